From an optimization exercise on the open Yosys and OpenROAD flow, aimed at a short achievable clock period and few clock cycles; shortcuts taken in it are not production practice.
RTL that was checked went through simulation tests only; none was proved equivalent to the original.
Order is by start time. A run may have started before the one above it ended, and the first run may already hold edits.
Not every run is shown, and edits may drop behaviour that the tests do not exercise.
For runs 2, 3, 5, 12 and 13, only the layout was checked, not whether the RTL still works.
No activity file was given, so power comes from the tool's default toggle rates.

[run.sh]
#!/bin/bash
# synth_recipe.tcl (not shown) runs the flow's synth.tcl, then flattens the netlist and writes it again
# the make line also repeats each setting of config.mk as NAME=value (left out here)
make -C /OpenROAD-flow-scripts/flow DESIGN_CONFIG=/design/flow/config.mk WORK_HOME=/design/flow/orfs CLKGATE_MAP_FILE= SYNTH_SCRIPT=/design/flow/synth_recipe.tcl finish
[config.mk]
export PLATFORM = sky130hd
export DESIGN_NAME = riscv_forwarding_pipeline
export DESIGN_NICKNAME = riscv_forwarding_pipeline
export VERILOG_FILES = /design/flow/design.v
export SDC_FILE = /design/flow/constraint.sdc
export NUM_CORES = 4
export LEC_CHECK = 0
export CAP_MARGIN = 20
export CORE_MARGIN = 2
export CORE_UTILIZATION = 40
export SLEW_MARGIN = 20
[constraint.sdc]
create_clock -name core_clock -period 7.0 [get_ports {clk}]
set_input_delay 1.4000 -clock core_clock [delete_from_list [all_inputs] [get_ports {clk}]]
set_output_delay 1.4000 -clock core_clock [all_outputs]
set_load 0.01 [all_outputs]
[design.v]
localparam[3:0] ALUOP_AND = 4'b0000;
localparam[3:0] ALUOP_OR = 4'b0001;
localparam[3:0] ALUOP_ADD = 4'b0010;
localparam[3:0] ALUOP_SUB = 4'b0011;
localparam[3:0] ALUOP_LT = 4'b0111;
localparam[3:0] ALUOP_XOR = 4'b1101;
`timescale 1 ns / 1 ps 
module alu(op1, op2, alu_op, result);
    input [31:0] op1, op2;
    input [3:0] alu_op;
    output [31:0] result;
localparam[3:0] ALUOP_AND = 4'b0000;
localparam[3:0] ALUOP_OR = 4'b0001;
localparam[3:0] ALUOP_ADD = 4'b0010;
localparam[3:0] ALUOP_SUB = 4'b0011;
localparam[3:0] ALUOP_LT = 4'b0111;
localparam[3:0] ALUOP_XOR = 4'b1101;
    logic [31:0] math;
    always_comb begin
        math = op1 + op2;
        case (alu_op)
            ALUOP_AND: 
                math = op1 & op2;
            ALUOP_OR: 
                math = op1 | op2;
            ALUOP_SUB: 
                math = op1 - op2;
            ALUOP_LT: 
                math = $signed(op1) < $signed(op2);
            ALUOP_XOR: 
                math = op1 ^ op2;
            default: 
                math = op1 + op2;
        endcase
    end
    assign result = math;
endmodule
`timescale 1 ns / 1 ps 
module regfile(clk, regAddrA, regAddrB, regAddrWrite, regWriteData, regWrite, regReadDataA, regReadDataB);
    input clk, regWrite;
    input [4:0] regAddrA, regAddrB, regAddrWrite;
    input [31:0] regWriteData;
    output logic [31:0] regReadDataA, regReadDataB;
    localparam regZero = 5'b00000;
    logic [31:0] register[31:0];
    always_ff@(posedge clk) begin
        regReadDataA <= (regAddrA == regZero) ? 32'h0 : register[regAddrA];
        regReadDataB <= (regAddrB == regZero) ? 32'h0 : register[regAddrB];
        if(regWrite && !(regAddrWrite == regZero)) begin
            register[regAddrWrite] <= regWriteData;
            if (regAddrA == regAddrWrite)
                regReadDataA <= regWriteData;
            if (regAddrB == regAddrWrite)
                regReadDataB <= regWriteData;
        end
    end
endmodule
`timescale 1 ns / 1 ps 
module riscv_forwarding_pipeline #(parameter INITIAL_PC = 32'h00400000)
(clk, rst, instruction, dReadData, PC, iMemRead, dAddress, dWriteData, MemRead, MemWrite);
    input wire logic clk, rst;
    input wire logic [31:0] instruction, dReadData;
    output logic iMemRead, MemRead, MemWrite;
    output logic [31:0] PC, dAddress, dWriteData;
localparam[3:0] ALUOP_AND = 4'b0000;
localparam[3:0] ALUOP_OR = 4'b0001;
localparam[3:0] ALUOP_ADD = 4'b0010;
localparam[3:0] ALUOP_SUB = 4'b0011;
localparam[3:0] ALUOP_LT = 4'b0111;
localparam[3:0] ALUOP_XOR = 4'b1101;
    localparam [31:0] PC_INIT = 32'h00400000;
    localparam [19:0] IMM_ONES = 20'hfffff;
    localparam [19:0] IMM_ZEROS = 20'h00000;
    localparam ZERO_HI = 1'b1;
    localparam ZERO_LOW = 1'b0;
    localparam LOAD_PC_HIGH = 1'b1;
    localparam [6:0] BRANCH_OPCODE = 7'b1100011;
    localparam [6:0] R_TYPE_OPCODE = 7'b0110011;
    localparam [6:0] LOAD_OPCODE = 7'b0000011;
    localparam [6:0] IMM_OPCODE = 7'b0010011;
    localparam [6:0] STORE_OPCODE = 7'b0100011;
    localparam[3:0] FUNC3_AND = 3'b111;
    localparam[3:0] FUNC3_OR = 3'b110;
    localparam[3:0] FUNC3_ADD = 3'b000;
    localparam[3:0] FUNC3_LT = 3'b010;
    localparam[3:0] FUNC3_XOR = 3'b100;
    localparam[6:0] FUNC7_SUB = 7'b0100000;
    localparam[6:0] FUNC7_ADD = 7'b0000000;
    localparam[31:0] NOP_INSTRUCTION = 32'h00000013;
    localparam [4:0] REG_ZERO = 5'b00000;
    logic [31:0] if_PC;
    logic [31:0] id_PC;
    logic [6:0] id_opCode, id_func7;
    logic [2:0] id_func3;
    logic [31:0] id_s_imm_data, id_i_imm_data, id_imm_data, id_branch_offset;
    logic [3:0] id_ALUCtrl;
    logic id_s_type, id_branch, id_ALUSrc, id_MemWrite, id_MemRead, id_RegWrite, id_MemtoReg;
    logic [4:0] id_regWriteAddr, id_rs1, id_rs2;
    logic [31:0] ex_PC, ex_imm_data, ex_op2, ex_op1, ex_op2_forwarding, ex_result;
    logic [3:0] ex_ALUCtrl;
    logic [31:0] ex_regReadDataA, ex_regReadDataB, ex_branch_target, ex_branch_offset;
    logic ex_Zero, ex_branch, ex_ALUSrc, ex_MemWrite, ex_MemRead, ex_RegWrite, ex_MemtoReg;
    logic [4:0] ex_regWriteAddr, ex_rs1, ex_rs2;
    logic [31:0] mem_PC, mem_result;
    logic mem_PCSrc, mem_MemWrite, mem_MemRead;
    logic [31:0] mem_branch_target, mem_regReadDataB, mem_dWriteData, mem_dAddress, mem_op2_forwarding;
    logic mem_Zero, mem_branch, mem_RegWrite, mem_MemtoReg;    
    logic [4:0] mem_regWriteAddr;
    logic [31:0] wb_PC;
    logic wb_MemtoReg, wb_RegWrite, wb_Zero, wb_branch;
    logic [31:0] wb_regWriteData, wb_result;
    logic [4:0] wb_regWriteAddr;
    logic load_use_hazard, branch_mem_taken, branch_wb_taken;
    always_ff@(posedge clk) begin
        if (rst)
            if_PC <= INITIAL_PC;
        else if (load_use_hazard)
            if_PC <= if_PC;
        else if (mem_PCSrc)
            if_PC <= mem_branch_target; 
        else
            if_PC <= if_PC + 4;  
    end
    always_ff@(posedge clk) begin
        if(rst)
            id_PC <= PC_INIT;
        else if (load_use_hazard)
            id_PC <= id_PC;
        else
            id_PC <= if_PC;
    end 
    assign iMemRead = !load_use_hazard;
    assign id_opCode = instruction[6:0];
    assign id_func3 = instruction[14:12];
    assign id_func7 = instruction[31:25];    
    assign id_rs1 = instruction[19:15];
    assign id_rs2 = instruction[24:20];
    assign id_MemRead = (id_opCode == LOAD_OPCODE);
    assign id_MemWrite = (id_opCode == STORE_OPCODE);
    assign id_branch = (id_opCode == BRANCH_OPCODE);
    assign id_MemtoReg = (id_opCode == LOAD_OPCODE);
    assign id_RegWrite = ((id_opCode == R_TYPE_OPCODE) || (id_opCode == LOAD_OPCODE) || (id_opCode == IMM_OPCODE));
    assign id_ALUSrc = ((id_opCode == R_TYPE_OPCODE) || (id_opCode == BRANCH_OPCODE))?1'b0:1'b1;
    always_comb begin
        case (id_func3)
                FUNC3_AND: begin
                    id_ALUCtrl = ALUOP_AND;
            end FUNC3_OR: begin
                    id_ALUCtrl = ALUOP_OR;
            end FUNC3_ADD: begin 
                    if ((id_func7 == FUNC7_SUB) && (id_opCode == R_TYPE_OPCODE))
                        id_ALUCtrl = ALUOP_SUB;
                    else 
                        id_ALUCtrl = ALUOP_ADD;
            end FUNC3_LT: begin
                    id_ALUCtrl = ALUOP_LT;
            end FUNC3_XOR: begin
                    id_ALUCtrl = ALUOP_XOR;
            end default: begin
                    id_ALUCtrl = ALUOP_ADD;
            end
        endcase
        if (id_opCode == BRANCH_OPCODE)
          id_ALUCtrl = ALUOP_SUB;
        if ((id_opCode == LOAD_OPCODE) || (id_opCode == STORE_OPCODE))
          id_ALUCtrl = ALUOP_ADD;    
        id_regWriteAddr = instruction[11:7];   
    end
    assign id_i_imm_data[11:0] = instruction[31:20];
    assign id_i_imm_data[31:12] = id_i_imm_data[11]?IMM_ONES:IMM_ZEROS;
    assign id_s_imm_data[4:0] = instruction[11:7];
    assign id_s_imm_data[11:5] = instruction[31:25];
    assign id_s_imm_data[31:12] = id_s_imm_data[11]?IMM_ONES:IMM_ZEROS;
    assign id_s_type = (instruction[7:0] == STORE_OPCODE)?1'b1:1'b0;
    assign id_imm_data = id_s_type?id_s_imm_data:id_i_imm_data;
    assign id_branch_offset[0] = ZERO_LOW;
    assign id_branch_offset[4:1] = instruction[11:8];
    assign id_branch_offset[10:5] = instruction[30:25];
    assign id_branch_offset[11] = instruction[7]; 
    assign id_branch_offset[12] = instruction[31];
    assign id_branch_offset[31:13] = id_branch_offset[12]?19'b1111111111111111111:19'b0000000000000000000;
    regfile my_regfile(.clk(clk), .regAddrA(instruction[19:15]), .regAddrB(instruction[24:20]), .regAddrWrite(wb_regWriteAddr),
                        .regWriteData(wb_regWriteData), .regWrite(wb_RegWrite), .regReadDataA(ex_regReadDataA), .regReadDataB(ex_regReadDataB));
    always_ff@(posedge clk) begin
        if (rst || load_use_hazard || branch_mem_taken || branch_wb_taken) begin 
            ex_PC <= PC_INIT; 
            ex_ALUSrc <= 1'b0;
            ex_RegWrite <= 0;
            ex_MemtoReg <= 0;
            ex_ALUCtrl <= ALUOP_ADD;
            ex_MemRead <= 0;
            ex_MemWrite <= 0;
            ex_branch <= 0;
            ex_branch_offset <= 0;
            ex_regWriteAddr <= 0;
            ex_imm_data <= 0;
            ex_rs1 <= 0;
            ex_rs2 <= 0;
        end
        else begin
            ex_PC <= id_PC;
            ex_ALUCtrl <= id_ALUCtrl;
            ex_imm_data <= id_imm_data;
            ex_ALUSrc <= id_ALUSrc;
            ex_MemWrite <= id_MemWrite;
            ex_MemRead <= id_MemRead;
            ex_RegWrite <= id_RegWrite;
            ex_MemtoReg <= id_MemtoReg;
            ex_regWriteAddr <= id_regWriteAddr;
            ex_branch_offset <= id_branch_offset;
            ex_branch <= id_branch;
            ex_rs1 <= id_rs1;
            ex_rs2 <= id_rs2;
        end
    end
    always_comb begin
        ex_op1 = ex_regReadDataA;
        ex_op2_forwarding = ex_regReadDataB;
        ex_op2 = ex_op2_forwarding;
        if(!(ex_rs1 == REG_ZERO)) begin
            if ((mem_regWriteAddr == ex_rs1) && mem_RegWrite)
                ex_op1 = mem_result;
            else if ((wb_regWriteAddr == ex_rs1) && wb_RegWrite)
                ex_op1 = wb_regWriteData;   
        end
        if(!(ex_rs2 == REG_ZERO)) begin
            if ((mem_regWriteAddr == ex_rs2) && mem_RegWrite)
                ex_op2_forwarding = mem_result;
            else if ((wb_regWriteAddr == ex_rs2) && wb_RegWrite)
                ex_op2_forwarding = wb_regWriteData;  
        end
        if(ex_ALUSrc)
            ex_op2 = ex_imm_data;
        else 
            ex_op2 = ex_op2_forwarding;
    end
    alu my_alu(.op1(ex_op1), .op2(ex_op2), .alu_op(ex_ALUCtrl), .result(ex_result));
    assign ex_Zero = ex_result?1'b0:1'b1;
    assign ex_branch_target = ex_PC + $signed(ex_branch_offset);
    always_ff@(posedge clk) begin
        if (rst || branch_mem_taken || branch_wb_taken) begin
            mem_PC <= PC_INIT;
            mem_result <= 0;
            mem_Zero <= 0;
            mem_branch <= 0;
            mem_branch_target <= 0;
            mem_MemWrite <= 0;
            mem_MemRead <= 0;
            mem_MemtoReg <= 0;
            mem_RegWrite <= 0;
            mem_regWriteAddr <= 0;
            mem_regReadDataB <= 0;
        end
        else begin 
            mem_PC <= ex_PC;
            mem_result <= ex_result;
            mem_Zero <= ex_Zero;
            mem_branch <= ex_branch;
            mem_branch_target <= ex_branch_target;
            mem_MemWrite <= ex_MemWrite;
            mem_MemRead <= ex_MemRead;
            mem_MemtoReg <= ex_MemtoReg;
            mem_RegWrite <= ex_RegWrite;
            mem_regWriteAddr <= ex_regWriteAddr;
            mem_regReadDataB <= ex_regReadDataB;
            mem_op2_forwarding <= ex_op2_forwarding;
        end
    end
    assign mem_PCSrc = (mem_Zero && mem_branch);
    assign branch_mem_taken = (mem_Zero && mem_branch);
    assign mem_dWriteData = mem_op2_forwarding;
    assign mem_dAddress = mem_result;
    assign MemRead = mem_MemRead;
    assign MemWrite = mem_MemWrite;
    always_ff@(posedge clk) begin
        if(rst || branch_wb_taken) begin
            wb_PC <= PC_INIT;
            wb_result <= 0;
            wb_MemtoReg <= 0;
            wb_RegWrite <= 0;
            wb_regWriteAddr <= 0;
            wb_Zero <= 0;
            wb_branch <= 0;
        end
        else begin
            wb_PC <= mem_PC;
            wb_result <= mem_result;
            wb_MemtoReg <= mem_MemtoReg;
            wb_RegWrite <= mem_RegWrite;
            wb_regWriteAddr <= mem_regWriteAddr;
            wb_Zero <= mem_Zero;
            wb_branch <= mem_branch;
        end
    end
    assign wb_regWriteData = wb_MemtoReg?dReadData:wb_result;
    assign branch_wb_taken = (wb_Zero && wb_branch);
    assign PC = if_PC;  
    assign dWriteData = mem_dWriteData;  
    assign dAddress = mem_dAddress;
    assign load_use_hazard = (ex_MemRead && ((ex_regWriteAddr == id_rs1) || (ex_regWriteAddr == id_rs2)) && !(mem_Zero && mem_branch));
endmodule
==> results.py, run 1 <==
metrics = {
    "run_status": {
        "outcome": "timing/DRC/antenna clean",
    },
    "yosys": {
        "yosysWarnings": 3,
        "synth.top_cell.area_share_pct": 46.6,
        "syn_avg_cell_area_um2": 12.7,
        "synth-async-reset-ratio_pct": 0,
        "synth_ff_type": "edfxtp_1",
        "synth-edff-count": 1056,
        "yosysUniqueCellTypes": 100,
        "synthTopCellsByArea": "edfxtp_1 47%, dfxtp_1 9.1%, mux4_2 8.7%",
        "synth_top_area_cell": "edfxtp_1",
        "ys_ff_latch": 1367,
        "yosysSeqAreaShare_pct": 55.7,
        "netlist_instances": 5354,
        "synthesis.area_um2": 68100,
    },
    "global_routing": {
        "antenna_found_initial": 3,
        "track_usage_pct": 26.7,
        "overflow": 0,
        "grt_pass1_wl_um": 338000,
        "grt_pass1_vias": 48100,
        "grt_max_degree": 93,
    },
    "route": {
        "dr.max_layer_used": "met4",
        "wl_per_cell_um": 30.2,
        "wl_met3_um": 20600,
        "wl_um": 236000,
        "drcViolationCount": 0,
        "wl_met1_um": 94200,
        "vias": 49100,
        "via_per_inst": 6.27,
        "met2WireLength_um": 112000,
        "dr.pass1.iters": 8,
        "drtIter0Drc": 4996,
        "ant_nets": 0,
    },
    "cts": {
        "cts_max_path_buffers": 3,
        "cts_tree": "yes",
        "cts_resized": 0,
        "clkTransAtPathRegs_ps": 60,
        "cts.htree.levels": 4,
        "cts_sinks": 1367,
        "cts-root-buf": "clkbuf_16",
        "cts_buffers": 142,
        "clock_latency_ps": 800,
        "ctsHoldBuffers": 0,
        "post_cts_buffers": 0,
    },
    "placed_design": {
        "hpwl_um": 144000,
        "portBuffers": 164,
        "dp_cells": 7556,
        "place_congestion": 0.946,
    },
    "timing": {
        "finalCritPeriodShare_pct": 90.0,
        "finalSetupTns_ps": 0,
        "relSlewSlack_pct": 23.7,
        "finalClockSkew_ps": 33.8,
        "grt_setup_unrepaired": "no",
        "clock.fmax_ghz": 0.159,
        "setup_viol": 0,
        "hold_violations": 0,
        "tightest_slew_ps": 1130,
        "report.final.slew_viol_count": 0,
        "min_period_ps": 6300,
    },
    "job": {
        "maxCapViolations": 0,
    },
    "finish": {
        "nets": 5679,
        "final-seq-area_um2": 37900,
        "area_growth_syn_to_layout_pct": 14.1,
        "multi_input_area_um2": 28500,
        "fin_cells": 7819,
        "drive_gt1_share_pct": 15.9,
        "nFillCells": 15000,
    },
    "die": {
        "core_area_um2": 169000,
        "core.rowCount": 151,
        "die-area_um2": 173000,
        "io_pins": 165,
        "die_h_um": 416,
        "start_util_pct": 40.2,
        "dieWidth_um": 416,
    },
    "setup_path": {
        "cp_max_fo": 19,
        "crit_path_start_kind": "flop",
        "critical_path_class": "flop to flop",
        "arrival_ps": 7050,
        "critical_path_required_ps": 7750,
        "end_kind": "flop",
    },
    "pwr": {
        "vdd_drop_max_uv": 211,
        "p_per_area_nw_per_um2": 258,
        "p_leak_nw": 27.4,
    },
    "worst_hold_path": {
        "hp-class": "flop to flop",
    },
}
[kinds of logic after synthesis]
kind of cell | after synthesis | synth area share [%]
buffers and inverters | 532 | 3.04
other | 1 | 0.00551
DFF | 1367 | 55.7
adders and majority gates | 130 | 2.42
and+or+nand+nor | 1000 | 7.03
muxes | 819 | 17.1
xor gates and xnor gates | 93 | 1.20
AOI/OAI and AO/OA | 1412 | 13.5
[sequential cells by signal, summed over array words and instances (netlist names), 4 cells and up]
signal	count
my_regfile.register	1024
ex_PC	32
id_PC	32
if_PC	32
mem_branch_target	32
mem_op2_forwarding	32
mem_result	32
my_regfile.regReadDataA	32
my_regfile.regReadDataB	32
wb_result	32
ex_imm_data	12
ex_branch_offset	5
ex_rs1	5
ex_rs2	5
mem_regWriteAddr	5
wb_regWriteAddr	5
ex_ALUCtrl	4
[cell type report]
| class | instances | share of cell area, % |
|---|---|---|
| flip-flops and latches | 1367 | 48.9 |
| multi-input cells | 3486 | 36.8 |
| diodes | 2 | 0.00645 |
| inverters | 152 | 0.735 |
| well taps | 2218 | 3.57 |
| repair buffers | 334 | 4.08 |
| clock inverters | 72 | 0.957 |
| clock buffers | 188 | 5.02 |
[through the flow]
stage / total power, mW / worst slack (ps) / util, % / cell area (um2) / hold WS, ps
finish: 20.0 / 698 / 45.9 / 77600 / 436
global route: 20.7 / 328 / 45.9 / 77600 / 461
CTS: 20.1 / 814 / 45.8 / 77600 / 444
detailed placement: 12.5 / 420 / 43.1 / 73000 / 430
global placement: 12.4 / 488 / 43.1 / 73000 / 421
floorplan: 11.2 / 1790 / - / 68200 / 415
[power breakdown]
| group | internal (mW) | switching [mW] |
|---|---|---|
| Sequential | 9.08 | 0.185 |
| Clock | 4.36 | 3.30 |
| Combinational | 1.10 | 1.99 |
[synthesized netlist by cell type (31+ instances only)]
master,number
buf_1,75
nand2_1,187
o21ai_0,361
ha_1,127
a21oi_1,333
nand3_1,51
mux2_2,127
clkbuf_1,283
dfxtp_1,311
xnor2_1,39
nor2_1,407
inv_1,150
and2_1,117
nor3_1,43
a21o_1,31
a22oi_1,126
xor2_1,54
mux2i_1,430
o22ai_1,71
mux4_2,262
a221oi_1,127
edfxtp_1,1056
o211ai_1,85
a211oi_1,56
o22a_1,35
[cell usage in the layout, fill, tap and decap left out, types with 145 or more instances in the layout]
master and count:
mux4_2 262, clkdlybuf4s50_1 153, a21oi_1 331, nor2_1 370, inv_1 145, nand2_1 185, clkbuf_16 145, o21ai_0 360
dfxtp_1 309, buf_4 154, edfxtp_1 1056, mux2i_1 430
[critical path, cell delays in order (launching register included)]
cell and delay (ps):
dfxtp_1 650, xor2_1 140, nor4_1 330, nand3_1 190, or2_2 390, buf_4 260
nor2_1 130, a21oi_1 50, o21ai_0 250, o21ai_0 220, ha_1 690, inv_1 210
nand2b_1 190, a211oi_1 80, a211oi_1 500, o211ai_2 210, and2_4 220, a2111o_1 400
a22o_1 250, nor4_1 390, and4_1 290, and4_1 190
[path summary, 6_finish.rpt]
path / startpoint / to / slack, ps / depth (start not counted)
setup / recovery: wb_regWriteAddr[3] / mem_Zero / 700 / 21
hold reg to reg: mem_branch_target[0] / if_PC[0] / 440 / 2
hold / removal: mem_branch_target[0] / if_PC[0] / 440 / 2
setup reg to reg: wb_regWriteAddr[3] / mem_Zero / 700 / 21
[routing by layer]
metal / vias to the layer above / track usage, %
li1: 21000 / -
met1: 25100 / 34.9
met2: 2394 / 43.8
met3: 493 / 5.08
met4: 0 / 10.4
met5: - / 0
Testbench counts, summed over its fixed seeds: cycles 287,081.
==> inputs of run 2 (changes only) <==
==> design.v (replaced) <==
localparam[3:0] ALUOP_AND = 4'b0000;
localparam[3:0] ALUOP_OR = 4'b0001;
localparam[3:0] ALUOP_ADD = 4'b0010;
localparam[3:0] ALUOP_SUB = 4'b0011;
localparam[3:0] ALUOP_LT = 4'b0111;
localparam[3:0] ALUOP_XOR = 4'b1101;
`timescale 1 ns / 1 ps
module alu(op1, op2, op_add, op_sub, op_and, op_or, op_xor, op_slt, result);
    input  [31:0] op1, op2;
    input         op_add, op_sub, op_and, op_or, op_xor, op_slt;
    output [31:0] result;
    logic [31:0] sum, diff;
    logic        lt;
    assign sum  = op1 + op2;
    assign diff = op1 - op2;
    assign lt   = (op1[31] ^ op2[31]) ? op1[31] : diff[31];
    assign result = ({32{op_add}} & sum)
                  | ({32{op_sub}} & diff)
                  | ({32{op_and}} & (op1 & op2))
                  | ({32{op_or}}  & (op1 | op2))
                  | ({32{op_xor}} & (op1 ^ op2))
                  | ({31'b0, op_slt & lt});
endmodule
`timescale 1 ns / 1 ps
module regfile(clk, regAddrA, regAddrB, regAddrWrite, regWriteData, regWrite, regReadDataA, regReadDataB);
    input clk, regWrite;
    input [4:0] regAddrA, regAddrB, regAddrWrite;
    input [31:0] regWriteData;
    output logic [31:0] regReadDataA, regReadDataB;
    logic [31:0] register[31:1];
    always_ff@(posedge clk) begin
        if (regWrite && regAddrWrite != 5'd0)
            register[regAddrWrite] <= regWriteData;
    end
    always_comb begin
        if (regAddrA == 5'd0)
            regReadDataA = 32'h0;
        else if (regWrite && regAddrWrite == regAddrA)
            regReadDataA = regWriteData;
        else
            regReadDataA = register[regAddrA];
        if (regAddrB == 5'd0)
            regReadDataB = 32'h0;
        else if (regWrite && regAddrWrite == regAddrB)
            regReadDataB = regWriteData;
        else
            regReadDataB = register[regAddrB];
    end
endmodule
`timescale 1 ns / 1 ps
module riscv_forwarding_pipeline #(parameter INITIAL_PC = 32'h00400000)
(clk, rst, instruction, dReadData, PC, iMemRead, dAddress, dWriteData, MemRead, MemWrite);
    input wire logic clk, rst;
    input wire logic [31:0] instruction, dReadData;
    output logic iMemRead, MemRead, MemWrite;
    output logic [31:0] PC, dAddress, dWriteData;
    localparam [6:0] BRANCH_OPCODE = 7'b1100011;
    localparam [6:0] R_TYPE_OPCODE = 7'b0110011;
    localparam [6:0] LOAD_OPCODE   = 7'b0000011;
    localparam [6:0] IMM_OPCODE    = 7'b0010011;
    localparam [6:0] STORE_OPCODE  = 7'b0100011;
    localparam BTB_BITS = 3;
    localparam BTB_N    = 1 << BTB_BITS;
    logic [31:0] pc_f;
    logic        stall;                  
    logic        btb_v    [BTB_N];
    logic [31:BTB_BITS+2] btb_tag [BTB_N];
    logic [31:0] btb_tgt  [BTB_N];
    logic [31:0] btb_word [BTB_N];
    logic [31:0] pc_d;
    logic        d_valid;
    logic        d_pred;                 
    logic [31:0] d_pred_word;            
    logic [31:0] ex_a, ex_b, ex_sd;      
    logic [31:0] ex_tgt;                 
    logic        ex_add, ex_sub, ex_and, ex_or, ex_xor, ex_slt;
    logic        ex_cbr, ex_ld, ex_st, ex_wr;
    logic [4:0]  ex_rd;
    logic        fa_m, fa_w, fa_wl;      
    logic        fb_m, fb_w, fb_wl;      
    logic        fs_m, fs_w, fs_wl;      
    logic [31:0] mem_res, mem_sd;
    logic        mem_ld, mem_st, mem_wr;
    logic [4:0]  mem_rd;
    logic [31:0] wb_res;
    logic        wb_ld, wb_wr;
    logic [4:0]  wb_rd;
    logic [31:0] wb_data;
    assign wb_data = wb_ld ? dReadData : wb_res;
    logic [31:0] op_a, op_b, op_sd, ex_result;
    logic        ex_redirect;
    assign op_a  = fa_wl ? dReadData : fa_m ? mem_res : fa_w ? wb_res : ex_a;
    assign op_b  = fb_wl ? dReadData : fb_m ? mem_res : fb_w ? wb_res : ex_b;
    assign op_sd = fs_wl ? dReadData : fs_m ? mem_res : fs_w ? wb_res : ex_sd;
    alu my_alu(.op1(op_a), .op2(op_b), .op_add(ex_add), .op_sub(ex_sub), .op_and(ex_and),
               .op_or(ex_or), .op_xor(ex_xor), .op_slt(ex_slt), .result(ex_result));
    assign ex_redirect = ex_cbr && !stall && (op_a == op_b);
    logic [6:0]  d_op;
    logic [2:0]  d_f3;
    logic [4:0]  d_rs1, d_rs2, d_rd;
    logic        d_is_r, d_is_i, d_is_ld, d_is_st, d_is_br, d_dk;
    logic        d_use1, d_use2, d_wr, d_alusrc;
    logic [31:0] d_iimm, d_simm, d_boff, d_imm, d_tgt, d_pc4;
    logic [31:0] rf_a, rf_b;
    logic        d_add, d_sub, d_and, d_or, d_xor, d_slt;
    assign d_op  = instruction[6:0];
    assign d_f3  = instruction[14:12];
    assign d_rd  = instruction[11:7];
    assign d_rs1 = instruction[19:15];
    assign d_rs2 = instruction[24:20];
    assign d_is_r  = (d_op == R_TYPE_OPCODE);
    assign d_is_i  = (d_op == IMM_OPCODE);
    assign d_is_ld = (d_op == LOAD_OPCODE);
    assign d_is_st = (d_op == STORE_OPCODE);
    assign d_is_br = (d_op == BRANCH_OPCODE);
    assign d_dk    = d_is_br && (d_rs1 == d_rs2);        
    assign d_use1   = d_is_r || d_is_i || d_is_ld || d_is_st || (d_is_br && !d_dk);
    assign d_use2   = d_is_r || d_is_st || (d_is_br && !d_dk);
    assign d_wr     = (d_is_r || d_is_i || d_is_ld) && (d_rd != 5'd0);
    assign d_alusrc = d_is_i || d_is_ld || d_is_st;
    assign d_iimm = {{20{instruction[31]}}, instruction[31:20]};
    assign d_simm = {{20{instruction[31]}}, instruction[31:25], instruction[11:7]};
    assign d_boff = {{19{instruction[31]}}, instruction[31], instruction[7], instruction[30:25], instruction[11:8], 1'b0};
    assign d_imm  = d_is_st ? d_simm : d_iimm;
    assign d_tgt  = pc_d + d_boff;
    assign d_pc4  = pc_d + 32'd4;
    always_comb begin
        d_add = 1'b0; d_sub = 1'b0; d_and = 1'b0; d_or = 1'b0; d_xor = 1'b0; d_slt = 1'b0;
        if (d_is_r || d_is_i) begin
            case (d_f3)
                3'b111: d_and = 1'b1;
                3'b110: d_or  = 1'b1;
                3'b100: d_xor = 1'b1;
                3'b010: d_slt = 1'b1;
                3'b000: if (d_is_r && instruction[31:25] == 7'b0100000) d_sub = 1'b1; else d_add = 1'b1;
                default: d_add = 1'b1;
            endcase
        end else
            d_add = 1'b1;
    end
    regfile my_regfile(.clk(clk), .regAddrA(d_rs1), .regAddrB(d_rs2), .regAddrWrite(wb_rd),
                       .regWriteData(wb_data), .regWrite(wb_wr), .regReadDataA(rf_a), .regReadDataB(rf_b));
    logic d_mismatch, d_redirect, d_adv, load_use;
    assign d_mismatch = d_pred && (instruction != d_pred_word);
    assign d_redirect = d_valid && !stall && !ex_redirect && (d_pred ? d_mismatch : d_dk);
    assign d_adv      = d_valid && !stall && !ex_redirect;    
    assign load_use = ex_ld && ((d_use1 && d_rs1 == ex_rd) || (d_use2 && d_rs2 == ex_rd));
    logic [BTB_BITS-1:0] f_idx, d_idx;
    logic                btb_hit;
    assign f_idx   = pc_f[BTB_BITS+1:2];
    assign d_idx   = pc_d[BTB_BITS+1:2];
    assign btb_hit = btb_v[f_idx] && (btb_tag[f_idx] == pc_f[31:BTB_BITS+2]);
    always_ff @(posedge clk) begin
        if (rst)
            pc_f <= INITIAL_PC;
        else if (stall)
            pc_f <= pc_f;
        else if (ex_redirect)
            pc_f <= ex_tgt;
        else if (d_redirect)
            pc_f <= d_dk ? d_tgt : d_pc4;
        else if (btb_hit)
            pc_f <= btb_tgt[f_idx];
        else
            pc_f <= pc_f + 32'd4;
    end
    always_ff @(posedge clk) begin
        if (rst) begin
            for (int i = 0; i < BTB_N; i++) btb_v[i] <= 1'b0;
        end else if (d_redirect) begin
            btb_v[d_idx]    <= d_dk;
            btb_tag[d_idx]  <= pc_d[31:BTB_BITS+2];
            btb_tgt[d_idx]  <= d_tgt;
            btb_word[d_idx] <= instruction;
        end
    end
    always_ff @(posedge clk) begin
        if (rst) begin
            d_valid <= 1'b0;
            d_pred  <= 1'b0;
        end else if (!stall) begin
            d_valid <= !(ex_redirect || d_redirect);
            d_pred  <= btb_hit && !(ex_redirect || d_redirect);
        end
        if (!stall) begin
            pc_d        <= pc_f;
            d_pred_word <= btb_word[f_idx];
        end
    end
    always_ff @(posedge clk) begin
        if (rst)
            stall <= 1'b0;
        else
            stall <= d_adv && load_use;
    end
    assign iMemRead = !stall;
    always_ff @(posedge clk) begin
        if (rst) begin
            ex_cbr <= 1'b0; ex_ld <= 1'b0; ex_st <= 1'b0; ex_wr <= 1'b0;
            fa_m <= 1'b0; fa_w <= 1'b0; fa_wl <= 1'b0;
            fb_m <= 1'b0; fb_w <= 1'b0; fb_wl <= 1'b0;
            fs_m <= 1'b0; fs_w <= 1'b0; fs_wl <= 1'b0;
        end else if (stall) begin
            ex_a  <= op_a;
            ex_b  <= op_b;
            ex_sd <= op_sd;
            fa_wl <= fa_m && mem_ld; fa_m <= 1'b0; fa_w <= 1'b0;
            fb_wl <= fb_m && mem_ld; fb_m <= 1'b0; fb_w <= 1'b0;
            fs_wl <= fs_m && mem_ld; fs_m <= 1'b0; fs_w <= 1'b0;
        end else begin
            ex_a   <= rf_a;
            ex_b   <= d_alusrc ? d_imm : rf_b;
            ex_sd  <= rf_b;
            ex_tgt <= d_tgt;
            ex_rd  <= d_rd;
            ex_add <= d_add; ex_sub <= d_sub; ex_and <= d_and;
            ex_or  <= d_or;  ex_xor <= d_xor; ex_slt <= d_slt;
            ex_cbr <= d_adv && d_is_br && !d_dk;
            ex_ld  <= d_adv && d_is_ld;
            ex_st  <= d_adv && d_is_st;
            ex_wr  <= d_adv && d_wr;
            fa_m  <= d_rs1 != 5'd0 && ex_wr && ex_rd == d_rs1;
            fa_w  <= d_rs1 != 5'd0 && !(ex_wr && ex_rd == d_rs1) && mem_wr && !mem_ld && mem_rd == d_rs1;
            fa_wl <= d_rs1 != 5'd0 && !(ex_wr && ex_rd == d_rs1) && mem_wr &&  mem_ld && mem_rd == d_rs1;
            fb_m  <= !d_alusrc && d_rs2 != 5'd0 && ex_wr && ex_rd == d_rs2;
            fb_w  <= !d_alusrc && d_rs2 != 5'd0 && !(ex_wr && ex_rd == d_rs2) && mem_wr && !mem_ld && mem_rd == d_rs2;
            fb_wl <= !d_alusrc && d_rs2 != 5'd0 && !(ex_wr && ex_rd == d_rs2) && mem_wr &&  mem_ld && mem_rd == d_rs2;
            fs_m  <= d_rs2 != 5'd0 && ex_wr && ex_rd == d_rs2;
            fs_w  <= d_rs2 != 5'd0 && !(ex_wr && ex_rd == d_rs2) && mem_wr && !mem_ld && mem_rd == d_rs2;
            fs_wl <= d_rs2 != 5'd0 && !(ex_wr && ex_rd == d_rs2) && mem_wr &&  mem_ld && mem_rd == d_rs2;
        end
    end
    always_ff @(posedge clk) begin
        if (rst || stall) begin
            mem_ld <= 1'b0; mem_st <= 1'b0; mem_wr <= 1'b0;
        end else begin
            mem_ld <= ex_ld;
            mem_st <= ex_st;
            mem_wr <= ex_wr;
        end
        mem_res <= ex_result;
        mem_sd  <= op_sd;
        mem_rd  <= ex_rd;
    end
    assign MemRead    = mem_ld;
    assign MemWrite   = mem_st;
    assign dAddress   = mem_res;
    assign dWriteData = mem_sd;
    assign PC         = pc_f;
    always_ff @(posedge clk) begin
        if (rst) begin
            wb_ld <= 1'b0; wb_wr <= 1'b0;
        end else begin
            wb_ld <= mem_ld;
            wb_wr <= mem_wr;
        end
        wb_res <= mem_res;
        wb_rd  <= mem_rd;
    end
endmodule
--- a/config.mk
+++ b/config.mk
@@ -8,4 +8,5 @@
 export CAP_MARGIN = 20
 export CORE_MARGIN = 2
 export CORE_UTILIZATION = 40
+export SETUP_SLACK_MARGIN = 4.0
 export SLEW_MARGIN = 20
==> run 2 against run 1 <==
Against the previous run: critical path depth is 3 lower; flip-flop and latch count is 726 higher; die area is 43% higher; core utilization is 6.0 points higher; critical endpoint is now pc_f[1]; largest cell class unchanged.
==> results.py, run 2 <==
metrics = {
    "run_status": {
        "outcome": "timing/DRC/antenna clean",
    },
    "pwr": {
        "p_leak_nw": 42.8,
        "vdd_drop_max_uv": 212,
        "p_per_area_nw_per_um2": 241,
    },
    "timing": {
        "finalClockSkew_ps": 48.3,
        "hold_slack_ps": 394,
        "relSlewSlack_pct": 29.6,
        "min_period_ps": 4380,
        "tightest_slew_ps": 1060,
        "finalSetupTns_ps": 0,
        "report.final.slew_viol_count": 0,
        "hold_violations": 0,
        "grt_setup_unrepaired": "yes",
        "finalCritPeriodShare_pct": 62.6,
        "clock.fmax_ghz": 0.228,
        "worst_slack_ps": 2620,
        "setup_viol": 0,
    },
    "die": {
        "start_util_pct": 40.2,
        "die_h_um": 498,
        "core_area_um2": 243000,
        "dieWidth_um": 498,
        "io_pins": 165,
        "die-area_um2": 248000,
        "core.rowCount": 181,
    },
    "yosys": {
        "yosysWarnings": 2,
        "synth-async-reset-ratio_pct": 0,
        "synthSimpleGateAreaFrac_pct": 4.87,
        "synthTopCellsByArea": "edfxtp_1 59%, mux4_2 14%, mux2i_1 3.7%",
        "synth_xor_area_share_pct": 1.76,
        "yosysSeqAreaShare_pct": 62.6,
        "synthesis.area_um2": 97800,
        "synth_compound_area_share_pct": 7.65,
        "yosysUniqueCellTypes": 77,
        "synth_mux_area_share_pct": 19.1,
        "synth_most_common_cell": "edfxtp_1",
        "synth_top_area_cell": "edfxtp_1",
        "synth_ff_type": "edfxtp_1",
        "synth.top_cell.area_share_pct": 59.3,
        "synthTopCellsByCount": "1931 x edfxtp_1, 600 x mux4_2, 464 x a21oi_1",
        "ys_ff_latch": 2093,
        "synth_adder_area_share_pct": 1.71,
        "synth-edff-count": 1931,
        "netlist_instances": 6339,
        "synth_top_family_by_area": "multiplexers",
        "syn_avg_cell_area_um2": 15.4,
    },
    "finish": {
        "largest-register": "my_regfile.register",
        "post-route-util_pct": 51.9,
        "area_growth_syn_to_layout_pct": 29.0,
        "drive_gt1_share_pct": 37.7,
        "nFillCells": 19500,
        "layout_commonest_cell": "edfxtp_1",
        "top_regs": "my_regfile.register: 992 flops, btb_tgt: 256 flops, btb_word: 256 flops",
        "fin_cells": 10600,
        "nets": 7382,
        "largest_reg_flops": 992,
        "most-common-layout-cells": "1931 x edfxtp_1, 600 x mux4_2, 426 x buf_4, 370 x a21oi_1, 350 x mux2i_1",
    },
    "route": {
        "wl_um": 368000,
        "vias": 67600,
        "wl_per_cell_um": 34.8,
        "via_per_inst": 6.40,
        "drcViolationCount": 0,
        "drtIter0Drc": 9295,
        "ant_nets": 0,
        "dr.pass1.iters": 9,
    },
    "global_routing": {
        "overflow": 0,
        "use_met2_pct": 44.5,
        "antenna_found_initial": 35,
        "track_usage_pct": 28.7,
        "met1_usage_pct": 37.8,
        "grt_max_degree": 68,
        "grt_pass1_vias": 65600,
        "grt_pass1_wl_um": 508000,
        "top_usage_layer": "met2",
        "use_met3_pct": 6.48,
    },
    "cts": {
        "cts_max_path_buffers": 3,
        "cts.htree.levels": 4,
        "cts_buffers": 211,
        "ctsHoldBuffers": 0,
        "clock_latency_ps": 900,
        "cts_sinks": 2093,
        "cts_tree": "yes",
        "cts-root-buf": "clkbuf_16",
        "clkTransAtPathRegs_ps": 70,
    },
    "setup_path": {
        "crit_chain": "clkdlybuf4s50_1 -> nand2_1 -> o21ai_2 -> inv_1 -> ha_4 -> nor3_4 -> nand2_2 -> nand4b_1 -> or4_4 -> o2111ai_4 -> buf_12 -> buf_12 -> nor2_4 -> buf_4 -> or3_1 -> a21oi_2 -> mux2i_1 -> nor2_1",
        "max_stage_delay_ps": 660,
        "r2r-start": "fb_w",
        "r2r-end": "pc_f[1]",
        "critical_path_required_ps": 7800,
        "arrival_ps": 5180,
        "cp_slowest_cell": "or4_4",
        "end_kind": "flop",
        "crit_top_cell": "buf_12",
        "ff2ff_path_depth": 21,
        "regToRegSetupSlack_ps": 2650,
        "critical_path_class": "input pin to flop",
        "crit_path_start_kind": "input pin",
        "cp_max_fo": 6,
    },
    "placed_design": {
        "dp_slack_ps": 546,
        "portBuffers": 164,
        "place_congestion": 0.909,
        "dp_cells": 9457,
        "hpwl_um": 190000,
    },
    "worst_hold_path": {
        "hold_path_end": "wb_res[15]",
        "hold_path_depth": 0,
        "min_from": "mem_res[15]",
        "hp-class": "flop to flop",
    },
    "job": {
        "maxCapViolations": 0,
    },
}
run 2: kinds of logic after synthesis:
family	Yosys count
buffers and inverters	569
AO/OA/AOI/OAI	1214
AND/OR/NAND/NOR	1035
flip-flops	2093
adder cells (fa/ha/maj)	131
multiplexers	1100
XOR/XNOR	197
run 2: per-stage QoR:
stage	area, um2	total power, mW
after global routing	126000	31.2
after CTS	123000	30.1
final	126000	30.4
after detailed placement	104000	17.9
after global placement	104000	17.8
after floorplan	98300	16.6
run 2: cell type report:
cell class	count	area [um2]	area share [%]
inverter	130	552	0.437
timing repair buffer	1054	14100	11.2
timing repair inverter	1	8.76	0.00694
antenna	8	20.0	0.0159
clock buffer	253	5560	4.41
clock inverter	138	1600	1.27
multi-input combinational	3694	38800	30.8
sequential	2093	61500	48.7
tap	3202	4010	3.18
run 2: metal layers:
| metal | up-vias | part of all wire, % | wire length (um) |
|---|---|---|---|
| met2 | 4427 | 45 | 167000 |
| met4 | 24 | 6.4 | 23800 |
| met3 | 1107 | 11 | 41000 |
| met5 | - | 0.049 | 179 |
| met1 | 34900 | 37 | 136000 |
| li1 | 27200 | - | - |
run 2: report_power, final:
part | leakage [nW] | switching, mW | internal (mW) | total (mW)
registers | 18.9 | 0.218 | 14.2 | 14.4
clock network | 3.47 | 5.10 | 6.76 | 11.9
logic | 20.3 | 2.46 | 1.63 | 4.09
run 2: what timing repair did:
action                                   CTS  global route
pin swaps                                169           168
endpoints found under the setup margin  1292          1393
cloned                                   145             9
resized for setup                       1340           362
endpoints found under the hold margin      0             0
setup buffers                            380           183
run 2: how the worst max path moves through the flow:
stage	from	to	slack [ps]	depth (start not counted)
2_1_floorplan	dReadData[12]	btb_v[1]	1260	14
3_3_place_gp	dReadData[7]	mem_res[31]	580	18
3_5_place_dp	dReadData[7]	mem_res[31]	550	18
4_1_cts	fb_w	mem_res[31]	2790	21
5_1_grt	fa_w	mem_res[31]	2520	21
6_report	dReadData[27]	pc_f[1]	2620	18
run 2: worst max-delay path, delay by kind of cell:
kind	cells	cell delay, ps
AND/OR/NAND/NOR	8	1850
multiplexers	1	100
adder cells (fa/ha/maj)	1	260
buffers and inverters	5	1140
AO/OA/AOI/OAI	3	420
==> inputs of run 3 (changes only) <==
==> design.v (replaced) <==
localparam[3:0] ALUOP_AND = 4'b0000;
localparam[3:0] ALUOP_OR = 4'b0001;
localparam[3:0] ALUOP_ADD = 4'b0010;
localparam[3:0] ALUOP_SUB = 4'b0011;
localparam[3:0] ALUOP_LT = 4'b0111;
localparam[3:0] ALUOP_XOR = 4'b1101;
`timescale 1 ns / 1 ps
module ks_add #(parameter W = 32) (a, b, cin, s);
    input  [W-1:0] a, b;
    input          cin;
    output [W-1:0] s;
    localparam L = $clog2(W);
    logic [W-1:0] g [0:L];
    logic [W-1:0] p [0:L];
    logic [W-1:0] x, c;
    always_comb begin
        g[0] = a & b;
        p[0] = a | b;
        g[0][0] = (a[0] & b[0]) | ((a[0] | b[0]) & cin);
        for (int l = 0; l < L; l++) begin
            for (int i = 0; i < W; i++) begin
                if (i >= (1 << l)) begin
                    g[l+1][i] = g[l][i] | (p[l][i] & g[l][i - (1 << l)]);
                    p[l+1][i] = p[l][i] & p[l][i - (1 << l)];
                end else begin
                    g[l+1][i] = g[l][i];
                    p[l+1][i] = p[l][i];
                end
            end
        end
    end
    assign x = a ^ b;
    assign c = {g[L][W-2:0], cin};
    assign s = x ^ c;
endmodule
module alu(op1, op2, lop1, lop2, op_add, op_sub, op_and, op_or, op_xor, op_slt, sum, result);
    input  [31:0] op1, op2;          
    input  [31:0] lop1, lop2;        
    input         op_add, op_sub, op_and, op_or, op_xor, op_slt;
    output [31:0] sum;
    output [31:0] result;
    logic [31:0] diff;
    logic        lt;
    ks_add #(32) add_u(.a(op1), .b(op2),  .cin(1'b0), .s(sum));
    ks_add #(32) sub_u(.a(op1), .b(~op2), .cin(1'b1), .s(diff));
    assign lt = (op1[31] ^ op2[31]) ? op1[31] : diff[31];
    assign result = ({32{op_add}} & sum)
                  | ({32{op_sub}} & diff)
                  | ({32{op_and}} & (lop1 & lop2))
                  | ({32{op_or}}  & (lop1 | lop2))
                  | ({32{op_xor}} & (lop1 ^ lop2))
                  | ({31'b0, op_slt & lt});
endmodule
`timescale 1 ns / 1 ps
module regfile(clk, regAddrA, regAddrB, regAddrWrite, regWriteData, regWrite, regReadDataA, regReadDataB);
    input clk, regWrite;
    input [4:0] regAddrA, regAddrB, regAddrWrite;
    input [31:0] regWriteData;
    output logic [31:0] regReadDataA, regReadDataB;
    logic [31:0] register[31:1];
    always_ff@(posedge clk) begin
        if (regWrite && regAddrWrite != 5'd0)
            register[regAddrWrite] <= regWriteData;
    end
    assign regReadDataA = (regAddrA == 5'd0) ? 32'h0 : register[regAddrA];
    assign regReadDataB = (regAddrB == 5'd0) ? 32'h0 : register[regAddrB];
endmodule
`timescale 1 ns / 1 ps
module riscv_forwarding_pipeline #(parameter INITIAL_PC = 32'h00400000)
(clk, rst, instruction, dReadData, PC, iMemRead, dAddress, dWriteData, MemRead, MemWrite);
    input wire logic clk, rst;
    input wire logic [31:0] instruction, dReadData;
    output logic iMemRead, MemRead, MemWrite;
    output logic [31:0] PC, dAddress, dWriteData;
    localparam [6:0] BRANCH_OPCODE = 7'b1100011;
    localparam [6:0] R_TYPE_OPCODE = 7'b0110011;
    localparam [6:0] LOAD_OPCODE   = 7'b0000011;
    localparam [6:0] IMM_OPCODE    = 7'b0010011;
    localparam [6:0] STORE_OPCODE  = 7'b0100011;
    localparam BTB_N    = 4;                  
    localparam TAG_HI   = 11;                 
    localparam TAG_LO   = 2;
    logic [31:0] pc_f;
    logic        stall, stall2;               
    logic [BTB_N-1:0] btb_v;
    logic [TAG_HI:TAG_LO] btb_tag [BTB_N];
    logic [31:0] btb_tgt  [BTB_N];
    logic [31:0] btb_word [BTB_N];
    logic [31:TAG_HI+1] btb_hi [BTB_N];      
    logic [1:0]  btb_ptr;                     
    logic        bw_en;
    logic [TAG_HI:TAG_LO] bw_tag;
    logic [31:0] bw_tgt, bw_word;
    logic [31:TAG_HI+1] bw_hi;
    logic [31:0] pc_d;
    logic [31:13] pc_d_hi_p1, pc_d_hi_m1;     
    logic        d_valid;
    logic        d_pred;                      
    logic [BTB_N-1:0] d_hitv;                 
    logic [31:0] d_pred_word;                 
    logic [31:TAG_HI+1] d_pred_hi;            
    logic [31:0] ex_a, ex_b, ex_sd;           
    logic [31:0] ex_tgt;                      
    logic [31:0] ex_pc;                       
    logic [BTB_N-1:0] ex_hitv;
    logic        ex_add, ex_sub, ex_and, ex_or, ex_xor, ex_slt;
    logic        ex_cbr, ex_fix, ex_ld, ex_st, ex_wr, ex_go;
    logic [4:0]  ex_rd;
    logic        la0, la1, lb0, lb1, ls0, ls1;
    logic [31:0] mem_res, dq_addr, dq_wdata;
    logic        mem_ld, mem_st, mem_wr;
    logic [4:0]  mem_rd;
    logic [31:0] wb_res;
    logic        wb_ld, wb_wr;
    logic [4:0]  wb_rd;
    logic [31:0] wb_data;
    assign wb_data = wb_ld ? dReadData : wb_res;
    logic [31:0] opf_a, opf_b, opf_sd, ex_sum, ex_result;
    logic        ex_taken, ex_redirect;
    assign opf_a  = la0 ? dReadData : ex_a;
    assign opf_b  = lb0 ? dReadData : ex_b;
    assign opf_sd = ls0 ? dReadData : ex_sd;
    alu my_alu(.op1(ex_a), .op2(ex_b), .lop1(opf_a), .lop2(opf_b),
               .op_add(ex_add), .op_sub(ex_sub), .op_and(ex_and),
               .op_or(ex_or), .op_xor(ex_xor), .op_slt(ex_slt),
               .sum(ex_sum), .result(ex_result));
    assign ex_taken    = ex_cbr && (ex_a == ex_b);
    assign ex_redirect = ex_go && (ex_taken || ex_fix);
    logic [6:0]  d_op;
    logic [2:0]  d_f3;
    logic [4:0]  d_rs1, d_rs2, d_rd;
    logic        d_is_r, d_is_i, d_is_ld, d_is_st, d_is_br, d_dk, d_logic;
    logic        d_use1, d_use2, d_wr, d_alusrc, d_slow1, d_slow2;
    logic [31:0] d_iimm, d_simm, d_imm, d_tgt;
    logic [12:0] d_boff;
    logic [13:0] d_tgt_lo;
    logic [31:0] rf_a, rf_b;
    logic        d_add, d_sub, d_and, d_or, d_xor, d_slt;
    assign d_op  = instruction[6:0];
    assign d_f3  = instruction[14:12];
    assign d_rd  = instruction[11:7];
    assign d_rs1 = instruction[19:15];
    assign d_rs2 = instruction[24:20];
    assign d_is_r  = (d_op == R_TYPE_OPCODE);
    assign d_is_i  = (d_op == IMM_OPCODE);
    assign d_is_ld = (d_op == LOAD_OPCODE);
    assign d_is_st = (d_op == STORE_OPCODE);
    assign d_is_br = (d_op == BRANCH_OPCODE);
    assign d_dk    = d_is_br && (d_rs1 == d_rs2);        
    assign d_logic = (d_is_r || d_is_i) && (d_f3 == 3'b100 || d_f3 == 3'b110 || d_f3 == 3'b111);
    assign d_use1   = d_is_r || d_is_i || d_is_ld || d_is_st || (d_is_br && !d_dk);
    assign d_use2   = d_is_r || d_is_st || (d_is_br && !d_dk);
    assign d_wr     = (d_is_r || d_is_i || d_is_ld) && (d_rd != 5'd0);
    assign d_alusrc = d_is_i || d_is_ld || d_is_st;
    assign d_slow1  = d_use1 && !d_logic;
    assign d_slow2  = (d_is_r && !d_logic) || (d_is_br && !d_dk);
    assign d_iimm = {{20{instruction[31]}}, instruction[31:20]};
    assign d_simm = {{20{instruction[31]}}, instruction[31:25], instruction[11:7]};
    assign d_imm  = d_is_st ? d_simm : d_iimm;
    assign d_boff = {instruction[31], instruction[7], instruction[30:25], instruction[11:8], 1'b0};
    ks_add #(14) tgt_add(.a({1'b0, pc_d[12:0]}), .b({1'b0, d_boff}), .cin(1'b0), .s(d_tgt_lo));
    always_comb begin
        d_tgt[12:0] = d_tgt_lo[12:0];
        case ({instruction[31], d_tgt_lo[13]})
            2'b01:   d_tgt[31:13] = pc_d_hi_p1;
            2'b10:   d_tgt[31:13] = pc_d_hi_m1;
            default: d_tgt[31:13] = pc_d[31:13];
        endcase
    end
    always_comb begin
        d_add = 1'b0; d_sub = 1'b0; d_and = 1'b0; d_or = 1'b0; d_xor = 1'b0; d_slt = 1'b0;
        if (d_is_r || d_is_i) begin
            case (d_f3)
                3'b111: d_and = 1'b1;
                3'b110: d_or  = 1'b1;
                3'b100: d_xor = 1'b1;
                3'b010: d_slt = 1'b1;
                3'b000: if (d_is_r && instruction[31:25] == 7'b0100000) d_sub = 1'b1; else d_add = 1'b1;
                default: d_add = 1'b1;
            endcase
        end else
            d_add = 1'b1;
    end
    regfile my_regfile(.clk(clk), .regAddrA(d_rs1), .regAddrB(d_rs2), .regAddrWrite(wb_rd),
                       .regWriteData(wb_data), .regWrite(wb_wr), .regReadDataA(rf_a), .regReadDataB(rf_b));
    logic d_adv, d_redirect, d_mismatch;
    assign d_adv      = d_valid && !stall && !ex_redirect;    
    assign d_redirect = d_adv && !d_pred && d_dk;
    assign d_mismatch = d_pred && (instruction != d_pred_word || pc_d[31:TAG_HI+1] != d_pred_hi);
    logic e1a, e1b, m2a, m2b;
    assign e1a = ex_wr && (ex_rd == d_rs1);
    assign e1b = ex_wr && (ex_rd == d_rs2);
    assign m2a = !e1a && mem_wr && (mem_rd == d_rs1);
    assign m2b = !e1b && mem_wr && (mem_rd == d_rs2);
    logic haz_one, haz_two;
    assign haz_two = ex_ld && ((e1a && d_slow1) || (e1b && d_slow2));
    assign haz_one = ex_ld && ((e1a && d_use1) || (e1b && d_use2)) ||
                     mem_ld && ((m2a && d_slow1) || (m2b && d_slow2));
    logic [BTB_N-1:0] f_hitv;
    logic             btb_hit, d_redir_raw;
    logic [31:0]      btb_t, btb_w, pc_seq, pc_next;
    logic [31:TAG_HI+1] btb_h;
    always_comb begin
        btb_t = 32'h0;
        btb_w = 32'h0;
        btb_h = '0;
        for (int i = 0; i < BTB_N; i++) begin
            f_hitv[i] = btb_v[i] && (btb_tag[i] == pc_f[TAG_HI:TAG_LO]);
            btb_t = btb_t | ({32{f_hitv[i]}} & btb_tgt[i]);
            btb_w = btb_w | ({32{f_hitv[i]}} & btb_word[i]);
            btb_h = btb_h | ({(31-TAG_HI){f_hitv[i]}} & btb_hi[i]);
        end
    end
    assign btb_hit = |f_hitv;
    assign d_redir_raw = d_valid && !d_pred && d_dk;
    always_comb begin
        pc_seq = btb_hit ? btb_t : pc_f + 32'd4;
        if (ex_redirect)
            pc_next = ex_fix ? ex_pc : ex_tgt;
        else if (d_redir_raw)
            pc_next = d_tgt;
        else
            pc_next = pc_seq;
    end
    always_ff @(posedge clk) begin
        if (rst)
            pc_f <= INITIAL_PC;
        else if (!stall)
            pc_f <= pc_next;
    end
    always_ff @(posedge clk) begin
        if (rst)
            bw_en <= 1'b0;
        else
            bw_en <= d_redirect;
        bw_tag  <= pc_d[TAG_HI:TAG_LO];
        bw_tgt  <= d_tgt;
        bw_word <= instruction;
        bw_hi   <= pc_d[31:TAG_HI+1];
    end
    always_ff @(posedge clk) begin
        if (rst) begin
            btb_v   <= '0;
            btb_ptr <= 2'd0;
        end else if (ex_redirect && ex_fix) begin
            btb_v   <= btb_v & ~ex_hitv;
        end else if (bw_en) begin
            btb_v[btb_ptr]    <= 1'b1;
            btb_tag[btb_ptr]  <= bw_tag;
            btb_tgt[btb_ptr]  <= bw_tgt;
            btb_word[btb_ptr] <= bw_word;
            btb_hi[btb_ptr]   <= bw_hi;
            btb_ptr           <= btb_ptr + 2'd1;
        end
    end
    always_ff @(posedge clk) begin
        if (rst) begin
            d_valid <= 1'b0;
            d_pred  <= 1'b0;
        end else if (!stall) begin
            d_valid <= !(ex_redirect || d_redirect);
            d_pred  <= btb_hit && !(ex_redirect || d_redirect);
            d_hitv  <= f_hitv;
        end
        if (!stall) begin
            pc_d        <= pc_f;
            pc_d_hi_p1  <= pc_f[31:13] + 19'd1;
            pc_d_hi_m1  <= pc_f[31:13] - 19'd1;
            d_pred_word <= btb_w;
            d_pred_hi   <= btb_h;
        end
    end
    always_ff @(posedge clk) begin
        if (rst) begin
            stall  <= 1'b0;
            stall2 <= 1'b0;
        end else begin
            stall  <= stall2 || (d_adv && (haz_one || haz_two));
            stall2 <= d_adv && haz_two;
        end
    end
    assign iMemRead = !stall;
    logic [31:0] hold_a, hold_b, hold_sd;         
    logic [31:0] nx_a, nx_b, nx_sd;
    logic        w3a, w3b, rfa, rfb;
    assign w3a = !e1a && !m2a && wb_wr && (wb_rd == d_rs1);
    assign w3b = !e1b && !m2b && wb_wr && (wb_rd == d_rs2);
    assign rfa = !e1a && !m2a && !w3a && (d_rs1 != 5'd0);
    assign rfb = !e1b && !m2b && !w3b && (d_rs2 != 5'd0);
    assign nx_a  = ({32{e1a}} & ex_result) | ({32{m2a}} & mem_res) |
                   ({32{w3a}} & wb_data)   | ({32{rfa}} & rf_a);
    assign nx_sd = ({32{e1b}} & ex_result) | ({32{m2b}} & mem_res) |
                   ({32{w3b}} & wb_data)   | ({32{rfb}} & rf_b);
    assign nx_b  = d_alusrc ? d_imm : nx_sd;
    always_ff @(posedge clk) begin
        ex_a    <= !stall ? nx_a  : la0 ? dReadData : hold_a;
        ex_b    <= !stall ? nx_b  : lb0 ? dReadData : hold_b;
        ex_sd   <= !stall ? nx_sd : ls0 ? dReadData : hold_sd;
        hold_a  <= !stall ? nx_a  : la0 ? dReadData : ex_a;
        hold_b  <= !stall ? nx_b  : lb0 ? dReadData : ex_b;
        hold_sd <= !stall ? nx_sd : ls0 ? dReadData : ex_sd;
    end
    always_ff @(posedge clk) begin
        if (rst) begin
            ex_cbr <= 1'b0; ex_fix <= 1'b0; ex_ld <= 1'b0; ex_st <= 1'b0; ex_wr <= 1'b0;
            ex_go <= 1'b1;
            la0 <= 1'b0; la1 <= 1'b0; lb0 <= 1'b0; lb1 <= 1'b0; ls0 <= 1'b0; ls1 <= 1'b0;
        end else if (stall) begin
            la0 <= la1; la1 <= 1'b0;
            lb0 <= lb1; lb1 <= 1'b0;
            ls0 <= ls1; ls1 <= 1'b0;
            ex_go <= !stall2;
        end else begin
            la1 <= e1a && ex_ld;
            la0 <= m2a && mem_ld;
            lb1 <= !d_alusrc && e1b && ex_ld;
            lb0 <= !d_alusrc && m2b && mem_ld;
            ls1 <= e1b && ex_ld;
            ls0 <= m2b && mem_ld;
            ex_tgt     <= d_tgt;
            ex_pc      <= pc_d;
            ex_hitv    <= d_hitv;
            ex_rd      <= d_rd;
            ex_add <= d_add; ex_sub <= d_sub; ex_and <= d_and;
            ex_or  <= d_or;  ex_xor <= d_xor; ex_slt <= d_slt;
            ex_cbr <= d_adv && d_is_br && !d_dk;
            ex_fix <= d_adv && d_mismatch;
            ex_ld  <= d_adv && d_is_ld;
            ex_st  <= d_adv && d_is_st;
            ex_wr  <= d_adv && d_wr;
            ex_go  <= !(d_adv && (haz_one || haz_two));
        end
    end
    always_ff @(posedge clk) begin
        if (rst || stall || ex_fix) begin
            mem_ld <= 1'b0; mem_st <= 1'b0; mem_wr <= 1'b0;
        end else begin
            mem_ld <= ex_ld;
            mem_st <= ex_st;
            mem_wr <= ex_wr;
        end
        mem_res <= ex_result;
        mem_rd  <= ex_rd;
        if ((ex_ld || ex_st) && !stall)
            dq_addr <= ex_sum;
        if (ex_st && !stall)
            dq_wdata <= opf_sd;
    end
    assign MemRead    = mem_ld;
    assign MemWrite   = mem_st;
    assign dAddress   = dq_addr;
    assign dWriteData = dq_wdata;
    assign PC         = pc_f;
    always_ff @(posedge clk) begin
        if (rst) begin
            wb_ld <= 1'b0; wb_wr <= 1'b0;
        end else begin
            wb_ld <= mem_ld;
            wb_wr <= mem_wr;
        end
        wb_res <= mem_res;
        wb_rd  <= mem_rd;
    end
endmodule
==> flow/run.sh (new file) <==
#!/bin/bash
# Layout flow: the standard ORFS flow, with one change to synthesis:
# no ADDER_MAP_FILE, so Yosys does not extract full/half adder cells and
# ABC maps the adders (and everything else) as plain logic. Registers,
# their names and cell types are the same as in the standard synthesis.
set -euo pipefail
bash standard.sh ADDER_MAP_FILE= finish > flow_make.log 2>&1
==> standard.sh (new file) <==
#!/bin/bash
# synth_recipe.tcl (not shown) runs the flow's synth.tcl, then flattens the netlist and writes it again
# the make line also repeats each setting of config.mk as NAME=value (left out here)
make -C /OpenROAD-flow-scripts/flow DESIGN_CONFIG=/design/flow/config.mk WORK_HOME=/design/flow/orfs CLKGATE_MAP_FILE= SYNTH_SCRIPT=/design/flow/synth_recipe.tcl "${@:-finish}"
removed: run.sh
==> run 3 against run 2 <==
Against the previous run: fmax grew 33%; cell area shrank 11%; synthesized area shrank 6.1%; worst setup slack gained 1100 ps.
==> results.py, run 3 <==
metrics = {
    "run_status": {
        "outcome": "timing/DRC/antenna clean",
    },
    "yosys": {
        "synth_ff_type": "edfxtp_1",
        "synth_most_common_cell": "edfxtp_1",
        "synth.top_cell.area_share_pct": 53.5,
        "synth-async-reset-ratio_pct": 0,
        "synth-edff-count": 1635,
        "yosysSeqAreaShare_pct": 62.6,
        "netlist_instances": 6036,
        "synth_top_area_cell": "edfxtp_1",
        "synth_mux_area_share_pct": 18.0,
        "syn_avg_cell_area_um2": 15.2,
        "yosysWarnings": 8,
        "synth_xor_area_share_pct": 2.56,
        "synth_compound_area_share_pct": 8.63,
        "synthTopCellsByCount": "1635 x edfxtp_1, 576 x mux4_2, 420 x dfxtp_1",
        "yosysUniqueCellTypes": 104,
        "ys_ff_latch": 2055,
        "synth_top_family_by_area": "multiplexers",
        "synth_adder_area_share_pct": 0.535,
        "synthTopCellsByArea": "edfxtp_1 53%, mux4_2 14%, dfxtp_1 9.2%",
        "synthSimpleGateAreaFrac_pct": 5.31,
        "synthesis.area_um2": 91900,
    },
    "route": {
        "wl_um": 304000,
        "ant_nets": 0,
        "vias": 60000,
        "drtIter0Drc": 7339,
        "wl_per_cell_um": 31.5,
        "dr.pass1.iters": 6,
        "via_per_inst": 6.21,
        "drcViolationCount": 0,
    },
    "die": {
        "io_pins": 165,
        "dieWidth_um": 483,
        "start_util_pct": 40.3,
        "die-area_um2": 233000,
        "die_h_um": 483,
        "core.rowCount": 175,
        "core_area_um2": 228000,
    },
    "finish": {
        "drive_gt1_share_pct": 31.5,
        "multi_input_area_um2": 35500,
        "layout_commonest_cell": "edfxtp_1",
        "most-common-layout-cells": "1635 x edfxtp_1, 576 x mux4_2, 329 x dfxtp_1, 281 x buf_4, 276 x nand2_1",
        "largest-register": "my_regfile.register",
        "top_regs": "my_regfile.register: 992 flops, btb_tgt: 128 flops, btb_word: 128 flops",
        "final-seq-area_um2": 57700,
        "nets": 6520,
        "area_growth_syn_to_layout_pct": 22.2,
        "nFillCells": 18700,
        "largest_reg_flops": 992,
    },
    "setup_path": {
        "crit_chain": "buf_16 -> buf_16 -> buf_12 -> buf_16 -> mux4_2 -> mux4_2 -> mux2i_4 -> o21ai_2 -> a41oi_2 -> o211ai_1 -> nor2_1 -> o21ba_2",
        "critical_path_required_ps": 7760,
        "max_stage_delay_ps": 520,
        "cp_max_fo": 7,
        "crit_path_start_kind": "input pin",
        "critical_path_class": "input pin to flop",
        "arrival_ps": 4060,
        "crit_top_cell": "buf_16",
        "cp_slowest_cell": "mux4_2",
        "end_kind": "flop",
    },
    "pwr": {
        "p_leak_nw": 37.3,
        "internal-power_mw": 22.3,
        "p_comb_share_pct": 15.0,
        "seqPwrFrac_pct": 47.6,
        "power.share.clock_pct": 37.5,
        "vdd_drop_max_uv": 241,
        "power_mw": 30.2,
        "p_per_area_nw_per_um2": 269,
        "switching_share_pct": 26.3,
        "switchingPower_mw": 7.94,
    },
    "cts": {
        "cts_tree": "yes",
        "cts-root-buf": "clkbuf_16",
        "cts_max_path_buffers": 3,
        "clock_latency_ps": 870,
        "cts.htree.levels": 4,
        "clkTransAtPathRegs_ps": 60,
        "cts_sinks": 2055,
        "cts_buffers": 204,
    },
    "global_routing": {
        "track_usage_pct": 25.0,
        "grt_max_degree": 149,
        "grt_pass1_vias": 57100,
        "overflow": 0,
        "antenna_found_initial": 20,
        "grt_pass1_wl_um": 422000,
    },
    "timing": {
        "setup_viol": 0,
        "relSlewSlack_pct": 29.8,
        "finalClockSkew_ps": 41.7,
        "finalSetupTns_ps": 0,
        "hold_violations": 0,
        "grt_setup_unrepaired": "yes",
        "min_period_ps": 3300,
        "clock.fmax_ghz": 0.303,
        "finalCritPeriodShare_pct": 47.1,
        "tightest_slew_ps": 1050,
        "report.final.slew_viol_count": 0,
        "worst_slack_ps": 3700,
        "hold_slack_ps": 369,
    },
    "placed_design": {
        "portBuffers": 164,
        "place_congestion": 0.934,
        "hpwl_um": 172000,
        "dp_slack_ps": 1830,
    },
    "job": {
        "maxCapViolations": 0,
    },
    "worst_hold_path": {
        "hp-class": "flop to flop",
    },
}
[run 3: power groups by stage]
stage | sequential, mW | clock (mW) | combinational, mW
2_1_floorplan | 14.4 | 0 | 2.43
3_3_place_gp | 14.6 | 0 | 3.48
3_5_place_dp | 14.6 | 0 | 3.53
4_1_cts | 14.3 | 11.4 | 4.12
5_1_grt | 14.4 | 11.9 | 4.74
6_report | 14.4 | 11.3 | 4.52
[run 3: routing by layer]
| metal | global-route usage (%) | routed length [um] |
|---|---|---|
| met1 | 34.1 | 120000 |
| met4 | 9.27 | 12200 |
| met3 | 4.65 | 27500 |
| met5 | 0 | 39 |
| met2 | 40.0 | 144000 |
[run 3: layout make-up]
| class | count | area share (%) |
|---|---|---|
| diodes | 9 | 0.0201 |
| clock buffers | 270 | 5.03 |
| clock inverters | 116 | 1.11 |
| inverters | 104 | 0.369 |
| multi-input cells | 3436 | 31.6 |
| flip-flops and latches | 2055 | 51.5 |
| well taps | 3009 | 3.35 |
| repair buffers | 650 | 6.99 |
| repair inverters | 3 | 0.0234 |
[run 3: final timing paths]
kind | slack (ps) | start | end | depth (start not counted)
max | 3700 | instruction[20] | hold_sd[15] | 12
min | 370 | mem_res[4] | wb_res[4] | 0
max reg2reg | 3810 | ex_b[3] | hold_sd[14] | 11
min reg2reg | 370 | mem_res[4] | wb_res[4] | 0
[run 3: repair_timing]
action,in CTS,in global routing
setup endpoints to repair,548,325
resized for setup,852,308
endpoints found under the hold margin,0,0
hold buffers,0,0
setup buffers,194,100
gates cloned,46,14
pin swaps,97,112
[run 3: through the flow]
step           util, %  area (um2)  instances
5_1_grt           49.2      112000       9650
4_1_cts           48.2      110000       9529
3_5_place_dp      42.7       97400       8903
6_report          49.2      112000       9652
2_1_floorplan        -       93200       6036
3_3_place_gp      42.7       97400       8902
[run 3: kinds of logic (layout without fill, tap and decap cells)]
family | Yosys count | in the layout
flops | 2055 | 2055
compound gates | 1171 | 1171
simple gates | 1021 | 1024
mux | 924 | 924
buf+inv | 548 | 1143
xor+xnor | 268 | 268
fa+ha+maj | 49 | 49
other cells | 0 | 9
[run 3: worst max-delay path: cells and delay by family]
family | cells | cell delay (ps)
multiplexers | 3 | 1240
AND/OR/NAND/NOR | 1 | 190
AO/OA/AOI/OAI | 4 | 650
buffers and inverters | 4 | 530
==> inputs of run 4 (changes only) <==
--- a/design.v
+++ b/design.v
@@ -5,11 +5,10 @@
 localparam[3:0] ALUOP_LT = 4'b0111;
 localparam[3:0] ALUOP_XOR = 4'b1101;
 `timescale 1 ns / 1 ps
-module ks_add #(parameter W = 32) (a, b, cin, s);
+module ks_add #(parameter W = 32, parameter L = 5) (a, b, cin, s);   
     input  [W-1:0] a, b;
     input          cin;
     output [W-1:0] s;
-    localparam L = $clog2(W);
     logic [W-1:0] g [0:L];
     logic [W-1:0] p [0:L];
     logic [W-1:0] x, c;
@@ -158,7 +157,7 @@
     assign d_simm = {{20{instruction[31]}}, instruction[31:25], instruction[11:7]};
     assign d_imm  = d_is_st ? d_simm : d_iimm;
     assign d_boff = {instruction[31], instruction[7], instruction[30:25], instruction[11:8], 1'b0};
-    ks_add #(14) tgt_add(.a({1'b0, pc_d[12:0]}), .b({1'b0, d_boff}), .cin(1'b0), .s(d_tgt_lo));
+    ks_add #(14, 4) tgt_add(.a({1'b0, pc_d[12:0]}), .b({1'b0, d_boff}), .cin(1'b0), .s(d_tgt_lo));
     always_comb begin
         d_tgt[12:0] = d_tgt_lo[12:0];
         case ({instruction[31], d_tgt_lo[13]})
==> run 4 against run 3 <==
Against the previous run: non-clock buffer count stayed put; wire length is the same; synthesized area unchanged; critical endpoint unchanged; largest power group unchanged; highest routed layer unchanged.
==> results.py, run 4 <==
metrics = {
    "run_status": {
        "outcome": "timing/DRC/antenna clean",
    },
    "yosys": {
        "netlist_instances": 6036,
        "synthTopCellsByArea": "edfxtp_1 53%, mux4_2 14%, dfxtp_1 9.2%",
        "syn_avg_cell_area_um2": 15.2,
        "synthTopCellsByCount": "1635 x edfxtp_1, 576 x mux4_2, 420 x dfxtp_1",
        "synthesis.area_um2": 91900,
        "synth_most_common_cell": "edfxtp_1",
        "synth_top_area_cell": "edfxtp_1",
        "synth_ff_type": "edfxtp_1",
        "synth-async-reset-ratio_pct": 0,
        "ys_ff_latch": 2055,
        "synth-edff-count": 1635,
        "synth.top_cell.area_share_pct": 53.5,
        "yosysWarnings": 8,
        "yosysUniqueCellTypes": 104,
        "yosysSeqAreaShare_pct": 62.6,
    },
    "cts": {
        "cts_buffers": 204,
        "cts_max_path_buffers": 3,
        "clock_latency_ps": 870,
        "cts_tree": "yes",
        "cts_sinks": 2055,
        "clkTransAtPathRegs_ps": 60,
        "cts-root-buf": "clkbuf_16",
        "cts.htree.levels": 4,
    },
    "global_routing": {
        "grt_pass1_wl_um": 422000,
        "grt_pass1_vias": 57100,
        "grt_max_degree": 149,
        "antenna_found_initial": 20,
        "overflow": 0,
        "track_usage_pct": 25.0,
    },
    "route": {
        "wl_per_cell_um": 31.5,
        "ant_nets": 0,
        "via_per_inst": 6.21,
        "vias": 60000,
        "drcViolationCount": 0,
        "wl_um": 304000,
        "dr.pass1.iters": 6,
        "drtIter0Drc": 7339,
    },
    "timing": {
        "relSlewSlack_pct": 29.8,
        "min_period_ps": 3300,
        "tightest_slew_ps": 1050,
        "finalCritPeriodShare_pct": 47.1,
        "hold_violations": 0,
        "finalSetupTns_ps": 0,
        "grt_setup_unrepaired": "yes",
        "clock.fmax_ghz": 0.303,
        "finalClockSkew_ps": 41.7,
        "setup_viol": 0,
        "report.final.slew_viol_count": 0,
    },
    "finish": {
        "drive_gt1_share_pct": 31.5,
        "most-common-layout-cells": "1635 x edfxtp_1, 576 x mux4_2, 329 x dfxtp_1, 281 x buf_4, 276 x nand2_1",
        "area_growth_syn_to_layout_pct": 22.2,
        "nFillCells": 18700,
        "nets": 6520,
        "layout_commonest_cell": "edfxtp_1",
        "top_regs": "my_regfile.register: 992 flops, btb_tgt: 128 flops, btb_word: 128 flops",
        "largest-register": "my_regfile.register",
        "largest_reg_flops": 992,
        "fin_cells": 9652,
    },
    "pwr": {
        "power.share.clock_pct": 37.5,
        "p_leak_nw": 37.3,
        "switchingPower_mw": 7.94,
        "internal-power_mw": 22.3,
        "seqPwrFrac_pct": 47.6,
        "switching_share_pct": 26.3,
        "p_per_area_nw_per_um2": 269,
        "p_comb_share_pct": 15.0,
        "vdd_drop_max_uv": 241,
    },
    "placed_design": {
        "dp_cells": 8903,
        "hpwl_um": 172000,
        "place_congestion": 0.934,
        "portBuffers": 164,
    },
    "die": {
        "io_pins": 165,
        "start_util_pct": 40.3,
        "die-area_um2": 233000,
        "dieWidth_um": 483,
        "core.rowCount": 175,
        "die_h_um": 483,
        "core_area_um2": 228000,
    },
    "worst_hold_path": {
        "hp-class": "flop to flop",
    },
    "setup_path": {
        "cp_max_fo": 7,
        "critical_path_class": "input pin to flop",
        "crit_path_start_kind": "input pin",
        "critical_path_required_ps": 7760,
        "end_kind": "flop",
        "arrival_ps": 4060,
    },
    "job": {
        "maxCapViolations": 0,
    },
}
run 4: cell counts after synthesis:
No cell type changed its count.
run 4: path summary, 6_finish.rpt:
check | startpoint | endpoint | slack [ps] | cells after the start
max | instruction[20] | hold_sd[15] | 3700 | 12
min reg2reg | mem_res[4] | wb_res[4] | 370 | 0
max reg2reg | ex_b[3] | hold_sd[14] | 3810 | 11
min | mem_res[4] | wb_res[4] | 370 | 0
run 4: kinds of logic after synthesis:
group                    after synthesis  share of synthesized area [%]
flip-flops                          2055                           62.6
AO/OA/AOI/OAI                       1171                           8.63
AND/OR/NAND/NOR                     1021                           5.31
multiplexers                         924                           18.0
buffers and inverters                548                           2.37
XOR/XNOR                             268                           2.56
adder cells (fa/ha/maj)               49                          0.535
run 4: area by class of cell:
class / count / area, um2 / area share, %
Multi-Input combinational cell: 3436 / 35500 / 31.6
Clock buffer: 270 / 5640 / 5.03
Tap cell: 3009 / 3760 / 3.35
Timing Repair Buffer: 650 / 7850 / 6.99
Antenna cell: 9 / 22.5 / 0.0201
Clock inverter: 116 / 1240 / 1.11
Timing Repair inverter: 3 / 26.3 / 0.0234
Sequential cell: 2055 / 57700 / 51.5
Inverter: 104 / 414 / 0.369
run 4: power by group through the flow:
stage	clock (mW)	sequential, mW	combinational, mW
finish	11.3	14.4	4.52
global route	11.9	14.4	4.74
CTS	11.4	14.3	4.12
detailed placement	0	14.6	3.53
global placement	0	14.6	3.48
floorplan	0	14.4	2.43
run 4: critical path: stages:
cell	delay [ps]
buf_16	140
buf_16	160
buf_12	110
buf_16	120
mux4_2	500
mux4_2	520
mux2i_4	220
o21ai_2	90
a41oi_2	160
o211ai_1	230
nor2_1	190
o21ba_2	170
run 4: stage by stage:
step,util [%],power (mW),instance area (um2),hold WS (ps),setup slack (ps)
floorplan,-,16.8,93200,351,2380
global placement,42.7,18.1,97400,357,1830
detailed placement,42.7,18.1,97400,359,1830
CTS,48.2,29.9,110000,363,3750
global route,49.2,31.1,112000,377,3670
finish,49.2,30.2,112000,369,3700
run 4: repair_timing:
action | CTS | global route
endpoints found under the setup margin | 548 | 325
resized for setup | 852 | 308
endpoints found under the hold margin | 0 | 0
pin swaps | 97 | 112
cloned | 46 | 14
buffers inserted | 194 | 100
hold buffers | 0 | 0
run 4: routing by layer:
| metal | vias to the layer above | global-route usage (%) | share of wire (%) |
|---|---|---|---|
| met3 | 620 | 4.65 | 9.1 |
| met5 | - | 0 | 0.013 |
| met2 | 3065 | 40.0 | 47 |
| met4 | 6 | 9.27 | 4.0 |
| met1 | 31300 | 34.1 | 40 |
| li1 | 25000 | - | - |
Testbench counts for the RTL of run 4, summed over its fixed seeds: cycles 223,586.
==> inputs of run 5 (changes only) <==
--- a/design.v
+++ b/design.v
@@ -186,11 +186,13 @@
     assign d_adv      = d_valid && !stall && !ex_redirect;    
     assign d_redirect = d_adv && !d_pred && d_dk;
     assign d_mismatch = d_pred && (instruction != d_pred_word || pc_d[31:TAG_HI+1] != d_pred_hi);
-    logic e1a, e1b, m2a, m2b;
+    logic e1a, e1b, m2a, m2b, sh_m, sh_w;
+    assign sh_m = ex_wr && (ex_rd == mem_rd);
+    assign sh_w = (ex_wr && (ex_rd == wb_rd)) || (mem_wr && (mem_rd == wb_rd));
     assign e1a = ex_wr && (ex_rd == d_rs1);
     assign e1b = ex_wr && (ex_rd == d_rs2);
-    assign m2a = !e1a && mem_wr && (mem_rd == d_rs1);
-    assign m2b = !e1b && mem_wr && (mem_rd == d_rs2);
+    assign m2a = mem_wr && !sh_m && (mem_rd == d_rs1);
+    assign m2b = mem_wr && !sh_m && (mem_rd == d_rs2);
     logic haz_one, haz_two;
     assign haz_two = ex_ld && ((e1a && d_slow1) || (e1b && d_slow2));
     assign haz_one = ex_ld && ((e1a && d_use1) || (e1b && d_use2)) ||
@@ -227,6 +229,13 @@
         else if (!stall)
             pc_f <= pc_next;
     end
+    logic [31:0] pc_out;
+    always_ff @(posedge clk) begin
+        if (rst)
+            pc_out <= INITIAL_PC;
+        else
+            pc_out <= (stall && !stall2) ? pc_f : pc_next;
+    end
     always_ff @(posedge clk) begin
         if (rst)
             bw_en <= 1'b0;
@@ -269,23 +278,26 @@
             d_pred_hi   <= btb_h;
         end
     end
+    logic fetch_en;                           
     always_ff @(posedge clk) begin
         if (rst) begin
-            stall  <= 1'b0;
-            stall2 <= 1'b0;
+            stall    <= 1'b0;
+            stall2   <= 1'b0;
+            fetch_en <= 1'b1;
         end else begin
-            stall  <= stall2 || (d_adv && (haz_one || haz_two));
-            stall2 <= d_adv && haz_two;
+            stall    <= stall2 || (d_adv && (haz_one || haz_two));
+            stall2   <= d_adv && haz_two;
+            fetch_en <= !(stall2 || (d_adv && (haz_one || haz_two)));
         end
     end
-    assign iMemRead = !stall;
+    assign iMemRead = fetch_en;
     logic [31:0] hold_a, hold_b, hold_sd;         
     logic [31:0] nx_a, nx_b, nx_sd;
     logic        w3a, w3b, rfa, rfb;
-    assign w3a = !e1a && !m2a && wb_wr && (wb_rd == d_rs1);
-    assign w3b = !e1b && !m2b && wb_wr && (wb_rd == d_rs2);
-    assign rfa = !e1a && !m2a && !w3a && (d_rs1 != 5'd0);
-    assign rfb = !e1b && !m2b && !w3b && (d_rs2 != 5'd0);
+    assign w3a = wb_wr && !sh_w && (wb_rd == d_rs1);
+    assign w3b = wb_wr && !sh_w && (wb_rd == d_rs2);
+    assign rfa = !(e1a || m2a || w3a);
+    assign rfb = !(e1b || m2b || w3b);
     assign nx_a  = ({32{e1a}} & ex_result) | ({32{m2a}} & mem_res) |
                    ({32{w3a}} & wb_data)   | ({32{rfa}} & rf_a);
     assign nx_sd = ({32{e1b}} & ex_result) | ({32{m2b}} & mem_res) |
@@ -340,16 +352,14 @@
         end
         mem_res <= ex_result;
         mem_rd  <= ex_rd;
-        if ((ex_ld || ex_st) && !stall)
-            dq_addr <= ex_sum;
-        if (ex_st && !stall)
-            dq_wdata <= opf_sd;
+        dq_addr  <= ex_sum;
+        dq_wdata <= opf_sd;
     end
     assign MemRead    = mem_ld;
     assign MemWrite   = mem_st;
     assign dAddress   = dq_addr;
     assign dWriteData = dq_wdata;
-    assign PC         = pc_f;
+    assign PC         = pc_out;
     always_ff @(posedge clk) begin
         if (rst) begin
             wb_ld <= 1'b0; wb_wr <= 1'b0;
==> flow/run.sh (replaced) <==
#!/bin/bash
# Layout flow: the standard ORFS flow (standard.sh) with two changes:
#  - synthesis without ADDER_MAP_FILE, so Yosys does not extract full/half
#    adder cells and ABC maps the adders like the rest of the logic
#    (registers, their names and cell types are those of the standard
#    synthesis);
#  - the buffers that global placement puts on every input and output port
#    are buf_4 cells instead of the flow's default choice.
set -euo pipefail
bash standard.sh ADDER_MAP_FILE= "BUFFER_PORTS_ARGS=-buffer_cell sky130_fd_sc_hd__buf_4" finish > flow_make.log 2>&1
--- a/config.mk
+++ b/config.mk
@@ -8,5 +8,5 @@
 export CAP_MARGIN = 20
 export CORE_MARGIN = 2
 export CORE_UTILIZATION = 40
-export SETUP_SLACK_MARGIN = 4.0
+export SETUP_SLACK_MARGIN = 4.4
 export SLEW_MARGIN = 20
==> run 5 against run 4 <==
Against the previous run: die area increased by 1.2%; clock skew increased by 1.9 ps; power increased by 5.9%; synthesized area increased by 1.2%; worst hold slack got worse by 11 ps; non-clock buffer count increased by 161; flip-flop and latch count increased by 33; critical path type is now flop to flop.
==> results.py, run 5 <==
metrics = {
    "timing": {
        "clock.fmax_ghz": 0.307,
        "setup_viol": 0,
        "finalCritPeriodShare_pct": 46.5,
        "report.final.slew_viol_count": 0,
        "hold_slack_ps": 358,
        "hold_violations": 0,
        "relSlewSlack_pct": 20.7,
        "tightest_slew_ps": 1170,
        "finalClockSkew_ps": 43.7,
        "finalSetupTns_ps": 0,
        "grt_setup_unrepaired": "yes",
        "min_period_ps": 3250,
    },
    "die": {
        "dieWidth_um": 486,
        "start_util_pct": 40.3,
        "die-area_um2": 236000,
        "io_pins": 165,
        "die_h_um": 486,
        "core_area_um2": 231000,
        "core.rowCount": 176,
    },
    "cts": {
        "cts-root-buf": "clkbuf_16",
        "ctsHoldBuffers": 0,
        "cts_sinks": 2088,
        "cts_tree": "yes",
        "clock_latency_ps": 870,
        "cts.htree.levels": 4,
        "cts_max_path_buffers": 3,
        "clkTransAtPathRegs_ps": 60,
        "cts_buffers": 207,
    },
    "global_routing": {
        "grt_max_degree": 162,
        "overflow": 0,
        "grt_pass1_vias": 61000,
        "track_usage_pct": 26.6,
        "grt_pass1_wl_um": 453000,
        "antenna_found_initial": 21,
    },
    "placed_design": {
        "portBuffers": 164,
        "place_congestion": 0.913,
        "hpwl_um": 170000,
    },
    "finish": {
        "most-common-layout-cells": "1571 x edfxtp_1, 576 x mux4_2, 342 x buf_4, 334 x dfxtp_1, 290 x nand2_1",
        "top_regs": "my_regfile.register: 992 flops, btb_tgt: 128 flops, btb_word: 128 flops",
        "nFillCells": 18500,
        "multi_input_area_um2": 38100,
        "area_growth_syn_to_layout_pct": 27.0,
        "largest_reg_flops": 992,
        "final-seq-area_um2": 57900,
        "largest-register": "my_regfile.register",
        "nets": 6918,
        "layout_commonest_cell": "edfxtp_1",
        "drive_gt1_share_pct": 38.5,
    },
    "pwr": {
        "p_per_area_nw_per_um2": 271,
        "p_leak_nw": 39.8,
        "vdd_drop_max_uv": 223,
    },
    "setup_path": {
        "ff2ff_path_depth": 11,
        "end_kind": "flop",
        "critPathCapture": "hold_b[30]",
        "crit_start": "ex_b[1]",
        "crit_chain": "inv_2 -> a2111oi_4 -> o31ai_2 -> buf_4 -> o21ai_4 -> a211oi_4 -> o41ai_2 -> xor2_2 -> a21o_2 -> or3_4 -> o41a_1",
        "arrival_ps": 4010,
        "regToRegSetupSlack_ps": 3750,
        "r2r-start": "ex_b[1]",
        "cp_max_fo": 4,
        "crit_path_start_kind": "flop",
        "max_stage_delay_ps": 410,
        "cp_slowest_cell": "or3_4",
        "r2r-end": "hold_b[30]",
        "critical_path_required_ps": 7760,
        "critical_path_class": "flop to flop",
    },
    "yosys": {
        "yosysSeqAreaShare_pct": 61.9,
        "synth-async-reset-ratio_pct": 0,
        "syn_avg_cell_area_um2": 14.8,
        "netlist_instances": 6292,
        "synth_ff_type": "edfxtp_1",
        "synth.top_cell.area_share_pct": 50.8,
        "ys_ff_latch": 2088,
        "synth-edff-count": 1571,
        "synthesis.area_um2": 92900,
        "synth_most_common_cell": "edfxtp_1",
        "yosysWarnings": 8,
        "yosysUniqueCellTypes": 105,
        "synthTopCellsByCount": "1571 x edfxtp_1, 576 x mux4_2, 517 x dfxtp_1",
        "synthTopCellsByArea": "edfxtp_1 51%, mux4_2 14%, dfxtp_1 11%",
        "synth_top_area_cell": "edfxtp_1",
    },
    "worst_hold_path": {
        "hp-class": "flop to flop",
    },
    "route": {
        "via_per_inst": 6.31,
        "drcViolationCount": 0,
        "wl_um": 326000,
        "wl_per_cell_um": 32.3,
        "drtIter0Drc": 8023,
        "dr.pass1.iters": 6,
        "vias": 63600,
        "ant_nets": 0,
    },
    "run_status": {
        "outcome": "timing/DRC/antenna clean",
    },
    "job": {
        "maxCapViolations": 0,
    },
}
## run 5: cell types whose count changed in the layout (fill, tap and decap cells not counted), moves of 25 or more
cell,previous run,this run
buf_6,63,239
buf_16,57,90
clkdlybuf4s50_1,35,0
dlygate4sd2_1,62,0
o21ai_2,31,56
a21oi_2,33,86
dfxtp_2,41,112
buf_4,281,342
nor2b_1,26,54
edfxtp_1,1635,1571
a22oi_1,200,135
## run 5: layer usage
| metal | up-vias | track usage, % | part of all wire [%] |
|---|---|---|---|
| met2 | 3795 | 41.9 | 46 |
| met3 | 701 | 5.58 | 11 |
| met4 | 2 | 10.0 | 4.3 |
| li1 | 26100 | - | - |
| met5 | - | 0 | 0.0055 |
| met1 | 33000 | 36.4 | 39 |
## run 5: logic make-up after synthesis
logic type	synth area share (%)
AO/OA/AOI/OAI	8.92
XOR/XNOR	2.60
adder cells (fa/ha/maj)	0.599
buffers and inverters	2.56
flip-flops	61.9
multiplexers	17.8
AND/OR/NAND/NOR	5.61
## run 5: repair_timing
action                                   CTS  global route
gates cloned                              82            12
endpoints found under the setup margin  1464           945
gates resized for setup                 1247           464
pin swaps                                235           168
buffers inserted                         298           135
## run 5: worst min-delay path by stage
stage                start          to  slack [ps]  cells past startpoint
3_5_place_dp   mem_res[12]  wb_res[12]         360                      0
6_report       mem_res[25]  wb_res[25]         360                      0
4_1_cts        mem_res[25]  wb_res[25]         360                      0
5_1_grt        mem_res[23]  wb_res[23]         380                      0
3_3_place_gp   mem_res[25]  wb_res[25]         350                      0
2_1_floorplan    mem_rd[2]    wb_rd[2]         330                      0
## run 5: final cells by class
type / instances / area share [%]
tap: 3026 / 3.21
timing repair buffer: 811 / 9.04
antenna: 7 / 0.0148
inverter: 123 / 0.424
timing repair inverter: 3 / 0.0170
multi-input combinational: 3618 / 32.3
clock buffer: 261 / 4.82
clock inverter: 127 / 1.10
sequential: 2088 / 49.1
## run 5: through the flow
step                utilization, %  power, mW  cells  worst slack, ps  instance area (um2)
floorplan                        -       17.3   6292             2390                94100
global placement              42.4       18.8   9140             1660                97700
detailed placement            42.4       18.8   9140             1690                97700
CTS                           49.7       31.4   9908             3790               115000
global route                  51.2       32.9  10100             3690               118000
finish                        51.2       32.0  10100             3750               118000
## run 5: worst max-delay path: cells and delay by family (launching register included)
| family | cells | cell delay, ps |
|---|---|---|
| AO/OA/AOI/OAI | 7 | 1900 |
| AND/OR/NAND/NOR | 1 | 410 |
| flip-flops | 1 | 380 |
| buffers and inverters | 2 | 240 |
| XOR/XNOR | 1 | 200 |
## run 5: power by group
| part | internal [mW] | total (mW) | leakage (nW) | switching, mW |
|---|---|---|---|---|
| sequential | 14.3 | 14.7 | 18.8 | 0.437 |
| clock | 6.57 | 11.5 | 3.42 | 4.92 |
| combinational | 2.42 | 5.74 | 17.5 | 3.32 |
==> inputs of run 6 (changes only) <==
--- a/design.v
+++ b/design.v
@@ -104,6 +104,7 @@
     logic [BTB_N-1:0] ex_hitv;
     logic        ex_add, ex_sub, ex_and, ex_or, ex_xor, ex_slt;
     logic        ex_cbr, ex_fix, ex_ld, ex_st, ex_wr, ex_go;
+    logic        ex_cbr_r, ex_fix_r, ex_ld_r, ex_st_r, ex_wr_r, ex_kill;
     logic [4:0]  ex_rd;
     logic        la0, la1, lb0, lb1, ls0, ls1;
     logic [31:0] mem_res, dq_addr, dq_wdata;
@@ -123,6 +124,11 @@
                .op_add(ex_add), .op_sub(ex_sub), .op_and(ex_and),
                .op_or(ex_or), .op_xor(ex_xor), .op_slt(ex_slt),
                .sum(ex_sum), .result(ex_result));
+    assign ex_cbr = ex_cbr_r && !ex_kill;
+    assign ex_fix = ex_fix_r && !ex_kill;
+    assign ex_ld  = ex_ld_r  && !ex_kill;
+    assign ex_st  = ex_st_r  && !ex_kill;
+    assign ex_wr  = ex_wr_r  && !ex_kill;
     assign ex_taken    = ex_cbr && (ex_a == ex_b);
     assign ex_redirect = ex_go && (ex_taken || ex_fix);
     logic [6:0]  d_op;
@@ -183,7 +189,7 @@
     regfile my_regfile(.clk(clk), .regAddrA(d_rs1), .regAddrB(d_rs2), .regAddrWrite(wb_rd),
                        .regWriteData(wb_data), .regWrite(wb_wr), .regReadDataA(rf_a), .regReadDataB(rf_b));
     logic d_adv, d_redirect, d_mismatch;
-    assign d_adv      = d_valid && !stall && !ex_redirect;    
+    assign d_adv      = d_valid && !stall;
     assign d_redirect = d_adv && !d_pred && d_dk;
     assign d_mismatch = d_pred && (instruction != d_pred_word || pc_d[31:TAG_HI+1] != d_pred_hi);
     logic e1a, e1b, m2a, m2b, sh_m, sh_w;
@@ -313,7 +319,8 @@
     end
     always_ff @(posedge clk) begin
         if (rst) begin
-            ex_cbr <= 1'b0; ex_fix <= 1'b0; ex_ld <= 1'b0; ex_st <= 1'b0; ex_wr <= 1'b0;
+            ex_cbr_r <= 1'b0; ex_fix_r <= 1'b0; ex_ld_r <= 1'b0; ex_st_r <= 1'b0; ex_wr_r <= 1'b0;
+            ex_kill <= 1'b0;
             ex_go <= 1'b1;
             la0 <= 1'b0; la1 <= 1'b0; lb0 <= 1'b0; lb1 <= 1'b0; ls0 <= 1'b0; ls1 <= 1'b0;
         end else if (stall) begin
@@ -334,11 +341,12 @@
             ex_rd      <= d_rd;
             ex_add <= d_add; ex_sub <= d_sub; ex_and <= d_and;
             ex_or  <= d_or;  ex_xor <= d_xor; ex_slt <= d_slt;
-            ex_cbr <= d_adv && d_is_br && !d_dk;
-            ex_fix <= d_adv && d_mismatch;
-            ex_ld  <= d_adv && d_is_ld;
-            ex_st  <= d_adv && d_is_st;
-            ex_wr  <= d_adv && d_wr;
+            ex_cbr_r <= d_adv && d_is_br && !d_dk;
+            ex_fix_r <= d_adv && d_mismatch;
+            ex_ld_r  <= d_adv && d_is_ld;
+            ex_st_r  <= d_adv && d_is_st;
+            ex_wr_r  <= d_adv && d_wr;
+            ex_kill  <= ex_redirect;
             ex_go  <= !(d_adv && (haz_one || haz_two));
         end
     end
==> run 6 against run 5 <==
Against the previous run: still clean; fmax up 0.27%; final cell count increased by 0.55%; critical path type unchanged; combinational power is 1% lower; worst setup slack better by 8.8 ps.
==> results.py, run 6 <==
metrics = {
    "run_status": {
        "outcome": "timing/DRC/antenna clean",
    },
    "timing": {
        "min_period_ps": 3240,
        "grt_setup_unrepaired": "yes",
        "clock.fmax_ghz": 0.308,
        "finalCritPeriodShare_pct": 46.3,
        "hold_slack_ps": 367,
        "finalSetupTns_ps": 0,
        "report.final.slew_viol_count": 0,
        "tightest_slew_ps": 1160,
        "hold_violations": 0,
        "relSlewSlack_pct": 22.4,
        "finalClockSkew_ps": 71.7,
        "setup_viol": 0,
    },
    "pwr": {
        "vdd_drop_max_uv": 206,
        "power.share.clock_pct": 35.8,
        "p_comb_share_pct": 17.8,
        "switchingPower_mw": 8.75,
        "internal-power_mw": 23.1,
        "seqPwrFrac_pct": 46.3,
        "p_per_area_nw_per_um2": 267,
        "p_leak_nw": 40.6,
        "switching_share_pct": 27.5,
        "power_mw": 31.8,
    },
    "yosys": {
        "synth-async-reset-ratio_pct": 0,
        "yosysWarnings": 8,
        "yosysUniqueCellTypes": 88,
        "syn_avg_cell_area_um2": 14.8,
        "synthTopCellsByCount": "1571 x edfxtp_1, 576 x mux4_2, 518 x dfxtp_1",
        "synth.top_cell.area_share_pct": 50.7,
        "synth_ff_type": "edfxtp_1",
        "synth_top_area_cell": "edfxtp_1",
        "yosysSeqAreaShare_pct": 61.8,
        "synth-edff-count": 1571,
        "ys_ff_latch": 2089,
        "synth_most_common_cell": "edfxtp_1",
        "synthesis.area_um2": 93100,
        "netlist_instances": 6283,
        "synthTopCellsByArea": "edfxtp_1 51%, mux4_2 14%, dfxtp_1 11%",
    },
    "finish": {
        "nets": 6950,
        "area_growth_syn_to_layout_pct": 28.1,
        "final_cell_area_um2": 119000,
        "multi_input_area_um2": 39100,
        "largest-register": "my_regfile.register",
        "final-seq-area_um2": 58000,
        "layout_commonest_cell": "edfxtp_1",
        "most-common-layout-cells": "1571 x edfxtp_1, 576 x mux4_2, 413 x buf_4, 339 x dfxtp_1, 271 x nor2_1",
        "drive_gt1_share_pct": 39.7,
        "top_regs": "my_regfile.register: 992 flops, btb_tgt: 128 flops, btb_word: 128 flops",
        "nFillCells": 18600,
        "largest_reg_flops": 992,
    },
    "worst_hold_path": {
        "min_from": "mem_res[17]",
        "hp-class": "flop to flop",
        "hold_path_end": "wb_res[17]",
        "hold_path_depth": 0,
    },
    "die": {
        "core.rowCount": 177,
        "die-area_um2": 237000,
        "die_h_um": 487,
        "dieWidth_um": 487,
        "core_area_um2": 232000,
        "io_pins": 165,
        "start_util_pct": 40.1,
    },
    "route": {
        "dr.pass1.iters": 6,
        "via_per_inst": 6.35,
        "vias": 64200,
        "wl_um": 334000,
        "wl_per_cell_um": 33.0,
        "drtIter0Drc": 8448,
        "ant_nets": 0,
        "drcViolationCount": 0,
    },
    "cts": {
        "cts_buffers": 210,
        "cts_sinks": 2089,
        "clkTransAtPathRegs_ps": 70,
        "cts.htree.levels": 4,
        "ctsHoldBuffers": 0,
        "cts_tree": "yes",
        "clock_latency_ps": 910,
        "cts_max_path_buffers": 3,
        "cts-root-buf": "clkbuf_16",
    },
    "global_routing": {
        "grt_pass1_wl_um": 463000,
        "grt_max_degree": 95,
        "overflow": 0,
        "antenna_found_initial": 19,
        "track_usage_pct": 27.3,
        "grt_pass1_vias": 62300,
    },
    "setup_path": {
        "end_kind": "flop",
        "arrival_ps": 4010,
        "ff2ff_path_depth": 16,
        "cp_max_fo": 5,
        "r2r-end": "pc_f[16]",
        "regToRegSetupSlack_ps": 3760,
        "r2r-start": "ex_b[4]",
        "crit_path_start_kind": "flop",
        "critical_path_required_ps": 7770,
        "critical_path_class": "flop to flop",
    },
    "job": {
        "maxCapViolations": 0,
    },
    "placed_design": {
        "portBuffers": 164,
        "placed_area_um2": 97900,
        "hpwl_um": 177000,
        "place_congestion": 0.905,
    },
}
[run 6: cell count changes in the layout (fill, tap and decap cells not counted), sizes merged, moves of 17 or more]
cell,previous run,this run
nand2,335,280
mux2,49,72
nor2b,63,31
nor2,305,344
nand2b,51,68
o21ai,262,223
nand3,74,55
inv,124,96
a21oi,353,314
a31oi,51,69
mux2i,303,325
buf,782,825
[run 6: layer usage]
layer	vias to the layer above	share of wire (%)	track usage [%]
li1	26200	-	-
met1	33200	37	35.6
met2	3866	46	43.3
met3	876	10	5.57
met4	6	6.2	13.7
met5	-	0.013	0
[run 6: timing repair]
action | CTS | global route
setup buffers | 354 | 128
endpoints found under the setup margin | 1624 | 502
pin swaps | 299 | 226
resized for setup | 1446 | 402
gates cloned | 85 | 7
[run 6: worst max path at each step]
stage | slack (ps) | to | depth (start not counted) | start
floorplan | 2590 | btb_hi[0][0] | 3 | rst
global placement | 1560 | ex_b[29] | 11 | instruction[22]
finish | 3760 | pc_f[16] | 16 | ex_b[4]
global route | 3710 | hold_b[28] | 10 | ex_b[4]
detailed placement | 1590 | hold_b[31] | 11 | instruction[22]
CTS | 3810 | hold_b[28] | 10 | ex_b[4]
[run 6: worst max-delay path, stage by stage (launching register included)]
cell and delay, ps:
dfxtp_4 390, buf_4 140, buf_6 110, buf_6 110, buf_12 120, xnor2_4 160
nand4_1 310, nor4_4 420, a41o_4 320, buf_12 120, buf_6 90, buf_8 100
and2_4 280, a31oi_2 70, o221ai_2 80, o22a_1 210, a211oi_2 80
[run 6: per-stage QoR]
stage / util (%) / worst slack, ps / instances
after CTS: 50.0 / 3810 / 9974
after global placement: 42.2 / 1560 / 9140
after floorplan: - / 2590 / 6283
final: 51.4 / 3760 / 10100
after global routing: 51.4 / 3710 / 10100
after detailed placement: 42.2 / 1590 / 9140
[run 6: area by class of cell]
class | count | area share (%)
Clock inverter | 116 | 0.940
Sequential cell | 2089 | 48.6
Inverter | 96 | 0.322
Tap cell | 3043 | 3.19
Clock buffer | 279 | 4.93
Multi-Input combinational cell | 3624 | 32.8
Timing Repair Buffer | 863 | 9.24
Antenna cell | 9 | 0.0189
[run 6: cell families (layout without fill, tap and decap cells)]
family                   Yosys count  in the layout  share of synthesized area, %
buffers and inverters            580           1354                          2.41
XOR/XNOR                         292            292                          2.75
other                              0              9                             0
flip-flops                      2089           2089                          61.8
adder cells (fa/ha/maj)           35             39                         0.380
AO/OA/AOI/OAI                   1241           1241                          8.87
AND/OR/NAND/NOR                 1073           1079                          5.51
multiplexers                     973            973                          18.3
[run 6: power by group through the flow]
stage | registers (mW) | logic (mW) | clock network, mW
after floorplan | 14.8 | 2.33 | 0
after global placement | 14.9 | 3.69 | 0
after detailed placement | 14.9 | 3.75 | 0
after CTS | 14.7 | 5.10 | 11.5
after global routing | 14.8 | 5.91 | 12.0
final | 14.7 | 5.68 | 11.4
Testbench counts for the RTL of run 6, summed over its fixed seeds: cycles 223,586.
==> inputs of run 7 (changes only) <==
--- a/design.v
+++ b/design.v
@@ -188,10 +188,6 @@
     end
     regfile my_regfile(.clk(clk), .regAddrA(d_rs1), .regAddrB(d_rs2), .regAddrWrite(wb_rd),
                        .regWriteData(wb_data), .regWrite(wb_wr), .regReadDataA(rf_a), .regReadDataB(rf_b));
-    logic d_adv, d_redirect, d_mismatch;
-    assign d_adv      = d_valid && !stall;
-    assign d_redirect = d_adv && !d_pred && d_dk;
-    assign d_mismatch = d_pred && (instruction != d_pred_word || pc_d[31:TAG_HI+1] != d_pred_hi);
     logic e1a, e1b, m2a, m2b, sh_m, sh_w;
     assign sh_m = ex_wr && (ex_rd == mem_rd);
     assign sh_w = (ex_wr && (ex_rd == wb_rd)) || (mem_wr && (mem_rd == wb_rd));
@@ -199,6 +195,19 @@
     assign e1b = ex_wr && (ex_rd == d_rs2);
     assign m2a = mem_wr && !sh_m && (mem_rd == d_rs1);
     assign m2b = mem_wr && !sh_m && (mem_rd == d_rs2);
+    logic        w3a, w3b, rfa, rfb;
+    assign w3a = wb_wr && !sh_w && (wb_rd == d_rs1);
+    assign w3b = wb_wr && !sh_w && (wb_rd == d_rs2);
+    assign rfa = !(e1a || m2a || w3a);
+    assign rfb = !(e1b || m2b || w3b);
+    logic mem_zero, wb_zero, d_zt;
+    assign mem_zero = (mem_res == 32'h0);
+    assign d_zt = d_is_br && (d_rs2 == 5'd0) &&
+                  ((m2a && !mem_ld && mem_zero) || (w3a && !wb_ld && wb_zero));
+    logic d_adv, d_redirect, d_mismatch;
+    assign d_adv      = d_valid && !stall;
+    assign d_redirect = d_adv && !d_pred && (d_dk || d_zt);
+    assign d_mismatch = d_pred && (instruction != d_pred_word || pc_d[31:TAG_HI+1] != d_pred_hi);
     logic haz_one, haz_two;
     assign haz_two = ex_ld && ((e1a && d_slow1) || (e1b && d_slow2));
     assign haz_one = ex_ld && ((e1a && d_use1) || (e1b && d_use2)) ||
@@ -219,7 +228,7 @@
         end
     end
     assign btb_hit = |f_hitv;
-    assign d_redir_raw = d_valid && !d_pred && d_dk;
+    assign d_redir_raw = d_valid && !d_pred && (d_dk || d_zt);
     always_comb begin
         pc_seq = btb_hit ? btb_t : pc_f + 32'd4;
         if (ex_redirect)
@@ -246,7 +255,7 @@
         if (rst)
             bw_en <= 1'b0;
         else
-            bw_en <= d_redirect;
+            bw_en <= d_redirect && d_dk;
         bw_tag  <= pc_d[TAG_HI:TAG_LO];
         bw_tgt  <= d_tgt;
         bw_word <= instruction;
@@ -299,11 +308,6 @@
     assign iMemRead = fetch_en;
     logic [31:0] hold_a, hold_b, hold_sd;         
     logic [31:0] nx_a, nx_b, nx_sd;
-    logic        w3a, w3b, rfa, rfb;
-    assign w3a = wb_wr && !sh_w && (wb_rd == d_rs1);
-    assign w3b = wb_wr && !sh_w && (wb_rd == d_rs2);
-    assign rfa = !(e1a || m2a || w3a);
-    assign rfb = !(e1b || m2b || w3b);
     assign nx_a  = ({32{e1a}} & ex_result) | ({32{m2a}} & mem_res) |
                    ({32{w3a}} & wb_data)   | ({32{rfa}} & rf_a);
     assign nx_sd = ({32{e1b}} & ex_result) | ({32{m2b}} & mem_res) |
@@ -341,7 +345,7 @@
             ex_rd      <= d_rd;
             ex_add <= d_add; ex_sub <= d_sub; ex_and <= d_and;
             ex_or  <= d_or;  ex_xor <= d_xor; ex_slt <= d_slt;
-            ex_cbr_r <= d_adv && d_is_br && !d_dk;
+            ex_cbr_r <= d_adv && d_is_br && !d_dk && !d_zt;
             ex_fix_r <= d_adv && d_mismatch;
             ex_ld_r  <= d_adv && d_is_ld;
             ex_st_r  <= d_adv && d_is_st;
@@ -376,6 +380,7 @@
             wb_wr <= mem_wr;
         end
         wb_res <= mem_res;
+        wb_zero <= mem_zero;
         wb_rd  <= mem_rd;
     end
 endmodule
==> run 7 against run 6 <==
Against the previous run: clock-buffer cell count grew 10; clock power is essentially flat; flip-flop and latch count grew 1; cell area grew 2.5%; worst hold slack gained 29 ps; non-clock buffer count grew 113; combinational power grew 4.4%; core utilization grew 1.1 points; sequential power is essentially flat; wire length grew 7.3%; highest routed layer unchanged.
==> results.py, run 7 <==
metrics = {
    "setup_path": {
        "crit_path_start_kind": "input pin",
        "end_kind": "flop",
        "cp_slowest_cell": "a221oi_2",
        "cp_max_fo": 9,
        "critical_path_class": "input pin to flop",
        "max_stage_delay_ps": 360,
        "critical_path_required_ps": 7780,
        "cp_num_buf_inv": 4,
        "arrival_ps": 4100,
        "critPathTopFamily": "compound AO/OA/AOI/OAI gates",
        "crit_chain": "buf_16 -> a21o_1 -> a221oi_2 -> or2_4 -> buf_4 -> nand2_4 -> a31o_4 -> o21ai_4 -> buf_8 -> buf_4 -> o22ai_4 -> a221oi_2 -> o21a_1 -> o21a_1",
    },
    "finish": {
        "most-common-layout-cells": "1571 x edfxtp_1, 500 x mux4_2, 451 x buf_4, 337 x nand2_1, 325 x dfxtp_1",
        "nets": 7289,
        "post-route-util_pct": 52.5,
        "area_growth_syn_to_layout_pct": 30.4,
        "largest_reg_flops": 992,
        "top_regs": "my_regfile.register: 992 flops, btb_tgt: 128 flops, btb_word: 128 flops",
        "layout_commonest_cell": "edfxtp_1",
        "largest-register": "my_regfile.register",
        "drive_gt1_share_pct": 40.8,
    },
    "cts": {
        "ctsHoldBuffers": 0,
        "clock_latency_ps": 900,
        "cts_sinks": 2090,
        "cts.htree.levels": 4,
        "clkTransAtPathRegs_ps": 60,
        "cts-root-buf": "clkbuf_16",
        "cts_buffers": 209,
        "cts_max_path_buffers": 3,
        "cts_tree": "yes",
    },
    "placed_design": {
        "place_congestion": 0.937,
        "hpwl_um": 192000,
        "dp_slack_ps": 1680,
        "portBuffers": 164,
    },
    "timing": {
        "grt_setup_unrepaired": "yes",
        "setup_viol": 0,
        "hold_violations": 0,
        "min_period_ps": 3320,
        "finalSetupTns_ps": 0,
        "finalClockSkew_ps": 43.7,
        "finalCritPeriodShare_pct": 47.5,
        "tightest_slew_ps": 1260,
        "report.final.slew_viol_count": 0,
        "relSlewSlack_pct": 15.2,
        "clock.fmax_ghz": 0.301,
        "worst_slack_ps": 3680,
    },
    "yosys": {
        "synthTopCellsByArea": "edfxtp_1 50%, mux4_2 12%, dfxtp_1 11%",
        "synth-async-reset-ratio_pct": 0,
        "synth.top_cell.area_share_pct": 50.3,
        "netlist_instances": 6534,
        "synthTopCellsByCount": "1571 x edfxtp_1, 519 x dfxtp_1, 500 x mux4_2",
        "synth_most_common_cell": "edfxtp_1",
        "synth_ff_type": "edfxtp_1",
        "synth-edff-count": 1571,
        "syn_avg_cell_area_um2": 14.4,
        "synthesis.area_um2": 93800,
        "yosysSeqAreaShare_pct": 61.3,
        "yosysWarnings": 8,
        "yosysUniqueCellTypes": 101,
        "ys_ff_latch": 2090,
        "synth_top_area_cell": "edfxtp_1",
    },
    "route": {
        "dr.pass1.iters": 6,
        "wl_um": 359000,
        "wl_per_cell_um": 34.0,
        "vias": 67900,
        "drcViolationCount": 0,
        "drtIter0Drc": 9162,
        "ant_nets": 0,
        "via_per_inst": 6.44,
    },
    "die": {
        "io_pins": 165,
        "core_area_um2": 233000,
        "die_h_um": 488,
        "dieWidth_um": 488,
        "die-area_um2": 238000,
        "start_util_pct": 40.3,
        "core.rowCount": 177,
    },
    "global_routing": {
        "grt_pass1_wl_um": 493000,
        "track_usage_pct": 29.0,
        "antenna_found_initial": 17,
        "grt_max_degree": 197,
        "overflow": 0,
        "grt_pass1_vias": 64800,
    },
    "job": {
        "maxCapViolations": 0,
    },
    "worst_hold_path": {
        "hp-class": "flop to flop",
    },
    "pwr": {
        "power.share.clock_pct": 35.1,
        "p_per_area_nw_per_um2": 260,
        "p_leak_nw": 41.8,
        "seqPwrFrac_pct": 46.3,
        "switching_share_pct": 27.8,
        "power_mw": 31.8,
        "internal-power_mw": 23.0,
        "switchingPower_mw": 8.85,
        "vdd_drop_max_uv": 234,
        "p_comb_share_pct": 18.6,
    },
    "run_status": {
        "outcome": "timing/DRC/antenna clean",
    },
}
## run 7: cell count changes in the layout (fill, tap and decap cells not counted), sizes merged, moves of 34 or more
cell,previous run,this run
buf,825,934
mux4,576,500
a221oi,40,96
o21ai,223,257
nand2,280,375
mux2i,325,290
nand3,55,98
## run 7: power by group through the flow
stage	registers (mW)	clock network, mW	logic, mW
6_report	14.7	11.2	5.93
5_1_grt	14.7	11.7	6.12
4_1_cts	14.7	11.2	5.29
3_5_place_dp	14.9	0	3.86
3_3_place_gp	14.9	0	3.82
2_1_floorplan	14.7	0	2.37
## run 7: layout make-up
class / count / area (um2)
Antenna cell: 7 / 17.5
Clock buffer: 289 / 5850
Clock inverter: 101 / 851
Fill cell: 18700 / 111000
Inverter: 95 / 398
Multi-Input combinational cell: 3851 / 40900
Sequential cell: 2090 / 58000
Tap cell: 3132 / 3920
Timing Repair Buffer: 976 / 12500
## run 7: timing repair
item	in CTS	in global routing
pin swaps	352	267
gates resized for setup	1532	549
endpoints found under the setup margin	1548	744
gates cloned	90	11
buffers inserted	412	161
## run 7: worst register-to-register path, stage by stage, from the launching register on
cell      delay, ps
dfxtp_4         380
and2_4          170
maj3_2          340
o31ai_4         390
buf_4           190
nor4_4           60
o21ai_2         240
buf_4           170
a21oi_4          60
a311oi_2        320
o211ai_1        270
buf_4           250
a211oi_4        210
o22ai_1         100
## run 7: kinds of logic after synthesis
kind of cell / count (synthesis) / synth area share, %
and+or+nand+nor: 1219 / 6.18
DFF: 2090 / 61.3
AOI/OAI and AO/OA: 1407 / 10.5
buffers and inverters: 601 / 2.61
muxes: 886 / 16.2
adders and majority gates: 46 / 0.493
xor gates and xnor gates: 285 / 2.66
## run 7: metrics by stage
| stage | std cells | hold WS [ps] | cell area (um2) |
|---|---|---|---|
| 6_report | 10500 | 397 | 122000 |
| 5_1_grt | 10500 | 409 | 122000 |
| 4_1_cts | 10400 | 389 | 118000 |
| 3_5_place_dp | 9470 | 377 | 98800 |
| 3_3_place_gp | 9470 | 373 | 98800 |
| 2_1_floorplan | 6534 | 346 | 94600 |
## run 7: final timing paths
check | from | to | slack, ps | cells past startpoint
max | instruction[25] | pc_out[30] | 3680 | 14
min | mem_res[12] | wb_res[12] | 400 | 0
max reg2reg | ex_a[2] | ex_b[28] | 3730 | 13
min reg2reg | mem_res[12] | wb_res[12] | 400 | 0
## run 7: per-layer routing
metal | GRT usage, % | part of all wire [%] | wire length, um | vias to the layer above
met3 | 6.48 | 11 | 39400 | 1091
li1 | - | - | - | 27400
met4 | 16.2 | 7.1 | 25500 | 10
met1 | 37.6 | 36 | 130000 | 34900
met2 | 45.3 | 46 | 163000 | 4488
met5 | 0 | 0.019 | 67 | -
Testbench counts for the RTL of run 7, summed over its fixed seeds: cycles 220,848.
==> inputs of run 8 (changes only) <==
--- a/design.v
+++ b/design.v
@@ -189,8 +189,6 @@
     regfile my_regfile(.clk(clk), .regAddrA(d_rs1), .regAddrB(d_rs2), .regAddrWrite(wb_rd),
                        .regWriteData(wb_data), .regWrite(wb_wr), .regReadDataA(rf_a), .regReadDataB(rf_b));
     logic e1a, e1b, m2a, m2b, sh_m, sh_w;
-    assign sh_m = ex_wr && (ex_rd == mem_rd);
-    assign sh_w = (ex_wr && (ex_rd == wb_rd)) || (mem_wr && (mem_rd == wb_rd));
     assign e1a = ex_wr && (ex_rd == d_rs1);
     assign e1b = ex_wr && (ex_rd == d_rs2);
     assign m2a = mem_wr && !sh_m && (mem_rd == d_rs1);
@@ -214,7 +212,7 @@
                      mem_ld && ((m2a && d_slow1) || (m2b && d_slow2));
     logic [BTB_N-1:0] f_hitv;
     logic             btb_hit, d_redir_raw;
-    logic [31:0]      btb_t, btb_w, pc_seq, pc_next;
+    logic [31:0]      btb_t, btb_w, pc_seq;
     logic [31:TAG_HI+1] btb_h;
     always_comb begin
         btb_t = 32'h0;
@@ -229,28 +227,19 @@
     end
     assign btb_hit = |f_hitv;
     assign d_redir_raw = d_valid && !d_pred && (d_dk || d_zt);
-    always_comb begin
-        pc_seq = btb_hit ? btb_t : pc_f + 32'd4;
-        if (ex_redirect)
-            pc_next = ex_fix ? ex_pc : ex_tgt;
-        else if (d_redir_raw)
-            pc_next = d_tgt;
-        else
-            pc_next = pc_seq;
-    end
-    always_ff @(posedge clk) begin
-        if (rst)
-            pc_f <= INITIAL_PC;
-        else if (!stall)
-            pc_f <= pc_next;
-    end
+    logic        exr, dr;
+    logic [31:0] ex_target, pc_hold_f, pc_hold_o;
+    assign exr       = ex_redirect && !rst;
+    assign dr        = d_redir_raw && !stall && !rst;
+    assign ex_target = ex_fix ? ex_pc : ex_tgt;
+    assign pc_seq    = btb_hit ? btb_t : pc_f + 32'd4;
+    assign pc_hold_f = rst ? INITIAL_PC : stall ? pc_f : pc_seq;
+    always_ff @(posedge clk)
+        pc_f <= exr ? ex_target : dr ? d_tgt : pc_hold_f;
     logic [31:0] pc_out;
-    always_ff @(posedge clk) begin
-        if (rst)
-            pc_out <= INITIAL_PC;
-        else
-            pc_out <= (stall && !stall2) ? pc_f : pc_next;
-    end
+    assign pc_hold_o = rst ? INITIAL_PC : (stall && !stall2) ? pc_f : pc_seq;
+    always_ff @(posedge clk)
+        pc_out <= exr ? ex_target : dr ? d_tgt : pc_hold_o;
     always_ff @(posedge clk) begin
         if (rst)
             bw_en <= 1'b0;
@@ -293,6 +282,15 @@
             d_pred_hi   <= btb_h;
         end
     end
+    always_ff @(posedge clk) begin
+        if (stall) begin
+            sh_m <= 1'b0;
+            sh_w <= ex_wr && (ex_rd == mem_rd);
+        end else begin
+            sh_m <= d_adv && d_wr && ex_wr_r && (d_rd == ex_rd);
+            sh_w <= (d_adv && d_wr && (d_rd == mem_rd)) || (ex_wr && (ex_rd == mem_rd));
+        end
+    end
     logic fetch_en;                           
     always_ff @(posedge clk) begin
         if (rst) begin
@@ -307,19 +305,35 @@
     end
     assign iMemRead = fetch_en;
     logic [31:0] hold_a, hold_b, hold_sd;         
-    logic [31:0] nx_a, nx_b, nx_sd;
-    assign nx_a  = ({32{e1a}} & ex_result) | ({32{m2a}} & mem_res) |
-                   ({32{w3a}} & wb_data)   | ({32{rfa}} & rf_a);
-    assign nx_sd = ({32{e1b}} & ex_result) | ({32{m2b}} & mem_res) |
-                   ({32{w3b}} & wb_data)   | ({32{rfb}} & rf_b);
-    assign nx_b  = d_alusrc ? d_imm : nx_sd;
-    always_ff @(posedge clk) begin
-        ex_a    <= !stall ? nx_a  : la0 ? dReadData : hold_a;
-        ex_b    <= !stall ? nx_b  : lb0 ? dReadData : hold_b;
-        ex_sd   <= !stall ? nx_sd : ls0 ? dReadData : hold_sd;
-        hold_a  <= !stall ? nx_a  : la0 ? dReadData : ex_a;
-        hold_b  <= !stall ? nx_b  : lb0 ? dReadData : ex_b;
-        hold_sd <= !stall ? nx_sd : ls0 ? dReadData : ex_sd;
+    logic [31:0] oth_a, oth_b, oth_sd, oth_ha, oth_hb, oth_hs;
+    logic        tk_a, tk_b, tk_sd;                   
+    assign tk_a  = !stall && e1a;
+    assign tk_b  = !stall && e1b && !d_alusrc;
+    assign tk_sd = !stall && e1b;
+    logic        ns, nsb;
+    assign ns  = !stall;
+    assign nsb = !stall && !d_alusrc;
+    assign oth_a  = ({32{ns && m2a}} & mem_res) | ({32{ns && w3a}} & wb_data) | ({32{ns && rfa}} & rf_a) |
+                    ({32{stall && la0}} & dReadData) | ({32{stall && !la0}} & hold_a);
+    assign oth_ha = ({32{ns && m2a}} & mem_res) | ({32{ns && w3a}} & wb_data) | ({32{ns && rfa}} & rf_a) |
+                    ({32{stall && la0}} & dReadData) | ({32{stall && !la0}} & ex_a);
+    assign oth_b  = ({32{nsb && m2b}} & mem_res) | ({32{nsb && w3b}} & wb_data) | ({32{nsb && rfb}} & rf_b) |
+                    ({32{ns && d_alusrc}} & d_imm) |
+                    ({32{stall && lb0}} & dReadData) | ({32{stall && !lb0}} & hold_b);
+    assign oth_hb = ({32{nsb && m2b}} & mem_res) | ({32{nsb && w3b}} & wb_data) | ({32{nsb && rfb}} & rf_b) |
+                    ({32{ns && d_alusrc}} & d_imm) |
+                    ({32{stall && lb0}} & dReadData) | ({32{stall && !lb0}} & ex_b);
+    assign oth_sd = ({32{ns && m2b}} & mem_res) | ({32{ns && w3b}} & wb_data) | ({32{ns && rfb}} & rf_b) |
+                    ({32{stall && ls0}} & dReadData) | ({32{stall && !ls0}} & hold_sd);
+    assign oth_hs = ({32{ns && m2b}} & mem_res) | ({32{ns && w3b}} & wb_data) | ({32{ns && rfb}} & rf_b) |
+                    ({32{stall && ls0}} & dReadData) | ({32{stall && !ls0}} & ex_sd);
+    always_ff @(posedge clk) begin
+        ex_a    <= tk_a  ? ex_result : oth_a;
+        ex_b    <= tk_b  ? ex_result : oth_b;
+        ex_sd   <= tk_sd ? ex_result : oth_sd;
+        hold_a  <= tk_a  ? ex_result : oth_ha;
+        hold_b  <= tk_b  ? ex_result : oth_hb;
+        hold_sd <= tk_sd ? ex_result : oth_hs;
     end
     always_ff @(posedge clk) begin
         if (rst) begin
==> run 8 against run 7 <==
Against the previous run: still clean on timing, DRC and antenna; die area down 0.16%; sequential share of layout area increased by 0.89 points; wire length down 6.3%.
==> results.py, run 8 <==
metrics = {
    "global_routing": {
        "overflow": 0,
        "grt_max_degree": 81,
        "track_usage_pct": 27.4,
        "antenna_found_initial": 18,
        "grt_pass1_wl_um": 469000,
        "grt_pass1_vias": 63100,
    },
    "cts": {
        "ctsHoldBuffers": 0,
        "cts_buffers": 205,
        "clock_latency_ps": 870,
        "cts_sinks": 2092,
        "cts_max_path_buffers": 3,
        "cts-root-buf": "clkbuf_16",
        "clkTransAtPathRegs_ps": 70,
        "cts_tree": "yes",
        "cts.htree.levels": 4,
    },
    "finish": {
        "most-common-layout-cells": "1603 x edfxtp_1, 576 x mux4_2, 428 x buf_4, 367 x nand2_1, 335 x a21oi_1",
        "top_regs": "my_regfile.register: 992 flops, btb_tgt: 128 flops, btb_word: 128 flops",
        "nets": 7182,
        "layout_commonest_cell": "edfxtp_1",
        "area_growth_syn_to_layout_pct": 28.9,
        "largest-register": "my_regfile.register",
        "largest_reg_flops": 992,
        "post-route-util_pct": 51.9,
        "drive_gt1_share_pct": 39.3,
    },
    "timing": {
        "relSlewSlack_pct": 23.6,
        "report.final.slew_viol_count": 0,
        "tightest_slew_ps": 1150,
        "clock.fmax_ghz": 0.314,
        "finalClockSkew_ps": 29.7,
        "hold_violations": 0,
        "finalCritPeriodShare_pct": 45.4,
        "grt_setup_unrepaired": "yes",
        "setup_viol": 0,
        "min_period_ps": 3180,
        "finalSetupTns_ps": 0,
    },
    "yosys": {
        "yosysWarnings": 8,
        "synth.top_cell.area_share_pct": 51.4,
        "syn_avg_cell_area_um2": 14.6,
        "synth_most_common_cell": "edfxtp_1",
        "synth-edff-count": 1603,
        "synth-async-reset-ratio_pct": 0,
        "synth_ff_type": "edfxtp_1",
        "yosysUniqueCellTypes": 94,
        "synthTopCellsByArea": "edfxtp_1 51%, mux4_2 14%, dfxtp_1 10%",
        "synthesis.area_um2": 93700,
        "synthTopCellsByCount": "1603 x edfxtp_1, 576 x mux4_2, 489 x dfxtp_1",
        "yosysSeqAreaShare_pct": 61.8,
        "synth_top_area_cell": "edfxtp_1",
        "ys_ff_latch": 2092,
        "netlist_instances": 6433,
    },
    "die": {
        "die_h_um": 488,
        "core_area_um2": 233000,
        "dieWidth_um": 488,
        "die-area_um2": 238000,
        "core.rowCount": 177,
        "start_util_pct": 40.2,
        "io_pins": 165,
    },
    "pwr": {
        "p_per_area_nw_per_um2": 259,
        "p_leak_nw": 40.9,
        "vdd_drop_max_uv": 221,
    },
    "worst_hold_path": {
        "hp-class": "flop to flop",
        "min_from": "mem_res[10]",
    },
    "setup_path": {
        "critPathTopFamily": "compound AO/OA/AOI/OAI gates",
        "cp_slowest_cell": "o311a_4",
        "crit_start": "ex_a[8]",
        "arrival_ps": 3910,
        "critical_path_required_ps": 7720,
        "r2r-start": "ex_a[8]",
        "crit_path_start_kind": "flop",
        "end_kind": "flop",
        "crit_chain": "nor2b_4 -> maj3_2 -> maj3_2 -> maj3_2 -> a21o_1 -> o311a_4 -> a2111oi_4 -> nor4_4 -> a31oi_4 -> buf_12 -> a22oi_2",
        "crit_top_cell": "maj3_2",
        "cp_num_buf_inv": 1,
        "cp_max_fo": 7,
        "max_stage_delay_ps": 390,
        "critical_path_class": "flop to flop",
    },
    "route": {
        "vias": 65800,
        "drcViolationCount": 0,
        "ant_nets": 0,
        "drtIter0Drc": 8483,
        "wl_per_cell_um": 32.2,
        "dr.pass1.iters": 6,
        "via_per_inst": 6.31,
        "wl_um": 336000,
    },
    "job": {
        "maxCapViolations": 0,
    },
    "placed_design": {
        "place_congestion": 0.914,
        "portBuffers": 164,
        "hpwl_um": 171000,
    },
    "run_status": {
        "outcome": "timing/DRC/antenna clean",
    },
}
-- run 8: cell type report --
type	instances	area [um2]
Sequential cell	2092	58300
Clock inverter	119	1200
Antenna cell	9	22.5
Clock buffer	267	5570
Inverter	80	327
Tap cell	3132	3920
Multi-Input combinational cell	3792	38800
Timing Repair Buffer	945	12700
Fill cell	18500	112000
-- run 8: metrics by stage --
stage | power, mW | worst slack [ps] | hold WS (ps) | area, um2 | instances
3_5_place_dp | 18.5 | 1880 | 379 | 98600 | 9385
6_report | 31.3 | 3820 | 394 | 121000 | 10400
5_1_grt | 32.1 | 3790 | 384 | 121000 | 10400
2_1_floorplan | 17.1 | 1780 | 364 | 94500 | 6433
3_3_place_gp | 18.4 | 1920 | 380 | 98600 | 9384
4_1_cts | 30.8 | 3830 | 369 | 118000 | 10300
-- run 8: routing by layer --
layer,GRT usage [%],up-vias,part of all wire [%]
met1,37.3,34000,38
met2,43.1,4147,46
met5,0,-,0.074
met4,10.7,6,4.6
met3,5.90,826,11
li1,-,26800,-
-- run 8: repair_timing --
item | in CTS | in global routing
pin swaps | 237 | 220
setup endpoints to repair | 1332 | 673
cloned | 120 | 15
hold endpoints to repair | 0 | 0
buffers inserted | 400 | 121
gates resized for setup | 1354 | 419
-- run 8: final timing paths --
check | to | slack (ps) | cells past startpoint
max | ex_b[28] | 3820 | 11
min | wb_res[10] | 390 | 0
min reg2reg | wb_res[10] | 390 | 0
max reg2reg | ex_b[28] | 3820 | 11
-- run 8: power by group --
| part | internal (mW) | switching, mW | total [mW] |
|---|---|---|---|
| Combinational | 2.22 | 3.01 | 5.24 |
| Clock | 6.33 | 4.93 | 11.3 |
| Sequential | 14.3 | 0.463 | 14.8 |
| Total | 22.9 | 8.40 | 31.3 |
-- run 8: worst reg2reg max path: stages, from the launching register on --
cell and delay [ps]:
dfxtp_4 370, nor2b_4 140, maj3_2 320, maj3_2 320, maj3_2 340, a21o_1 230
o311a_4 390, a2111oi_4 390, nor4_4 100, a31oi_4 220, buf_12 160, a22oi_2 70
-- run 8: kinds of logic (layout without fill, tap and decap cells) --
group                      count (synthesis)  after routing  share of synthesized area [%]
and+or+nand+nor                         1293           1301                           6.45
AOI/OAI and AO/OA                       1277           1278                           8.99
xor gates and xnor gates                 284            284                           2.66
other                                      0              9                              0
buffers and inverters                    558           1411                           2.35
adders and majority gates                 44             44                          0.475
DFF                                     2092           2092                           61.8
muxes                                    885            885                           17.2
Testbench counts for the RTL of run 8, summed over its fixed seeds: cycles 220,848.
==> inputs of run 9 (changes only) <==
--- a/design.v
+++ b/design.v
@@ -40,8 +40,8 @@
     output [31:0] result;
     logic [31:0] diff;
     logic        lt;
-    ks_add #(32) add_u(.a(op1), .b(op2),  .cin(1'b0), .s(sum));
-    ks_add #(32) sub_u(.a(op1), .b(~op2), .cin(1'b1), .s(diff));
+    assign sum  = op1 + op2;
+    assign diff = op1 - op2;
     assign lt = (op1[31] ^ op2[31]) ? op1[31] : diff[31];
     assign result = ({32{op_add}} & sum)
                   | ({32{op_sub}} & diff)
@@ -50,6 +50,29 @@
                   | ({32{op_xor}} & (lop1 ^ lop2))
                   | ({31'b0, op_slt & lt});
 endmodule
+module inc_dec #(parameter W = 30, parameter L = 5) (x, inc, dec);
+    input  [W-1:0] x;
+    output [W-1:0] inc, dec;
+    logic [W-1:0] one [0:L];         
+    logic [W-1:0] zer [0:L];         
+    always_comb begin
+        one[0] = {x[W-2:0], 1'b1};
+        zer[0] = {~x[W-2:0], 1'b1};
+        for (int l = 0; l < L; l++) begin
+            for (int i = 0; i < W; i++) begin
+                if (i >= (1 << l)) begin
+                    one[l+1][i] = one[l][i] & one[l][i - (1 << l)];
+                    zer[l+1][i] = zer[l][i] & zer[l][i - (1 << l)];
+                end else begin
+                    one[l+1][i] = one[l][i];
+                    zer[l+1][i] = zer[l][i];
+                end
+            end
+        end
+    end
+    assign inc = x ^ one[L];
+    assign dec = x ^ zer[L];
+endmodule
 `timescale 1 ns / 1 ps
 module regfile(clk, regAddrA, regAddrB, regAddrWrite, regWriteData, regWrite, regReadDataA, regReadDataB);
     input clk, regWrite;
@@ -232,7 +255,9 @@
     assign exr       = ex_redirect && !rst;
     assign dr        = d_redir_raw && !stall && !rst;
     assign ex_target = ex_fix ? ex_pc : ex_tgt;
-    assign pc_seq    = btb_hit ? btb_t : pc_f + 32'd4;
+    logic [31:2] pc_f_inc;
+    inc_dec #(30, 5) pc_inc(.x(pc_f[31:2]), .inc(pc_f_inc), .dec());
+    assign pc_seq    = btb_hit ? btb_t : {pc_f_inc, pc_f[1:0]};
     assign pc_hold_f = rst ? INITIAL_PC : stall ? pc_f : pc_seq;
     always_ff @(posedge clk)
         pc_f <= exr ? ex_target : dr ? d_tgt : pc_hold_f;
@@ -265,6 +290,8 @@
             btb_ptr           <= btb_ptr + 2'd1;
         end
     end
+    logic [31:13] pc_hi_inc, pc_hi_dec;
+    inc_dec #(19, 5) pc_hi_id(.x(pc_f[31:13]), .inc(pc_hi_inc), .dec(pc_hi_dec));
     always_ff @(posedge clk) begin
         if (rst) begin
             d_valid <= 1'b0;
@@ -276,8 +303,8 @@
         end
         if (!stall) begin
             pc_d        <= pc_f;
-            pc_d_hi_p1  <= pc_f[31:13] + 19'd1;
-            pc_d_hi_m1  <= pc_f[31:13] - 19'd1;
+            pc_d_hi_p1  <= pc_hi_inc;
+            pc_d_hi_m1  <= pc_hi_dec;
             d_pred_word <= btb_w;
             d_pred_hi   <= btb_h;
         end
==> run 9 against run 8 <==
Against the previous run: still clean on timing, DRC and antenna; synthesized cell count increased by 1.1%; first-iteration DRC count is 14% higher; clock power about the same; final cell count rose by 1.4%; register-to-register slack hardly changed; combinational power grew 7.3%; sequential power about the same; global-route usage fell by 0.32 points; non-clock buffer count up 71; largest power group unchanged.
==> results.py, run 9 <==
metrics = {
    "yosys": {
        "synthesis.area_um2": 94200,
        "synth-edff-count": 1603,
        "syn_avg_cell_area_um2": 14.5,
        "yosysWarnings": 11,
        "synth_most_common_cell": "edfxtp_1",
        "ys_ff_latch": 2092,
        "synth.top_cell.area_share_pct": 51.1,
        "yosysSeqAreaShare_pct": 61.5,
        "synthTopCellsByCount": "1603 x edfxtp_1, 576 x mux4_2, 489 x dfxtp_1",
        "yosysUniqueCellTypes": 90,
        "synth_top_area_cell": "edfxtp_1",
        "synth-async-reset-ratio_pct": 0,
        "synthTopCellsByArea": "edfxtp_1 51%, mux4_2 14%, dfxtp_1 10%",
        "netlist_instances": 6501,
        "synth_ff_type": "edfxtp_1",
    },
    "timing": {
        "report.final.slew_viol_count": 0,
        "relSlewSlack_pct": 24.6,
        "hold_violations": 0,
        "tightest_slew_ps": 1130,
        "grt_setup_unrepaired": "yes",
        "finalClockSkew_ps": 48.1,
        "finalCritPeriodShare_pct": 47.2,
        "finalSetupTns_ps": 0,
        "clock.fmax_ghz": 0.303,
        "setup_viol": 0,
        "min_period_ps": 3300,
    },
    "die": {
        "die-area_um2": 239000,
        "die_h_um": 489,
        "core_area_um2": 235000,
        "core.rowCount": 178,
        "dieWidth_um": 489,
        "io_pins": 165,
        "start_util_pct": 40.1,
    },
    "run_status": {
        "outcome": "timing/DRC/antenna clean",
    },
    "cts": {
        "clock_latency_ps": 880,
        "cts.htree.levels": 4,
        "cts-root-buf": "clkbuf_16",
        "clkTransAtPathRegs_ps": 60,
        "cts_max_path_buffers": 3,
        "cts_sinks": 2092,
        "cts_tree": "yes",
        "ctsHoldBuffers": 0,
        "cts_buffers": 207,
    },
    "pwr": {
        "p_leak_nw": 41.5,
        "p_per_area_nw_per_um2": 261,
        "vdd_drop_max_uv": 194,
    },
    "finish": {
        "layout_commonest_cell": "edfxtp_1",
        "nets": 7309,
        "largest-register": "my_regfile.register",
        "area_growth_syn_to_layout_pct": 29.6,
        "nFillCells": 18800,
        "most-common-layout-cells": "1603 x edfxtp_1, 576 x mux4_2, 491 x buf_4, 386 x nand2_1, 329 x dfxtp_1",
        "fin_cells": 10600,
        "top_regs": "my_regfile.register: 992 flops, btb_tgt: 128 flops, btb_word: 128 flops",
        "largest_reg_flops": 992,
        "drive_gt1_share_pct": 39.3,
    },
    "setup_path": {
        "critical_path_required_ps": 7620,
        "ff2ff_path_depth": 12,
        "crit_start": "instruction[9]",
        "r2r-start": "ex_b[0]",
        "cp_max_fo": 8,
        "end_kind": "flop",
        "arrival_ps": 3930,
        "crit_path_start_kind": "input pin",
        "critical_path_class": "input pin to flop",
    },
    "placed_design": {
        "portBuffers": 164,
        "dp_cells": 9474,
        "hpwl_um": 182000,
        "place_congestion": 0.902,
    },
    "route": {
        "ant_nets": 0,
        "wl_met3_um": 35600,
        "drtIter0Drc": 9631,
        "wl_um": 336000,
        "wl_per_cell_um": 31.8,
        "dr.max_layer_used": "met5",
        "wl_met1_um": 128000,
        "drcViolationCount": 0,
        "dr.pass1.iters": 6,
        "via_per_inst": 6.32,
        "vias": 66800,
        "met2WireLength_um": 156000,
    },
    "global_routing": {
        "grt_pass1_wl_um": 467000,
        "track_usage_pct": 27.1,
        "antenna_found_initial": 16,
        "overflow": 0,
        "grt_pass1_vias": 63600,
        "grt_max_degree": 95,
    },
    "worst_hold_path": {
        "hp-class": "flop to flop",
        "min_from": "mem_res[0]",
        "hold_path_depth": 0,
    },
    "job": {
        "maxCapViolations": 0,
    },
}
run 9: cell count changes in the layout (fill, tap and decap cells not counted), moves of 26 or more:
cell / before / now
o211ai_1: 17 / 43
inv_1: 62 / 92
buf_6: 231 / 267
buf_16: 121 / 93
buf_4: 428 / 491
a221oi_1: 10 / 36
nor2_1: 318 / 283
run 9: layout make-up:
class | instances | area [um2] | share of cell area [%]
clock inverters | 110 | 1220 | 0.997
multi-input cells | 3805 | 39700 | 32.5
flip-flops and latches | 2092 | 58300 | 47.7
diodes | 6 | 15.0 | 0.0123
repair inverters | 3 | 20.0 | 0.0164
clock buffers | 277 | 5790 | 4.74
repair buffers | 1016 | 12700 | 10.4
inverters | 118 | 478 | 0.392
well taps | 3150 | 3940 | 3.23
run 9: path summary, 6_finish.rpt:
path	end	slack (ps)
worst max-delay path	pc_f[20]	3700
worst min-delay path	wb_res[0]	400
worst max register to register	ex_b[29]	3830
worst min register to register	wb_res[0]	400
run 9: routing by layer:
| metal | track usage [%] | vias up |
|---|---|---|
| li1 | - | 27300 |
| met1 | 36.4 | 34400 |
| met2 | 42.7 | 4315 |
| met3 | 5.64 | 832 |
| met4 | 11.6 | 6 |
| met5 | 0 | - |
run 9: repair_timing:
item / in CTS / in global routing
setup endpoints to repair: 1629 / 880
cloned: 99 / 12
pin swaps: 301 / 233
resized for setup: 1374 / 451
setup buffers: 419 / 176
run 9: cells by family after synthesis:
group	count (synthesis)	share of synthesized area, %
adders and majority gates	37	0.395
AOI/OAI and AO/OA	1348	9.65
xor gates and xnor gates	310	2.88
buffers and inverters	615	2.55
muxes	861	16.9
and+or+nand+nor	1238	6.15
DFF	2092	61.5
run 9: power by group:
group	total [mW]	internal, mW	switching, mW
clock	11.5	6.59	4.90
sequential	14.8	14.3	0.482
combinational	5.62	2.38	3.24
run 9: stage by stage:
stage               hold slack (ps)  setup WS, ps  util, %  power, mW  area, um2
global route                    407          3710     52.0       32.8     122000
finish                          396          3700     52.0       31.9     122000
CTS                             385          3830     50.3       31.4     118000
global placement                378          1860     42.2       18.6      99200
floorplan                       346          2650        -       17.1      94600
detailed placement              380          1830     42.2       18.7      99200
run 9: worst max-delay path: stages:
cell and delay, ps:
buf_16 130, a31oi_4 210, o31ai_4 80, maj3_2 380
o31ai_4 240, buf_6 170, o31ai_4 70, buf_6 140
mux2i_4 210, buf_6 210, a221o_1 370, a211o_1 290
Testbench counts for the RTL of run 9, summed over its fixed seeds: cycles 220,848.
==> inputs of run 10 (changes only) <==
--- a/design.v
+++ b/design.v
@@ -115,14 +115,14 @@
     logic [31:0] bw_tgt, bw_word;
     logic [31:TAG_HI+1] bw_hi;
     logic [31:0] pc_d;
-    logic [31:13] pc_d_hi_p1, pc_d_hi_m1;     
     logic        d_valid;
     logic        d_pred;                      
     logic [BTB_N-1:0] d_hitv;                 
     logic [31:0] d_pred_word;                 
     logic [31:TAG_HI+1] d_pred_hi;            
     logic [31:0] ex_a, ex_b, ex_sd;           
-    logic [31:0] ex_tgt;                      
+    logic [12:0] ex_tgt_lo;                   
+    logic        ex_tgt_up, ex_tgt_dn;        
     logic [31:0] ex_pc;                       
     logic [BTB_N-1:0] ex_hitv;
     logic        ex_add, ex_sub, ex_and, ex_or, ex_xor, ex_slt;
@@ -185,16 +185,11 @@
     assign d_iimm = {{20{instruction[31]}}, instruction[31:20]};
     assign d_simm = {{20{instruction[31]}}, instruction[31:25], instruction[11:7]};
     assign d_imm  = d_is_st ? d_simm : d_iimm;
+    logic d_hi_same;
     assign d_boff = {instruction[31], instruction[7], instruction[30:25], instruction[11:8], 1'b0};
     ks_add #(14, 4) tgt_add(.a({1'b0, pc_d[12:0]}), .b({1'b0, d_boff}), .cin(1'b0), .s(d_tgt_lo));
-    always_comb begin
-        d_tgt[12:0] = d_tgt_lo[12:0];
-        case ({instruction[31], d_tgt_lo[13]})
-            2'b01:   d_tgt[31:13] = pc_d_hi_p1;
-            2'b10:   d_tgt[31:13] = pc_d_hi_m1;
-            default: d_tgt[31:13] = pc_d[31:13];
-        endcase
-    end
+    assign d_hi_same = (d_tgt_lo[13] == instruction[31]);
+    assign d_tgt     = {pc_d[31:13], d_tgt_lo[12:0]};
     always_comb begin
         d_add = 1'b0; d_sub = 1'b0; d_and = 1'b0; d_or = 1'b0; d_xor = 1'b0; d_slt = 1'b0;
         if (d_is_r || d_is_i) begin
@@ -227,7 +222,7 @@
                   ((m2a && !mem_ld && mem_zero) || (w3a && !wb_ld && wb_zero));
     logic d_adv, d_redirect, d_mismatch;
     assign d_adv      = d_valid && !stall;
-    assign d_redirect = d_adv && !d_pred && (d_dk || d_zt);
+    assign d_redirect = d_adv && !d_pred && (d_dk || d_zt) && d_hi_same;
     assign d_mismatch = d_pred && (instruction != d_pred_word || pc_d[31:TAG_HI+1] != d_pred_hi);
     logic haz_one, haz_two;
     assign haz_two = ex_ld && ((e1a && d_slow1) || (e1b && d_slow2));
@@ -249,12 +244,16 @@
         end
     end
     assign btb_hit = |f_hitv;
-    assign d_redir_raw = d_valid && !d_pred && (d_dk || d_zt);
+    assign d_redir_raw = d_valid && !d_pred && (d_dk || d_zt) && d_hi_same;
     logic        exr, dr;
     logic [31:0] ex_target, pc_hold_f, pc_hold_o;
     assign exr       = ex_redirect && !rst;
     assign dr        = d_redir_raw && !stall && !rst;
-    assign ex_target = ex_fix ? ex_pc : ex_tgt;
+    logic [31:13] ex_hi_inc, ex_hi_dec;
+    inc_dec #(19, 5) ex_hi_id(.x(ex_pc[31:13]), .inc(ex_hi_inc), .dec(ex_hi_dec));
+    assign ex_target = ex_fix    ? ex_pc :
+                       ex_tgt_up ? {ex_hi_inc, ex_tgt_lo} :
+                       ex_tgt_dn ? {ex_hi_dec, ex_tgt_lo} : {ex_pc[31:13], ex_tgt_lo};
     logic [31:2] pc_f_inc;
     inc_dec #(30, 5) pc_inc(.x(pc_f[31:2]), .inc(pc_f_inc), .dec());
     assign pc_seq    = btb_hit ? btb_t : {pc_f_inc, pc_f[1:0]};
@@ -290,8 +289,6 @@
             btb_ptr           <= btb_ptr + 2'd1;
         end
     end
-    logic [31:13] pc_hi_inc, pc_hi_dec;
-    inc_dec #(19, 5) pc_hi_id(.x(pc_f[31:13]), .inc(pc_hi_inc), .dec(pc_hi_dec));
     always_ff @(posedge clk) begin
         if (rst) begin
             d_valid <= 1'b0;
@@ -303,8 +300,6 @@
         end
         if (!stall) begin
             pc_d        <= pc_f;
-            pc_d_hi_p1  <= pc_hi_inc;
-            pc_d_hi_m1  <= pc_hi_dec;
             d_pred_word <= btb_w;
             d_pred_hi   <= btb_h;
         end
@@ -380,13 +375,15 @@
             lb0 <= !d_alusrc && m2b && mem_ld;
             ls1 <= e1b && ex_ld;
             ls0 <= m2b && mem_ld;
-            ex_tgt     <= d_tgt;
+            ex_tgt_lo  <= d_tgt_lo[12:0];
+            ex_tgt_up  <= d_tgt_lo[13] && !instruction[31];
+            ex_tgt_dn  <= !d_tgt_lo[13] && instruction[31];
             ex_pc      <= pc_d;
             ex_hitv    <= d_hitv;
             ex_rd      <= d_rd;
             ex_add <= d_add; ex_sub <= d_sub; ex_and <= d_and;
             ex_or  <= d_or;  ex_xor <= d_xor; ex_slt <= d_slt;
-            ex_cbr_r <= d_adv && d_is_br && !d_dk && !d_zt;
+            ex_cbr_r <= d_adv && d_is_br && !d_pred && !((d_dk || d_zt) && d_hi_same);
             ex_fix_r <= d_adv && d_mismatch;
             ex_ld_r  <= d_adv && d_is_ld;
             ex_st_r  <= d_adv && d_is_st;
==> run 10 against run 9 <==
Against the previous run: wire length up 1.2%; worst hold slack better by 4.9 ps; largest cell class unchanged; largest power group unchanged; critical path depth up 1; worst setup slack better by 120 ps; combinational power down 1%; global-route usage up 2.0 points; still clean.
==> results.py, run 10 <==
metrics = {
    "pwr": {
        "internal-power_mw": 22.0,
        "p_leak_nw": 39.5,
        "switching_share_pct": 27.5,
        "power.share.clock_pct": 36.4,
        "p_per_area_nw_per_um2": 262,
        "p_comb_share_pct": 18.3,
        "switchingPower_mw": 8.36,
        "seqPwrFrac_pct": 45.3,
        "vdd_drop_max_uv": 271,
    },
    "yosys": {
        "synthTopCellsByCount": "1473 x edfxtp_1, 527 x a21oi_1, 470 x dfxtp_1",
        "synth-async-reset-ratio_pct": 0,
        "synthTopCellsByArea": "edfxtp_1 50%, mux4_2 12%, dfxtp_1 11%",
        "synth_ff_type": "edfxtp_1",
        "synthesis.area_um2": 89100,
        "syn_avg_cell_area_um2": 13.9,
        "netlist_instances": 6413,
        "synth.top_cell.area_share_pct": 49.6,
        "ys_ff_latch": 1943,
        "yosysWarnings": 11,
        "yosysUniqueCellTypes": 105,
        "synth-edff-count": 1473,
        "yosysSeqAreaShare_pct": 60.2,
        "synth_top_area_cell": "edfxtp_1",
        "synth_most_common_cell": "edfxtp_1",
    },
    "setup_path": {
        "r2r-start": "ex_b[11]",
        "end_kind": "flop",
        "critical_path_required_ps": 7600,
        "crit_chain": "buf_16 -> a21oi_4 -> o31ai_4 -> o21ai_2 -> a2111oi_4 -> buf_4 -> mux2i_4 -> buf_6 -> buf_6 -> buf_6 -> and3_4 -> o211ai_1 -> o211a_1",
        "cp_slowest_cell": "a2111oi_4",
        "cp_max_fo": 5,
        "arrival_ps": 3790,
        "crit_start": "instruction[8]",
        "max_stage_delay_ps": 330,
        "regToRegSetupSlack_ps": 3830,
        "critical_path_class": "input pin to flop",
        "crit_path_start_kind": "input pin",
        "crit_top_cell": "buf_6",
    },
    "placed_design": {
        "place_congestion": 0.920,
        "hpwl_um": 179000,
        "dp_cells": 9244,
        "portBuffers": 164,
    },
    "route": {
        "wl_per_cell_um": 33.2,
        "drtIter0Drc": 8972,
        "ant_nets": 0,
        "wl_um": 340000,
        "via_per_inst": 6.45,
        "drcViolationCount": 0,
        "dr.pass1.iters": 6,
        "vias": 66100,
    },
    "timing": {
        "clock.fmax_ghz": 0.314,
        "grt_setup_unrepaired": "yes",
        "min_period_ps": 3180,
        "setup_viol": 0,
        "hold_violations": 0,
        "hold_slack_ps": 401,
        "finalClockSkew_ps": 33.4,
        "relSlewSlack_pct": 29.1,
        "report.final.slew_viol_count": 0,
        "finalCritPeriodShare_pct": 45.5,
        "finalSetupTns_ps": 0,
        "tightest_slew_ps": 1060,
    },
    "cts": {
        "cts_tree": "yes",
        "clock_latency_ps": 870,
        "cts_sinks": 1943,
        "cts_max_path_buffers": 3,
        "cts.htree.levels": 4,
        "cts_buffers": 195,
        "cts-root-buf": "clkbuf_16",
        "clkTransAtPathRegs_ps": 60,
    },
    "finish": {
        "largest-register": "my_regfile.register",
        "drive_gt1_share_pct": 38.2,
        "nets": 7168,
        "top_regs": "my_regfile.register: 992 flops, btb_word: 128 flops, btb_hi: 76 flops",
        "area_growth_syn_to_layout_pct": 30.0,
        "layout_commonest_cell": "edfxtp_1",
        "nFillCells": 17800,
        "largest_reg_flops": 992,
        "most-common-layout-cells": "1473 x edfxtp_1, 460 x mux4_2, 454 x buf_4, 399 x a21oi_1, 320 x nand2_1",
        "fin_cells": 10200,
    },
    "global_routing": {
        "grt_pass1_vias": 63300,
        "grt_pass1_wl_um": 470000,
        "antenna_found_initial": 17,
        "track_usage_pct": 29.1,
        "grt_max_degree": 63,
        "overflow": 0,
    },
    "die": {
        "core_area_um2": 222000,
        "die-area_um2": 227000,
        "core.rowCount": 173,
        "die_h_um": 476,
        "io_pins": 165,
        "start_util_pct": 40.2,
        "dieWidth_um": 476,
    },
    "worst_hold_path": {
        "min_from": "mem_res[14]",
        "hp-class": "flop to flop",
    },
    "run_status": {
        "outcome": "timing/DRC/antenna clean",
    },
    "job": {
        "maxCapViolations": 0,
    },
}
run 10: repair_timing:
action	in CTS	in global routing
hold buffers	0	0
endpoints found under the hold margin	0	0
setup endpoints to repair	1487	775
setup buffers	368	139
pin swaps	305	237
gates cloned	114	13
gates resized for setup	1390	420
run 10: power groups by stage:
stage | clock [mW] | combinational (mW) | sequential (mW)
floorplan | 0 | 2.35 | 13.7
global placement | 0 | 3.64 | 13.9
detailed placement | 0 | 3.71 | 13.9
CTS | 11.1 | 4.90 | 13.8
global route | 11.6 | 5.79 | 13.8
finish | 11.1 | 5.55 | 13.8
run 10: per-stage QoR:
step / area [um2] / setup slack [ps] / util [%] / power (mW)
after global routing: 116000 / 3830 / 52.2 / 31.2
after detailed placement: 93900 / 1510 / 42.3 / 17.6
after CTS: 113000 / 3930 / 50.7 / 29.8
after floorplan: 89200 / 2460 / - / 16.1
after global placement: 93900 / 1600 / 42.3 / 17.6
final: 116000 / 3820 / 52.2 / 30.4
run 10: logic make-up (layout without fill, tap and decap cells):
| kind of cell | Yosys count | in the layout | share of synthesized area, % |
|---|---|---|---|
| adders and majority gates | 36 | 36 | 0.413 |
| buffers and inverters | 577 | 1413 | 2.66 |
| and+or+nand+nor | 1157 | 1177 | 6.13 |
| AOI/OAI and AO/OA | 1527 | 1527 | 11.2 |
| xor gates and xnor gates | 305 | 305 | 3.01 |
| other | 0 | 5 | 0 |
| muxes | 868 | 868 | 16.4 |
| DFF | 1943 | 1943 | 60.2 |
run 10: final cells by class:
cell class / count / area [um2] / area share, %
clock buffer: 256 / 5350 / 4.62
antenna: 5 / 12.5 / 0.0108
timing repair inverter: 8 / 57.6 / 0.0497
sequential: 1943 / 54000 / 46.6
inverter: 110 / 472 / 0.407
tap: 2975 / 3720 / 3.21
timing repair buffer: 931 / 12100 / 10.4
clock inverter: 108 / 1360 / 1.17
multi-input combinational: 3913 / 38800 / 33.5
run 10: critical path, delay by kind of cell:
family / cells / cell delay (ps)
AND/OR/NAND/NOR: 1 / 300
AO/OA/AOI/OAI: 6 / 1100
buffers and inverters: 5 / 670
multiplexers: 1 / 280
run 10: final timing paths:
check             cells after the start          to
setup / recovery                     13    pc_f[16]
hold / removal                        0  wb_res[14]
setup reg to reg                     10   ex_sd[21]
hold reg to reg                       0  wb_res[14]
run 10: metal layers:
layer	global-route usage (%)	part of all wire [%]	wire [um]
met5	0	0.013	43
met4	14.4	6.0	20400
met3	6.65	12	39800
met2	46.1	46	157000
met1	37.7	36	123000
Testbench counts for the RTL of run 10, summed over its fixed seeds: cycles 220,848.
==> inputs of run 11 (changes only) <==
--- a/design.v
+++ b/design.v
@@ -128,6 +128,7 @@
     logic        ex_add, ex_sub, ex_and, ex_or, ex_xor, ex_slt;
     logic        ex_cbr, ex_fix, ex_ld, ex_st, ex_wr, ex_go;
     logic        ex_cbr_r, ex_fix_r, ex_ld_r, ex_st_r, ex_wr_r, ex_kill;
+    logic        ex_hifix_r, ex_hifix;        
     logic [4:0]  ex_rd;
     logic        la0, la1, lb0, lb1, ls0, ls1;
     logic [31:0] mem_res, dq_addr, dq_wdata;
@@ -149,11 +150,12 @@
                .sum(ex_sum), .result(ex_result));
     assign ex_cbr = ex_cbr_r && !ex_kill;
     assign ex_fix = ex_fix_r && !ex_kill;
+    assign ex_hifix = ex_hifix_r && !ex_kill;
     assign ex_ld  = ex_ld_r  && !ex_kill;
     assign ex_st  = ex_st_r  && !ex_kill;
     assign ex_wr  = ex_wr_r  && !ex_kill;
     assign ex_taken    = ex_cbr && (ex_a == ex_b);
-    assign ex_redirect = ex_go && (ex_taken || ex_fix);
+    assign ex_redirect = ex_go && (ex_taken || ex_fix || ex_hifix);
     logic [6:0]  d_op;
     logic [2:0]  d_f3;
     logic [4:0]  d_rs1, d_rs2, d_rd;
@@ -222,7 +224,7 @@
                   ((m2a && !mem_ld && mem_zero) || (w3a && !wb_ld && wb_zero));
     logic d_adv, d_redirect, d_mismatch;
     assign d_adv      = d_valid && !stall;
-    assign d_redirect = d_adv && !d_pred && (d_dk || d_zt) && d_hi_same;
+    assign d_redirect = d_adv && !d_pred && (d_dk || d_zt);
     assign d_mismatch = d_pred && (instruction != d_pred_word || pc_d[31:TAG_HI+1] != d_pred_hi);
     logic haz_one, haz_two;
     assign haz_two = ex_ld && ((e1a && d_slow1) || (e1b && d_slow2));
@@ -244,7 +246,7 @@
         end
     end
     assign btb_hit = |f_hitv;
-    assign d_redir_raw = d_valid && !d_pred && (d_dk || d_zt) && d_hi_same;
+    assign d_redir_raw = d_valid && !d_pred && (d_dk || d_zt);
     logic        exr, dr;
     logic [31:0] ex_target, pc_hold_f, pc_hold_o;
     assign exr       = ex_redirect && !rst;
@@ -268,7 +270,7 @@
         if (rst)
             bw_en <= 1'b0;
         else
-            bw_en <= d_redirect && d_dk;
+            bw_en <= d_redirect && d_dk && d_hi_same;
         bw_tag  <= pc_d[TAG_HI:TAG_LO];
         bw_tgt  <= d_tgt;
         bw_word <= instruction;
@@ -359,7 +361,7 @@
     end
     always_ff @(posedge clk) begin
         if (rst) begin
-            ex_cbr_r <= 1'b0; ex_fix_r <= 1'b0; ex_ld_r <= 1'b0; ex_st_r <= 1'b0; ex_wr_r <= 1'b0;
+            ex_cbr_r <= 1'b0; ex_fix_r <= 1'b0; ex_hifix_r <= 1'b0; ex_ld_r <= 1'b0; ex_st_r <= 1'b0; ex_wr_r <= 1'b0;
             ex_kill <= 1'b0;
             ex_go <= 1'b1;
             la0 <= 1'b0; la1 <= 1'b0; lb0 <= 1'b0; lb1 <= 1'b0; ls0 <= 1'b0; ls1 <= 1'b0;
@@ -383,7 +385,8 @@
             ex_rd      <= d_rd;
             ex_add <= d_add; ex_sub <= d_sub; ex_and <= d_and;
             ex_or  <= d_or;  ex_xor <= d_xor; ex_slt <= d_slt;
-            ex_cbr_r <= d_adv && d_is_br && !d_pred && !((d_dk || d_zt) && d_hi_same);
+            ex_cbr_r <= d_adv && d_is_br && !d_pred && !(d_dk || d_zt);
+            ex_hifix_r <= d_redirect && !d_hi_same;
             ex_fix_r <= d_adv && d_mismatch;
             ex_ld_r  <= d_adv && d_is_ld;
             ex_st_r  <= d_adv && d_is_st;
==> run 11 against run 10 <==
Against the previous run: power fell by 2.6%; fmax is 3.2% lower; clock skew up 32 ps; global-route usage down 1.4 points; sequential share of layout area up 0.28 points; clock power is 5% lower; non-clock buffer count rose by 27; largest cell class unchanged; final cell count shrank 2.4%; sequential power about the same; worst hold slack worse by 19 ps; via count down 3.5%; clock-buffer cell count decreased by 7.
==> results.py, run 11 <==
metrics = {
    "finish": {
        "drive_gt1_share_pct": 40.4,
        "most-common-layout-cells": "1473 x edfxtp_1, 500 x mux4_2, 463 x buf_4, 340 x a21oi_1, 310 x dfxtp_1",
        "largest_reg_flops": 992,
        "nets": 6945,
        "final_cell_area_um2": 115000,
        "largest-register": "my_regfile.register",
        "layout_commonest_cell": "edfxtp_1",
        "post-route-util_pct": 52.4,
        "area_growth_syn_to_layout_pct": 30.2,
        "top_regs": "my_regfile.register: 992 flops, btb_word: 128 flops, btb_hi: 76 flops",
    },
    "yosys": {
        "netlist_instances": 6159,
        "synth-async-reset-ratio_pct": 0,
        "yosysWarnings": 11,
        "yosysUniqueCellTypes": 103,
        "synthesis.area_um2": 88500,
        "synth_ff_type": "edfxtp_1",
        "synth_most_common_cell": "edfxtp_1",
        "synthTopCellsByArea": "edfxtp_1 50%, mux4_2 13%, dfxtp_1 11%",
        "synth_top_area_cell": "edfxtp_1",
        "synthTopCellsByCount": "1473 x edfxtp_1, 500 x mux4_2, 495 x a21oi_1",
        "ys_ff_latch": 1944,
        "syn_avg_cell_area_um2": 14.4,
        "yosysSeqAreaShare_pct": 60.7,
        "synth-edff-count": 1473,
        "synth.top_cell.area_share_pct": 50.0,
    },
    "global_routing": {
        "antenna_found_initial": 8,
        "grt_pass1_wl_um": 450000,
        "use_met2_pct": 44.1,
        "overflow": 0,
        "grt_pass1_vias": 61200,
        "use_met3_pct": 5.56,
        "met1_usage_pct": 37.3,
        "track_usage_pct": 27.7,
        "top_usage_layer": "met2",
        "grt_max_degree": 65,
    },
    "die": {
        "dieWidth_um": 474,
        "die-area_um2": 225000,
        "start_util_pct": 40.3,
        "io_pins": 165,
        "die_h_um": 474,
        "core_area_um2": 220000,
        "core.rowCount": 172,
    },
    "pwr": {
        "p_leak_nw": 39.1,
        "p_per_area_nw_per_um2": 257,
        "vdd_drop_max_uv": 203,
    },
    "route": {
        "drcViolationCount": 0,
        "wl_per_cell_um": 32.0,
        "drtIter0Drc": 8785,
        "dr.pass1.iters": 9,
        "ant_nets": 0,
        "via_per_inst": 6.38,
        "vias": 63800,
        "wl_um": 320000,
    },
    "setup_path": {
        "cp_max_fo": 5,
        "end_kind": "flop",
        "critical_path_class": "input pin to flop",
        "crit_path_start_kind": "input pin",
        "cp_num_buf_inv": 5,
        "crit_chain": "buf_16 -> buf_16 -> buf_6 -> buf_12 -> buf_16 -> mux4_2 -> mux4_2 -> o21ai_2 -> a31oi_4 -> a221o_1 -> a21oi_1 -> nor2_1",
        "critPathTopFamily": "multiplexers",
        "cp_slowest_cell": "mux4_2",
        "arrival_ps": 4040,
        "crit_top_cell": "buf_16",
        "critical_path_required_ps": 7760,
        "max_stage_delay_ps": 530,
    },
    "worst_hold_path": {
        "hp-class": "flop to flop",
    },
    "cts": {
        "cts_max_path_buffers": 3,
        "cts_buffers": 193,
        "cts_tree": "yes",
        "clock_latency_ps": 870,
        "cts.htree.levels": 4,
        "cts-root-buf": "clkbuf_16",
        "cts_sinks": 1944,
        "clkTransAtPathRegs_ps": 70,
        "ctsHoldBuffers": 0,
    },
    "placed_design": {
        "place_congestion": 0.899,
        "hpwl_um": 174000,
        "portBuffers": 164,
        "placed_area_um2": 93300,
    },
    "job": {
        "maxCapViolations": 0,
    },
    "timing": {
        "clock.fmax_ghz": 0.304,
        "tightest_slew_ps": 991,
        "relSlewSlack_pct": 33.9,
        "hold_violations": 0,
        "min_period_ps": 3290,
        "finalSetupTns_ps": 0,
        "grt_setup_unrepaired": "yes",
        "finalClockSkew_ps": 65.3,
        "report.final.slew_viol_count": 0,
        "finalCritPeriodShare_pct": 47.0,
        "setup_viol": 0,
    },
    "run_status": {
        "outcome": "timing/DRC/antenna clean",
    },
}
run 11: cell types whose count changed after synthesis, moves of 25 or more:
cell / before / now
inv_1: 109 / 79
a31oi_1: 59 / 34
mux4_2: 460 / 500
o221ai_1: 62 / 28
o21ai_0: 244 / 159
mux2i_1: 294 / 232
nand2_1: 353 / 315
o22ai_1: 36 / 6
a21oi_1: 527 / 495
run 11: final cells by class:
type | count | area, um2
Inverter | 85 | 360
Multi-Input combinational cell | 3694 | 38600
Fill cell | 17400 | 105000
Sequential cell | 1944 | 54000
Antenna cell | 4 | 10.0
Clock buffer | 249 | 5290
Timing Repair Buffer | 958 | 12100
Timing Repair inverter | 3 | 23.8
Clock inverter | 105 | 1130
Tap cell | 2958 | 3700
run 11: layer usage:
metal	up-vias	part of all wire, %
li1	25900	-
met1	32800	38
met2	4204	46
met3	836	11
met4	0	4.8
met5	-	0
run 11: cell families after synthesis:
| family | synth area share, % |
|---|---|
| multiplexers | 16.9 |
| buffers and inverters | 2.50 |
| AO/OA/AOI/OAI | 10.3 |
| AND/OR/NAND/NOR | 6.00 |
| adder cells (fa/ha/maj) | 0.536 |
| XOR/XNOR | 3.16 |
| flip-flops | 60.7 |
run 11: worst paths after layout:
path | startpoint | endpoint | cells after the start | slack (ps)
setup / recovery | instruction[20] | ex_sd[29] | 12 | 3710
hold / removal | mem_res[6] | wb_res[6] | 0 | 380
setup reg to reg | ex_b[5] | pc_f[4] | 12 | 3890
hold reg to reg | mem_res[6] | wb_res[6] | 0 | 380
run 11: per-stage QoR:
| step | hold WS, ps | setup slack (ps) | instances | power, mW |
|---|---|---|---|---|
| global route | 418 | 3720 | 9997 | 30.4 |
| floorplan | 364 | 3230 | 6159 | 16.0 |
| global placement | 395 | 1050 | 8975 | 17.4 |
| CTS | 388 | 3860 | 9852 | 29.2 |
| finish | 382 | 3710 | 10000 | 29.6 |
| detailed placement | 389 | 1600 | 8975 | 17.4 |
run 11: what timing repair did:
action,4_1_cts,5_1_grt
endpoints found under the setup margin,915,944
buffers inserted,439,131
hold endpoints to repair,0,0
cloned,84,12
gates resized for setup,1387,380
pin swaps,310,266
run 11: power by group:
part | leakage (nW) | total, mW | internal (mW) | switching [mW]
clock | 3.11 | 10.6 | 5.95 | 4.67
sequential | 17.5 | 13.8 | 13.3 | 0.479
combinational | 18.4 | 5.20 | 2.24 | 2.96
Testbench counts for the RTL of run 11, summed over its fixed seeds: cycles 220,848.
==> inputs of run 12 (changes only) <==
--- a/design.v
+++ b/design.v
@@ -143,7 +143,7 @@
     logic        ex_taken, ex_redirect;
     assign opf_a  = la0 ? dReadData : ex_a;
     assign opf_b  = lb0 ? dReadData : ex_b;
-    assign opf_sd = ls0 ? dReadData : ex_sd;
+    assign opf_sd = ls0 ? dReadData : fe_s ? mem_res : ex_sd;
     alu my_alu(.op1(ex_a), .op2(ex_b), .lop1(opf_a), .lop2(opf_b),
                .op_add(ex_add), .op_sub(ex_sub), .op_and(ex_and),
                .op_or(ex_or), .op_xor(ex_xor), .op_slt(ex_slt),
@@ -330,34 +330,43 @@
     assign iMemRead = fetch_en;
     logic [31:0] hold_a, hold_b, hold_sd;         
     logic [31:0] oth_a, oth_b, oth_sd, oth_ha, oth_hb, oth_hs;
-    logic        tk_a, tk_b, tk_sd;                   
+    logic        tk_a, tk_b;                          
+    logic        fe_a, fe_b, fe_s;
     assign tk_a  = !stall && e1a;
     assign tk_b  = !stall && e1b && !d_alusrc;
-    assign tk_sd = !stall && e1b;
-    logic        ns, nsb;
-    assign ns  = !stall;
-    assign nsb = !stall && !d_alusrc;
-    assign oth_a  = ({32{ns && m2a}} & mem_res) | ({32{ns && w3a}} & wb_data) | ({32{ns && rfa}} & rf_a) |
-                    ({32{stall && la0}} & dReadData) | ({32{stall && !la0}} & hold_a);
-    assign oth_ha = ({32{ns && m2a}} & mem_res) | ({32{ns && w3a}} & wb_data) | ({32{ns && rfa}} & rf_a) |
-                    ({32{stall && la0}} & dReadData) | ({32{stall && !la0}} & ex_a);
-    assign oth_b  = ({32{nsb && m2b}} & mem_res) | ({32{nsb && w3b}} & wb_data) | ({32{nsb && rfb}} & rf_b) |
+    logic        ns, nsb, sm_a, sm_b, sm_s, sh_a, sh_b, sh_s;
+    assign ns   = !stall;
+    assign nsb  = !stall && !d_alusrc;
+    assign sm_a = stall && !la0 && fe_a;                  
+    assign sm_b = stall && !lb0 && fe_b;
+    assign sm_s = stall && !ls0 && fe_s;
+    assign sh_a = stall && !la0 && !fe_a;                 
+    assign sh_b = stall && !lb0 && !fe_b;
+    assign sh_s = stall && !ls0 && !fe_s;
+    assign oth_a  = ({32{(ns && m2a) || sm_a}} & mem_res) | ({32{ns && w3a}} & wb_data) | ({32{ns && rfa}} & rf_a) |
+                    ({32{stall && la0}} & dReadData) | ({32{sh_a}} & hold_a);
+    assign oth_ha = ({32{(ns && m2a) || sm_a}} & mem_res) | ({32{ns && w3a}} & wb_data) | ({32{ns && rfa}} & rf_a) |
+                    ({32{stall && la0}} & dReadData) | ({32{sh_a}} & ex_a);
+    assign oth_b  = ({32{(nsb && m2b) || sm_b}} & mem_res) | ({32{nsb && w3b}} & wb_data) | ({32{nsb && rfb}} & rf_b) |
                     ({32{ns && d_alusrc}} & d_imm) |
-                    ({32{stall && lb0}} & dReadData) | ({32{stall && !lb0}} & hold_b);
-    assign oth_hb = ({32{nsb && m2b}} & mem_res) | ({32{nsb && w3b}} & wb_data) | ({32{nsb && rfb}} & rf_b) |
+                    ({32{stall && lb0}} & dReadData) | ({32{sh_b}} & hold_b);
+    assign oth_hb = ({32{(nsb && m2b) || sm_b}} & mem_res) | ({32{nsb && w3b}} & wb_data) | ({32{nsb && rfb}} & rf_b) |
                     ({32{ns && d_alusrc}} & d_imm) |
-                    ({32{stall && lb0}} & dReadData) | ({32{stall && !lb0}} & ex_b);
-    assign oth_sd = ({32{ns && m2b}} & mem_res) | ({32{ns && w3b}} & wb_data) | ({32{ns && rfb}} & rf_b) |
-                    ({32{stall && ls0}} & dReadData) | ({32{stall && !ls0}} & hold_sd);
-    assign oth_hs = ({32{ns && m2b}} & mem_res) | ({32{ns && w3b}} & wb_data) | ({32{ns && rfb}} & rf_b) |
-                    ({32{stall && ls0}} & dReadData) | ({32{stall && !ls0}} & ex_sd);
-    always_ff @(posedge clk) begin
-        ex_a    <= tk_a  ? ex_result : oth_a;
-        ex_b    <= tk_b  ? ex_result : oth_b;
-        ex_sd   <= tk_sd ? ex_result : oth_sd;
-        hold_a  <= tk_a  ? ex_result : oth_ha;
-        hold_b  <= tk_b  ? ex_result : oth_hb;
-        hold_sd <= tk_sd ? ex_result : oth_hs;
+                    ({32{stall && lb0}} & dReadData) | ({32{sh_b}} & ex_b);
+    assign oth_sd = ({32{(ns && m2b) || sm_s}} & mem_res) | ({32{ns && w3b}} & wb_data) | ({32{ns && rfb}} & rf_b) |
+                    ({32{stall && ls0}} & dReadData) | ({32{sh_s}} & hold_sd);
+    assign oth_hs = ({32{(ns && m2b) || sm_s}} & mem_res) | ({32{ns && w3b}} & wb_data) | ({32{ns && rfb}} & rf_b) |
+                    ({32{stall && ls0}} & dReadData) | ({32{sh_s}} & ex_sd);
+    always_ff @(posedge clk) begin
+        ex_a    <= tk_a ? ex_result : oth_a;
+        ex_b    <= tk_b ? ex_result : oth_b;
+        ex_sd   <= oth_sd;
+        hold_a  <= oth_ha;
+        hold_b  <= oth_hb;
+        hold_sd <= oth_hs;
+        fe_a    <= tk_a;
+        fe_b    <= tk_b;
+        fe_s    <= !stall && e1b;
     end
     always_ff @(posedge clk) begin
         if (rst) begin
==> run 12 against run 11 <==
Against the previous run: die area shrank 1.1%; clock power is essentially flat; worst setup slack gained 95 ps; flip-flop and latch count grew 3; still clean on timing, DRC and antenna; register-to-register slack lost 40 ps; non-clock buffer count grew 3; sequential share of layout area grew 0.64 points; synthesized area shrank 1.1%; synthesized cell count shrank 2.6%.
==> results.py, run 12 <==
metrics = {
    "yosys": {
        "synth-edff-count": 1473,
        "synthTopCellsByArea": "edfxtp_1 51%, mux4_2 13%, dfxtp_1 11%",
        "yosysWarnings": 11,
        "ys_ff_latch": 1947,
        "synthTopCellsByCount": "1473 x edfxtp_1, 510 x mux4_2, 474 x dfxtp_1",
        "netlist_instances": 5997,
        "synth_ff_type": "edfxtp_1",
        "synth_top_area_cell": "edfxtp_1",
        "yosysUniqueCellTypes": 96,
        "synth_most_common_cell": "edfxtp_1",
        "yosysSeqAreaShare_pct": 61.4,
        "synth-async-reset-ratio_pct": 0,
        "syn_avg_cell_area_um2": 14.6,
        "synthesis.area_um2": 87500,
        "synth.top_cell.area_share_pct": 50.6,
    },
    "finish": {
        "most-common-layout-cells": "1473 x edfxtp_1, 510 x mux4_2, 459 x buf_4, 338 x nand2_1, 312 x dfxtp_1",
        "drive_gt1_share_pct": 40.5,
        "final_cell_area_um2": 114000,
        "layout_commonest_cell": "edfxtp_1",
        "largest_reg_flops": 992,
        "nFillCells": 17300,
        "top_regs": "my_regfile.register: 992 flops, btb_word: 128 flops, btb_hi: 76 flops",
        "nets": 6765,
        "post-route-util_pct": 52.4,
        "fin_cells": 9721,
        "multi_input_area_um2": 37200,
        "area_growth_syn_to_layout_pct": 30.1,
        "final-seq-area_um2": 54100,
        "largest-register": "my_regfile.register",
    },
    "timing": {
        "relSlewSlack_pct": 28.0,
        "hold_violations": 0,
        "grt_setup_unrepaired": "yes",
        "finalCritPeriodShare_pct": 45.6,
        "finalSetupTns_ps": 0,
        "clock.fmax_ghz": 0.313,
        "report.final.slew_viol_count": 0,
        "hold_slack_ps": 419,
        "finalClockSkew_ps": 49.2,
        "worst_slack_ps": 3810,
        "min_period_ps": 3190,
        "tightest_slew_ps": 1070,
        "setup_viol": 0,
    },
    "setup_path": {
        "crit_path_start_kind": "input pin",
        "cp_slowest_cell": "maj3_2",
        "end_kind": "flop",
        "critical_path_class": "input pin to flop",
        "cp_max_fo": 10,
        "arrival_ps": 3800,
        "crit_top_cell": "maj3_2",
        "crit_chain": "buf_4 -> nor2_4 -> o31ai_4 -> o21bai_2 -> a21oi_2 -> o22a_1 -> a221o_1 -> maj3_2 -> maj3_2 -> xnor2_4 -> o21ai_1",
        "max_stage_delay_ps": 410,
        "critical_path_required_ps": 7610,
    },
    "die": {
        "core.rowCount": 171,
        "start_util_pct": 40.2,
        "die-area_um2": 222000,
        "dieWidth_um": 472,
        "io_pins": 165,
        "die_h_um": 472,
        "core_area_um2": 217000,
    },
    "job": {
        "maxCapViolations": 0,
    },
    "placed_design": {
        "portBuffers": 164,
        "dp_slack_ps": 1690,
        "placed_area_um2": 92200,
        "dp_cells": 8702,
        "place_congestion": 0.876,
        "hpwl_um": 167000,
    },
    "cts": {
        "cts_sinks": 1947,
        "clock_latency_ps": 880,
        "cts.htree.levels": 4,
        "clkTransAtPathRegs_ps": 70,
        "cts-root-buf": "clkbuf_16",
        "cts_buffers": 192,
        "cts_max_path_buffers": 3,
        "cts_tree": "yes",
    },
    "route": {
        "dr.pass1.iters": 9,
        "via_per_inst": 6.33,
        "drcViolationCount": 0,
        "wl_um": 314000,
        "drtIter0Drc": 8345,
        "ant_nets": 0,
        "wl_per_cell_um": 32.3,
        "vias": 61500,
    },
    "worst_hold_path": {
        "hp-class": "flop to flop",
    },
    "global_routing": {
        "grt_max_degree": 86,
        "antenna_found_initial": 10,
        "grt_pass1_wl_um": 433000,
        "track_usage_pct": 26.9,
        "overflow": 0,
        "grt_pass1_vias": 58600,
    },
    "pwr": {
        "vdd_drop_max_uv": 199,
        "power_mw": 29.6,
        "p_per_area_nw_per_um2": 260,
        "p_leak_nw": 39.3,
    },
    "run_status": {
        "outcome": "timing/DRC/antenna clean",
    },
}
## run 12: cell types whose count changed after synthesis, moves of 34 or more
cell,before,now
a222oi_1,2,44
nand2_1,315,388
a21o_1,22,108
or3_1,50,6
o21ai_0,159,193
a21oi_1,495,314
## run 12: cell families (layout without fill, tap and decap cells)
| group | count (synthesis) | after routing | share of synthesized area, % |
|---|---|---|---|
| AO/OA/AOI/OAI | 1203 | 1205 | 9.34 |
| other | 0 | 4 | 0 |
| XOR/XNOR | 301 | 301 | 3.05 |
| flip-flops | 1947 | 1947 | 61.4 |
| AND/OR/NAND/NOR | 1104 | 1107 | 5.76 |
| multiplexers | 871 | 871 | 17.4 |
| buffers and inverters | 520 | 1381 | 2.43 |
| adder cells (fa/ha/maj) | 51 | 51 | 0.594 |
## run 12: area by class of cell
type                            count  share of cell area [%]
Antenna cell                        4                 0.00879
Clock buffer                      256                    4.69
Clock inverter                    102                   0.953
Inverter                           62                   0.215
Multi-Input combinational cell   3535                    32.6
Sequential cell                  1947                    47.5
Tap cell                         2854                    3.14
Timing Repair Buffer              961                    10.8
## run 12: power breakdown
part | switching (mW) | total [mW] | internal (mW)
logic | 2.88 | 5.19 | 2.31
clock network | 4.55 | 10.6 | 6.07
registers | 0.466 | 13.8 | 13.3
## run 12: final timing paths
check,from,cells past startpoint,endpoint,slack (ps)
max,instruction[10],11,pc_f[12],3810
min,hold_sd[6],1,ex_sd[6],420
max reg2reg,mem_res[27],12,pc_f[30],3850
min reg2reg,hold_sd[6],1,ex_sd[6],420
## run 12: timing repair
| action | CTS | global route |
|---|---|---|
| endpoints found under the setup margin | 893 | 837 |
| setup buffers | 371 | 187 |
| cloned | 77 | 22 |
| resized for setup | 1310 | 455 |
| pin swaps | 273 | 277 |
| hold buffers | 0 | 0 |
## run 12: worst max-delay path: cells and delay by family
family	cells	cell delay [ps]
xor gates and xnor gates	1	220
adders and majority gates	2	770
AOI/OAI and AO/OA	6	1000
buffers and inverters	1	200
and+or+nand+nor	1	190
## run 12: routing by layer
metal	part of all wire, %	routed length, um	vias to the layer above	track usage [%]
li1	-	-	25200	-
met2	47	147000	3862	43.2
met5	0.025	80	-	0
met4	4.9	15400	12	10.5
met1	37	118000	31700	36.0
met3	11	33500	793	5.36
==> inputs of run 13 (changes only) <==
--- a/design.v
+++ b/design.v
@@ -40,8 +40,8 @@
     output [31:0] result;
     logic [31:0] diff;
     logic        lt;
-    assign sum  = op1 + op2;
-    assign diff = op1 - op2;
+    ks_add #(32) add_u(.a(op1), .b(op2),  .cin(1'b0), .s(sum));
+    ks_add #(32) sub_u(.a(op1), .b(~op2), .cin(1'b1), .s(diff));
     assign lt = (op1[31] ^ op2[31]) ? op1[31] : diff[31];
     assign result = ({32{op_add}} & sum)
                   | ({32{op_sub}} & diff)
@@ -50,29 +50,6 @@
                   | ({32{op_xor}} & (lop1 ^ lop2))
                   | ({31'b0, op_slt & lt});
 endmodule
-module inc_dec #(parameter W = 30, parameter L = 5) (x, inc, dec);
-    input  [W-1:0] x;
-    output [W-1:0] inc, dec;
-    logic [W-1:0] one [0:L];         
-    logic [W-1:0] zer [0:L];         
-    always_comb begin
-        one[0] = {x[W-2:0], 1'b1};
-        zer[0] = {~x[W-2:0], 1'b1};
-        for (int l = 0; l < L; l++) begin
-            for (int i = 0; i < W; i++) begin
-                if (i >= (1 << l)) begin
-                    one[l+1][i] = one[l][i] & one[l][i - (1 << l)];
-                    zer[l+1][i] = zer[l][i] & zer[l][i - (1 << l)];
-                end else begin
-                    one[l+1][i] = one[l][i];
-                    zer[l+1][i] = zer[l][i];
-                end
-            end
-        end
-    end
-    assign inc = x ^ one[L];
-    assign dec = x ^ zer[L];
-endmodule
 `timescale 1 ns / 1 ps
 module regfile(clk, regAddrA, regAddrB, regAddrWrite, regWriteData, regWrite, regReadDataA, regReadDataB);
     input clk, regWrite;
@@ -115,20 +92,19 @@
     logic [31:0] bw_tgt, bw_word;
     logic [31:TAG_HI+1] bw_hi;
     logic [31:0] pc_d;
+    logic [31:13] pc_d_hi_p1, pc_d_hi_m1;     
     logic        d_valid;
     logic        d_pred;                      
     logic [BTB_N-1:0] d_hitv;                 
     logic [31:0] d_pred_word;                 
     logic [31:TAG_HI+1] d_pred_hi;            
     logic [31:0] ex_a, ex_b, ex_sd;           
-    logic [12:0] ex_tgt_lo;                   
-    logic        ex_tgt_up, ex_tgt_dn;        
+    logic [31:0] ex_tgt;                      
     logic [31:0] ex_pc;                       
     logic [BTB_N-1:0] ex_hitv;
     logic        ex_add, ex_sub, ex_and, ex_or, ex_xor, ex_slt;
     logic        ex_cbr, ex_fix, ex_ld, ex_st, ex_wr, ex_go;
     logic        ex_cbr_r, ex_fix_r, ex_ld_r, ex_st_r, ex_wr_r, ex_kill;
-    logic        ex_hifix_r, ex_hifix;        
     logic [4:0]  ex_rd;
     logic        la0, la1, lb0, lb1, ls0, ls1;
     logic [31:0] mem_res, dq_addr, dq_wdata;
@@ -150,12 +126,11 @@
                .sum(ex_sum), .result(ex_result));
     assign ex_cbr = ex_cbr_r && !ex_kill;
     assign ex_fix = ex_fix_r && !ex_kill;
-    assign ex_hifix = ex_hifix_r && !ex_kill;
     assign ex_ld  = ex_ld_r  && !ex_kill;
     assign ex_st  = ex_st_r  && !ex_kill;
     assign ex_wr  = ex_wr_r  && !ex_kill;
     assign ex_taken    = ex_cbr && (ex_a == ex_b);
-    assign ex_redirect = ex_go && (ex_taken || ex_fix || ex_hifix);
+    assign ex_redirect = ex_go && (ex_taken || ex_fix);
     logic [6:0]  d_op;
     logic [2:0]  d_f3;
     logic [4:0]  d_rs1, d_rs2, d_rd;
@@ -187,11 +162,16 @@
     assign d_iimm = {{20{instruction[31]}}, instruction[31:20]};
     assign d_simm = {{20{instruction[31]}}, instruction[31:25], instruction[11:7]};
     assign d_imm  = d_is_st ? d_simm : d_iimm;
-    logic d_hi_same;
     assign d_boff = {instruction[31], instruction[7], instruction[30:25], instruction[11:8], 1'b0};
     ks_add #(14, 4) tgt_add(.a({1'b0, pc_d[12:0]}), .b({1'b0, d_boff}), .cin(1'b0), .s(d_tgt_lo));
-    assign d_hi_same = (d_tgt_lo[13] == instruction[31]);
-    assign d_tgt     = {pc_d[31:13], d_tgt_lo[12:0]};
+    always_comb begin
+        d_tgt[12:0] = d_tgt_lo[12:0];
+        case ({instruction[31], d_tgt_lo[13]})
+            2'b01:   d_tgt[31:13] = pc_d_hi_p1;
+            2'b10:   d_tgt[31:13] = pc_d_hi_m1;
+            default: d_tgt[31:13] = pc_d[31:13];
+        endcase
+    end
     always_comb begin
         d_add = 1'b0; d_sub = 1'b0; d_and = 1'b0; d_or = 1'b0; d_xor = 1'b0; d_slt = 1'b0;
         if (d_is_r || d_is_i) begin
@@ -251,14 +231,8 @@
     logic [31:0] ex_target, pc_hold_f, pc_hold_o;
     assign exr       = ex_redirect && !rst;
     assign dr        = d_redir_raw && !stall && !rst;
-    logic [31:13] ex_hi_inc, ex_hi_dec;
-    inc_dec #(19, 5) ex_hi_id(.x(ex_pc[31:13]), .inc(ex_hi_inc), .dec(ex_hi_dec));
-    assign ex_target = ex_fix    ? ex_pc :
-                       ex_tgt_up ? {ex_hi_inc, ex_tgt_lo} :
-                       ex_tgt_dn ? {ex_hi_dec, ex_tgt_lo} : {ex_pc[31:13], ex_tgt_lo};
-    logic [31:2] pc_f_inc;
-    inc_dec #(30, 5) pc_inc(.x(pc_f[31:2]), .inc(pc_f_inc), .dec());
-    assign pc_seq    = btb_hit ? btb_t : {pc_f_inc, pc_f[1:0]};
+    assign ex_target = ex_fix ? ex_pc : ex_tgt;
+    assign pc_seq    = btb_hit ? btb_t : pc_f + 32'd4;
     assign pc_hold_f = rst ? INITIAL_PC : stall ? pc_f : pc_seq;
     always_ff @(posedge clk)
         pc_f <= exr ? ex_target : dr ? d_tgt : pc_hold_f;
@@ -270,7 +244,7 @@
         if (rst)
             bw_en <= 1'b0;
         else
-            bw_en <= d_redirect && d_dk && d_hi_same;
+            bw_en <= d_redirect && d_dk;
         bw_tag  <= pc_d[TAG_HI:TAG_LO];
         bw_tgt  <= d_tgt;
         bw_word <= instruction;
@@ -302,6 +276,8 @@
         end
         if (!stall) begin
             pc_d        <= pc_f;
+            pc_d_hi_p1  <= pc_f[31:13] + 19'd1;
+            pc_d_hi_m1  <= pc_f[31:13] - 19'd1;
             d_pred_word <= btb_w;
             d_pred_hi   <= btb_h;
         end
@@ -370,7 +346,7 @@
     end
     always_ff @(posedge clk) begin
         if (rst) begin
-            ex_cbr_r <= 1'b0; ex_fix_r <= 1'b0; ex_hifix_r <= 1'b0; ex_ld_r <= 1'b0; ex_st_r <= 1'b0; ex_wr_r <= 1'b0;
+            ex_cbr_r <= 1'b0; ex_fix_r <= 1'b0; ex_ld_r <= 1'b0; ex_st_r <= 1'b0; ex_wr_r <= 1'b0;
             ex_kill <= 1'b0;
             ex_go <= 1'b1;
             la0 <= 1'b0; la1 <= 1'b0; lb0 <= 1'b0; lb1 <= 1'b0; ls0 <= 1'b0; ls1 <= 1'b0;
@@ -386,16 +362,13 @@
             lb0 <= !d_alusrc && m2b && mem_ld;
             ls1 <= e1b && ex_ld;
             ls0 <= m2b && mem_ld;
-            ex_tgt_lo  <= d_tgt_lo[12:0];
-            ex_tgt_up  <= d_tgt_lo[13] && !instruction[31];
-            ex_tgt_dn  <= !d_tgt_lo[13] && instruction[31];
+            ex_tgt     <= d_tgt;
             ex_pc      <= pc_d;
             ex_hitv    <= d_hitv;
             ex_rd      <= d_rd;
             ex_add <= d_add; ex_sub <= d_sub; ex_and <= d_and;
             ex_or  <= d_or;  ex_xor <= d_xor; ex_slt <= d_slt;
-            ex_cbr_r <= d_adv && d_is_br && !d_pred && !(d_dk || d_zt);
-            ex_hifix_r <= d_redirect && !d_hi_same;
+            ex_cbr_r <= d_adv && d_is_br && !d_dk && !d_zt;
             ex_fix_r <= d_adv && d_mismatch;
             ex_ld_r  <= d_adv && d_is_ld;
             ex_st_r  <= d_adv && d_is_st;
==> run 13 against run 12 <==
Against the previous run: sequential share of layout area up 1.8 points; worst hold slack better by 3.3 ps; power grew 5.4%; synthesized area up 6.1%; die area is 6.0% higher; final cell count up 3.1%; via count is 3.4% higher; critical path type is now flop to flop; highest routed layer is now met4; sequential power increased by 7%.
==> results.py, run 13 <==
metrics = {
    "worst_hold_path": {
        "min_from": "d_hitv[0]",
        "hp-class": "flop to flop",
        "hold_path_depth": 0,
        "hold_path_end": "ex_hitv[0]",
    },
    "cts": {
        "clkTransAtPathRegs_ps": 60,
        "cts_buffers": 204,
        "cts_sinks": 2095,
        "ctsHoldBuffers": 0,
        "cts_max_path_buffers": 3,
        "clock_latency_ps": 880,
        "cts-root-buf": "clkbuf_16",
        "cts.htree.levels": 4,
        "cts_tree": "yes",
    },
    "setup_path": {
        "critical_path_class": "flop to flop",
        "cp_max_fo": 5,
        "critical_path_required_ps": 7620,
        "r2r-end": "pc_f[8]",
        "regToRegSetupSlack_ps": 3750,
        "crit_path_start_kind": "flop",
        "end_kind": "flop",
        "ff2ff_path_depth": 11,
        "arrival_ps": 3870,
        "r2r-start": "ex_b[15]",
    },
    "global_routing": {
        "grt_pass1_wl_um": 452000,
        "antenna_found_initial": 13,
        "track_usage_pct": 26.7,
        "grt_pass1_vias": 60900,
        "grt_max_degree": 96,
        "overflow": 0,
    },
    "yosys": {
        "synth_top_family_by_area": "multiplexers",
        "synth-async-reset-ratio_pct": 0,
        "yosysSeqAreaShare_pct": 62.5,
        "synthTopCellsByArea": "edfxtp_1 52%, mux4_2 14%, dfxtp_1 11%",
        "synth_xor_area_share_pct": 2.73,
        "ys_ff_latch": 2095,
        "synth-edff-count": 1603,
        "netlist_instances": 6196,
        "synth_compound_area_share_pct": 8.87,
        "synthTopCellsByCount": "1603 x edfxtp_1, 576 x mux4_2, 492 x dfxtp_1",
        "synthesis.area_um2": 92800,
        "synth_adder_area_share_pct": 0.561,
        "synth.top_cell.area_share_pct": 51.9,
        "yosysUniqueCellTypes": 89,
        "synth_most_common_cell": "edfxtp_1",
        "syn_avg_cell_area_um2": 15.0,
        "synthSimpleGateAreaFrac_pct": 5.69,
        "synth_ff_type": "edfxtp_1",
        "synth_top_area_cell": "edfxtp_1",
        "synth_mux_area_share_pct": 17.2,
        "yosysWarnings": 8,
    },
    "die": {
        "io_pins": 165,
        "core_area_um2": 230000,
        "core.rowCount": 176,
        "start_util_pct": 40.3,
        "dieWidth_um": 486,
        "die_h_um": 486,
        "die-area_um2": 236000,
    },
    "timing": {
        "finalSetupTns_ps": 0,
        "setup_viol": 0,
        "grt_setup_unrepaired": "yes",
        "finalCritPeriodShare_pct": 46.5,
        "report.final.slew_viol_count": 0,
        "hold_violations": 0,
        "tightest_slew_ps": 1170,
        "relSlewSlack_pct": 21.2,
        "clock.fmax_ghz": 0.307,
        "finalClockSkew_ps": 31.0,
        "min_period_ps": 3250,
    },
    "route": {
        "wl_um": 325000,
        "dr.pass1.iters": 7,
        "ant_nets": 0,
        "via_per_inst": 6.35,
        "wl_per_cell_um": 32.4,
        "drtIter0Drc": 8239,
        "vias": 63600,
        "drcViolationCount": 0,
    },
    "finish": {
        "final_cell_area_um2": 118000,
        "area_growth_syn_to_layout_pct": 27.5,
        "largest_reg_flops": 992,
        "layout_commonest_cell": "edfxtp_1",
        "largest-register": "my_regfile.register",
        "top_regs": "my_regfile.register: 992 flops, btb_tgt: 128 flops, btb_word: 128 flops",
        "most-common-layout-cells": "1603 x edfxtp_1, 576 x mux4_2, 369 x buf_4, 334 x dfxtp_1, 331 x nand2_1",
        "nets": 6884,
        "drive_gt1_share_pct": 37.4,
    },
    "pwr": {
        "p_leak_nw": 40.9,
        "vdd_drop_max_uv": 228,
        "p_per_area_nw_per_um2": 263,
    },
    "run_status": {
        "outcome": "timing/DRC/antenna clean",
    },
    "job": {
        "maxCapViolations": 0,
    },
    "placed_design": {
        "hpwl_um": 166000,
        "place_congestion": 0.870,
        "portBuffers": 164,
        "placed_area_um2": 97600,
    },
}
run 13: changes by cell type in the layout (fill, tap and decap cells not counted), moves of 33 or more:
cell / delta
edfxtp_1: +130
buf_4: -90
mux4_2: +66
inv_1: +56
mux2_2: -47
nor2_1: -46
a32oi_1: +44
a21oi_1: -42
mux2_4: -33
o22ai_2: +33
run 13: logic make-up after synthesis:
family | after synthesis
AO/OA/AOI/OAI | 1191
flip-flops | 2095
adder cells (fa/ha/maj) | 52
multiplexers | 871
XOR/XNOR | 289
buffers and inverters | 593
AND/OR/NAND/NOR | 1105
run 13: report_power, final:
group          total [mW]  internal [mW]  switching [mW]
sequential           14.8           14.3           0.474
combinational        5.08           2.24            2.85
clock                11.3           6.40            4.89
run 13: worst max path at each step:
stage | slack, ps | end | startpoint | depth (start not counted)
after floorplan | 1770 | btb_hi[3][0] | rst | 3
after global placement | 1850 | ex_b[28] | instruction[21] | 10
after detailed placement | 1830 | pc_f[23] | instruction[2] | 10
after CTS | 3760 | pc_f[2] | ex_b[15] | 11
after global routing | 3690 | pc_f[8] | ex_b[15] | 11
final | 3750 | pc_f[8] | ex_b[15] | 11
run 13: final cells by class:
cell class | count | area [um2]
fillers | 18400 | 112000
flip-flops and latches | 2095 | 58300
multi-input cells | 3514 | 37100
repair buffers | 883 | 11900
clock buffers | 263 | 5530
well taps | 3026 | 3790
clock inverters | 119 | 1250
inverters | 120 | 462
diodes | 5 | 12.5
run 13: per-layer routing:
metal / share of wire, % / wire [um] / up-vias / GRT usage (%)
met2: 47 / 152000 / 3915 / 42.3
met5: 0 / 0 / - / 0
met3: 10 / 34000 / 748 / 5.22
li1: - / - / 25900 / -
met1: 38 / 123000 / 33000 / 36.0
met4: 4.8 / 15700 / 0 / 11.0
run 13: what timing repair did:
item,in CTS,in global routing
gates cloned,103,13
setup buffers,344,143
setup endpoints to repair,909,877
pin swaps,222,195
gates resized for setup,1208,349
run 13: through the flow:
stage                     utilization (%)  setup slack [ps]  cells  hold slack (ps)  power (mW)
after floorplan                         -              1770   6196              329        17.0
after global placement               42.3              1850   9033              403        18.3
after detailed placement             42.4              1830   9035              409        18.4
after CTS                            50.1              3760   9864              424        30.8
after global routing                 51.4              3690  10000              437        32.0
final                                51.4              3750  10000              422        31.2
run 13: worst max-delay path, cell delays in order, from the launching register on:
cell and delay, ps:
dfxtp_4 360, nor2b_4 120, or4_4 530, or3_4 390, or4_4 480, o21ai_4 160, buf_8 150, buf_12 120
nand2_8 100, buf_12 210, a211oi_4 310, a21oi_2 60
==> inputs of run 14 (changes only) <==
--- a/design.v
+++ b/design.v
@@ -40,8 +40,8 @@
     output [31:0] result;
     logic [31:0] diff;
     logic        lt;
-    ks_add #(32) add_u(.a(op1), .b(op2),  .cin(1'b0), .s(sum));
-    ks_add #(32) sub_u(.a(op1), .b(~op2), .cin(1'b1), .s(diff));
+    assign sum  = op1 + op2;
+    assign diff = op1 - op2;
     assign lt = (op1[31] ^ op2[31]) ? op1[31] : diff[31];
     assign result = ({32{op_add}} & sum)
                   | ({32{op_sub}} & diff)
@@ -50,6 +50,29 @@
                   | ({32{op_xor}} & (lop1 ^ lop2))
                   | ({31'b0, op_slt & lt});
 endmodule
+module inc_dec #(parameter W = 30, parameter L = 5) (x, inc, dec);
+    input  [W-1:0] x;
+    output [W-1:0] inc, dec;
+    logic [W-1:0] one [0:L];         
+    logic [W-1:0] zer [0:L];         
+    always_comb begin
+        one[0] = {x[W-2:0], 1'b1};
+        zer[0] = {~x[W-2:0], 1'b1};
+        for (int l = 0; l < L; l++) begin
+            for (int i = 0; i < W; i++) begin
+                if (i >= (1 << l)) begin
+                    one[l+1][i] = one[l][i] & one[l][i - (1 << l)];
+                    zer[l+1][i] = zer[l][i] & zer[l][i - (1 << l)];
+                end else begin
+                    one[l+1][i] = one[l][i];
+                    zer[l+1][i] = zer[l][i];
+                end
+            end
+        end
+    end
+    assign inc = x ^ one[L];
+    assign dec = x ^ zer[L];
+endmodule
 `timescale 1 ns / 1 ps
 module regfile(clk, regAddrA, regAddrB, regAddrWrite, regWriteData, regWrite, regReadDataA, regReadDataB);
     input clk, regWrite;
@@ -92,19 +115,20 @@
     logic [31:0] bw_tgt, bw_word;
     logic [31:TAG_HI+1] bw_hi;
     logic [31:0] pc_d;
-    logic [31:13] pc_d_hi_p1, pc_d_hi_m1;     
     logic        d_valid;
     logic        d_pred;                      
     logic [BTB_N-1:0] d_hitv;                 
     logic [31:0] d_pred_word;                 
     logic [31:TAG_HI+1] d_pred_hi;            
     logic [31:0] ex_a, ex_b, ex_sd;           
-    logic [31:0] ex_tgt;                      
+    logic [12:0] ex_tgt_lo;                   
+    logic        ex_tgt_up, ex_tgt_dn;        
     logic [31:0] ex_pc;                       
     logic [BTB_N-1:0] ex_hitv;
     logic        ex_add, ex_sub, ex_and, ex_or, ex_xor, ex_slt;
     logic        ex_cbr, ex_fix, ex_ld, ex_st, ex_wr, ex_go;
     logic        ex_cbr_r, ex_fix_r, ex_ld_r, ex_st_r, ex_wr_r, ex_kill;
+    logic        ex_hifix_r, ex_hifix;        
     logic [4:0]  ex_rd;
     logic        la0, la1, lb0, lb1, ls0, ls1;
     logic [31:0] mem_res, dq_addr, dq_wdata;
@@ -126,11 +150,12 @@
                .sum(ex_sum), .result(ex_result));
     assign ex_cbr = ex_cbr_r && !ex_kill;
     assign ex_fix = ex_fix_r && !ex_kill;
+    assign ex_hifix = ex_hifix_r && !ex_kill;
     assign ex_ld  = ex_ld_r  && !ex_kill;
     assign ex_st  = ex_st_r  && !ex_kill;
     assign ex_wr  = ex_wr_r  && !ex_kill;
     assign ex_taken    = ex_cbr && (ex_a == ex_b);
-    assign ex_redirect = ex_go && (ex_taken || ex_fix);
+    assign ex_redirect = ex_go && (ex_taken || ex_fix || ex_hifix);
     logic [6:0]  d_op;
     logic [2:0]  d_f3;
     logic [4:0]  d_rs1, d_rs2, d_rd;
@@ -162,16 +187,13 @@
     assign d_iimm = {{20{instruction[31]}}, instruction[31:20]};
     assign d_simm = {{20{instruction[31]}}, instruction[31:25], instruction[11:7]};
     assign d_imm  = d_is_st ? d_simm : d_iimm;
+    logic       d_hi_same;
+    logic [10:0] d_tgt_f;
     assign d_boff = {instruction[31], instruction[7], instruction[30:25], instruction[11:8], 1'b0};
+    ks_add #(11, 4) tgt_fast(.a({1'b0, pc_d[9:0]}), .b({1'b0, d_boff[9:0]}), .cin(1'b0), .s(d_tgt_f));
     ks_add #(14, 4) tgt_add(.a({1'b0, pc_d[12:0]}), .b({1'b0, d_boff}), .cin(1'b0), .s(d_tgt_lo));
-    always_comb begin
-        d_tgt[12:0] = d_tgt_lo[12:0];
-        case ({instruction[31], d_tgt_lo[13]})
-            2'b01:   d_tgt[31:13] = pc_d_hi_p1;
-            2'b10:   d_tgt[31:13] = pc_d_hi_m1;
-            default: d_tgt[31:13] = pc_d[31:13];
-        endcase
-    end
+    assign d_hi_same = (d_boff[12:10] == 3'b000 && !d_tgt_f[10]) || (d_boff[12:10] == 3'b111 && d_tgt_f[10]);
+    assign d_tgt     = {pc_d[31:10], d_tgt_f[9:0]};
     always_comb begin
         d_add = 1'b0; d_sub = 1'b0; d_and = 1'b0; d_or = 1'b0; d_xor = 1'b0; d_slt = 1'b0;
         if (d_is_r || d_is_i) begin
@@ -231,8 +253,14 @@
     logic [31:0] ex_target, pc_hold_f, pc_hold_o;
     assign exr       = ex_redirect && !rst;
     assign dr        = d_redir_raw && !stall && !rst;
-    assign ex_target = ex_fix ? ex_pc : ex_tgt;
-    assign pc_seq    = btb_hit ? btb_t : pc_f + 32'd4;
+    logic [31:13] ex_hi_inc, ex_hi_dec;
+    inc_dec #(19, 5) ex_hi_id(.x(ex_pc[31:13]), .inc(ex_hi_inc), .dec(ex_hi_dec));
+    assign ex_target = ex_fix    ? ex_pc :
+                       ex_tgt_up ? {ex_hi_inc, ex_tgt_lo} :
+                       ex_tgt_dn ? {ex_hi_dec, ex_tgt_lo} : {ex_pc[31:13], ex_tgt_lo};
+    logic [31:2] pc_f_inc;
+    inc_dec #(30, 5) pc_inc(.x(pc_f[31:2]), .inc(pc_f_inc), .dec());
+    assign pc_seq    = btb_hit ? btb_t : {pc_f_inc, pc_f[1:0]};
     assign pc_hold_f = rst ? INITIAL_PC : stall ? pc_f : pc_seq;
     always_ff @(posedge clk)
         pc_f <= exr ? ex_target : dr ? d_tgt : pc_hold_f;
@@ -244,7 +272,7 @@
         if (rst)
             bw_en <= 1'b0;
         else
-            bw_en <= d_redirect && d_dk;
+            bw_en <= d_redirect && d_dk && d_hi_same;
         bw_tag  <= pc_d[TAG_HI:TAG_LO];
         bw_tgt  <= d_tgt;
         bw_word <= instruction;
@@ -276,8 +304,6 @@
         end
         if (!stall) begin
             pc_d        <= pc_f;
-            pc_d_hi_p1  <= pc_f[31:13] + 19'd1;
-            pc_d_hi_m1  <= pc_f[31:13] - 19'd1;
             d_pred_word <= btb_w;
             d_pred_hi   <= btb_h;
         end
@@ -346,7 +372,7 @@
     end
     always_ff @(posedge clk) begin
         if (rst) begin
-            ex_cbr_r <= 1'b0; ex_fix_r <= 1'b0; ex_ld_r <= 1'b0; ex_st_r <= 1'b0; ex_wr_r <= 1'b0;
+            ex_cbr_r <= 1'b0; ex_fix_r <= 1'b0; ex_hifix_r <= 1'b0; ex_ld_r <= 1'b0; ex_st_r <= 1'b0; ex_wr_r <= 1'b0;
             ex_kill <= 1'b0;
             ex_go <= 1'b1;
             la0 <= 1'b0; la1 <= 1'b0; lb0 <= 1'b0; lb1 <= 1'b0; ls0 <= 1'b0; ls1 <= 1'b0;
@@ -362,13 +388,16 @@
             lb0 <= !d_alusrc && m2b && mem_ld;
             ls1 <= e1b && ex_ld;
             ls0 <= m2b && mem_ld;
-            ex_tgt     <= d_tgt;
+            ex_tgt_lo  <= d_tgt_lo[12:0];
+            ex_tgt_up  <= d_tgt_lo[13] && !instruction[31];
+            ex_tgt_dn  <= !d_tgt_lo[13] && instruction[31];
             ex_pc      <= pc_d;
             ex_hitv    <= d_hitv;
             ex_rd      <= d_rd;
             ex_add <= d_add; ex_sub <= d_sub; ex_and <= d_and;
             ex_or  <= d_or;  ex_xor <= d_xor; ex_slt <= d_slt;
-            ex_cbr_r <= d_adv && d_is_br && !d_dk && !d_zt;
+            ex_cbr_r <= d_adv && d_is_br && !d_pred && !(d_dk || d_zt);
+            ex_hifix_r <= d_redirect && !d_hi_same;
             ex_fix_r <= d_adv && d_mismatch;
             ex_ld_r  <= d_adv && d_is_ld;
             ex_st_r  <= d_adv && d_is_st;
==> run 14 against run 13 <==
Against the previous run: power down 5.3%; sequential share of layout area shrank 2.1 points; core utilization increased by 0.52 points; synthesized area is 5.2% lower; clock skew up 32 ps; worst setup slack improved by 160 ps; cell area shrank 3.9%; synthesized cell count is 1.9% higher; flip-flop and latch count fell by 163.
==> results.py, run 14 <==
metrics = {
    "timing": {
        "grt_setup_unrepaired": "yes",
        "hold_violations": 0,
        "report.final.slew_viol_count": 0,
        "min_period_ps": 3100,
        "finalClockSkew_ps": 63.2,
        "finalCritPeriodShare_pct": 44.3,
        "clock.fmax_ghz": 0.323,
        "tightest_slew_ps": 1070,
        "relSlewSlack_pct": 28.7,
        "worst_slack_ps": 3900,
        "hold_slack_ps": 399,
        "setup_viol": 0,
        "finalSetupTns_ps": 0,
    },
    "global_routing": {
        "grt_pass1_vias": 60700,
        "grt_max_degree": 68,
        "grt_pass1_wl_um": 451000,
        "antenna_found_initial": 13,
        "track_usage_pct": 28.0,
        "overflow": 0,
    },
    "job": {
        "maxCapViolations": 0,
    },
    "die": {
        "core_area_um2": 219000,
        "dieWidth_um": 473,
        "start_util_pct": 40.2,
        "core.rowCount": 172,
        "io_pins": 165,
        "die_h_um": 473,
        "die-area_um2": 224000,
    },
    "route": {
        "dr.pass1.iters": 7,
        "drtIter0Drc": 8586,
        "via_per_inst": 6.38,
        "wl_um": 325000,
        "ant_nets": 0,
        "wl_per_cell_um": 32.5,
        "vias": 63900,
        "drcViolationCount": 0,
    },
    "yosys": {
        "synth_most_common_cell": "edfxtp_1",
        "synth-async-reset-ratio_pct": 0,
        "yosysSeqAreaShare_pct": 60.6,
        "yosysWarnings": 14,
        "syn_avg_cell_area_um2": 13.9,
        "synthTopCellsByArea": "edfxtp_1 50%, mux4_2 11%, dfxtp_1 11%",
        "yosysUniqueCellTypes": 90,
        "synth_ff_type": "edfxtp_1",
        "synth_top_area_cell": "edfxtp_1",
        "synth.top_cell.area_share_pct": 49.9,
        "netlist_instances": 6312,
        "ys_ff_latch": 1932,
        "synthesis.area_um2": 88000,
        "synth-edff-count": 1461,
        "synthTopCellsByCount": "1461 x edfxtp_1, 471 x dfxtp_1, 439 x nand2_1",
    },
    "cts": {
        "cts_max_path_buffers": 3,
        "cts_tree": "yes",
        "cts.htree.levels": 4,
        "cts_sinks": 1932,
        "cts-root-buf": "clkbuf_16",
        "clock_latency_ps": 880,
        "ctsHoldBuffers": 0,
        "clkTransAtPathRegs_ps": 60,
        "cts_buffers": 191,
    },
    "setup_path": {
        "crit_path_start_kind": "input pin",
        "cp_max_fo": 8,
        "arrival_ps": 3830,
        "crit_start": "instruction[23]",
        "critical_path_required_ps": 7730,
        "critPathTopFamily": "simple AND/OR/NAND/NOR gates",
        "max_stage_delay_ps": 440,
        "ff2ff_path_depth": 13,
        "cp_num_buf_inv": 3,
        "r2r-start": "ex_b[31]",
        "critical_path_class": "input pin to flop",
        "cp_slowest_cell": "or3_4",
        "r2r-end": "pc_f[5]",
        "crit_chain": "buf_16 -> or3_4 -> or3_4 -> and2_4 -> and4_4 -> buf_16 -> a32oi_4 -> buf_4 -> nand2_2 -> a21o_1",
        "end_kind": "flop",
        "regToRegSetupSlack_ps": 3930,
    },
    "finish": {
        "top_regs": "my_regfile.register: 992 flops, btb_word: 128 flops, btb_hi: 76 flops",
        "drive_gt1_share_pct": 37.3,
        "nets": 7046,
        "nFillCells": 17800,
        "final_cell_area_um2": 114000,
        "largest-register": "my_regfile.register",
        "post-route-util_pct": 51.9,
        "fin_cells": 10000,
        "largest_reg_flops": 992,
        "most-common-layout-cells": "1461 x edfxtp_1, 464 x buf_4, 436 x mux4_2, 387 x nand2_1, 301 x dfxtp_1",
        "layout_commonest_cell": "edfxtp_1",
        "area_growth_syn_to_layout_pct": 29.2,
    },
    "placed_design": {
        "hpwl_um": 178000,
        "dp_cells": 9035,
        "placed_area_um2": 92800,
        "place_congestion": 0.911,
        "portBuffers": 164,
        "dp_slack_ps": 1740,
    },
    "worst_hold_path": {
        "hp-class": "flop to flop",
        "hold_path_depth": 0,
        "hold_path_end": "wb_res[19]",
        "min_from": "mem_res[19]",
    },
    "pwr": {
        "power_mw": 29.5,
        "p_leak_nw": 39.3,
        "p_per_area_nw_per_um2": 260,
        "vdd_drop_max_uv": 213,
    },
    "run_status": {
        "outcome": "timing/DRC/antenna clean",
    },
}
run 14: worst max path at each step:
stage	end	slack, ps	cells after the start
2_1_floorplan	btb_hi[0][0]	3160	3
5_1_grt	ex_b[19]	3910	12
6_report	hold_sd[12]	3900	10
4_1_cts	pc_f[5]	3920	13
3_3_place_gp	ex_b[31]	1760	11
3_5_place_dp	ex_b[31]	1740	11
run 14: final cells by class:
class | instances | area, um2 | area share [%]
Sequential cell | 1932 | 53700 | 47.2
Multi-Input combinational cell | 3818 | 37900 | 33.3
Timing Repair Buffer | 934 | 11700 | 10.3
Clock buffer | 248 | 5170 | 4.55
Tap cell | 2871 | 3590 | 3.16
Clock inverter | 110 | 1250 | 1.10
Inverter | 101 | 410 | 0.361
Timing Repair inverter | 2 | 12.5 | 0.0110
Antenna cell | 5 | 12.5 | 0.0110
run 14: cells by family after synthesis:
kind of cell	synth area share, %
AOI/OAI and AO/OA	11.2
buffers and inverters	2.50
DFF	60.6
xor gates and xnor gates	3.11
adders and majority gates	0.570
muxes	16.1
and+or+nand+nor	5.97
run 14: where the power goes:
part | total [mW] | switching [mW] | internal [mW]
Clock | 10.6 | 4.64 | 5.96
Sequential | 13.7 | 0.486 | 13.2
Combinational | 5.19 | 3.01 | 2.18
run 14: routing by layer:
| layer | vias to the layer above | wire length, um | part of all wire [%] | global-route usage, % |
|---|---|---|---|---|
| met5 | - | 41 | 0.013 | 0 |
| met4 | 6 | 16400 | 5.0 | 11.7 |
| met3 | 818 | 34100 | 10 | 5.41 |
| met2 | 3955 | 150000 | 46 | 44.1 |
| met1 | 32900 | 125000 | 38 | 37.9 |
| li1 | 26200 | - | - | - |
run 14: repair_timing:
action                                 4_1_cts  5_1_grt
resized for setup                         1278      446
setup buffers                              348      180
gates cloned                                81       12
setup endpoints to repair                 1327      664
pin swaps                                  279      209
endpoints found under the hold margin        0        0
Testbench counts for the RTL of run 14, summed over its fixed seeds: cycles 220,848.
==> inputs of run 15 (changes only) <==
--- a/design.v
+++ b/design.v
@@ -32,24 +32,6 @@
     assign c = {g[L][W-2:0], cin};
     assign s = x ^ c;
 endmodule
-module alu(op1, op2, lop1, lop2, op_add, op_sub, op_and, op_or, op_xor, op_slt, sum, result);
-    input  [31:0] op1, op2;          
-    input  [31:0] lop1, lop2;        
-    input         op_add, op_sub, op_and, op_or, op_xor, op_slt;
-    output [31:0] sum;
-    output [31:0] result;
-    logic [31:0] diff;
-    logic        lt;
-    assign sum  = op1 + op2;
-    assign diff = op1 - op2;
-    assign lt = (op1[31] ^ op2[31]) ? op1[31] : diff[31];
-    assign result = ({32{op_add}} & sum)
-                  | ({32{op_sub}} & diff)
-                  | ({32{op_and}} & (lop1 & lop2))
-                  | ({32{op_or}}  & (lop1 | lop2))
-                  | ({32{op_xor}} & (lop1 ^ lop2))
-                  | ({31'b0, op_slt & lt});
-endmodule
 module inc_dec #(parameter W = 30, parameter L = 5) (x, inc, dec);
     input  [W-1:0] x;
     output [W-1:0] inc, dec;
@@ -74,19 +56,6 @@
     assign dec = x ^ zer[L];
 endmodule
 `timescale 1 ns / 1 ps
-module regfile(clk, regAddrA, regAddrB, regAddrWrite, regWriteData, regWrite, regReadDataA, regReadDataB);
-    input clk, regWrite;
-    input [4:0] regAddrA, regAddrB, regAddrWrite;
-    input [31:0] regWriteData;
-    output logic [31:0] regReadDataA, regReadDataB;
-    logic [31:0] register[31:1];
-    always_ff@(posedge clk) begin
-        if (regWrite && regAddrWrite != 5'd0)
-            register[regAddrWrite] <= regWriteData;
-    end
-    assign regReadDataA = (regAddrA == 5'd0) ? 32'h0 : register[regAddrA];
-    assign regReadDataB = (regAddrB == 5'd0) ? 32'h0 : register[regAddrB];
-endmodule
 `timescale 1 ns / 1 ps
 module riscv_forwarding_pipeline #(parameter INITIAL_PC = 32'h00400000)
 (clk, rst, instruction, dReadData, PC, iMemRead, dAddress, dWriteData, MemRead, MemWrite);
@@ -144,10 +113,17 @@
     assign opf_a  = la0 ? dReadData : ex_a;
     assign opf_b  = lb0 ? dReadData : ex_b;
     assign opf_sd = ls0 ? dReadData : fe_s ? mem_res : ex_sd;
-    alu my_alu(.op1(ex_a), .op2(ex_b), .lop1(opf_a), .lop2(opf_b),
-               .op_add(ex_add), .op_sub(ex_sub), .op_and(ex_and),
-               .op_or(ex_or), .op_xor(ex_xor), .op_slt(ex_slt),
-               .sum(ex_sum), .result(ex_result));
+    logic [31:0] ex_diff;
+    logic        ex_lt;
+    assign ex_sum  = ex_a + ex_b;
+    assign ex_diff = ex_a - ex_b;
+    assign ex_lt   = (ex_a[31] ^ ex_b[31]) ? ex_a[31] : ex_diff[31];
+    assign ex_result = ({32{ex_add}} & ex_sum)
+                     | ({32{ex_sub}} & ex_diff)
+                     | ({32{ex_and}} & (opf_a & opf_b))
+                     | ({32{ex_or}}  & (opf_a | opf_b))
+                     | ({32{ex_xor}} & (opf_a ^ opf_b))
+                     | ({31'b0, ex_slt && ex_lt});
     assign ex_cbr = ex_cbr_r && !ex_kill;
     assign ex_fix = ex_fix_r && !ex_kill;
     assign ex_hifix = ex_hifix_r && !ex_kill;
@@ -208,8 +184,13 @@
         end else
             d_add = 1'b1;
     end
-    regfile my_regfile(.clk(clk), .regAddrA(d_rs1), .regAddrB(d_rs2), .regAddrWrite(wb_rd),
-                       .regWriteData(wb_data), .regWrite(wb_wr), .regReadDataA(rf_a), .regReadDataB(rf_b));
+    logic [31:0] register [31:1];
+    always_ff @(posedge clk) begin
+        if (wb_wr && wb_rd != 5'd0)
+            register[wb_rd] <= wb_data;
+    end
+    assign rf_a = (d_rs1 == 5'd0) ? 32'h0 : register[d_rs1];
+    assign rf_b = (d_rs2 == 5'd0) ? 32'h0 : register[d_rs2];
     logic e1a, e1b, m2a, m2b, sh_m, sh_w;
     assign e1a = ex_wr && (ex_rd == d_rs1);
     assign e1b = ex_wr && (ex_rd == d_rs2);
--- a/config.mk
+++ b/config.mk
@@ -10,3 +10,5 @@
 export CORE_UTILIZATION = 40
 export SETUP_SLACK_MARGIN = 4.4
 export SLEW_MARGIN = 20
+export SYNTH_HIERARCHICAL = 1
+export SYNTH_MINIMUM_KEEP_SIZE = 0
==> run 15 against run 14 <==
Against the previous run: register-to-register slack barely moved; fmax barely moved; sequential power barely moved; combinational power fell by 2%; critical path depth rose by 4; worst setup slack got worse by 3.0 ps; highest routed layer unchanged; still clean; final cell count rose by 2.3%.
==> results.py, run 15 <==
metrics = {
    "worst_hold_path": {
        "hp-class": "flop to flop",
        "min_from": "lb1",
        "hold_path_end": "lb0",
        "hold_path_depth": 2,
    },
    "timing": {
        "worst_slack_ps": 3900,
        "grt_setup_unrepaired": "yes",
        "hold_violations": 0,
        "report.final.slew_viol_count": 0,
        "tightest_slew_ps": 1130,
        "finalClockSkew_ps": 69.2,
        "relSlewSlack_pct": 24.9,
        "clock.fmax_ghz": 0.322,
        "setup_viol": 0,
        "finalSetupTns_ps": 0,
        "finalCritPeriodShare_pct": 44.3,
        "min_period_ps": 3100,
    },
    "setup_path": {
        "r2r-start": "ex_b[21]",
        "r2r-end": "pc_f[22]",
        "end_kind": "flop",
        "critical_path_required_ps": 7780,
        "arrival_ps": 3880,
        "crit_path_start_kind": "input pin",
        "ff2ff_path_depth": 13,
        "critical_path_class": "input pin to flop",
        "regToRegSetupSlack_ps": 3930,
        "cp_max_fo": 7,
    },
    "placed_design": {
        "place_congestion": 0.902,
        "hpwl_um": 174000,
        "dp_slack_ps": 1670,
        "portBuffers": 164,
    },
    "yosys": {
        "netlist_instances": 6498,
        "syn_avg_cell_area_um2": 13.8,
        "yosysWarnings": 19,
        "synthesis.area_um2": 89700,
    },
    "global_routing": {
        "grt_pass1_vias": 62000,
        "overflow": 0,
        "grt_pass1_wl_um": 456000,
        "track_usage_pct": 27.5,
        "antenna_found_initial": 12,
        "grt_max_degree": 70,
    },
    "die": {
        "io_pins": 165,
        "die-area_um2": 228000,
        "core_area_um2": 223000,
        "start_util_pct": 40.3,
        "die_h_um": 478,
        "core.rowCount": 173,
        "dieWidth_um": 478,
    },
    "route": {
        "ant_nets": 0,
        "vias": 65000,
        "via_per_inst": 6.33,
        "wl_um": 326000,
        "drtIter0Drc": 8879,
        "wl_per_cell_um": 31.8,
        "drcViolationCount": 0,
        "dr.pass1.iters": 7,
    },
    "finish": {
        "layout_commonest_cell": "edfxtp_1",
        "largest-register": "register",
        "drive_gt1_share_pct": 37.2,
        "most-common-layout-cells": "1462 x edfxtp_1, 430 x buf_4, 420 x mux4_2, 314 x nand2_1, 308 x mux2i_1",
        "largest_reg_flops": 992,
        "nets": 7175,
        "top_regs": "register: 992 flops, btb_word: 128 flops, btb_hi: 76 flops",
        "area_growth_syn_to_layout_pct": 28.2,
    },
    "cts": {
        "cts.htree.levels": 4,
        "clkTransAtPathRegs_ps": 60,
        "cts_tree": "yes",
        "cts_max_path_buffers": 3,
        "cts-root-buf": "clkbuf_16",
        "cts_sinks": 1933,
        "cts_buffers": 194,
        "clock_latency_ps": 900,
    },
    "pwr": {
        "vdd_drop_max_uv": 196,
        "p_per_area_nw_per_um2": 253,
        "p_leak_nw": 40.2,
    },
    "job": {
        "maxCapViolations": 0,
    },
    "run_status": {
        "outcome": "timing/DRC/antenna clean",
    },
}
-- run 15: how the worst max path moves through the flow --
| stage | startpoint | cells past startpoint | to | slack (ps) |
|---|---|---|---|---|
| 3_5_place_dp | instruction[23] | 11 | ex_b[0] | 1670 |
| 2_1_floorplan | rst | 3 | btb_hi[0][0] | 2460 |
| 6_report | instruction[20] | 14 | ex_b[26] | 3900 |
| 4_1_cts | ex_b[14] | 11 | ex_b[31] | 3910 |
| 5_1_grt | instruction[20] | 11 | ex_b[25] | 3880 |
| 3_3_place_gp | instruction[23] | 11 | ex_b[0] | 1520 |
-- run 15: per-stage QoR --
stage          instance area [um2]  power [mW]  utilization [%]  hold slack [ps]  instances
2_1_floorplan                90800        16.0                -              385       6509
3_3_place_gp                 94300        17.4             42.4              404       9281
3_5_place_dp                 94300        17.4             42.4              408       9282
4_1_cts                     111000        28.6             50.1              381      10100
5_1_grt                     115000        29.8             51.7              429      10300
6_report                    115000        29.0             51.7              401      10300
-- run 15: critical path, cell delays in order --
cell	delay, ps
buf_16	140
buf_16	170
buf_12	150
buf_6	120
buf_6	110
xnor2_2	120
nand3_2	120
and4_4	290
nand2b_4	100
buf_12	170
a311oi_4	450
a221o_1	280
a211oi_2	40
a41oi_1	170
-- run 15: cell type report --
cell class	count	area, um2
Antenna cell	3	7.51
Clock buffer	250	5220
Clock inverter	115	957
Fill cell	18200	108000
Inverter	70	269
Multi-Input combinational cell	4010	39200
Sequential cell	1933	53700
Tap cell	2975	3720
Timing Repair Buffer	900	11900
-- run 15: power breakdown --
| part | internal, mW | switching (mW) |
|---|---|---|
| Sequential | 13.3 | 0.475 |
| Clock | 5.62 | 4.62 |
| Combinational | 2.13 | 2.94 |
-- run 15: what timing repair did --
item | CTS | global route
setup buffers | 332 | 159
cloned | 103 | 11
endpoints found under the setup margin | 1063 | 618
resized for setup | 1260 | 479
hold buffers | 0 | 0
endpoints found under the hold margin | 0 | 0
pin swaps | 264 | 248
-- run 15: per-layer routing --
metal | track usage [%] | routed length [um]
met2 | 43.5 | 152000
met5 | 0 | 41
met3 | 5.21 | 34300
met4 | 11.1 | 15100
met1 | 37.2 | 125000
Testbench counts for the RTL of run 15, summed over its fixed seeds: cycles 220,848.
==> inputs of run 16 (changes only) <==
--- a/design.v
+++ b/design.v
@@ -242,13 +242,13 @@
     logic [31:2] pc_f_inc;
     inc_dec #(30, 5) pc_inc(.x(pc_f[31:2]), .inc(pc_f_inc), .dec());
     assign pc_seq    = btb_hit ? btb_t : {pc_f_inc, pc_f[1:0]};
-    assign pc_hold_f = rst ? INITIAL_PC : stall ? pc_f : pc_seq;
-    always_ff @(posedge clk)
-        pc_f <= exr ? ex_target : dr ? d_tgt : pc_hold_f;
     logic [31:0] pc_out;
-    assign pc_hold_o = rst ? INITIAL_PC : (stall && !stall2) ? pc_f : pc_seq;
-    always_ff @(posedge clk)
+    assign pc_hold_f = rst ? INITIAL_PC : stall ? pc_out : pc_seq;
+    assign pc_hold_o = rst ? INITIAL_PC : stall ? pc_f : pc_seq;
+    always_ff @(posedge clk) begin
+        pc_f   <= exr ? ex_target : dr ? d_tgt : pc_hold_f;
         pc_out <= exr ? ex_target : dr ? d_tgt : pc_hold_o;
+    end
     always_ff @(posedge clk) begin
         if (rst)
             bw_en <= 1'b0;
==> run 16 against run 15 <==
Against the previous run: still clean; core utilization fell by 0.16 points; cell area fell by 1.7%; fmax fell by 2.1%; combinational power barely moved; clock skew fell by 9.9 ps; sequential share of layout area rose by 0.51 points; non-clock buffer count fell by 47; largest cell class unchanged.
==> results.py, run 16 <==
metrics = {
    "run_status": {
        "outcome": "timing/DRC/antenna clean",
    },
    "timing": {
        "relSlewSlack_pct": 19.5,
        "hold_violations": 0,
        "report.final.slew_viol_count": 0,
        "grt_setup_unrepaired": "yes",
        "finalSetupTns_ps": 0,
        "clock.fmax_ghz": 0.316,
        "setup_viol": 0,
        "finalClockSkew_ps": 59.4,
        "tightest_slew_ps": 1190,
        "min_period_ps": 3170,
        "finalCritPeriodShare_pct": 45.3,
    },
    "route": {
        "drtIter0Drc": 9665,
        "vias": 64500,
        "drcViolationCount": 0,
        "wl_per_cell_um": 33.3,
        "wl_um": 330000,
        "via_per_inst": 6.50,
        "dr.pass1.iters": 6,
        "ant_nets": 0,
    },
    "placed_design": {
        "hpwl_um": 171000,
        "place_congestion": 0.890,
        "portBuffers": 164,
    },
    "die": {
        "dieWidth_um": 474,
        "core_area_um2": 220000,
        "core.rowCount": 172,
        "io_pins": 165,
        "start_util_pct": 40.2,
        "die_h_um": 474,
        "die-area_um2": 224000,
    },
    "pwr": {
        "p_per_area_nw_per_um2": 256,
        "power_mw": 29.0,
        "vdd_drop_max_uv": 254,
        "p_leak_nw": 38.9,
    },
    "job": {
        "maxCapViolations": 0,
    },
    "global_routing": {
        "grt_pass1_vias": 60500,
        "track_usage_pct": 28.2,
        "antenna_found_initial": 14,
        "grt_max_degree": 80,
        "overflow": 0,
        "grt_pass1_wl_um": 454000,
    },
    "setup_path": {
        "cp_max_fo": 3,
        "critical_path_class": "flop to flop",
        "end_kind": "flop",
        "critical_path_required_ps": 7790,
        "crit_path_start_kind": "flop",
        "arrival_ps": 3960,
    },
    "finish": {
        "post-route-util_pct": 51.5,
        "multi_input_area_um2": 38200,
        "top_regs": "register: 992 flops, btb_word: 128 flops, btb_hi: 76 flops",
        "drive_gt1_share_pct": 36.4,
        "layout_commonest_cell": "edfxtp_1",
        "largest_reg_flops": 992,
        "most-common-layout-cells": "1430 x edfxtp_1, 428 x mux4_2, 414 x buf_4, 339 x dfxtp_1, 300 x a21oi_1",
        "final-seq-area_um2": 53400,
        "nFillCells": 17700,
        "largest-register": "register",
        "area_growth_syn_to_layout_pct": 28.2,
        "nets": 6939,
    },
    "cts": {
        "ctsHoldBuffers": 0,
        "clock_latency_ps": 860,
        "clkTransAtPathRegs_ps": 60,
        "cts_sinks": 1933,
        "cts.htree.levels": 4,
        "cts_buffers": 192,
        "cts-root-buf": "clkbuf_16",
        "cts_max_path_buffers": 3,
        "cts_tree": "yes",
    },
    "yosys": {
        "yosysWarnings": 19,
        "syn_avg_cell_area_um2": 14.0,
        "netlist_instances": 6310,
        "synthesis.area_um2": 88200,
    },
    "worst_hold_path": {
        "hp-class": "flop to flop",
    },
}
==> run 16: what timing repair did <==
item / 4_1_cts / 5_1_grt
buffers inserted: 299 / 136
setup endpoints to repair: 1255 / 626
gates cloned: 111 / 13
pin swaps: 229 / 202
resized for setup: 1215 / 543
==> run 16: worst paths after layout <==
kind              from         end  slack (ps)  cells after the start
max reg2reg    ex_b[4]    ex_b[31]        3830                     10
min          d_hitv[1]  ex_hitv[1]         390                      0
max            ex_b[4]    ex_b[31]        3830                     10
min reg2reg  d_hitv[1]  ex_hitv[1]         390                      0
==> run 16: stage by stage <==
stage	setup WS (ps)	hold WS [ps]	cell area [um2]	std cells
finish	3830	392	113000	9919
global route	3820	410	113000	9916
CTS	3870	385	109000	9762
detailed placement	1440	406	92700	8991
global placement	1450	402	92700	8991
floorplan	3170	329	88900	6321
==> run 16: routing by layer <==
metal  share of wire [%]  vias up  track usage (%)
li1                    -    26100                -
met1                  37    33000             37.2
met2                  46     4499             44.8
met3                  11      923             5.98
met4                 5.3        8             12.7
met5               0.014        -                0
==> run 16: critical path: stages (launching register included) <==
cell and delay, ps:
dfxtp_4 360, a222oi_1 320, o21ai_1 180, and3_4 220
o211a_4 250, or2_4 240, maj3_2 380, a31o_4 250
maj3_2 360, mux2_4 360, a31oi_1 190
==> run 16: final cells by class <==
type | instances | area share, %
Antenna cell | 8 | 0.0177
Clock buffer | 262 | 4.64
Clock inverter | 99 | 0.834
Inverter | 83 | 0.290
Multi-Input combinational cell | 3810 | 33.8
Sequential cell | 1933 | 47.2
Tap cell | 2871 | 3.18
Timing Repair Buffer | 853 | 10.1
==> run 16: report_power, final <==
part | total, mW | leakage [nW] | switching, mW | internal, mW
combinational | 5.06 | 18.5 | 2.92 | 2.14
clock | 10.3 | 3.02 | 4.66 | 5.60
sequential | 13.7 | 17.3 | 0.467 | 13.2
Testbench counts for the RTL of run 16, summed over its fixed seeds: cycles 220,848.

## afterwards: timing with drivers on the ports
How much do the figures lean on ideal ports? The routed layouts below were timed once more, with nothing changed but the port constraints.
Step 1, drivers: a clkbuf_16 drives clk and a buf_2 each remaining input, both assumed.
Step 2 adds t to the input delays and takes it off the output delays; t is the mean of the earliest and latest rising clock arrival at the registers after step 1. Input paths then give back, and output paths get back, about the clock's delay inside the block.
Three values: ideal, step 1, step 2; two values: the first two.
run	shift t [ns]	setup WS [ns]	hold slack, ns	clock arrival spread, ns	worst slew at a driven data input, ns
run 1	0.873	0.698 / 0.698 / 0.304	0.436 / 0.436 / 0.436	0.035 / 0.035	0.10
run 2	0.965	2.621 / 2.567 / 1.602	0.394 / 0.394 / 0.394	0.052 / 0.052	0.49
run 3	0.948	3.700 / 3.512 / 2.564	0.369 / 0.369 / 0.369	0.044 / 0.044	0.33
run 4	0.948	3.700 / 3.512 / 2.564	0.369 / 0.369 / 0.369	0.044 / 0.044	0.33
run 5	0.944	3.748 / 3.465 / 2.521	0.358 / 0.358 / 0.358	0.050 / 0.051	0.47
run 6	0.974	3.757 / 3.354 / 2.381	0.367 / 0.367 / 0.367	0.094 / 0.095	0.70
run 7	0.962	3.678 / 3.290 / 2.328	0.397 / 0.397 / 0.397	0.054 / 0.054	0.65
run 8	0.948	3.820 / 3.396 / 2.448	0.394 / 0.394 / 0.394	0.040 / 0.039	0.67
run 9	0.964	3.698 / 3.312 / 2.349	0.396 / 0.396 / 0.396	0.051 / 0.051	0.69
run 10	0.940	3.818 / 3.474 / 2.535	0.401 / 0.401 / 0.401	0.041 / 0.041	0.62
run 11	0.929	3.713 / 3.364 / 2.434	0.382 / 0.382 / 0.382	0.070 / 0.071	0.50
run 12	0.935	3.808 / 3.405 / 2.470	0.419 / 0.419 / 0.419	0.050 / 0.050	0.61
run 13	0.956	3.745 / 3.268 / 2.312	0.422 / 0.422 / 0.422	0.038 / 0.038	0.71
run 14	0.952	3.902 / 3.499 / 2.547	0.399 / 0.399 / 0.399	0.067 / 0.066	0.64
run 15	0.952	3.899 / 3.612 / 2.660	0.401 / 0.401 / 0.401	0.071 / 0.071	0.48
run 16	0.924	3.832 / 3.381 / 2.457	0.392 / 0.392 / 0.392	0.070 / 0.070	0.84
After both steps every run listed still meets setup and hold. The setup slack of run 13, which loses most, moves by -0.477 ns with the drivers and by -1.433 ns with both steps.
